What follows belongs to an exercise in optimizing a design on an open flow for small area; a production flow would make more cautious choices.
RTL that was checked went through simulation tests only; none was proved equivalent to the original.
Order is by start time. A run may have started before the one above it ended, and the first run may already hold edits.
The series may have gaps, and a smaller design here may also do less where the tests do not look.
Only the layout flow was run in runs 8 to 10; the RTL was not checked for function there.
No activity file was given, so power comes from the tool's default toggle rates.

==> design/flow/design.v <==
module ula(
    input [15:0] A,  
    input [15:0] B,
    input [2:0] opcode,
    output reg signed [15:0] res_com_sinal  
);
    localparam LOAD = 3'b000;
    localparam ADD = 3'b001;
    localparam ADDI = 3'b010;
    localparam SUB = 3'b011;
    localparam SUBI = 3'b100;
    localparam MUL = 3'b101;
    localparam CLR = 3'b110;
    localparam DISP = 3'b111;
    always@(*) begin
        res_com_sinal = 16'd0;
        case(opcode)
            LOAD: res_com_sinal = B;
            ADD,
            ADDI: res_com_sinal = A + B;
            SUB,
            SUBI: res_com_sinal = A - B;
            MUL: res_com_sinal = A * B;
            CLR: res_com_sinal = 16'd0;
            DISP: res_com_sinal = A;
            default: res_com_sinal = 16'd0;
        endcase
    end
endmodule
module memoria(input clk, input enable, input ativar_clear,
input [3:0] endereco_reg1, input [3:0] endereco_reg2, 
input [3:0] endereco_escrita, input [15:0] conteudo_escrita, 
output [15:0] conteudo_reg1, output [15:0] conteudo_reg2);
reg [15:0] banco_mem [15:0];
integer i;  
assign conteudo_reg1 = banco_mem[endereco_reg1];
assign conteudo_reg2 = banco_mem[endereco_reg2];
always@(posedge clk) begin
    if(ativar_clear) begin  
        for (i = 0; i < 16; i = i + 1) begin
            banco_mem[i] <= 16'd0;
        end
    end
    else if (enable) begin  
        banco_mem[endereco_escrita] <= conteudo_escrita; 
    end
end
endmodule
module binario_bcd (
    input [15:0] binario,
    output reg [3:0] dezemilhar,
    output reg [3:0] milhar,
    output reg [3:0] centena,
    output reg [3:0] dezena,
    output reg [3:0] unidade
);
    integer i;
    reg [19:0] bcd;
    always @(binario) begin
        bcd = 20'd0;
        for (i = 15; i >= 0; i = i - 1) begin
            if (bcd[3:0] >= 5) bcd[3:0] = bcd[3:0] + 3;
            if (bcd[7:4] >= 5) bcd[7:4] = bcd[7:4] + 3;
            if (bcd[11:8] >= 5) bcd[11:8] = bcd[11:8] + 3;
            if (bcd[15:12] >= 5) bcd[15:12] = bcd[15:12] + 3;
            if (bcd[19:16] >= 5) bcd[19:16] = bcd[19:16] + 3;
            bcd = bcd << 1;
            bcd[0] = binario[i];
        end
        dezemilhar = bcd[19:16];
        milhar = bcd[15:12];
        centena = bcd[11:8];
        dezena = bcd[7:4];
        unidade = bcd[3:0];
    end
endmodule
module displayLCD (
    input wire clk,
    input wire rst,  
    input wire btn_send,  
    input wire [2:0] op_selc,
    input wire [3:0] logger,
    input wire signed [15:0] result,
    output reg [7:0] lcd_data,
    output reg lcd_rs,
    output reg lcd_rw,
    output reg lcd_e
);
    reg [2:0] reg_op;
    reg [3:0] reg_logger;
    reg signed [15:0] reg_result;
    localparam [7:0] CMD_FUNC_SET = 8'h38;
    localparam [7:0] CMD_DISP_ON = 8'h0C;
    localparam [7:0] CMD_CLEAR = 8'h01;
    localparam [7:0] CMD_ENTRY = 8'h06;
    localparam [31:0] D_INIT_WAIT = 32'd20_000;
    localparam [31:0] D_CMD_STD = 32'd40;
    localparam [31:0] D_CMD_CLR = 32'd1_600;
    localparam [31:0] D_PULSE = 32'd8;
    localparam [31:0] D_SYNC = 32'd16;
    reg [7:0] cmd_rom_data;
    always @(*) begin
        case (cmd_idx[1:0])
            2'd0: cmd_rom_data = CMD_FUNC_SET;
            2'd1: cmd_rom_data = CMD_DISP_ON;
            2'd2: cmd_rom_data = CMD_CLEAR;
            default: cmd_rom_data = CMD_ENTRY;
        endcase
    end
    wire [15:0] magnitude = (reg_result < 0) ? -reg_result : reg_result;
    wire [3:0] w_d4, w_d3, w_d2, w_d1, w_d0;
    binario_bcd conversor (
        .binario(magnitude),
        .dezemilhar(w_d4),
        .milhar(w_d3),
        .centena(w_d2),
        .dezena(w_d1),
        .unidade(w_d0)
    );
    reg [7:0] message [0:31];
    integer i;
    always @(*) begin
        for(i=0; i<32; i=i+1)
            message[i] = " ";
        case (reg_op)
            3'b000: begin message[0]="L"; message[1]="O"; message[2]="A"; message[3]="D"; end
            3'b001: begin message[0]="A"; message[1]="D"; message[2]="D"; message[3]=" "; end
            3'b010: begin message[0]="A"; message[1]="D"; message[2]="D"; message[3]="I"; end
            3'b011: begin message[0]="S"; message[1]="U"; message[2]="B"; message[3]=" "; end
            3'b100: begin message[0]="S"; message[1]="U"; message[2]="B"; message[3]="I"; end
            3'b101: begin message[0]="M"; message[1]="U"; message[2]="L"; message[3]="T"; end
            3'b110: begin message[0]="C"; message[1]="L"; message[2]="R"; message[3]=" "; end
            3'b111: begin message[0]="D"; message[1]="P"; message[2]="L"; message[3]=" "; end
            default:begin message[0]="E"; message[1]="R"; message[2]="R"; message[3]="O"; end
        endcase
        message[10] = "[";
        message[11] = (reg_logger[3]) ? "1" : "0";
        message[12] = (reg_logger[2]) ? "1" : "0";
        message[13] = (reg_logger[1]) ? "1" : "0";
        message[14] = (reg_logger[0]) ? "1" : "0";
        message[15] = "]";
        message[26] = (reg_result < 0) ? "-" : "+";
        message[27] = 8'h30 + w_d4;
        message[28] = 8'h30 + w_d3;
        message[29] = 8'h30 + w_d2;
        message[30] = 8'h30 + w_d1;
        message[31] = 8'h30 + w_d0;
    end
    localparam [4:0]
        S_OFF = 5'd0,
        S_INIT_START = 5'd1,
        S_INIT_PULSE = 5'd2,
        S_INIT_WAIT = 5'd3,
        S_IDLE = 5'd4,
        S_SYNC_CPU = 5'd5,
        S_CMD_ADDR = 5'd6,
        S_CMD_PULSE = 5'd7,
        S_CMD_WAIT = 5'd8,
        S_DATA_WRITE = 5'd9,
        S_DATA_PULSE = 5'd10,
        S_DATA_WAIT = 5'd11,
        S_WAIT_RELEASE = 5'd12;
    reg [4:0] state, next_state;
    reg [31:0] cnt, next_cnt;
    reg [2:0] cmd_idx, next_cmd_idx;
    reg [5:0] msg_idx, next_msg_idx;
    reg load_inputs;
    always @(posedge clk) begin
        if(rst) begin
            state <= S_OFF;
            cnt <= 0;
            cmd_idx <= 0;
            msg_idx <= 0;
            reg_op <= 0;
            reg_logger <= 0;
            reg_result <= 0;
        end
        else begin
            state <= next_state;
            cnt <= next_cnt;
            cmd_idx <= next_cmd_idx;
            msg_idx <= next_msg_idx;
            if (load_inputs) begin
                reg_op <= op_selc;
                reg_logger <= logger;
                reg_result <= result;
            end
        end
    end
    always @(*) begin
        next_state = state;
        next_cnt = cnt;
        next_cmd_idx = cmd_idx;
        next_msg_idx = msg_idx;
        load_inputs = 0;
        case(state)
            S_OFF: begin
                next_cnt = 0;
                next_state = S_INIT_START;
            end
            S_INIT_START: begin
                if (cnt < D_INIT_WAIT)
                    next_cnt = cnt + 1;
                else begin
                    next_cnt = 0;
                    next_cmd_idx = 0;
                    next_state = S_INIT_PULSE;
                end
            end
            S_INIT_PULSE: begin
                if (cnt < D_PULSE)
                    next_cnt = cnt + 1;
                else begin
                    next_cnt = 0;
                    next_state = S_INIT_WAIT;
                end
            end
            S_INIT_WAIT: begin
                if (cnt < (cmd_idx == 2 ? D_CMD_CLR : D_CMD_STD))
                    next_cnt = cnt + 1;
                else begin
                    next_cnt = 0;
                    if (cmd_idx < 3) begin
                        next_cmd_idx = cmd_idx + 1;
                        next_state = S_INIT_PULSE;
                    end
                    else begin
                        next_msg_idx = 0;
                        next_state = S_CMD_ADDR;
                    end
                end
            end
            S_IDLE: begin
                if (btn_send) begin  
                    next_cnt = 0;
                    next_state = S_SYNC_CPU;
                end
            end
            S_SYNC_CPU: begin
                if (cnt < D_SYNC)  
                    next_cnt = cnt + 1;  
                else begin
                    load_inputs = 1;  
                    next_msg_idx = 0;
                    next_cnt = 0;
                    next_state = S_CMD_ADDR;
                end
            end
            S_CMD_ADDR: begin
                if (msg_idx == 0 || msg_idx == 16) begin
                    next_cnt = 0;
                    next_state = S_CMD_PULSE;
                end
                else begin
                    next_cnt = 0;
                    next_state = S_DATA_WRITE;
                end
            end
            S_CMD_PULSE: begin
                if (cnt < D_PULSE)
                    next_cnt = cnt + 1;
                else begin
                    next_cnt = 0;
                    next_state = S_CMD_WAIT;
                end
            end
            S_CMD_WAIT: begin
                if (cnt < D_CMD_STD)
                    next_cnt = cnt + 1;
                else begin
                    next_cnt = 0;
                    next_state = S_DATA_WRITE;
                end
            end
            S_DATA_WRITE: begin
                next_cnt = 0;
                next_state = S_DATA_PULSE;
            end
            S_DATA_PULSE: begin
                if (cnt < D_PULSE)
                    next_cnt = cnt + 1;
                else begin
                    next_cnt = 0;
                    next_state = S_DATA_WAIT;
                end
            end
            S_DATA_WAIT: begin
                if (cnt < D_CMD_STD)
                    next_cnt = cnt + 1;
                else begin
                    next_cnt = 0;
                    if (msg_idx == 31)
                        next_state = S_WAIT_RELEASE;
                    else begin
                        next_msg_idx = msg_idx + 1;
                        next_state = S_CMD_ADDR;
                    end
                end
            end
            S_WAIT_RELEASE: begin
                if (!btn_send)
                    next_state = S_IDLE;
            end
            default: begin
                next_state = S_OFF;
            end
        endcase
    end
    always @(*) begin
        lcd_e = 0;
        lcd_rs = 0;
        lcd_rw = 0;
        lcd_data = 0;
        case(state)
            S_INIT_PULSE: begin
                lcd_e = 1;
                lcd_data = cmd_rom_data;
            end
            S_INIT_WAIT: begin
                lcd_data = cmd_rom_data;
            end
            S_CMD_PULSE: begin
                lcd_e = 1;
                lcd_data = (msg_idx == 0) ? 8'h80 : 8'hC0;
            end
            S_CMD_WAIT: begin
                lcd_data = (msg_idx == 0) ? 8'h80 : 8'hC0;
            end
            S_DATA_PULSE: begin
                lcd_e = 1;
                lcd_rs = 1;
                lcd_data = message[msg_idx];
            end
            S_DATA_WAIT: begin
                lcd_rs = 1;
                lcd_data = message[msg_idx];
            end
        endcase
    end
endmodule
module detector_botao(
    input clk,
    input rst,
    input botao_agora,
    output reg flag_botao
);
    reg [19:0] contador;
    reg estado_estavel;
    reg estado_anterior;
    always @(posedge clk) begin
      if (rst) begin
        contador <= 20'd0;
        estado_estavel <= 1'b0;
        estado_anterior <= 1'b0;
        flag_botao <= 1'b0;
      end
      else begin
        if (botao_agora != estado_estavel) begin
            if (contador < 20'd2_000) begin  
                contador <= contador + 1;
            end
            else begin
                estado_estavel <= botao_agora;
                contador <= 0;
            end
        end
        else begin
            contador <= 0;
        end
        estado_anterior <= estado_estavel;
        if (!estado_anterior && estado_estavel)
            flag_botao <= 1;  
        else
            flag_botao <= 0;
      end
    end
endmodule
module CPU (
    input clk,
    input rst,  
    input botao_ligar_agora,
    input botao_enviar_agora,
    input [17:0] instrucao_completa,
    output reg flag_clear_memoria,  
    output reg flag_escrever,  
    output [7:0] lcd_data,
    output lcd_rs,
    output lcd_rw,
    output lcd_e,
    output lcd_on
);
    assign lcd_on = 1'b1;
    localparam OP_LOAD = 3'b000;
    localparam OP_ADD = 3'b001;
    localparam OP_ADDI = 3'b010;
    localparam OP_SUB = 3'b011;
    localparam OP_SUBI = 3'b100;
    localparam OP_MUL = 3'b101;
    localparam OP_CLEAR = 3'b110;
    localparam OP_DISPLAY = 3'b111;
    localparam S_DESLIGADO = 2'd0,
               S_AGUARDANDO = 2'd1,
               S_EXECUTANDO = 2'd2;
    reg [1:0] estado;
    reg sistema_ligado;
    wire flag_ligar, flag_enviar;
    reg [2:0] lcd_opcode_latched;
    reg [3:0] lcd_logger_latched;
    reg [15:0] lcd_result_latched;
    reg [3:0] reg_1_endereco, reg_2_endereco, escrita_endereco;
    wire [15:0] reg_1_conteudo, reg_2_conteudo;
    reg [15:0] operador_1, operador_2;
    wire [15:0] conteudo_resultado;
    wire [2:0] opcode_chaves = instrucao_completa[17:15];
    wire sinal = instrucao_completa[6];
    wire [5:0] modulo_imediato_curto = instrucao_completa[5:0];
    wire [15:0] imediato_estendido;
    assign imediato_estendido =
        (sinal) ? -{10'd0, modulo_imediato_curto} :
                  {10'd0, modulo_imediato_curto};
    memoria banco_memoria(
        .clk(clk),
        .enable(flag_escrever),
        .ativar_clear(flag_clear_memoria || ~sistema_ligado),  
        .endereco_reg1(reg_1_endereco),
        .endereco_reg2(reg_2_endereco),
        .endereco_escrita(escrita_endereco),
        .conteudo_escrita(conteudo_resultado),
        .conteudo_reg1(reg_1_conteudo),
        .conteudo_reg2(reg_2_conteudo)
    );
    ula ula(
        .A(operador_1),
        .B(operador_2),
        .opcode(opcode_chaves),
        .res_com_sinal(conteudo_resultado)
    );
    displayLCD LCD(
        .clk(clk),
        .rst(~sistema_ligado),  
        .btn_send(flag_enviar),  
        .op_selc(lcd_opcode_latched),
        .logger(lcd_logger_latched),
        .result(lcd_result_latched),
        .lcd_data(lcd_data),
        .lcd_rs(lcd_rs),
        .lcd_rw(lcd_rw),
        .lcd_e(lcd_e)
    );
    detector_botao detector_ligar (
        .clk(clk),
        .rst(rst),
        .botao_agora(botao_ligar_agora),
        .flag_botao(flag_ligar)
    );
    detector_botao detector_enviar(
        .clk(clk),
        .rst(rst),
        .botao_agora(botao_enviar_agora),
        .flag_botao(flag_enviar)
    );
    always@(posedge clk) begin
        if(rst)
            sistema_ligado <= 1'b0;
        else if(flag_ligar)
            sistema_ligado <= ~sistema_ligado;
    end
    always@(posedge clk) begin
        if(~sistema_ligado) begin
            estado <= S_DESLIGADO;
            lcd_opcode_latched <= 0;
            lcd_logger_latched <= 0;
            lcd_result_latched <= 0;
        end
        else begin
            case(estado)
                S_DESLIGADO: begin
                    estado <= S_AGUARDANDO;
                end
                S_AGUARDANDO: begin
                    if (flag_enviar) begin
                        lcd_opcode_latched <= opcode_chaves;
                        lcd_logger_latched <= escrita_endereco;  
                        if (opcode_chaves == OP_DISPLAY)
                            lcd_result_latched <= operador_1;  
                        else
                            lcd_result_latched <= conteudo_resultado;  
                        estado <= S_EXECUTANDO;
                    end
                end
                S_EXECUTANDO: begin
                    estado <= S_AGUARDANDO;
                end
            endcase
        end
    end
    always@(*) begin
        flag_escrever = 0;
        flag_clear_memoria = 0;
        reg_1_endereco = 0;
        reg_2_endereco = 0;
        escrita_endereco = 0;
        operador_1 = 0;
        operador_2 = 0;
        if (estado == S_AGUARDANDO || estado == S_EXECUTANDO) begin
            if (estado == S_EXECUTANDO) begin
                if (opcode_chaves == OP_CLEAR)
                    flag_clear_memoria = 1;
                else if (opcode_chaves != OP_DISPLAY)
                    flag_escrever = 1;
            end
            case (opcode_chaves)
                OP_LOAD: begin
                    escrita_endereco = instrucao_completa[14:11];
                    operador_1 = 16'd0;
                    operador_2 = imediato_estendido;
                end
                OP_ADD,
                OP_SUB: begin
                    escrita_endereco = instrucao_completa[14:11];
                    reg_1_endereco = instrucao_completa[10:7];
                    reg_2_endereco = instrucao_completa[3:0];
                    operador_1 = reg_1_conteudo;
                    operador_2 = reg_2_conteudo;
                end
                OP_ADDI,
                OP_SUBI,
                OP_MUL: begin
                    escrita_endereco = instrucao_completa[14:11];
                    reg_1_endereco = instrucao_completa[10:7];
                    operador_1 = reg_1_conteudo;
                    operador_2 = imediato_estendido;
                end
                OP_DISPLAY: begin
                    reg_1_endereco = instrucao_completa[14:11];
                    escrita_endereco = instrucao_completa[14:11];  
                    operador_1 = reg_1_conteudo;
                end
                default: begin
                end
            endcase
        end
    end
endmodule
==> design/flow/run.sh <==
#!/bin/bash
# synth_recipe.tcl (not shown) runs the flow's synth.tcl, then flattens the netlist and writes it again
# the make line also repeats each setting of config.mk as NAME=value (left out here)
make -C /OpenROAD-flow-scripts/flow DESIGN_CONFIG=/design/flow/config.mk WORK_HOME=/design/flow/orfs CLKGATE_MAP_FILE= SYNTH_SCRIPT=/design/flow/synth_recipe.tcl finish
==> design/flow/config.mk <==
export PLATFORM = sky130hd
export DESIGN_NAME = CPU
export DESIGN_NICKNAME = CPU
export VERILOG_FILES = /design/flow/design.v
export SDC_FILE = /design/flow/constraint.sdc
export NUM_CORES = 4
export LEC_CHECK = 0
export CAP_MARGIN = 20
export CORE_MARGIN = 2
export CORE_UTILIZATION = 40
export PLACE_DENSITY = 0.6
export SLEW_MARGIN = 20
==> design/flow/constraint.sdc <==
create_clock -name core_clock -period 25.0 [get_ports {clk}]
set_input_delay 5.0000 -clock core_clock [delete_from_list [all_inputs] [get_ports {clk}]]
set_output_delay 5.0000 -clock core_clock [all_outputs]
set_load 0.01 [all_outputs]
==> summary.md, run 1 <==
| Metric | Value |
|---|---|
| Ys async rst share | `0` |
| CTS tree | `built` |
| Mux cell area share after synthesis | `0.119` |
| Critical Path Most Common Cell | `ha_1` |
| Drc violations | `0` |
| All-layer global routing usage | `0.219` |
| Final HPWL from detailed placement | `about 60 mm` |
| # hold bufs at CTS | `0` |
| F_max | `43.9 MHz` |
| Yosys warning count | `7` |
| Fraction of the yosys area taken by sequential cells | `0.349` |
| Primary FF master, synth | `edfxtp_1` |
| Num CTS Buffers | `43` |
| Grt peak-use layer | `met2` |
| Reg-to-Reg Start | `estado[0]$_SDFFE_PN0P_` |
| Final count of negative-setup-slack endpoints | `0` |
| Area of all sequential standard cells | `10800 µm²` |
| Starting DRT DRC Count | `approximately 2300` |
| Crit path max fanout | `18` |
| TNS Setup | `0 ns` |
| Total power | `1.62 mW` |
| Max Slew Vio Count | `0` |
| Post-layout min period | `22.78 ns` |
| Largest net degree at the start of global routing | `between 60 and 70` |
| Maxcap violations | `0` |
| Post-synth EDFFs | `256` |
| Yosys reg bits | `413` |
| R2r setup slk | `15.01 ns` |
| Max incr delay on CP | `~0.64 ns` |
| Worst hold path class | `register to register` |
| Syn Area/Cell | `9.42 µm²` |
| Lkg Pwr | `roughly 14 nW` |
| Distinct cells, synth | `114` |
| Pwr/cell area | `approximately 48 nW/µm²` |
| Most common cell after layout, fill and taps aside | `nor2_1` |
| Worst Hold End | `detector_enviar.flag_botao$_SDFF_PP0_` |
| DR vias/cell | `5.74` |
| Met1 Use GR | `0.298` |
| Via count | `about 25000` |
| Die height | `283 µm` |
| Core footprint | `77100 µm²` |
| Slew @ Worst Pin | `1.20 ns` |
| PortBufs | `33` |
| Xor/xnor share of the synthesized area | `0.0442` |
| PostCTS Resize Cnt | `0` |
| GRT Residual Overflow | `0` |
| Met2 usage | `0.367` |
| Fin. Hold Viols | `0` |
| I/O pin cnt | `36` |
| Largest family of logic cells by synthesized area | `simple AND/OR/NAND/NOR gates` |
| Clock net sink count | `413` |
| Crit. End Element | `output port` |
| Max rail drop VDD | `57.4 µV` |
| Met3 usage in global routing | `0.0250` |
| Critical path startpoint category | `register` |
| Layout Nets | `3498` |
| Crit Path Category | `register to output port` |
| N_diodes | `0` |
| Post-Synth Adder-Cell Area | `0.111` |
| Clk Latency, worst-skew pair | `0.56 ns` |
| Pre-Repair DR Iteration Count | `6` |
| Commonest non-fill, non-tap cells in the layout | `nor2_1 (479), nand2_1 (310), edfxtp_1 (256)` |
| Drt total wl | `87.4 mm` |
| Critical Path AT | `17.78 ns` |
| RR Endpoint | `lcd_result_latched[15]$_SDFFE_PN0P_` |
| Fillers | `7444` |
| Post-Route Skew | `approximately 0.019 ns` |
| Outcome | `complete, no violations` |
| Area of the multi-input gates | `about 19000 µm²` |
| Unrepaired setup endpoints after global routing | `no` |
| Post-CTS Setup Inserts | `0` |
| WHS Path Cells | `1` |
| Worst hold start | `detector_enviar.estado_anterior$_SDFF_PP0_` |
| Post-Syn Area | `between 30000 and 40000 µm²` |
| Initial Util | `0.403` |
| R2r worst-path depth | `39` |
| Slowest-stage cell, CP | `or4b_2` |
| CTS Buffer Depth | `3` |
| # H-tree levels | `2` |
| Post-DRT Antenna Nets | `0` |
| First-pass GRT wire length | `137 mm` |
| Vias in the first global route | `23700` |
| Post-synthesis compound-gate area fraction | `0.156` |
| # rows | `102` |
| Mean routed wirelength per cell | `20.2 µm` |
| Placer Congestion | `a little under 0.9` |
| Clock root buffer master | `clkbuf_16` |
| Period utilization | `0.911` |
| Clock-pin slew on the worst setup and hold paths | `about 0.06 ns` |
| Initial antenna violation count | `1` |
| Area delta synth->final | `9.24%` |
| Die area | `79800 µm²` |
| Chip Width | `283 µm` |
| Slew HR | `0.201` |
| Post-Synthesis Cells | `3295` |
| Simple-gate share of the synthesized area | `0.171` |
| Share of cells above drive strength 1 | `0.0999` |
| Req. time, crit path | `20.00 ns` |
flip-flops by register name, summed over array words and instances, names as in the netlist, 2 cells and up:
name,count
LCD.cmd_idx,3
LCD.cnt,32
LCD.message,17
LCD.msg_idx,6
LCD.reg_logger,4
LCD.reg_op,3
LCD.reg_result,16
LCD.state,4
banco_memoria.banco_mem,256
detector_enviar.contador,20
detector_ligar.contador,20
estado,2
lcd_logger_latched,4
lcd_opcode_latched,3
lcd_result_latched,16
worst max-delay path by stage:
stage                                   start          end  slack (ns)  depth (start not counted)
5_1_grt        LCD.reg_result[0]$_SDFFE_PN0P_  lcd_data[0]        1.02                         70
3_3_place_gp   LCD.reg_result[0]$_SDFFE_PN0P_  lcd_data[0]        3.60                         70
3_5_place_dp   LCD.reg_result[0]$_SDFFE_PN0P_  lcd_data[0]        3.24                         70
2_1_floorplan  LCD.reg_result[0]$_SDFFE_PN0P_  lcd_data[0]        5.64                         77
6_report       LCD.reg_result[0]$_SDFFE_PN0P_  lcd_data[0]        2.22                         70
4_1_cts        LCD.reg_result[0]$_SDFFE_PN0P_  lcd_data[0]        2.54                         70
final cells by class:
type,instances,share of cell area
Sequential cell,413,0.319
Inverter,209,0.0231
Multi-Input combinational cell,2492,0.554
Tap cell,1040,0.0384
Timing Repair Buffer,91,0.0230
Clock inverter,16,0.00517
Clock buffer,62,0.0365
power by group:
part / internal [mW] / switching [mW] / total, mW / leakage [nW]
Clock: 0.377 / 0.275 / 0.652 / 0.686
Combinational: 0.0763 / 0.134 / 0.210 / 8.62
Sequential: 0.747 / 0.0128 / 0.760 / 4.30
Total: 1.20 / 0.421 / 1.62 / 13.6
routing by layer:
metal  part of all wire  vias up
met3              0.063      131
met2               0.47      836
li1                   -    11800
met5            0.00013        -
met4              0.025        2
met1               0.44    12100
worst max-delay path: cells and delay by family, from the launching register on:
family                     cells  cell delay, ns
AOI/OAI and AO/OA             19            5.76
and+or+nand+nor               24            5.00
adders and majority gates     12            3.10
buffers and inverters          8            1.28
xor gates and xnor gates       5            1.24
muxes                          2            0.45
DFF                            1            0.33
cell families after synthesis:
logic type | after synthesis
and+or+nand+nor | 1171
muxes | 227
AOI/OAI and AO/OA | 697
adders and majority gates | 227
DFF | 413
buffers and inverters | 408
other | 2
xor gates and xnor gates | 150
cell usage after synthesis, types with 17 or more instances:
library cell,n,area (µm²)
nor2_1,481,1810
nand2_1,316,1190
edfxtp_1,256,7690
inv_1,201,754
a21oi_1,185,926
clkbuf_1,169,634
dfxtp_1,157,3140
ha_1,145,1810
mux4_2,110,2480
mux2i_1,99,991
xnor2_1,89,780
o21ai_0,84,420
fa_1,81,1620
xor2_1,55,482
nor3_1,54,270
nand3_1,53,265
a21o_1,51,383
a22oi_1,45,338
and3_1,45,282
nor2b_1,45,282
a221oi_1,41,359
and2_1,40,250
a31oi_1,33,206
a211oi_1,31,233
o211ai_1,25,188
nand2b_1,20,125
nand4_1,19,119
buf_1,18,67.6
or2_2,17,106
through the flow:
step / cell area [µm²] / worst slack (ns) / util / hold slack [ns] / std cells
2_1_floorplan: 31100 / 5.64 / - / 0.367 / 3313
3_3_place_gp: 32400 / 3.60 / 0.421 / 0.372 / 4242
3_5_place_dp: 32400 / 3.24 / 0.421 / 0.375 / 4242
4_1_cts: 33900 / 2.54 / 0.439 / 0.372 / 4320
5_1_grt: 33900 / 1.02 / 0.440 / 0.397 / 4323
6_report: 33900 / 2.22 / 0.440 / 0.372 / 4323
==> run 2, diff against run 1 <==
==> design/flow/design.v (replaced) <==
module ula(
    input [15:0] A,
    input [15:0] B,
    input [5:0] mag,
    input sinal,
    input [2:0] opcode,
    output [15:0] res
);
    wire [15:0] prod = A * mag;
    reg [15:0] x, y;
    reg inv;
    always @(*) begin
        x = 16'd0; y = 16'd0; inv = 1'b0;
        case (opcode)
            3'd0: begin y = {10'd0, mag}; inv = sinal; end
            3'd1: begin x = A; y = B; end
            3'd2: begin x = A; y = {10'd0, mag}; inv = sinal; end
            3'd3: begin x = A; y = B; inv = 1'b1; end
            3'd4: begin x = A; y = {10'd0, mag}; inv = ~sinal; end
            3'd5: begin y = prod; inv = sinal; end
            3'd6: ;
            3'd7: x = A;
        endcase
    end
    assign res = x + (y ^ {16{inv}}) + {15'd0, inv};
endmodule
module memoria(input clk, input enable, input ativar_clear,
    input [3:0] endereco_reg1, input [3:0] endereco_reg2,
    input [3:0] endereco_escrita, input [15:0] conteudo_escrita,
    output [15:0] conteudo_reg1, output [15:0] conteudo_reg2);
    reg [15:0] banco_mem [15:0];
    integer i;
    assign conteudo_reg1 = banco_mem[endereco_reg1];
    assign conteudo_reg2 = banco_mem[endereco_reg2];
    always @(posedge clk) begin
        for (i = 0; i < 16; i = i + 1)
            if (ativar_clear || (enable && endereco_escrita == i))
                banco_mem[i] <= ativar_clear ? 16'd0 : conteudo_escrita;
    end
endmodule
module binario_bcd (
    input [18:0] x,
    input [3:0] k,
    output [18:0] y
);
    wire [18:0] c;
    wire en0 = |k;
    wire en1 = k > 4'd4;
    wire en2 = k > 4'd8;
    wire en3 = k > 4'd12;
    assign c[3:0]   = (en0 && x[3:0]   >= 4'd5) ? x[3:0]   + 4'd3 : x[3:0];
    assign c[7:4]   = (en1 && x[7:4]   >= 4'd5) ? x[7:4]   + 4'd3 : x[7:4];
    assign c[11:8]  = (en2 && x[11:8]  >= 4'd5) ? x[11:8]  + 4'd3 : x[11:8];
    assign c[15:12] = (en3 && x[15:12] >= 4'd5) ? x[15:12] + 4'd3 : x[15:12];
    assign c[18:16] = x[18:16];
    assign y = {c[17:0], c[18]};
endmodule
module displayLCD (
    input wire clk,
    input wire rst,
    input wire btn_send,
    input wire [2:0] op_selc,
    input wire [3:0] logger,
    input wire [15:0] result,
    output reg [7:0] lcd_data,
    output reg lcd_rs,
    output wire lcd_rw,
    output reg lcd_e
);
    assign lcd_rw = 1'b0;
    localparam [3:0]
        S_OFF = 4'd0,
        S_INIT_START = 4'd1,
        S_INIT_PW = 4'd2,
        S_IDLE = 4'd3,
        S_SYNC = 4'd4,
        S_CMD_ADDR = 4'd5,
        S_CMD_PW = 4'd6,
        S_DATA_WRITE = 4'd7,
        S_DATA_PW = 4'd8,
        S_WAIT_RELEASE = 4'd9;
    reg [3:0] state;
    reg [10:0] cnt;
    reg [1:0] cmd_idx;
    reg [4:0] msg_idx;
    reg [2:0] reg_op;
    reg [3:0] reg_logger;
    reg reg_neg;
    reg [18:0] bcd;
    wire [18:0] bcd_step;
    binario_bcd conv(.x(bcd), .k(cnt[3:0]), .y(bcd_step));
    wire [15:0] magnitude = result[15] ? -result : result;
    wire init_end = msg_idx[3] & msg_idx[0] & cnt[10] & cnt[9] & cnt[5];  
    wire pw_end_std = &{cnt[5:4], cnt[0]};                                 
    wire pw_end_clr = &{cnt[10:9], cnt[6], cnt[3], cnt[0]};                
    wire pulse = cnt < 11'd9;
    wire sync_end = cnt[4];                                                
    always @(posedge clk) begin
        if (rst) begin
            state <= S_OFF;
            cnt <= 0;
            cmd_idx <= 0;
            msg_idx <= 0;
            reg_op <= 0;
            reg_logger <= 0;
            reg_neg <= 0;
            bcd <= 0;
        end else begin
            case (state)
                S_OFF: begin
                    cnt <= 0;
                    state <= S_INIT_START;
                end
                S_INIT_START: begin
                    if (init_end) begin
                        cnt <= 0;
                        msg_idx <= 0;
                        cmd_idx <= 0;
                        state <= S_INIT_PW;
                    end else
                        {msg_idx, cnt} <= {msg_idx, cnt} + 16'd1;
                end
                S_INIT_PW: begin
                    if (cmd_idx == 2'd2 ? pw_end_clr : pw_end_std) begin
                        cnt <= 0;
                        cmd_idx <= cmd_idx + 2'd1;
                        if (cmd_idx == 2'd3) begin
                            msg_idx <= 0;
                            state <= S_CMD_ADDR;
                        end
                    end else
                        cnt <= cnt + 11'd1;
                end
                S_IDLE: begin
                    if (btn_send) begin
                        cnt <= 0;
                        reg_op <= op_selc;
                        reg_logger <= logger;
                        reg_neg <= result[15];
                        bcd <= {magnitude, 3'b000};
                        state <= S_SYNC;
                    end
                end
                S_SYNC: begin
                    if (!cnt[4])
                        bcd <= bcd_step;
                    if (sync_end) begin
                        msg_idx <= 0;
                        cnt <= 0;
                        state <= S_CMD_ADDR;
                    end else
                        cnt <= cnt + 11'd1;
                end
                S_CMD_ADDR: begin
                    cnt <= 0;
                    if (msg_idx == 5'd0 || msg_idx == 5'd16)
                        state <= S_CMD_PW;
                    else
                        state <= S_DATA_WRITE;
                end
                S_CMD_PW: begin
                    if (pw_end_std) begin
                        cnt <= 0;
                        state <= S_DATA_WRITE;
                    end else
                        cnt <= cnt + 11'd1;
                end
                S_DATA_WRITE: begin
                    cnt <= 0;
                    state <= S_DATA_PW;
                end
                S_DATA_PW: begin
                    if (pw_end_std) begin
                        cnt <= 0;
                        if (msg_idx == 5'd31)
                            state <= S_WAIT_RELEASE;
                        else begin
                            msg_idx <= msg_idx + 5'd1;
                            state <= S_CMD_ADDR;
                        end
                    end else
                        cnt <= cnt + 11'd1;
                end
                S_WAIT_RELEASE: begin
                    if (!btn_send)
                        state <= S_IDLE;
                end
                default: state <= S_OFF;
            endcase
        end
    end
    reg [7:0] ch;
    reg [3:0] digit;
    always @(*) begin
        case (msg_idx[2:0])
            3'd3: digit = {1'b0, bcd[18:16]};
            3'd4: digit = bcd[15:12];
            3'd5: digit = bcd[11:8];
            3'd6: digit = bcd[7:4];
            default: digit = bcd[3:0];
        endcase
        ch = " ";
        case (msg_idx)
            5'd0: case (reg_op)
                3'd0: ch = "L"; 3'd1: ch = "A"; 3'd2: ch = "A"; 3'd3: ch = "S";
                3'd4: ch = "S"; 3'd5: ch = "M"; 3'd6: ch = "C"; default: ch = "D";
            endcase
            5'd1: case (reg_op)
                3'd0: ch = "O"; 3'd1: ch = "D"; 3'd2: ch = "D"; 3'd3: ch = "U";
                3'd4: ch = "U"; 3'd5: ch = "U"; 3'd6: ch = "L"; default: ch = "P";
            endcase
            5'd2: case (reg_op)
                3'd0: ch = "A"; 3'd1: ch = "D"; 3'd2: ch = "D"; 3'd3: ch = "B";
                3'd4: ch = "B"; 3'd5: ch = "L"; 3'd6: ch = "R"; default: ch = "L";
            endcase
            5'd3: case (reg_op)
                3'd0: ch = "D"; 3'd2: ch = "I"; 3'd4: ch = "I"; 3'd5: ch = "T";
                default: ch = " ";
            endcase
            5'd10: ch = "[";
            5'd11: ch = {7'b0011000, reg_logger[3]};
            5'd12: ch = {7'b0011000, reg_logger[2]};
            5'd13: ch = {7'b0011000, reg_logger[1]};
            5'd14: ch = {7'b0011000, reg_logger[0]};
            5'd15: ch = "]";
            5'd26: ch = reg_neg ? "-" : "+";
            5'd27, 5'd28, 5'd29, 5'd30, 5'd31: ch = {4'b0011, digit};
            default: ch = " ";
        endcase
    end
    always @(*) begin
        lcd_e = 1'b0;
        lcd_rs = 1'b0;
        lcd_data = 8'd0;
        case (state)
            S_INIT_PW: begin
                lcd_e = pulse;
                case (cmd_idx)
                    2'd0: lcd_data = 8'h38;
                    2'd1: lcd_data = 8'h0C;
                    2'd2: lcd_data = 8'h01;
                    default: lcd_data = 8'h06;
                endcase
            end
            S_CMD_PW: begin
                lcd_e = pulse;
                lcd_data = msg_idx[4] ? 8'hC0 : 8'h80;
            end
            S_DATA_PW: begin
                lcd_e = pulse;
                lcd_rs = 1'b1;
                lcd_data = ch;
            end
            default: ;
        endcase
    end
endmodule
module detector_botao(
    input clk,
    input rst,
    input botao_agora,
    output reg flag_botao
);
    reg [10:0] contador;
    reg estado_estavel;
    reg estado_anterior;
    wire fim = &{contador[10:6], contador[4]};
    always @(posedge clk) begin
        if (rst) begin
            contador <= 11'd0;
            estado_estavel <= 1'b0;
            estado_anterior <= 1'b0;
            flag_botao <= 1'b0;
        end else begin
            if (botao_agora != estado_estavel) begin
                if (!fim)
                    contador <= contador + 11'd1;
                else begin
                    estado_estavel <= botao_agora;
                    contador <= 11'd0;
                end
            end else
                contador <= 11'd0;
            estado_anterior <= estado_estavel;
            flag_botao <= estado_estavel & ~estado_anterior;
        end
    end
endmodule
module CPU (
    input clk,
    input rst,  
    input botao_ligar_agora,
    input botao_enviar_agora,
    input [17:0] instrucao_completa,
    output reg flag_clear_memoria,
    output reg flag_escrever,
    output [7:0] lcd_data,
    output lcd_rs,
    output lcd_rw,
    output lcd_e,
    output lcd_on
);
    assign lcd_on = 1'b1;
    localparam OP_CLEAR = 3'b110;
    localparam OP_DISPLAY = 3'b111;
    localparam S_DESLIGADO = 2'd0,
               S_AGUARDANDO = 2'd1,
               S_EXECUTANDO = 2'd2;
    reg [1:0] estado;
    reg sistema_ligado;
    wire flag_ligar, flag_enviar;
    wire [2:0] opcode_chaves = instrucao_completa[17:15];
    wire [3:0] rd = instrucao_completa[14:11];
    wire [15:0] reg_1_conteudo, reg_2_conteudo;
    wire [15:0] conteudo_resultado;
    memoria banco_memoria(
        .clk(clk),
        .enable(flag_escrever),
        .ativar_clear(flag_clear_memoria || ~sistema_ligado),
        .endereco_reg1(opcode_chaves == OP_DISPLAY ? rd : instrucao_completa[10:7]),
        .endereco_reg2(instrucao_completa[3:0]),
        .endereco_escrita(rd),
        .conteudo_escrita(conteudo_resultado),
        .conteudo_reg1(reg_1_conteudo),
        .conteudo_reg2(reg_2_conteudo)
    );
    ula ula(
        .A(reg_1_conteudo),
        .B(reg_2_conteudo),
        .mag(instrucao_completa[5:0]),
        .sinal(instrucao_completa[6]),
        .opcode(opcode_chaves),
        .res(conteudo_resultado)
    );
    displayLCD LCD(
        .clk(clk),
        .rst(~sistema_ligado),
        .btn_send(flag_enviar),
        .op_selc(opcode_chaves),
        .logger(opcode_chaves == OP_CLEAR ? 4'd0 : rd),
        .result(conteudo_resultado),
        .lcd_data(lcd_data),
        .lcd_rs(lcd_rs),
        .lcd_rw(lcd_rw),
        .lcd_e(lcd_e)
    );
    detector_botao detector_ligar (
        .clk(clk), .rst(rst),
        .botao_agora(botao_ligar_agora),
        .flag_botao(flag_ligar)
    );
    detector_botao detector_enviar (
        .clk(clk), .rst(rst),
        .botao_agora(botao_enviar_agora),
        .flag_botao(flag_enviar)
    );
    always @(posedge clk) begin
        if (rst)
            sistema_ligado <= 1'b0;
        else if (flag_ligar)
            sistema_ligado <= ~sistema_ligado;
    end
    always @(posedge clk) begin
        if (~sistema_ligado)
            estado <= S_DESLIGADO;
        else case (estado)
            S_DESLIGADO: estado <= S_AGUARDANDO;
            S_AGUARDANDO: if (flag_enviar) estado <= S_EXECUTANDO;
            default: estado <= S_AGUARDANDO;
        endcase
    end
    always @(*) begin
        flag_escrever = 1'b0;
        flag_clear_memoria = 1'b0;
        if (estado == S_EXECUTANDO) begin
            if (opcode_chaves == OP_CLEAR)
                flag_clear_memoria = 1'b1;
            else if (opcode_chaves != OP_DISPLAY)
                flag_escrever = 1'b1;
        end
    end
endmodule
==> run 2 against run 1 <==
Effect of this change:
- fmax rose by 59%
- clock-buffer cell count fell by 13
- die area fell by 34%
- critical path depth fell by 40
- power fell by 22%
- first-iteration DRC count rose by 4.1%
- largest cell class unchanged
==> summary.md, run 2 <==
| Metric | Value |
|---|---|
| Chip Width | `229 µm (-19%)` |
| Leading area contributor after synthesis | `edfxtp_1` |
| Commonest non-fill, non-tap cells in the layout | `edfxtp_1 (256), nor2_1 (222), a22oi_1 (166)` |
| Placed Cells | `2650 (-38%)` |
| Clock power share | `0.436 (+0.034)` |
| Slew @ Worst Pin | `1.18 ns (-0.0114 ns)` |
| Fillers | `4777 (-36%)` |
| Clk Latency, worst-skew pair | `0.58 ns (+0.02 ns)` |
| Layout Nets | `2143 (-39%)` |
| Post-CTS Setup Inserts | `0 (unchanged)` |
| Starting DRT DRC Count | `2344 (+4.1%)` |
| Critical path startpoint category | `primary input` |
| R2r worst-path depth | `29 (-26%)` |
| Post-synth EDFFs | `256 (unchanged)` |
| Distinct cells, synth | `76 (-33%)` |
| Core footprint | `50100 µm² (-35%)` |
| Total power | `1.26 mW (-22%)` |
| Net Switching | `0.312 mW (-26%)` |
| # hold bufs at CTS | `0 (unchanged)` |
| Synth top area cells | `edfxtp_1 (38%), dfxtp_1 (7.9%), a22oi_1 (6.1%), fa_1 (4.5%), nor2_1 (4.2%)` |
| Fin. Hold Viols | `0 (unchanged)` |
| Unrepaired setup endpoints after global routing | `no` |
| Ys async rst share | `0 (unchanged)` |
| Clock net sink count | `336 (-19%)` |
| Most common cell after layout, fill and taps aside | `edfxtp_1` |
| Primary FF master, synth | `edfxtp_1` |
| Slowest-stage cell, CP | `o22ai_1` |
| Lkg Pwr | `8.56 nW (-37%)` |
| # rows | `82 (-20%)` |
| Post-layout min period | `14.30 ns (-8.48 ns)` |
| GRT Residual Overflow | `0 (unchanged)` |
| Placed Area | `21500 µm² (-34%)` |
| Req. time, crit path | `25.22 ns (+5.22 ns)` |
| Clock root buffer master | `clkbuf_16` |
| Share of cells above drive strength 1 | `0.0826 (-0.0173)` |
| Final count of negative-setup-slack endpoints | `0 (unchanged)` |
| Largest registers | `banco_memoria.banco_mem x256, LCD.bcd x19` |
| Initial antenna violation count | `1 (unchanged)` |
| Fraction of the yosys area taken by sequential cells | `0.458 (+0.109)` |
| Internal | `0.949 mW (-21%)` |
| Top-count cell post-synth | `edfxtp_1` |
| All-layer global routing usage | `0.261 (+0.0422)` |
| Crit. End Element | `register` |
| I/O pin cnt | `36 (unchanged)` |
| Top-area cell type share of the netlist area | `0.379 (+0.132)` |
| Drt total wl | `70.6 mm (-19%)` |
| Post-Route Skew | `0.0370 ns (+0.0176 ns)` |
| Crit path max fanout | `24 (+6)` |
| Largest net degree at the start of global routing | `32 (-51%)` |
| DR vias/cell | `6.50 (+13%)` |
| Yosys reg bits | `336 (-19%)` |
| Maxcap violations | `0 (unchanged)` |
| Vias in the first global route | `16800 (-29%)` |
| Slew HR | `0.208 (+0.00708)` |
| RR Endpoint | `banco_memoria.banco_mem[0][15]$_DFFE_PP_` |
| Die height | `229 µm (-19%)` |
| Sw Ratio | `0.247 (-0.0125)` |
| Largest register FFs | `256 (unchanged)` |
| Post-Syn Area | `20300 µm² (-35%)` |
| Clock-pin slew on the worst setup and hold paths | `0.06 ns (about the same)` |
| Yosys warning count | `6 (-1)` |
| CTS tree | `built` |
| Num CTS Buffers | `38 (-12%)` |
| Max Slew Vio Count | `0 (unchanged)` |
| F_max | `69.9 MHz (+59%)` |
| Area delta synth->final | `12.0%` |
| Seq pwr share | `0.470 (about the same)` |
| Final Hold Slack | `0.380 ns (+0.00836 ns)` |
| Final instance area | `22700 µm² (-33%)` |
| PostCTS Resize Cnt | `0 (unchanged)` |
| PortBufs | `33 (unchanged)` |
| CTS Buffer Depth | `3 (unchanged)` |
| Most instantiated cells after synthesis | `edfxtp_1 (256), nor2_1 (226), a22oi_1 (166)` |
| Mean routed wirelength per cell | `26.0 µm (+28%)` |
| Outcome | `complete, no violations` |
| Worst hold start | `detector_ligar.estado_anterior$_SDFF_PP0_` |
| Die area | `52500 µm² (-34%)` |
| Finished Layout Cells | `2718 (-37%)` |
| Max rail drop VDD | `45.6 µV (-21%)` |
| Top reg by flops | `banco_memoria.banco_mem` |
| Post-Synthesis Cells | `2016 (-39%)` |
| Final HPWL from detailed placement | `45.8 mm (-23%)` |
| Crit Path Category | `primary input to register` |
| Pwr/cell area | `55.6 nW/µm² (+16%)` |
| Initial Util | `0.405 (+0.00210)` |
| Placer Congestion | `0.934 (+6.1%)` |
| Share of total power in combinational logic | `0.094 (-0.036)` |
| # H-tree levels | `2 (unchanged)` |
| Max incr delay on CP | `0.84 ns (+0.20 ns)` |
| Via count | `17700 (-29%)` |
| Worst Hold End | `detector_ligar.flag_botao$_SDFF_PP0_` |
| Syn Area/Cell | `10.1 µm² (+6.7%)` |
| Period utilization | `0.572 (-0.339)` |
| Pre-Repair DR Iteration Count | `7 (+1)` |
| WHS Path Cells | `1 (unchanged)` |
| Reg-to-Reg Start | `banco_memoria.banco_mem[8][0]$_DFFE_PP_` |
| R2r setup slk | `16.62 ns (+1.61 ns)` |
| Critical Path AT | `14.53 ns (-3.25 ns)` |
| Post-DRT Antenna Nets | `0 (unchanged)` |
| Drc violations | `0 (unchanged)` |
| First-pass GRT wire length | `104 mm (-24%)` |
| TNS Setup | `0 ns (unchanged)` |
| N_diodes | `0 (unchanged)` |
| Worst hold path class | `register to register` |
## run 2: changes by cell type after synthesis, sizes merged, moves of 79 or more
| cell | before | now |
|---|---|---|
| nor2 | 481 | 227 |
| nand2 | 316 | 107 |
| a22oi | 45 | 166 |
| mux4 | 110 | 1 |
| inv | 207 | 102 |
| ha | 145 | 57 |
| clkbuf | 170 | 91 |
## run 2: stage by stage
step                setup WS, ns   util
floorplan                  12.66      -
global placement           10.60  0.429
detailed placement         10.37  0.429
CTS                        10.96  0.453
global route               10.15  0.453
finish                     10.70  0.453
## run 2: cells by family after synthesis
group                    after synthesis  share of synthesized area
other                                  2                   0.000371
buffers and inverters                227                     0.0454
adder cells (fa/ha/maj)              103                     0.0806
AO/OA/AOI/OAI                        587                      0.199
AND/OR/NAND/NOR                      626                      0.153
multiplexers                          39                     0.0212
flip-flops                           336                      0.458
XOR/XNOR                              96                     0.0428
## run 2: worst max path at each step
stage               slack, ns                                       end  cells after the start              startpoint
floorplan               12.66  banco_memoria.banco_mem[0][15]$_DFFE_PP_                     33  instrucao_completa[17]
detailed placement      10.37  banco_memoria.banco_mem[3][15]$_DFFE_PP_                     32  instrucao_completa[15]
CTS                     10.96  banco_memoria.banco_mem[9][15]$_DFFE_PP_                     30  instrucao_completa[15]
finish                  10.70  banco_memoria.banco_mem[0][15]$_DFFE_PP_                     30  instrucao_completa[15]
global route            10.15  banco_memoria.banco_mem[9][15]$_DFFE_PP_                     30  instrucao_completa[15]
global placement        10.60  banco_memoria.banco_mem[3][15]$_DFFE_PP_                     32  instrucao_completa[15]
## run 2: area by class of cell
type / instances / area [µm²] / share of cell area
sequential: 336 / 9290 / 0.409
clock buffer: 49 / 1050 / 0.0463
clock inverter: 19 / 163 / 0.00717
multi-input combinational: 1453 / 10200 / 0.452
inverter: 106 / 398 / 0.0175
timing repair buffer: 83 / 706 / 0.0311
tap: 672 / 841 / 0.0371
## run 2: power by group through the flow
stage / registers [mW] / clock network [mW] / logic [mW]
2_1_floorplan: 0.605 / 0 / 0.0737
6_report: 0.593 / 0.550 / 0.118
3_5_place_dp: 0.605 / 0 / 0.112
3_3_place_gp: 0.605 / 0 / 0.111
5_1_grt: 0.593 / 0.580 / 0.124
4_1_cts: 0.593 / 0.559 / 0.113
## run 2: critical path, delay by kind of cell
family / cells / cell delay (ns)
AND/OR/NAND/NOR: 4 / 1.65
multiplexers: 1 / 0.65
AO/OA/AOI/OAI: 14 / 3.41
adder cells (fa/ha/maj): 5 / 2.22
buffers and inverters: 3 / 1.09
XOR/XNOR: 3 / 0.47
## run 2: per-layer routing
layer | GRT usage | part of all wire
met1 | 0.344 | 0.40
met2 | 0.398 | 0.43
met3 | 0.0746 | 0.12
met4 | 0.117 | 0.051
met5 | 0 | 0.0011
==> run 3, diff against run 2 <==
--- a/design/flow/design.v
+++ b/design/flow/design.v
@@ -1,36 +1,111 @@
 module ula(
-    input [15:0] A,
-    input [15:0] B,
-    input [5:0] mag,
-    input sinal,
-    input [2:0] opcode,
-    output [15:0] res
+    input clk,
+    input rst,
+    input start_p,
+    input exec,
+    input [17:0] chaves,
+    input [2:0] op_p,
+    input [3:0] d_p,
+    input [10:0] fonte_p,
+    input [15:0] rd,
+    output [3:0] raddr,
+    output we,
+    output wclr,
+    output [3:0] waddr,
+    output reg [15:0] acc,
+    output neg_step,
+    output xfer_step,
+    output dab_step,
+    output [3:0] k_dab
 );
-    wire [15:0] prod = A * mag;
+    reg [17:0] E;
+    reg [4:0] sc;
+    reg run, pm;
+    wire srcE = sc[3];
+    wire [2:0] op = srcE ? E[17:15] : op_p;
+    wire [3:0] d = srcE ? E[14:11] : d_p;
+    wire [10:0] f = srcE ? E[10:0] : fonte_p;
+    wire [3:0] a = f[10:7];
+    wire s = f[6];
+    wire [5:0] m = f[5:0];
+    wire [3:0] b = f[3:0];
+    wire [2:0] k = sc[2:0];
+    wire step = run && !sc[4] && !(k[2] && k[1]);
+    assign neg_step = run && pm && sc == 5'd6;
+    assign xfer_step = run && pm && sc == 5'd7;
+    assign dab_step = run && pm && sc[4];
+    assign k_dab = sc[3:0];
+    wire wr = run && sc == 5'd14;
+    assign we = wr && (E[17:16] != 2'b11);
+    assign wclr = wr && (E[17:15] == 3'd6);
+    assign waddr = E[14:11];
+    reg mbit;
+    always @(*) begin
+        case (k)
+            3'd0: mbit = m[5];
+            3'd1: mbit = m[4];
+            3'd2: mbit = m[3];
+            3'd3: mbit = m[2];
+            3'd4: mbit = m[1];
+            default: mbit = m[0];
+        endcase
+    end
+    wire k0 = (k == 3'd0);
+    wire k1 = (k == 3'd1);
+    wire addsub = !op[2] && op[0];    
+    assign raddr = (op == 3'd7) ? d : (k1 && addsub) ? b : a;
     reg [15:0] x, y;
     reg inv;
     always @(*) begin
-        x = 16'd0; y = 16'd0; inv = 1'b0;
-        case (opcode)
-            3'd0: begin y = {10'd0, mag}; inv = sinal; end
-            3'd1: begin x = A; y = B; end
-            3'd2: begin x = A; y = {10'd0, mag}; inv = sinal; end
-            3'd3: begin x = A; y = B; inv = 1'b1; end
-            3'd4: begin x = A; y = {10'd0, mag}; inv = ~sinal; end
-            3'd5: begin y = prod; inv = sinal; end
-            3'd6: ;
-            3'd7: x = A;
-        endcase
+        x = acc; y = 16'd0; inv = 1'b0;
+        if (step) begin
+            case (op)
+                3'd0: if (k0) begin x = 0; y = {10'd0, m}; inv = s; end
+                3'd1, 3'd3: if (k0) begin x = 0; y = rd; end
+                            else if (k1) begin y = rd; inv = op[1]; end
+                3'd2, 3'd4: if (k0) begin x = 0; y = rd; end
+                            else if (k1) begin y = {10'd0, m}; inv = s ^ op[2]; end
+                3'd5: begin
+                    x = k0 ? 16'd0 : {acc[14:0], 1'b0};
+                    y = mbit ? rd : 16'd0;
+                    inv = s & mbit;
+                end
+                3'd6: if (k0) x = 0;
+                default: if (k0) begin x = 0; y = rd; end
+            endcase
+        end else if (neg_step) begin
+            x = 0; y = acc; inv = acc[15];
+        end
+    end
+    always @(posedge clk) begin
+        acc <= x + (y ^ {16{inv}}) + {15'd0, inv};
+        if (exec)
+            E <= chaves;
+        if (rst) begin
+            run <= 1'b0;
+            pm <= 1'b0;
+        end else if (start_p) begin
+            run <= 1'b1;
+            pm <= 1'b1;
+            sc <= 5'd0;
+        end else if (exec && !run) begin
+            run <= 1'b1;
+            sc <= 5'd8;
+        end else if (run) begin
+            sc <= sc + 5'd1;
+            if (pm ? (sc == 5'd31) : (sc == 5'd14)) begin
+                run <= 1'b0;
+                pm <= 1'b0;
+            end
+        end
     end
-    assign res = x + (y ^ {16{inv}}) + {15'd0, inv};
 endmodule
 module memoria(input clk, input enable, input ativar_clear,
-    input [3:0] endereco_reg1, input [3:0] endereco_reg2,
+    input [3:0] endereco_leitura,
     input [3:0] endereco_escrita, input [15:0] conteudo_escrita,
-    output [15:0] conteudo_reg1, output [15:0] conteudo_reg2);
+    output [15:0] conteudo_leitura);
     reg [15:0] banco_mem [15:0];
     integer i;
-    assign conteudo_reg1 = banco_mem[endereco_reg1];
-    assign conteudo_reg2 = banco_mem[endereco_reg2];
+    assign conteudo_leitura = banco_mem[endereco_leitura];
     always @(posedge clk) begin
         for (i = 0; i < 16; i = i + 1)
@@ -62,5 +137,14 @@
     input wire [2:0] op_selc,
     input wire [3:0] logger,
-    input wire [15:0] result,
+    input wire [10:0] fonte,
+    input wire [15:0] acc,
+    input wire neg_step,
+    input wire xfer_step,
+    input wire dab_step,
+    input wire [3:0] k_dab,
+    output wire start_p,
+    output wire [2:0] op_p,
+    output wire [3:0] d_p,
+    output wire [10:0] fonte_p,
     output reg [7:0] lcd_data,
     output reg lcd_rs,
@@ -89,6 +173,9 @@
     reg [18:0] bcd;
     wire [18:0] bcd_step;
-    binario_bcd conv(.x(bcd), .k(cnt[3:0]), .y(bcd_step));
-    wire [15:0] magnitude = result[15] ? -result : result;
+    binario_bcd conv(.x(bcd), .k(k_dab), .y(bcd_step));
+    assign start_p = (state == S_IDLE) && btn_send;
+    assign op_p = reg_op;
+    assign d_p = reg_logger;
+    assign fonte_p = bcd[10:0];
     wire init_end = msg_idx[3] & msg_idx[0] & cnt[10] & cnt[9] & cnt[5];  
     wire pw_end_std = &{cnt[5:4], cnt[0]};                                 
@@ -137,12 +224,9 @@
                         reg_op <= op_selc;
                         reg_logger <= logger;
-                        reg_neg <= result[15];
-                        bcd <= {magnitude, 3'b000};
+                        bcd[10:0] <= fonte;
                         state <= S_SYNC;
                     end
                 end
                 S_SYNC: begin
-                    if (!cnt[4])
-                        bcd <= bcd_step;
                     if (sync_end) begin
                         msg_idx <= 0;
@@ -188,4 +272,10 @@
                 default: state <= S_OFF;
             endcase
+            if (neg_step)
+                reg_neg <= acc[15];
+            if (xfer_step)
+                bcd <= {acc, 3'b000};
+            if (dab_step)
+                bcd <= bcd_step;
         end
     end
@@ -312,24 +402,39 @@
     wire [2:0] opcode_chaves = instrucao_completa[17:15];
     wire [3:0] rd = instrucao_completa[14:11];
-    wire [15:0] reg_1_conteudo, reg_2_conteudo;
-    wire [15:0] conteudo_resultado;
+    wire [15:0] leitura, acc;
+    wire [3:0] raddr, waddr;
+    wire we, wclr, start_p, neg_step, xfer_step, dab_step;
+    wire [3:0] k_dab;
+    wire [2:0] op_p;
+    wire [3:0] d_p;
+    wire [10:0] fonte_p;
     memoria banco_memoria(
         .clk(clk),
-        .enable(flag_escrever),
-        .ativar_clear(flag_clear_memoria || ~sistema_ligado),
-        .endereco_reg1(opcode_chaves == OP_DISPLAY ? rd : instrucao_completa[10:7]),
-        .endereco_reg2(instrucao_completa[3:0]),
-        .endereco_escrita(rd),
-        .conteudo_escrita(conteudo_resultado),
-        .conteudo_reg1(reg_1_conteudo),
-        .conteudo_reg2(reg_2_conteudo)
+        .enable(we),
+        .ativar_clear(wclr || ~sistema_ligado),
+        .endereco_leitura(raddr),
+        .endereco_escrita(waddr),
+        .conteudo_escrita(acc),
+        .conteudo_leitura(leitura)
     );
     ula ula(
-        .A(reg_1_conteudo),
-        .B(reg_2_conteudo),
-        .mag(instrucao_completa[5:0]),
-        .sinal(instrucao_completa[6]),
-        .opcode(opcode_chaves),
-        .res(conteudo_resultado)
+        .clk(clk),
+        .rst(~sistema_ligado),
+        .start_p(start_p),
+        .exec(estado == S_EXECUTANDO),
+        .chaves(instrucao_completa),
+        .op_p(op_p),
+        .d_p(d_p),
+        .fonte_p(fonte_p),
+        .rd(leitura),
+        .raddr(raddr),
+        .we(we),
+        .wclr(wclr),
+        .waddr(waddr),
+        .acc(acc),
+        .neg_step(neg_step),
+        .xfer_step(xfer_step),
+        .dab_step(dab_step),
+        .k_dab(k_dab)
     );
     displayLCD LCD(
@@ -339,5 +444,14 @@
         .op_selc(opcode_chaves),
         .logger(opcode_chaves == OP_CLEAR ? 4'd0 : rd),
-        .result(conteudo_resultado),
+        .fonte(instrucao_completa[10:0]),
+        .acc(acc),
+        .neg_step(neg_step),
+        .xfer_step(xfer_step),
+        .dab_step(dab_step),
+        .k_dab(k_dab),
+        .start_p(start_p),
+        .op_p(op_p),
+        .d_p(d_p),
+        .fonte_p(fonte_p),
         .lcd_data(lcd_data),
         .lcd_rs(lcd_rs),
==> run 3 against run 2 <==
Effect of this change:
- synthesized area shrank 11%
- critical endpoint is now flag_clear_memoria
- critical path depth shrank 26
- hold slack gained 0.0024 ns
- synthesized cell count shrank 20%
- cell area shrank 9.4%
- die area shrank 11%
- first-iteration DRC count shrank 38%
- fmax grew 25%
- non-clock buffer count shrank 11
- sequential share of layout area grew 9.4 points
- via count shrank 24%
==> summary.md, run 3 <==
| Metric | Value |
|---|---|
| Outcome | `complete, no violations` |
| Final Hold Slack | `0.383 ns (+0.00240 ns)` |
| Mean routed wirelength per cell | `22.3 µm (-14%)` |
| Worst-path cell chain | `clkdlybuf4s50_1, nand3b_1, nor2_1, clkdlybuf4s50_1` |
| Req. time, crit path | `20.00 ns (-5.22 ns)` |
| Primary FF master, synth | `edfxtp_1` |
| Clock root buffer master | `clkbuf_16` |
| Post-DRT Antenna Nets | `0 (unchanged)` |
| Post-Syn Area | `18100 µm² (-11%)` |
| DR vias/cell | `5.89 (-9.5%)` |
| Distinct cells, synth | `87 (+14%)` |
| Final count of negative-setup-slack endpoints | `0 (unchanged)` |
| Fin. Hold Viols | `0 (unchanged)` |
| Post-synth EDFFs | `279 (+9.0%)` |
| Core footprint | `44400 µm² (-11%)` |
| Most common cell after layout, fill and taps aside | `edfxtp_1` |
| PortBufs | `33 (unchanged)` |
| Vias in the first global route | `12800 (-24%)` |
| Largest net degree at the start of global routing | `34 (+6.3%)` |
| # H-tree levels | `2 (unchanged)` |
| Ys async rst share | `0 (unchanged)` |
| Top reg by flops | `banco_memoria.banco_mem` |
| Most instantiated cells after synthesis | `edfxtp_1 (279), nand2_1 (139), nor2_1 (110)` |
| F_max | `87.7 MHz (+25%)` |
| Yosys warning count | `6 (unchanged)` |
| Top-count cell post-synth | `edfxtp_1` |
| Slowest-stage cell, CP | `clkdlybuf4s50_1` |
| I/O pin cnt | `36 (unchanged)` |
| Reg-to-Reg Start | `ula.sc[3]$_SDFFCE_PP0P_` |
| Drt total wl | `50.6 mm (-28%)` |
| Post-Synthesis Cells | `1613 (-20%)` |
| Post-synthesis compound-gate area fraction | `0.176 (-0.0225)` |
| Xor/xnor share of the synthesized area | `0.0330 (-0.00985)` |
| Die area | `46800 µm² (-11%)` |
| Leading area contributor after synthesis | `edfxtp_1` |
| Critical path startpoint category | `primary input` |
| Finished Layout Cells | `2271 (-16%)` |
| Chip Width | `216 µm (-5.5%)` |
| Crit path max fanout | `5 (-79%)` |
| Die height | `216 µm (-5.5%)` |
| TNS Setup | `0 ns (unchanged)` |
| Largest family of logic cells by synthesized area | `compound AO/OA/AOI/OAI gates` |
| Clock-pin slew on the worst setup and hold paths | `0.05 ns (about the same)` |
| Critical Path AT | `6.40 ns (-8.13 ns)` |
| Final instance area | `20600 µm² (-9.4%)` |
| Yosys reg bits | `377 (+12%)` |
| Worst hold path class | `register to register` |
| Placed Cells | `2194 (-17%)` |
| Period utilization | `0.456 (-0.116)` |
| Largest register FFs | `256 (unchanged)` |
| Post-Synth Adder-Cell Area | `0.0309 (-0.0497)` |
| RR Endpoint | `ula.acc[15]$_DFF_P_` |
| Starting DRT DRC Count | `1446 (-38%)` |
| Critical Path Most Common Cell | `clkdlybuf4s50_1` |
| Max incr delay on CP | `0.55 ns (-0.29 ns)` |
| Fillers | `4066 (-15%)` |
| Worst Hold End | `detector_ligar.flag_botao$_SDFF_PP0_` |
| WHS Path Cells | `1 (unchanged)` |
| N_diodes | `0 (unchanged)` |
| # hold bufs at CTS | `0 (unchanged)` |
| Via count | `13400 (-24%)` |
| Slew HR | `0.352 (+0.144)` |
| Fraction of the yosys area taken by sequential cells | `0.573 (+0.114)` |
| GRT Residual Overflow | `0 (unchanged)` |
| Worst path bufs/invs | `2 (-1)` |
| Mux cell area share after synthesis | `0.0182 (-0.00308)` |
| Unrepaired setup endpoints after global routing | `no` |
| Simple-gate share of the synthesized area | `0.139 (-0.0139)` |
| Slew @ Worst Pin | `0.970 ns (-0.215 ns)` |
| Max Slew Vio Count | `0 (unchanged)` |
| Top-area cell type share of the netlist area | `0.464 (+0.0848)` |
| Placer Congestion | `0.862 (-7.7%)` |
| Clock net sink count | `377 (+12%)` |
| R2r setup slk | `17.46 ns (+0.84 ns)` |
| Crit. End Element | `output port` |
| Syn Area/Cell | `11.2 µm² (+11%)` |
| CTS Buffer Depth | `3 (unchanged)` |
| Placed Area | `19200 µm² (-11%)` |
| First-pass GRT wire length | `77.4 mm (-26%)` |
| Share of cells above drive strength 1 | `0.0858 (+0.00317)` |
| All-layer global routing usage | `0.216 (-0.0451)` |
| CTS tree | `built` |
| Largest registers | `banco_memoria.banco_mem x256, LCD.bcd x19, ula.E x18` |
| Synth top area cells | `edfxtp_1 (46%), dfxtp_1 (11%), a22oi_1 (3.8%), ha_1 (3.0%), nand2_1 (2.9%)` |
| Layout Nets | `1712 (-20%)` |
| Area delta synth->final | `13.9%` |
| # rows | `77 (-6.1%)` |
| Crit Path Category | `primary input to output port` |
| Worst hold start | `detector_ligar.estado_anterior$_SDFF_PP0_` |
| Final HPWL from detailed placement | `32.2 mm (-30%)` |
| Worst path top cell family by delay | `buffers and inverters` |
| Pre-Repair DR Iteration Count | `5 (-2)` |
| Initial antenna violation count | `0 (-1)` |
| Drc violations | `0 (unchanged)` |
| Commonest non-fill, non-tap cells in the layout | `edfxtp_1 (279), nand2_1 (139), nor2_1 (110)` |
| PostCTS Resize Cnt | `0 (unchanged)` |
| Maxcap violations | `0 (unchanged)` |
| Post-Route Skew | `0.0403 ns (+0.00338 ns)` |
| Num CTS Buffers | `42 (+11%)` |
| Initial Util | `0.406 (+0.00167)` |
| Post-CTS Setup Inserts | `0 (unchanged)` |
| Post-layout min period | `11.40 ns (-2.90 ns)` |
| Clk Latency, worst-skew pair | `0.59 ns (about the same)` |
| R2r worst-path depth | `21 (-28%)` |
==> run 3: how the worst max path moves through the flow <==
| stage | startpoint | depth (start not counted) | slack, ns | to |
|---|---|---|---|---|
| global route | instrucao_completa[16] | 4 | 13.52 | flag_clear_memoria |
| finish | instrucao_completa[15] | 4 | 13.60 | flag_clear_memoria |
| floorplan | instrucao_completa[15] | 2 | 14.61 | flag_clear_memoria |
| detailed placement | instrucao_completa[15] | 4 | 13.60 | flag_clear_memoria |
| CTS | instrucao_completa[15] | 4 | 13.58 | flag_clear_memoria |
| global placement | instrucao_completa[17] | 4 | 13.64 | flag_clear_memoria |
==> run 3: cell families after synthesis <==
| group | count (synthesis) |
|---|---|
| and+or+nand+nor | 499 |
| AOI/OAI and AO/OA | 460 |
| DFF | 377 |
| buffers and inverters | 131 |
| xor gates and xnor gates | 68 |
| adders and majority gates | 44 |
| muxes | 32 |
| other | 2 |
==> run 3: per-stage QoR <==
step | setup slack (ns) | util
final | 13.60 | 0.463
after global placement | 13.64 | 0.431
after detailed placement | 13.60 | 0.431
after floorplan | 14.61 | -
after global routing | 13.52 | 0.463
after CTS | 13.58 | 0.463
==> run 3: cell type report <==
| class | instances | area, µm² | share of cell area |
|---|---|---|---|
| clock buffer | 49 | 1100 | 0.0534 |
| timing repair buffer | 72 | 623 | 0.0303 |
| clock inverter | 28 | 304 | 0.0148 |
| sequential | 377 | 10300 | 0.503 |
| inverter | 48 | 180 | 0.00876 |
| tap | 592 | 741 | 0.0360 |
| multi-input combinational | 1105 | 7270 | 0.354 |
==> run 3: layer usage <==
layer / up-vias / track usage / share of wire
met5: - / 0 / 0
met4: 0 / 0.0655 / 0.027
met3: 81 / 0.0366 / 0.067
met2: 485 / 0.346 / 0.46
met1: 6574 / 0.299 / 0.44
li1: 6227 / - / -
Power of run 3 is not shown: the default activity estimate is doubtful for this run.
==> run 4, diff against run 3 <==
--- a/design/flow/design.v
+++ b/design/flow/design.v
@@ -15,12 +15,10 @@
     output reg [15:0] acc,
     output neg_step,
-    output xfer_step,
-    output dab_step,
-    output [3:0] k_dab
+    output dab_step
 );
     reg [17:0] E;
     reg [4:0] sc;
     reg run, pm;
-    wire srcE = sc[3];
+    wire srcE = sc[4];
     wire [2:0] op = srcE ? E[17:15] : op_p;
     wire [3:0] d = srcE ? E[14:11] : d_p;
@@ -31,10 +29,8 @@
     wire [3:0] b = f[3:0];
     wire [2:0] k = sc[2:0];
-    wire step = run && !sc[4] && !(k[2] && k[1]);
+    wire step = run && (sc[4] == sc[3]) && !(k[2] && k[1]);
     assign neg_step = run && pm && sc == 5'd6;
-    assign xfer_step = run && pm && sc == 5'd7;
-    assign dab_step = run && pm && sc[4];
-    assign k_dab = sc[3:0];
-    wire wr = run && sc == 5'd14;
+    assign dab_step = run && pm && (sc[4] != sc[3]);
+    wire wr = run && sc == 5'd30;
     assign we = wr && (E[17:16] != 2'b11);
     assign wclr = wr && (E[17:15] == 3'd6);
@@ -55,29 +51,41 @@
     wire addsub = !op[2] && op[0];    
     assign raddr = (op == 3'd7) ? d : (k1 && addsub) ? b : a;
-    reg [15:0] x, y;
-    reg inv;
+    reg x_acc, x_dbl, y_rd, y_mag, y_acc, inv;
     always @(*) begin
-        x = acc; y = 16'd0; inv = 1'b0;
+        x_acc = 1'b1; x_dbl = 1'b0; y_rd = 1'b0; y_mag = 1'b0; y_acc = 1'b0; inv = 1'b0;
         if (step) begin
             case (op)
-                3'd0: if (k0) begin x = 0; y = {10'd0, m}; inv = s; end
-                3'd1, 3'd3: if (k0) begin x = 0; y = rd; end
-                            else if (k1) begin y = rd; inv = op[1]; end
-                3'd2, 3'd4: if (k0) begin x = 0; y = rd; end
-                            else if (k1) begin y = {10'd0, m}; inv = s ^ op[2]; end
+                3'd0: if (k0) begin x_acc = 0; y_mag = 1; inv = s; end
+                3'd1, 3'd3: if (k0) begin x_acc = 0; y_rd = 1; end
+                            else if (k1) begin y_rd = 1; inv = op[1]; end
+                3'd2, 3'd4: if (k0) begin x_acc = 0; y_rd = 1; end
+                            else if (k1) begin y_mag = 1; inv = s ^ op[2]; end
                 3'd5: begin
-                    x = k0 ? 16'd0 : {acc[14:0], 1'b0};
-                    y = mbit ? rd : 16'd0;
+                    x_acc = 0; x_dbl = !k0;
+                    y_rd = mbit;
                     inv = s & mbit;
                 end
-                3'd6: if (k0) x = 0;
-                default: if (k0) begin x = 0; y = rd; end
+                3'd6: if (k0) x_acc = 0;
+                default: if (k0) begin x_acc = 0; y_rd = 1; end
             endcase
         end else if (neg_step) begin
-            x = 0; y = acc; inv = acc[15];
+            x_acc = 0; y_acc = 1; inv = acc[15];
+        end else if (dab_step) begin
+            x_acc = 0; x_dbl = 1;
         end
     end
+    wire [15:0] x = ({16{x_acc}} & acc) | ({16{x_dbl}} & {acc[14:0], 1'b0});
+    wire [15:0] y = (({16{y_rd}} & rd) | ({16{y_mag}} & {10'd0, m}) | ({16{y_acc}} & acc))
+                    ^ {16{inv}};
+    wire [16:0] c;
+    wire [15:0] sum;
+    assign c[0] = inv;
+    genvar i;
+    generate for (i = 0; i < 16; i = i + 1) begin : RC
+        assign sum[i] = x[i] ^ y[i] ^ c[i];
+        assign c[i+1] = (x[i] & y[i]) | (c[i] & (x[i] ^ y[i]));
+    end endgenerate
     always @(posedge clk) begin
-        acc <= x + (y ^ {16{inv}}) + {15'd0, inv};
+        acc <= sum;
         if (exec)
             E <= chaves;
@@ -91,8 +99,8 @@
         end else if (exec && !run) begin
             run <= 1'b1;
-            sc <= 5'd8;
+            sc <= 5'd24;
         end else if (run) begin
             sc <= sc + 5'd1;
-            if (pm ? (sc == 5'd31) : (sc == 5'd14)) begin
+            if (sc == 5'd30) begin
                 run <= 1'b0;
                 pm <= 1'b0;
@@ -116,18 +124,12 @@
 module binario_bcd (
     input [18:0] x,
-    input [3:0] k,
+    input bit_in,
     output [18:0] y
 );
-    wire [18:0] c;
-    wire en0 = |k;
-    wire en1 = k > 4'd4;
-    wire en2 = k > 4'd8;
-    wire en3 = k > 4'd12;
-    assign c[3:0]   = (en0 && x[3:0]   >= 4'd5) ? x[3:0]   + 4'd3 : x[3:0];
-    assign c[7:4]   = (en1 && x[7:4]   >= 4'd5) ? x[7:4]   + 4'd3 : x[7:4];
-    assign c[11:8]  = (en2 && x[11:8]  >= 4'd5) ? x[11:8]  + 4'd3 : x[11:8];
-    assign c[15:12] = (en3 && x[15:12] >= 4'd5) ? x[15:12] + 4'd3 : x[15:12];
-    assign c[18:16] = x[18:16];
-    assign y = {c[17:0], c[18]};
+    function [3:0] corr(input [3:0] d);
+        corr = (d >= 4'd5) ? d + 4'd3 : d;
+    endfunction
+    wire [17:0] c = {x[17:16], corr(x[15:12]), corr(x[11:8]), corr(x[7:4]), corr(x[3:0])};
+    assign y = {c, bit_in};
 endmodule
 module displayLCD (
@@ -140,7 +142,5 @@
     input wire [15:0] acc,
     input wire neg_step,
-    input wire xfer_step,
     input wire dab_step,
-    input wire [3:0] k_dab,
     output wire start_p,
     output wire [2:0] op_p,
@@ -173,5 +173,5 @@
     reg [18:0] bcd;
     wire [18:0] bcd_step;
-    binario_bcd conv(.x(bcd), .k(k_dab), .y(bcd_step));
+    binario_bcd conv(.x(bcd), .bit_in(acc[15]), .y(bcd_step));
     assign start_p = (state == S_IDLE) && btn_send;
     assign op_p = reg_op;
@@ -183,4 +183,21 @@
     wire pulse = cnt < 11'd9;
     wire sync_end = cnt[4];                                                
+    wire [15:0] mc = {msg_idx, cnt};
+    wire [16:0] ci;
+    wire [15:0] mc_inc;
+    wire [5:0] cm;
+    wire [4:0] msg_inc;
+    assign ci[0] = 1'b1;
+    assign cm[0] = 1'b1;
+    genvar gi;
+    generate for (gi = 0; gi < 16; gi = gi + 1) begin : INC
+        assign mc_inc[gi] = mc[gi] ^ ci[gi];
+        assign ci[gi+1] = mc[gi] & ci[gi];
+    end
+    for (gi = 0; gi < 5; gi = gi + 1) begin : INCM
+        assign msg_inc[gi] = msg_idx[gi] ^ cm[gi];
+        assign cm[gi+1] = msg_idx[gi] & cm[gi];
+    end endgenerate
+    wire [10:0] cnt_inc = mc_inc[10:0];
     always @(posedge clk) begin
         if (rst) begin
@@ -206,5 +223,5 @@
                         state <= S_INIT_PW;
                     end else
-                        {msg_idx, cnt} <= {msg_idx, cnt} + 16'd1;
+                        {msg_idx, cnt} <= mc_inc;
                 end
                 S_INIT_PW: begin
@@ -217,5 +234,5 @@
                         end
                     end else
-                        cnt <= cnt + 11'd1;
+                        cnt <= cnt_inc;
                 end
                 S_IDLE: begin
@@ -234,5 +251,5 @@
                         state <= S_CMD_ADDR;
                     end else
-                        cnt <= cnt + 11'd1;
+                        cnt <= cnt_inc;
                 end
                 S_CMD_ADDR: begin
@@ -248,5 +265,5 @@
                         state <= S_DATA_WRITE;
                     end else
-                        cnt <= cnt + 11'd1;
+                        cnt <= cnt_inc;
                 end
                 S_DATA_WRITE: begin
@@ -260,9 +277,9 @@
                             state <= S_WAIT_RELEASE;
                         else begin
-                            msg_idx <= msg_idx + 5'd1;
+                            msg_idx <= msg_inc;
                             state <= S_CMD_ADDR;
                         end
                     end else
-                        cnt <= cnt + 11'd1;
+                        cnt <= cnt_inc;
                 end
                 S_WAIT_RELEASE: begin
@@ -272,8 +289,8 @@
                 default: state <= S_OFF;
             endcase
-            if (neg_step)
+            if (neg_step) begin
                 reg_neg <= acc[15];
-            if (xfer_step)
-                bcd <= {acc, 3'b000};
+                bcd <= 19'd0;
+            end
             if (dab_step)
                 bcd <= bcd_step;
@@ -355,21 +372,19 @@
     reg estado_estavel;
     reg estado_anterior;
-    wire fim = &{contador[10:6], contador[4]};
+    wire fim = (contador == 11'b01110100111);
+    wire difere = botao_agora ^ estado_estavel;
+    wire [10:0] prox = {contador[9:0], ~(contador[10] ^ contador[8])};
     always @(posedge clk) begin
-        if (rst) begin
+        if (rst || !difere || fim)
             contador <= 11'd0;
+        else
+            contador <= prox;
+        if (rst) begin
             estado_estavel <= 1'b0;
             estado_anterior <= 1'b0;
             flag_botao <= 1'b0;
         end else begin
-            if (botao_agora != estado_estavel) begin
-                if (!fim)
-                    contador <= contador + 11'd1;
-                else begin
-                    estado_estavel <= botao_agora;
-                    contador <= 11'd0;
-                end
-            end else
-                contador <= 11'd0;
+            if (difere && fim)
+                estado_estavel <= botao_agora;
             estado_anterior <= estado_estavel;
             flag_botao <= estado_estavel & ~estado_anterior;
@@ -404,6 +419,5 @@
     wire [15:0] leitura, acc;
     wire [3:0] raddr, waddr;
-    wire we, wclr, start_p, neg_step, xfer_step, dab_step;
-    wire [3:0] k_dab;
+    wire we, wclr, start_p, neg_step, dab_step;
     wire [2:0] op_p;
     wire [3:0] d_p;
@@ -434,7 +448,5 @@
         .acc(acc),
         .neg_step(neg_step),
-        .xfer_step(xfer_step),
-        .dab_step(dab_step),
-        .k_dab(k_dab)
+        .dab_step(dab_step)
     );
     displayLCD LCD(
@@ -447,7 +459,5 @@
         .acc(acc),
         .neg_step(neg_step),
-        .xfer_step(xfer_step),
         .dab_step(dab_step),
-        .k_dab(k_dab),
         .start_p(start_p),
         .op_p(op_p),
==> run 4 against run 3 <==
Effect of this change:
- clock-buffer cell count increased by 5
- hold slack better by 0.017 ns
- flip-flop and latch count unchanged
- fmax decreased by 0.46%
- synthesized cell count decreased by 0.37%
- via count rose by 4.2%
==> summary.md, run 4 <==
| Metric | Value |
|---|---|
| Outcome | `complete, no violations` |
| Clk Latency, worst-skew pair | `0.58 ns (about the same)` |
| Starting DRT DRC Count | `1609 (+11%)` |
| Post-DRT Antenna Nets | `0 (unchanged)` |
| CTS tree | `built` |
| Layout Nets | `1705 (-0.41%)` |
| Yosys reg bits | `377 (unchanged)` |
| Most common cell after layout, fill and taps aside | `edfxtp_1` |
| Post-Route Skew | `0.0233 ns (-0.0171 ns)` |
| Vias in the first global route | `13400 (+4.5%)` |
| Finished Layout Cells | `2260 (-0.48%)` |
| Post-Syn Area | `18400 µm² (+1.9%)` |
| Post-layout min period | `11.45 ns (+0.0528 ns)` |
| Critical Path AT | `6.45 ns (+0.05 ns)` |
| I/O pin cnt | `36 (unchanged)` |
| Placed Cells | `2186 (-0.36%)` |
| TNS Setup | `0 ns (unchanged)` |
| Clock-pin slew on the worst setup and hold paths | `0.05 ns (about the same)` |
| Core footprint | `45400 µm² (+2.2%)` |
| Via count | `13900 (+4.2%)` |
| Crit. End Element | `output port` |
| Initial antenna violation count | `0 (unchanged)` |
| Reg-to-Reg Start | `ula.sc[4]$_SDFFCE_PP0P_` |
| Area delta synth->final | `13.1%` |
| Distinct cells, synth | `100 (+15%)` |
| Clock root buffer master | `clkbuf_16` |
| Die area | `47700 µm² (+1.8%)` |
| N_diodes | `0 (unchanged)` |
| Crit path max fanout | `5 (unchanged)` |
| Slew HR | `0.256 (-0.0958)` |
| Primary FF master, synth | `edfxtp_1` |
| F_max | `87.3 MHz (-0.46%)` |
| Largest register FFs | `256 (unchanged)` |
| Unrepaired setup endpoints after global routing | `no` |
| Crit Path Category | `primary input to output port` |
| Placer Congestion | `0.856 (-0.71%)` |
| Fraction of the yosys area taken by sequential cells | `0.562 (-0.0104)` |
| Final count of negative-setup-slack endpoints | `0 (unchanged)` |
| Worst Hold End | `detector_ligar.flag_botao$_SDFF_PP0_` |
| Critical path startpoint category | `primary input` |
| Mean routed wirelength per cell | `24.8 µm (+12%)` |
| Final Hold Slack | `0.400 ns (+0.0172 ns)` |
| GRT Residual Overflow | `0 (unchanged)` |
| Clock net sink count | `377 (unchanged)` |
| R2r setup slk | `14.52 ns (-2.94 ns)` |
| All-layer global routing usage | `0.236 (+0.0203)` |
| # hold bufs at CTS | `0 (unchanged)` |
| Leading area contributor after synthesis | `edfxtp_1` |
| Syn Area/Cell | `11.4 µm² (+2.2%)` |
| Yosys warning count | `7 (+1)` |
| # rows | `78 (+1.3%)` |
| Most instantiated cells after synthesis | `edfxtp_1 (279), o21ai_0 (129), nand2_1 (105)` |
| WHS Path Cells | `1 (unchanged)` |
| Fillers | `4085 (+0.47%)` |
| Worst hold path class | `register to register` |
| Slew @ Worst Pin | `1.12 ns (+0.147 ns)` |
| Post-synth EDFFs | `279 (unchanged)` |
| Ys async rst share | `0 (unchanged)` |
| Final HPWL from detailed placement | `35.5 mm (+10%)` |
| Top-count cell post-synth | `edfxtp_1` |
| Drc violations | `0 (unchanged)` |
| Post-CTS Setup Inserts | `0 (unchanged)` |
| RR Endpoint | `ula.acc[15]$_DFF_P_` |
| Commonest non-fill, non-tap cells in the layout | `edfxtp_1 (279), o21ai_0 (113), nand2_1 (105)` |
| Top reg by flops | `banco_memoria.banco_mem` |
| Chip Width | `218 µm (+0.90%)` |
| CTS Buffer Depth | `3 (unchanged)` |
| Synth top area cells | `edfxtp_1 (46%), dfxtp_1 (11%), o21ai_0 (3.5%), ha_1 (2.7%), nand3_1 (2.4%)` |
| Period utilization | `0.458 (+0.00211)` |
| Max Slew Vio Count | `0 (unchanged)` |
| Die height | `218 µm (+0.90%)` |
| Post-Synthesis Cells | `1607 (-0.37%)` |
| PostCTS Resize Cnt | `0 (unchanged)` |
| Top-area cell type share of the netlist area | `0.456 (-0.00843)` |
| DR vias/cell | `6.16 (+4.7%)` |
| Worst hold start | `detector_ligar.estado_anterior$_SDFF_PP0_` |
| Maxcap violations | `0 (unchanged)` |
| PortBufs | `33 (unchanged)` |
| Largest registers | `banco_memoria.banco_mem x256, LCD.bcd x19, ula.E x18` |
| Initial Util | `0.405 (-0.00130)` |
| Share of cells above drive strength 1 | `0.108 (+0.0227)` |
| Num CTS Buffers | `41 (-2.4%)` |
| Req. time, crit path | `20.00 ns (about the same)` |
| # H-tree levels | `2 (unchanged)` |
| Pre-Repair DR Iteration Count | `6 (+1)` |
| Finished Core Util | `0.458 (-0.00482)` |
| Fin. Hold Viols | `0 (unchanged)` |
| Largest net degree at the start of global routing | `44 (+29%)` |
| R2r worst-path depth | `27 (+29%)` |
| Drt total wl | `56.2 mm (+11%)` |
| First-pass GRT wire length | `84.4 mm (+9.1%)` |
==> run 4: stage by stage <==
| step | cell area [µm²] | setup WS, ns |
|---|---|---|
| floorplan | 18400 | 14.61 |
| global placement | 19400 | 13.53 |
| detailed placement | 19400 | 13.54 |
| CTS | 20800 | 13.52 |
| global route | 20800 | 13.47 |
| finish | 20800 | 13.55 |
==> run 4: cell families after synthesis <==
family | after synthesis | share of synthesized area
flip-flops | 377 | 0.562
adder cells (fa/ha/maj) | 54 | 0.0425
other | 2 | 0.000408
multiplexers | 47 | 0.0276
XOR/XNOR | 31 | 0.0148
buffers and inverters | 135 | 0.0356
AO/OA/AOI/OAI | 497 | 0.191
AND/OR/NAND/NOR | 464 | 0.126
==> run 4: worst max-delay path by stage <==
stage / endpoint / slack, ns / start
6_report: flag_clear_memoria / 13.55 / instrucao_completa[16]
5_1_grt: flag_clear_memoria / 13.47 / instrucao_completa[16]
4_1_cts: flag_clear_memoria / 13.52 / instrucao_completa[16]
3_5_place_dp: flag_clear_memoria / 13.54 / instrucao_completa[16]
3_3_place_gp: flag_clear_memoria / 13.53 / instrucao_completa[16]
2_1_floorplan: flag_clear_memoria / 14.61 / instrucao_completa[15]
==> run 4: final cells by class <==
cell class	instances	area [µm²]	area share
Tap cell	600	751	0.0361
Inverter	32	120	0.00578
Clock inverter	20	240	0.0116
Clock buffer	54	1150	0.0553
Timing Repair Buffer	82	698	0.0336
Sequential cell	377	10300	0.497
Multi-Input combinational cell	1095	7490	0.360
==> run 4: critical path, cell delays in order <==
cell             delay (ns)
clkdlybuf4s50_1        0.53
nand3b_1               0.21
nor2_1                 0.15
clkdlybuf4s50_1        0.56
==> run 4: per-layer routing <==
layer	wire [µm]	up-vias	track usage
met4	2030	0	0.0848
met2	25000	728	0.359
met1	23500	6835	0.330
met3	5590	127	0.0527
met5	0	-	0
li1	-	6234	-
Power of run 4 is not shown: the default activity estimate is doubtful for this run.
==> run 5, diff against run 4 <==
--- a/design/flow/config.mk
+++ b/design/flow/config.mk
@@ -8,5 +8,6 @@
 export CAP_MARGIN = 20
 export CORE_MARGIN = 2
-export CORE_UTILIZATION = 40
-export PLACE_DENSITY = 0.6
+export CORE_UTILIZATION = 60
+export CTS_BUF_LIST = sky130_fd_sc_hd__clkbuf_4
+export PLACE_DENSITY = 0.7
 export SLEW_MARGIN = 20
==> run 5 against run 4 <==
Effect of this change:
- global-route usage is 10 points higher
- critical path depth stayed put
- worst setup slack improved by 0.083 ns
- clock-buffer cell count up 95
- synthesized cell count stayed put
- fmax grew 0.73%
- cell area down 2.2%
- non-clock buffer count shrank 7
- routed wire length shrank 4.5%
- via count is 2.8% higher
- first-iteration DRC count grew 20%
- critical endpoint unchanged
==> summary.md, run 5 <==
| Metric | Value |
|---|---|
| Outcome | `complete, no violations` |
| Chip Width | `179 µm (-18%)` |
| GRT Residual Overflow | `0 (unchanged)` |
| Layout Nets | `1753 (+2.8%)` |
| # rows | `64 (-18%)` |
| Post-layout min period | `11.37 ns (-0.0834 ns)` |
| Final count of negative-setup-slack endpoints | `0 (unchanged)` |
| Max Slew Vio Count | `0 (unchanged)` |
| Largest net degree at the start of global routing | `45 (+2.3%)` |
| Mean routed wirelength per cell | `24.9 µm (+0.34%)` |
| Largest registers | `banco_memoria.banco_mem x256, LCD.bcd x19, ula.E x18` |
| # H-tree levels | `3 (+1)` |
| Crit Path Category | `primary input to output port` |
| Top reg by flops | `banco_memoria.banco_mem` |
| Top-area cell type share of the netlist area | `0.456 (unchanged)` |
| Post-Syn Area | `18400 µm² (unchanged)` |
| Core footprint | `30300 µm² (-33%)` |
| Crit. End Element | `output port` |
| Place WS | `13.65 ns (+0.106 ns)` |
| Critical Path AT | `6.37 ns (-0.08 ns)` |
| TNS Setup | `0 ns (unchanged)` |
| Initial antenna violation count | `2 (+2)` |
| Starting DRT DRC Count | `1925 (+20%)` |
| Top-count cell post-synth | `edfxtp_1` |
| Die area | `32100 µm² (-33%)` |
| Drt total wl | `53.7 mm (-4.5%)` |
| Placed Cells | `1975 (-9.7%)` |
| Clock root buffer master | `clkbuf_4` |
| RR Endpoint | `ula.acc[15]$_DFF_P_` |
| Most instantiated cells after synthesis | `edfxtp_1 (279), o21ai_0 (129), nand2_1 (105)` |
| Crit path max fanout | `5 (unchanged)` |
| R2r setup slk | `14.77 ns (+0.25 ns)` |
| Leading area contributor after synthesis | `edfxtp_1` |
| Clk Latency, worst-skew pair | `0.77 ns (+0.19 ns)` |
| Clock-pin slew on the worst setup and hold paths | `0.07 ns (+0.02 ns)` |
| All-layer global routing usage | `0.339 (+0.103)` |
| R2r worst-path depth | `27 (unchanged)` |
| Placer Congestion | `0.914 (+6.8%)` |
| # hold bufs at CTS | `0 (unchanged)` |
| CTS Buffer Depth | `3 (unchanged)` |
| Die height | `179 µm (-18%)` |
| Post-CTS Setup Inserts | `0 (unchanged)` |
| Num CTS Buffers | `96 (+130%)` |
| Area of all sequential standard cells | `10300 µm² (unchanged)` |
| I/O pin cnt | `36 (unchanged)` |
| Fraction of the yosys area taken by sequential cells | `0.562 (unchanged)` |
| Critical path startpoint category | `primary input` |
| Req. time, crit path | `20.00 ns (about the same)` |
| Distinct cells, synth | `100 (unchanged)` |
| Commonest non-fill, non-tap cells in the layout | `edfxtp_1 (279), clkbuf_4 (149), o21ai_0 (113)` |
| Worst setup margin | `13.63 ns (+0.0834 ns)` |
| Yosys warning count | `7 (unchanged)` |
| Clock net sink count | `377 (unchanged)` |
| Final HPWL from detailed placement | `33.7 mm (-5.1%)` |
| PortBufs | `33 (unchanged)` |
| F_max | `87.9 MHz (+0.73%)` |
| Slew HR | `0.324 (+0.0686)` |
| Yosys reg bits | `377 (unchanged)` |
| Unrepaired setup endpoints after global routing | `no` |
| Primary FF master, synth | `edfxtp_1` |
| Ys async rst share | `0 (unchanged)` |
| DR vias/cell | `6.65 (+8.0%)` |
| Worst hold path class | `register to register` |
| Worst Hold End | `detector_ligar.flag_botao$_SDFF_PP0_` |
| Maxcap violations | `0 (unchanged)` |
| Fillers | `2352 (-42%)` |
| Drc violations | `0 (unchanged)` |
| Post-Route Skew | `0.0372 ns (+0.0140 ns)` |
| PostCTS Resize Cnt | `0 (unchanged)` |
| Reg-to-Reg Start | `ula.sc[4]$_SDFFCE_PP0P_` |
| Synth top area cells | `edfxtp_1 (46%), dfxtp_1 (11%), o21ai_0 (3.5%), ha_1 (2.7%), nand3_1 (2.4%)` |
| WHS Path Cells | `1 (unchanged)` |
| Post-Synthesis Cells | `1607 (unchanged)` |
| Period utilization | `0.455 (-0.00334)` |
| Syn Area/Cell | `11.4 µm² (unchanged)` |
| Finished Core Util | `0.670 (+0.212)` |
| Post-DRT Antenna Nets | `0 (unchanged)` |
| CTS tree | `built` |
| Initial Util | `0.606 (+0.201)` |
| Vias in the first global route | `13700 (+2.7%)` |
| Most common cell after layout, fill and taps aside | `edfxtp_1` |
| Fin. Hold Viols | `0 (unchanged)` |
| Finished Layout Cells | `2152 (-4.8%)` |
| Area delta synth->final | `10.6%` |
| Area of the multi-input gates | `7470 µm² (-0.18%)` |
| Via count | `14300 (+2.8%)` |
| Largest register FFs | `256 (unchanged)` |
| Share of cells above drive strength 1 | `0.152 (+0.0439)` |
| Worst hold start | `detector_ligar.estado_anterior$_SDFF_PP0_` |
| First-pass GRT wire length | `80.8 mm (-4.3%)` |
| Slew @ Worst Pin | `1.01 ns (-0.110 ns)` |
| Pre-Repair DR Iteration Count | `6 (unchanged)` |
| Post-synth EDFFs | `279 (unchanged)` |
## run 5: worst max-delay path by stage
stage | from | to | slack [ns] | depth (start not counted)
2_1_floorplan | instrucao_completa[15] | flag_clear_memoria | 14.61 | 2
3_5_place_dp | instrucao_completa[16] | flag_clear_memoria | 13.65 | 4
5_1_grt | instrucao_completa[17] | flag_clear_memoria | 13.52 | 4
3_3_place_gp | instrucao_completa[17] | flag_clear_memoria | 13.64 | 4
6_report | instrucao_completa[16] | flag_clear_memoria | 13.63 | 4
4_1_cts | instrucao_completa[16] | flag_clear_memoria | 13.63 | 4
## run 5: layer usage
layer,global-route usage,up-vias,part of all wire,wire [µm]
li1,-,6395,-,-
met1,0.442,6881,0.39,20900
met2,0.541,860,0.46,24900
met3,0.0691,181,0.098,5260
met4,0.172,0,0.049,2630
met5,0,-,0,0
## run 5: layout make-up
cell class	instances	area share
multi-input cells	1095	0.368
repair buffers	75	0.0317
inverters	32	0.00591
well taps	396	0.0244
flip-flops and latches	377	0.508
clock inverters	25	0.00658
diodes	3	0.000369
clock buffers	149	0.0550
## run 5: through the flow
step	hold WS, ns	instance area [µm²]
4_1_cts	0.370	20300
3_3_place_gp	0.374	19100
6_report	0.373	20300
2_1_floorplan	0.367	18400
5_1_grt	0.368	20300
3_5_place_dp	0.374	19100
## run 5: worst max-delay path, cell delays in order
cell             delay, ns
clkdlybuf4s50_1       0.53
nand3b_1              0.18
nor2_1                0.13
clkdlybuf4s50_1       0.54
## run 5: kinds of logic after synthesis
family,count (synthesis),synth area share
AOI/OAI and AO/OA,497,0.191
xor gates and xnor gates,31,0.0148
and+or+nand+nor,464,0.126
buffers and inverters,135,0.0356
muxes,47,0.0276
other,2,0.000408
DFF,377,0.562
adders and majority gates,54,0.0425
Power of run 5 is not shown: the default activity estimate is doubtful for this run.
==> run 6, diff against run 5 <==
--- a/design/flow/config.mk
+++ b/design/flow/config.mk
@@ -9,5 +9,6 @@
 export CORE_MARGIN = 2
 export CORE_UTILIZATION = 60
-export CTS_BUF_LIST = sky130_fd_sc_hd__clkbuf_4
+export CTS_BUF_LIST = sky130_fd_sc_hd__clkbuf_2 sky130_fd_sc_hd__clkbuf_4 sky130_fd_sc_hd__clkbuf_8
+export CTS_CLUSTER_SIZE = 40
 export PLACE_DENSITY = 0.7
 export SLEW_MARGIN = 20
==> run 6 against run 5 <==
Effect of this change:
- critical path depth unchanged
- sequential share of layout area is 0.28 points higher
- synthesized cell count is the same
- hold slack better by 0.013 ns
- register-to-register slack got worse by 0.02 ns
- core utilization down 0.37 points
- cell count is 3.2% lower
- still clean on timing, DRC and antenna
- synthesized area did not move
- critical path type unchanged
- cell area shrank 0.55%
- clock skew decreased by 0.0052 ns
- global-route usage is 0.42 points lower
==> summary.md, run 6 <==
| Metric | Value |
|---|---|
| Layout Nets | `1716 (-2.1%)` |
| Post-layout min period | `11.37 ns (-0.00450 ns)` |
| Finished Layout Cells | `2084 (-3.2%)` |
| Pre-Repair DR Iteration Count | `6 (unchanged)` |
| PostCTS Resize Cnt | `0 (unchanged)` |
| Post-Route Skew | `0.0320 ns (-0.00520 ns)` |
| Placed Cells | `1975 (unchanged)` |
| Top-count cell post-synth | `edfxtp_1` |
| DR vias/cell | `6.77 (+1.7%)` |
| Clock-pin slew on the worst setup and hold paths | `0.06 ns (about the same)` |
| Xor/xnor share of the synthesized area | `0.0148 (unchanged)` |
| Die area | `32100 µm² (unchanged)` |
| Clk Latency, worst-skew pair | `0.63 ns (-0.14 ns)` |
| Req. time, crit path | `20.00 ns (about the same)` |
| Primary FF master, synth | `edfxtp_1` |
| Share of cells above drive strength 1 | `0.123 (-0.0291)` |
| Worst setup margin | `13.63 ns (+0.00450 ns)` |
| Num CTS Buffers | `59 (-39%)` |
| Clock root buffer master | `clkbuf_8` |
| Maxcap violations | `0 (unchanged)` |
| Core footprint | `30300 µm² (unchanged)` |
| Fin. Hold Viols | `0 (unchanged)` |
| Crit Path Category | `primary input to output port` |
| Area delta synth->final | `10.0%` |
| Initial antenna violation count | `0 (-2)` |
| Placer Congestion | `0.914 (unchanged)` |
| # rows | `64 (unchanged)` |
| Largest registers | `banco_memoria.banco_mem x256, LCD.bcd x19, ula.E x18` |
| Post-synth EDFFs | `279 (unchanged)` |
| Fillers | `2335 (-0.72%)` |
| Final count of negative-setup-slack endpoints | `0 (unchanged)` |
| Drc violations | `0 (unchanged)` |
| Leading area contributor after synthesis | `edfxtp_1` |
| Fraction of the yosys area taken by sequential cells | `0.562 (unchanged)` |
| Worst hold path class | `register to register` |
| Mux cell area share after synthesis | `0.0276 (unchanged)` |
| Place WS | `13.65 ns (unchanged)` |
| Period utilization | `0.455 (about the same)` |
| Chip Width | `179 µm (unchanged)` |
| Final HPWL from detailed placement | `33.7 mm (unchanged)` |
| Slew HR | `0.333 (+0.00845)` |
| R2r worst-path depth | `27 (unchanged)` |
| CTS Buffer Depth | `3 (unchanged)` |
| Drt total wl | `53.3 mm (-0.60%)` |
| Top reg by flops | `banco_memoria.banco_mem` |
| Critical path startpoint category | `primary input` |
| CTS tree | `built` |
| PortBufs | `33 (unchanged)` |
| Post-Synthesis Cells | `1607 (unchanged)` |
| Largest family of logic cells by synthesized area | `compound AO/OA/AOI/OAI gates` |
| Post-DRT Antenna Nets | `0 (unchanged)` |
| Top-area cell type share of the netlist area | `0.456 (unchanged)` |
| Unrepaired setup endpoints after global routing | `no` |
| First-pass GRT wire length | `80.2 mm (-0.79%)` |
| Synth top area cells | `edfxtp_1 (46%), dfxtp_1 (11%), o21ai_0 (3.5%), ha_1 (2.7%), nand3_1 (2.4%)` |
| Simple-gate share of the synthesized area | `0.126 (unchanged)` |
| Mean routed wirelength per cell | `25.6 µm (+2.6%)` |
| Die height | `179 µm (unchanged)` |
| Clock net sink count | `377 (unchanged)` |
| # H-tree levels | `2 (-1)` |
| Post-synthesis compound-gate area fraction | `0.191 (unchanged)` |
| Starting DRT DRC Count | `1706 (-11%)` |
| Commonest non-fill, non-tap cells in the layout | `edfxtp_1 (279), o21ai_0 (113), nand2_1 (105)` |
| Most instantiated cells after synthesis | `edfxtp_1 (279), o21ai_0 (129), nand2_1 (105)` |
| Max Slew Vio Count | `0 (unchanged)` |
| Syn Area/Cell | `11.4 µm² (unchanged)` |
| Yosys warning count | `7 (unchanged)` |
| TNS Setup | `0 ns (unchanged)` |
| F_max | `88.0 MHz (about the same)` |
| I/O pin cnt | `36 (unchanged)` |
| Outcome | `complete, no violations` |
| Via count | `14100 (-1.5%)` |
| Largest register FFs | `256 (unchanged)` |
| Crit path max fanout | `5 (unchanged)` |
| Post-CTS Setup Inserts | `0 (unchanged)` |
| Critical Path AT | `6.37 ns (about the same)` |
| WHS Path Cells | `1 (unchanged)` |
| GRT Residual Overflow | `0 (unchanged)` |
| Vias in the first global route | `13400 (-2.4%)` |
| Initial Util | `0.606 (unchanged)` |
| Crit. End Element | `output port` |
| Yosys reg bits | `377 (unchanged)` |
| Slew @ Worst Pin | `0.997 ns (-0.00963 ns)` |
| Post-Syn Area | `18400 µm² (unchanged)` |
| Distinct cells, synth | `100 (unchanged)` |
| Most common cell after layout, fill and taps aside | `edfxtp_1` |
| All-layer global routing usage | `0.335 (-0.00422)` |
| # hold bufs at CTS | `0 (unchanged)` |
| Ys async rst share | `0 (unchanged)` |
| N_diodes | `0 (-3)` |
| Largest net degree at the start of global routing | `45 (unchanged)` |
| Finished Core Util | `0.666 (-0.00367)` |
| Post-Synth Adder-Cell Area | `0.0425 (unchanged)` |
run 6: kinds of logic (layout without fill, tap and decap cells):
| group | count (synthesis) | count (layout) |
|---|---|---|
| AOI/OAI and AO/OA | 497 | 497 |
| and+or+nand+nor | 464 | 464 |
| DFF | 377 | 377 |
| buffers and inverters | 135 | 216 |
| adders and majority gates | 54 | 54 |
| muxes | 47 | 47 |
| xor gates and xnor gates | 31 | 31 |
| other | 2 | 2 |
run 6: layout make-up:
type | instances | area [µm²] | area share
clock buffer | 86 | 1030 | 0.0511
clock inverter | 23 | 115 | 0.00569
inverter | 32 | 120 | 0.00594
multi-input combinational | 1095 | 7470 | 0.370
sequential | 377 | 10300 | 0.511
tap | 396 | 495 | 0.0245
timing repair buffer | 75 | 646 | 0.0319
run 6: path summary, 6_finish.rpt:
kind	from	to	slack [ns]
worst max-delay path	instrucao_completa[17]	flag_clear_memoria	13.63
worst min-delay path	detector_enviar.estado_anterior$_SDFF_PP0_	detector_enviar.flag_botao$_SDFF_PP0_	0.39
worst max register to register	ula.sc[4]$_SDFFCE_PP0P_	ula.acc[15]$_DFF_P_	14.75
worst min register to register	detector_enviar.estado_anterior$_SDFF_PP0_	detector_enviar.flag_botao$_SDFF_PP0_	0.39
run 6: layer usage:
metal	vias up	GRT usage	share of wire	routed length [µm]
li1	6270	-	-	-
met1	6801	0.444	0.39	20600
met2	847	0.543	0.47	24800
met3	188	0.0553	0.099	5280
met4	0	0.155	0.050	2660
met5	-	0	0	0
run 6: stage by stage:
step	cell area (µm²)	hold WS, ns
after floorplan	18400	0.367
after global placement	19100	0.374
after detailed placement	19100	0.374
after CTS	20200	0.385
after global routing	20200	0.387
final	20200	0.387
run 6: critical path, stage by stage:
cell	delay, ns
clkdlybuf4s50_1	0.52
nand3b_1	0.18
nor2_1	0.12
clkdlybuf4s50_1	0.54
Power of run 6 is not shown: the default activity estimate is doubtful for this run.
==> run 7, diff against run 6 <==
--- a/design/flow/design.v
+++ b/design/flow/design.v
@@ -9,16 +9,17 @@
     input [10:0] fonte_p,
     input [15:0] rd,
-    output [3:0] raddr,
+    input [3:0] pos,
     output we,
     output wclr,
-    output [3:0] waddr,
     output reg [15:0] acc,
     output neg_step,
     output dab_step
 );
+    localparam [2:0] F_IDLE = 3'd0, F_RP = 3'd1, F_NEG = 3'd2, F_DAB = 3'd3,
+                     F_RE = 3'd4, F_WR = 3'd5;
     reg [17:0] E;
-    reg [4:0] sc;
-    reg run, pm;
-    wire srcE = sc[4];
+    reg [2:0] fase;
+    reg [2:0] k;
+    wire srcE = fase[2];
     wire [2:0] op = srcE ? E[17:15] : op_p;
     wire [3:0] d = srcE ? E[14:11] : d_p;
@@ -28,12 +29,16 @@
     wire [5:0] m = f[5:0];
     wire [3:0] b = f[3:0];
-    wire [2:0] k = sc[2:0];
-    wire step = run && (sc[4] == sc[3]) && !(k[2] && k[1]);
-    assign neg_step = run && pm && sc == 5'd6;
-    assign dab_step = run && pm && (sc[4] != sc[3]);
-    wire wr = run && sc == 5'd30;
-    assign we = wr && (E[17:16] != 2'b11);
-    assign wclr = wr && (E[17:15] == 3'd6);
-    assign waddr = E[14:11];
+    wire k0 = (k == 3'd0);
+    wire k1 = (k == 3'd1);
+    wire k5 = (k == 3'd5);
+    wire addsub = !op[2] && op[0];    
+    wire [3:0] raddr = (fase == F_WR || op == 3'd7) ? d : (k1 && addsub) ? b : a;
+    wire hit = (pos == raddr);
+    wire pos15 = &pos;
+    wire step = (fase == F_RP || fase == F_RE) && hit;
+    assign neg_step = (fase == F_NEG) && pos15;
+    assign dab_step = (fase == F_DAB);
+    assign we = (fase == F_WR) && hit && (E[17:16] != 2'b11);
+    assign wclr = (fase == F_RE) && (E[17:15] == 3'd6);
     reg mbit;
     always @(*) begin
@@ -47,8 +52,4 @@
         endcase
     end
-    wire k0 = (k == 3'd0);
-    wire k1 = (k == 3'd1);
-    wire addsub = !op[2] && op[0];    
-    assign raddr = (op == 3'd7) ? d : (k1 && addsub) ? b : a;
     reg x_acc, x_dbl, y_rd, y_mag, y_acc, inv;
     always @(*) begin
@@ -91,33 +92,34 @@
             E <= chaves;
         if (rst) begin
-            run <= 1'b0;
-            pm <= 1'b0;
-        end else if (start_p) begin
-            run <= 1'b1;
-            pm <= 1'b1;
-            sc <= 5'd0;
-        end else if (exec && !run) begin
-            run <= 1'b1;
-            sc <= 5'd24;
-        end else if (run) begin
-            sc <= sc + 5'd1;
-            if (sc == 5'd30) begin
-                run <= 1'b0;
-                pm <= 1'b0;
-            end
+            fase <= F_IDLE;
+            k <= 3'd0;
+        end else begin
+            if (step)
+                k <= k5 ? 3'd0 : k + 3'd1;
+            case (fase)
+                F_IDLE: if (start_p) fase <= F_RP;
+                        else if (exec) fase <= F_RE;
+                F_RP:  if (step && k5) fase <= F_NEG;
+                F_NEG: if (pos15) fase <= F_DAB;
+                F_DAB: if (pos15) fase <= F_RE;
+                F_RE:  if (step && k5) fase <= F_WR;
+                default: if (hit) fase <= F_IDLE;
+            endcase
         end
     end
 endmodule
-module memoria(input clk, input enable, input ativar_clear,
-    input [3:0] endereco_leitura,
-    input [3:0] endereco_escrita, input [15:0] conteudo_escrita,
+module memoria(input clk, input rst, input enable, input ativar_clear,
+    input [15:0] conteudo_escrita,
+    output [3:0] pos,
     output [15:0] conteudo_leitura);
-    reg [15:0] banco_mem [15:0];
-    integer i;
-    assign conteudo_leitura = banco_mem[endereco_leitura];
+    reg [255:0] anel;    
+    reg [3:0] p;
+    assign pos = p;
+    assign conteudo_leitura = anel[255:240];
+    wire [15:0] entrada = ativar_clear ? 16'd0 :
+                          enable ? conteudo_escrita : anel[255:240];
     always @(posedge clk) begin
-        for (i = 0; i < 16; i = i + 1)
-            if (ativar_clear || (enable && endereco_escrita == i))
-                banco_mem[i] <= ativar_clear ? 16'd0 : conteudo_escrita;
+        anel <= {anel[239:0], entrada};
+        p <= rst ? 4'd0 : p + 4'd1;
     end
 endmodule
@@ -418,16 +420,16 @@
     wire [3:0] rd = instrucao_completa[14:11];
     wire [15:0] leitura, acc;
-    wire [3:0] raddr, waddr;
     wire we, wclr, start_p, neg_step, dab_step;
     wire [2:0] op_p;
     wire [3:0] d_p;
     wire [10:0] fonte_p;
+    wire [3:0] pos;
     memoria banco_memoria(
         .clk(clk),
+        .rst(~sistema_ligado),
         .enable(we),
         .ativar_clear(wclr || ~sistema_ligado),
-        .endereco_leitura(raddr),
-        .endereco_escrita(waddr),
         .conteudo_escrita(acc),
+        .pos(pos),
         .conteudo_leitura(leitura)
     );
@@ -442,8 +444,7 @@
         .fonte_p(fonte_p),
         .rd(leitura),
-        .raddr(raddr),
+        .pos(pos),
         .we(we),
         .wclr(wclr),
-        .waddr(waddr),
         .acc(acc),
         .neg_step(neg_step),
==> design/flow/config.mk (replaced) <==
export PLATFORM = sky130hd
export DESIGN_NAME = CPU
export DESIGN_NICKNAME = CPU
export VERILOG_FILES = /design/flow/design.v
export SDC_FILE = /design/flow/constraint.sdc
export NUM_CORES = 4
export LEC_CHECK = 0
export CAP_MARGIN = 20
export CORE_MARGIN = 2
export CORE_UTILIZATION = 40
export PLACE_DENSITY = 0.6
export SLEW_MARGIN = 20
==> run 7 against run 6 <==
Effect of this change:
- via count fell by 37%
- cell count fell by 18%
- first-iteration DRC count fell by 58%
- global-route usage fell by 17 points
- hold slack got worse by 0.068 ns
- flip-flop and latch count rose by 3
- sequential share of layout area rose by 0.10 points
- routed wire length fell by 49%
- clock-buffer cell count fell by 35
- synthesized area fell by 28%
- synthesized cell count fell by 24%
==> summary.md, run 7 <==
| Metric | Value |
|---|---|
| Slew HR | `0.342 (+0.00868)` |
| Clk Latency, worst-skew pair | `0.53 ns (-0.10 ns)` |
| Ys async rst share | `0 (unchanged)` |
| Distinct cells, synth | `75 (-25%)` |
| TNS Setup | `0 ns (unchanged)` |
| Finished Layout Cells | `1714 (-18%)` |
| Area delta synth->final | `15.4%` |
| Mean routed wirelength per cell | `15.9 µm (-38%)` |
| Most common cell after layout, fill and taps aside | `dfxtp_1` |
| Die area | `34400 µm² (+7.3%)` |
| # hold bufs at CTS | `0 (unchanged)` |
| Drc violations | `0 (unchanged)` |
| Fillers | `2977 (+27%)` |
| Largest register FFs | `256 (unchanged)` |
| Crit path max fanout | `5 (unchanged)` |
| Post-CTS Setup Inserts | `0 (unchanged)` |
| Synth top area cells | `dfxtp_1 (55%), edfxtp_1 (4.1%), ha_1 (3.4%), nor2_1 (3.0%), a21oi_1 (2.7%)` |
| Core footprint | `32500 µm² (+6.9%)` |
| Top-area cell type share of the netlist area | `0.550 (+0.0943)` |
| Top reg by flops | `banco_memoria.anel` |
| Share of cells above drive strength 1 | `0.0716 (-0.0516)` |
| Top-count cell post-synth | `dfxtp_1` |
| Syn Area/Cell | `10.8 µm² (-5.8%)` |
| Period utilization | `0.456 (+0.00154)` |
| PortBufs | `33 (unchanged)` |
| Crit Path Category | `primary input to output port` |
| Clock-pin slew on the worst setup and hold paths | `0.06 ns (about the same)` |
| CTS tree | `built` |
| Via count | `8920 (-37%)` |
| I/O pin cnt | `36 (unchanged)` |
| Post-synth EDFFs | `18 (-94%)` |
| First-pass GRT wire length | `44.0 mm (-45%)` |
| Max Slew Vio Count | `0 (unchanged)` |
| Post-Syn Area | `13200 µm² (-28%)` |
| Post-layout min period | `11.40 ns (+0.0384 ns)` |
| Drt total wl | `27.3 mm (-49%)` |
| Final count of negative-setup-slack endpoints | `0 (unchanged)` |
| Yosys reg bits | `380 (+0.80%)` |
| Post-DRT Antenna Nets | `0 (unchanged)` |
| Fraction of the yosys area taken by sequential cells | `0.591 (+0.0286)` |
| F_max | `87.7 MHz (-0.34%)` |
| Maxcap violations | `0 (unchanged)` |
| Initial antenna violation count | `1 (+1)` |
| Placer Congestion | `0.871 (-4.7%)` |
| PostCTS Resize Cnt | `0 (unchanged)` |
| Num CTS Buffers | `39 (-34%)` |
| Largest registers | `banco_memoria.anel x256, LCD.bcd x19, ula.E x18` |
| Chip Width | `186 µm (+3.6%)` |
| Final Hold Slack | `0.319 ns (-0.0678 ns)` |
| # H-tree levels | `2 (unchanged)` |
| Critical Path AT | `6.40 ns (+0.03 ns)` |
| Yosys warning count | `6 (-1)` |
| Most instantiated cells after synthesis | `dfxtp_1 (362), nor2_1 (104), nand2_1 (76)` |
| Primary FF master, synth | `dfxtp_1` |
| Leading area contributor after synthesis | `dfxtp_1` |
| DR vias/cell | `5.20 (-23%)` |
| Placed Cells | `1645 (-17%)` |
| Pre-Repair DR Iteration Count | `5 (-1)` |
| Unrepaired setup endpoints after global routing | `no` |
| All-layer global routing usage | `0.161 (-0.174)` |
| Post-Route Skew | `0.0178 ns (-0.0142 ns)` |
| Outcome | `complete, no violations` |
| Worst hold path class | `register to register` |
| Fin. Hold Viols | `0 (unchanged)` |
| Initial Util | `0.406 (-0.200)` |
| Slew @ Worst Pin | `0.980 ns (-0.0168 ns)` |
| # rows | `66 (+3.1%)` |
| Area of all sequential standard cells | `7790 µm² (-25%)` |
| Crit. End Element | `output port` |
| Starting DRT DRC Count | `725 (-58%)` |
| Clock root buffer master | `clkbuf_16` |
| Area of the multi-input gates | `5000 µm² (-33%)` |
| Die height | `186 µm (+3.6%)` |
| GRT Residual Overflow | `0 (unchanged)` |
| Vias in the first global route | `8277 (-38%)` |
| Final HPWL from detailed placement | `17.8 mm (-47%)` |
| CTS Buffer Depth | `3 (unchanged)` |
| Commonest non-fill, non-tap cells in the layout | `dfxtp_1 (362), nor2_1 (104), nand2_1 (76)` |
| Critical path startpoint category | `primary input` |
| Largest net degree at the start of global routing | `52 (+16%)` |
| Layout Nets | `1316 (-23%)` |
| Req. time, crit path | `20.00 ns (about the same)` |
| Post-Synthesis Cells | `1223 (-24%)` |
| Clock net sink count | `380 (+0.80%)` |
-- run 7: cell count changes after synthesis, moves of 11 or more --
cell	change
a22o_1	-11
a22oi_1	-16
and2_1	-16
buf_2	-25
dfxtp_1	+264
edfxtp_1	-261
nand2_1	-29
nand3_1	-44
nand4_1	-14
o211ai_1	-13
o21ai_0	-80
xor2_1	+14
-- run 7: worst paths after layout --
path	from	endpoint	cells past startpoint	slack [ns]
hold reg to reg	banco_memoria.anel[188]$_DFF_P_	banco_memoria.anel[204]$_DFF_P_	0	0.32
setup / recovery	instrucao_completa[16]	flag_clear_memoria	4	13.60
setup reg to reg	ula.fase[2]$_SDFFE_PN0P_	ula.acc[15]$_DFF_P_	25	14.95
hold / removal	banco_memoria.anel[188]$_DFF_P_	banco_memoria.anel[204]$_DFF_P_	0	0.32
-- run 7: logic make-up (layout without fill, tap and decap cells) --
kind of cell	count (synthesis)	after routing	share of synthesized area
compound gates	274	274	0.139
buf+inv	94	142	0.0299
mux	40	40	0.0324
other cells	2	3	0.000570
simple gates	348	348	0.128
fa+ha+maj	50	50	0.0554
flops	380	380	0.591
xor+xnor	35	35	0.0233
-- run 7: layout make-up --
type                            count  share of cell area
Clock inverter                     17              0.0150
Sequential cell                   380               0.512
Tap cell                          442              0.0364
Timing Repair Buffer               41              0.0257
Multi-Input combinational cell    749               0.329
Antenna cell                        1            0.000165
Inverter                           33             0.00815
Clock buffer                       51              0.0733
-- run 7: metal layers --
layer | vias up | routed length (µm) | track usage
met4 | 0 | 449 | 0.0473
met3 | 36 | 1650 | 0.0344
met1 | 4270 | 13500 | 0.237
li1 | 4376 | - | -
met2 | 238 | 11700 | 0.237
met5 | - | 0 | 0
-- run 7: worst max-delay path, stage by stage --
cell and delay [ns]:
clkdlybuf4s50_1 0.55, nand3b_1 0.19, nor2_1 0.12, clkdlybuf4s50_1 0.54
-- run 7: metrics by stage --
| step | util | worst slack [ns] | area (µm²) |
|---|---|---|---|
| final | 0.468 | 13.60 | 15200 |
| after global routing | 0.468 | 13.48 | 15200 |
| after CTS | 0.468 | 13.60 | 15200 |
| after detailed placement | 0.427 | 13.61 | 13900 |
| after global placement | 0.427 | 13.62 | 13900 |
| after floorplan | - | 14.60 | 13200 |
Power of run 7 is not shown: the default activity estimate is doubtful for this run.
==> run 8, diff against run 7 <==
--- a/design/flow/design.v
+++ b/design/flow/design.v
@@ -155,16 +155,14 @@
 );
     assign lcd_rw = 1'b0;
-    localparam [3:0]
-        S_OFF = 4'd0,
-        S_INIT_START = 4'd1,
-        S_INIT_PW = 4'd2,
-        S_IDLE = 4'd3,
-        S_SYNC = 4'd4,
-        S_CMD_ADDR = 4'd5,
-        S_CMD_PW = 4'd6,
-        S_DATA_WRITE = 4'd7,
-        S_DATA_PW = 4'd8,
-        S_WAIT_RELEASE = 4'd9;
-    reg [3:0] state;
+    localparam [2:0]
+        S_OFF = 3'd0,
+        S_INIT_START = 3'd1,
+        S_INIT = 3'd2,
+        S_IDLE = 3'd3,
+        S_SYNC = 3'd4,
+        S_CMD = 3'd5,
+        S_DATA = 3'd6,
+        S_WAIT_RELEASE = 3'd7;
+    reg [2:0] state;
     reg [10:0] cnt;
     reg [1:0] cmd_idx;
@@ -180,122 +178,103 @@
     assign d_p = reg_logger;
     assign fonte_p = bcd[10:0];
-    wire init_end = msg_idx[3] & msg_idx[0] & cnt[10] & cnt[9] & cnt[5];  
-    wire pw_end_std = &{cnt[5:4], cnt[0]};                                 
-    wire pw_end_clr = &{cnt[10:9], cnt[6], cnt[3], cnt[0]};                
-    wire pulse = cnt < 11'd9;
-    wire sync_end = cnt[4];                                                
-    wire [15:0] mc = {msg_idx, cnt};
+    wire msg_step;
     wire [16:0] ci;
+    wire [15:0] mc = {msg_idx, cnt};
     wire [15:0] mc_inc;
-    wire [5:0] cm;
-    wire [4:0] msg_inc;
     assign ci[0] = 1'b1;
-    assign cm[0] = 1'b1;
     genvar gi;
     generate for (gi = 0; gi < 16; gi = gi + 1) begin : INC
-        assign mc_inc[gi] = mc[gi] ^ ci[gi];
-        assign ci[gi+1] = mc[gi] & ci[gi];
-    end
-    for (gi = 0; gi < 5; gi = gi + 1) begin : INCM
-        assign msg_inc[gi] = msg_idx[gi] ^ cm[gi];
-        assign cm[gi+1] = msg_idx[gi] & cm[gi];
+        wire cin = (gi == 11) ? (ci[gi] | msg_step) : ci[gi];
+        assign mc_inc[gi] = mc[gi] ^ cin;
+        assign ci[gi+1] = mc[gi] & cin;
     end endgenerate
-    wire [10:0] cnt_inc = mc_inc[10:0];
+    wire init_end = msg_idx[3] & msg_idx[0] & cnt[10] & cnt[9] & cnt[5];  
+    wire end50 = cnt[5] & cnt[4] & cnt[1];                                 
+    wire end1610 = cnt[10] & cnt[9] & cnt[6] & cnt[3] & cnt[1];            
+    wire zero = ~|cnt;
+    wire pulse = ~zero & (cnt < 11'd10);
+    wire sync_end = cnt[4];                                                
+    wire cmd_char = ~|msg_idx[3:0];                                        
+    wire unit_end = (state == S_INIT) ? (cmd_idx == 2'd2 ? end1610 : end50) :
+                    (state == S_CMD) ? (end50 | (zero & ~cmd_char)) : end50;
+    assign msg_step = (state == S_DATA) && end50;
+    reg [2:0] next_state;
+    reg cnt_clr, cnt_one, msg_clr, msg_en;
+    always @(*) begin
+        next_state = state;
+        cnt_clr = 1'b0; cnt_one = 1'b0; msg_clr = 1'b0; msg_en = 1'b0;
+        case (state)
+            S_OFF: begin
+                cnt_clr = 1'b1; msg_clr = 1'b1;
+                next_state = S_INIT_START;
+            end
+            S_INIT_START: begin
+                msg_en = 1'b1;
+                if (init_end) begin
+                    cnt_one = 1'b1; msg_clr = 1'b1;
+                    next_state = S_INIT;
+                end
+            end
+            S_INIT: if (unit_end) begin
+                cnt_one = 1'b1;
+                if (cmd_idx == 2'd3) begin
+                    cnt_clr = 1'b1; msg_clr = 1'b1;
+                    next_state = S_CMD;
+                end
+            end
+            S_IDLE: begin
+                cnt_clr = 1'b1;
+                if (btn_send) next_state = S_SYNC;
+            end
+            S_SYNC: if (sync_end) begin
+                cnt_clr = 1'b1; msg_clr = 1'b1;
+                next_state = S_CMD;
+            end
+            S_CMD: if (unit_end) begin
+                cnt_clr = 1'b1;
+                next_state = S_DATA;
+            end
+            S_DATA: if (end50) begin
+                cnt_clr = 1'b1;
+                if (msg_idx == 5'd31)
+                    next_state = S_WAIT_RELEASE;
+                else begin
+                    msg_en = 1'b1;
+                    next_state = S_CMD;
+                end
+            end
+            default: begin
+                cnt_clr = 1'b1;
+                if (!btn_send) next_state = S_IDLE;
+            end
+        endcase
+    end
     always @(posedge clk) begin
         if (rst) begin
             state <= S_OFF;
-            cnt <= 0;
             cmd_idx <= 0;
-            msg_idx <= 0;
             reg_op <= 0;
             reg_logger <= 0;
-            reg_neg <= 0;
-            bcd <= 0;
         end else begin
-            case (state)
-                S_OFF: begin
-                    cnt <= 0;
-                    state <= S_INIT_START;
-                end
-                S_INIT_START: begin
-                    if (init_end) begin
-                        cnt <= 0;
-                        msg_idx <= 0;
-                        cmd_idx <= 0;
-                        state <= S_INIT_PW;
-                    end else
-                        {msg_idx, cnt} <= mc_inc;
-                end
-                S_INIT_PW: begin
-                    if (cmd_idx == 2'd2 ? pw_end_clr : pw_end_std) begin
-                        cnt <= 0;
-                        cmd_idx <= cmd_idx + 2'd1;
-                        if (cmd_idx == 2'd3) begin
-                            msg_idx <= 0;
-                            state <= S_CMD_ADDR;
-                        end
-                    end else
-                        cnt <= cnt_inc;
-                end
-                S_IDLE: begin
-                    if (btn_send) begin
-                        cnt <= 0;
-                        reg_op <= op_selc;
-                        reg_logger <= logger;
-                        bcd[10:0] <= fonte;
-                        state <= S_SYNC;
-                    end
-                end
-                S_SYNC: begin
-                    if (sync_end) begin
-                        msg_idx <= 0;
-                        cnt <= 0;
-                        state <= S_CMD_ADDR;
-                    end else
-                        cnt <= cnt_inc;
-                end
-                S_CMD_ADDR: begin
-                    cnt <= 0;
-                    if (msg_idx == 5'd0 || msg_idx == 5'd16)
-                        state <= S_CMD_PW;
-                    else
-                        state <= S_DATA_WRITE;
-                end
-                S_CMD_PW: begin
-                    if (pw_end_std) begin
-                        cnt <= 0;
-                        state <= S_DATA_WRITE;
-                    end else
-                        cnt <= cnt_inc;
-                end
-                S_DATA_WRITE: begin
-                    cnt <= 0;
-                    state <= S_DATA_PW;
-                end
-                S_DATA_PW: begin
-                    if (pw_end_std) begin
-                        cnt <= 0;
-                        if (msg_idx == 5'd31)
-                            state <= S_WAIT_RELEASE;
-                        else begin
-                            msg_idx <= msg_inc;
-                            state <= S_CMD_ADDR;
-                        end
-                    end else
-                        cnt <= cnt_inc;
-                end
-                S_WAIT_RELEASE: begin
-                    if (!btn_send)
-                        state <= S_IDLE;
-                end
-                default: state <= S_OFF;
-            endcase
-            if (neg_step) begin
-                reg_neg <= acc[15];
-                bcd <= 19'd0;
+            state <= next_state;
+            if (state == S_INIT && unit_end)
+                cmd_idx <= cmd_idx + 2'd1;
+            if (start_p) begin
+                reg_op <= op_selc;
+                reg_logger <= logger;
             end
-            if (dab_step)
-                bcd <= bcd_step;
         end
+        cnt <= (rst || cnt_clr) ? 11'd0 : cnt_one ? 11'd1 : mc_inc[10:0];
+        if (rst || msg_clr)
+            msg_idx <= 5'd0;
+        else if (msg_en)
+            msg_idx <= mc_inc[15:11];
+        if (rst || neg_step) begin
+            reg_neg <= rst ? 1'b0 : acc[15];
+            bcd <= 19'd0;
+        end else if (start_p)
+            bcd[10:0] <= fonte;
+        else if (dab_step)
+            bcd <= bcd_step;
     end
     reg [7:0] ch;
@@ -309,5 +288,4 @@
             default: digit = bcd[3:0];
         endcase
-        ch = " ";
         case (msg_idx)
             5'd0: case (reg_op)
@@ -342,6 +320,6 @@
         lcd_rs = 1'b0;
         lcd_data = 8'd0;
-        case (state)
-            S_INIT_PW: begin
+        if (!zero) case (state)
+            S_INIT: begin
                 lcd_e = pulse;
                 case (cmd_idx)
@@ -352,9 +330,9 @@
                 endcase
             end
-            S_CMD_PW: begin
+            S_CMD: begin
                 lcd_e = pulse;
                 lcd_data = msg_idx[4] ? 8'hC0 : 8'h80;
             end
-            S_DATA_PW: begin
+            S_DATA: begin
                 lcd_e = pulse;
                 lcd_rs = 1'b1;
==> design/flow/flow/run.sh (new file) <==
#!/bin/bash
# Own layout flow: the standard ORFS flow with
#  - an area-oriented ABC script for the combinational logic in synthesis
#    (flow/abc_area.script, used through ABC_AREA=1 and a copy of ORFS's
#    scripts folder in which only that file differs);
#  - clock tree synthesis without dummy loads, with larger sink clusters;
#  - the smallest buffer for the port buffers;
#  - power recovery (downsizing of gates off the critical paths).
# Each tool's output goes to the ORFS logs under orfs/logs and to
# standard.log in this folder.
set -euo pipefail
HERE=$(pwd)
rm -rf "$HERE/scripts_area"
cp -r "$FLOW_HOME/scripts" "$HERE/scripts_area"
cp "$HERE/flow/abc_area.script" "$HERE/scripts_area/abc_area.script"
CTS="-sink_clustering_enable -repair_clock_nets -dont_use_dummy_load -sink_clustering_size 12 -sink_clustering_max_diameter 60 -buf_list sky130_fd_sc_hd__clkbuf_8"
bash standard.sh SCRIPTS_DIR="$HERE/scripts_area" ABC_AREA=1 \
  CTS_ARGS="$CTS" \
  BUFFER_PORTS_ARGS="-buffer_cell sky130_fd_sc_hd__buf_1" \
  RECOVER_POWER=100 \
  finish > "$HERE/standard.log" 2>&1
==> design/flow/flow/abc_area.script (new file) <==
strash
ifraig
dch -f
amap
topo
==> design/flow/standard.sh (new file) <==
#!/bin/bash
# synth_recipe.tcl (not shown) runs the flow's synth.tcl, then flattens the netlist and writes it again
# the make line also repeats each setting of config.mk as NAME=value (left out here)
make -C /OpenROAD-flow-scripts/flow DESIGN_CONFIG=/design/flow/config.mk WORK_HOME=/design/flow/orfs CLKGATE_MAP_FILE= SYNTH_SCRIPT=/design/flow/synth_recipe.tcl "${@:-finish}"
removed: design/flow/run.sh
==> run 8 against run 7 <==
Effect of this change:
- global-route usage down 1.3 points
- fmax about the same
- sequential share of layout area up 8.1 points
- critical path depth up 30
- core utilization down 2.4 points
- cell count down 8.4%
- clock-buffer cell count down 12
- critical path type is now register to register
- critical endpoint is now ula.acc[15]$_DFF_P_
==> summary.md, run 8 <==
| Metric | Value |
|---|---|
| Via count | `7878 (-12%)` |
| Clock root buffer master | `clkbuf_8` |
| Area of the multi-input gates | `3670 µm² (-27%)` |
| Post-synth EDFFs | `19 (+1)` |
| PortBufs | `33 (unchanged)` |
| Distinct cells, synth | `42 (-44%)` |
| Syn Area/Cell | `10.8 µm² (+0.32%)` |
| Largest register FFs | `256 (unchanged)` |
| Yosys reg bits | `379 (-0.26%)` |
| Drt total wl | `22.6 mm (-17%)` |
| Clock-pin slew on the worst setup and hold paths | `0.08 ns (+0.02 ns)` |
| Fillers | `2794 (-6.1%)` |
| DR vias/cell | `5.02 (-3.6%)` |
| Final count of negative-setup-slack endpoints | `0 (unchanged)` |
| Yosys warning count | `6 (unchanged)` |
| Leading area contributor after synthesis | `dfxtp_1` |
| Top-area cell type share of the netlist area | `0.605 (+0.0551)` |
| Critical Path AT | `11.83 ns (+5.43 ns)` |
| Critical Path Most Common Cell | `fa_1` |
| Mean routed wirelength per cell | `14.4 µm (-9.9%)` |
| First-pass GRT wire length | `37.5 mm (-15%)` |
| Starting DRT DRC Count | `553 (-24%)` |
| Clock net sink count | `379 (-0.26%)` |
| Share of cells above drive strength 1 | `0.0390 (-0.0326)` |
| Post-Route Skew | `0.0703 ns (+0.0524 ns)` |
| Max Slew Vio Count | `0 (unchanged)` |
| Top-count cell post-synth | `dfxtp_1` |
| Period utilization | `0.456 (about the same)` |
| Unrepaired setup endpoints after global routing | `no` |
| # H-tree levels | `2 (unchanged)` |
| I/O pin cnt | `36 (unchanged)` |
| Chip Width | `177 µm (-4.8%)` |
| Largest net degree at the start of global routing | `33 (-37%)` |
| Initial Util | `0.404 (-0.00200)` |
| Worst path bufs/invs | `4 (+2)` |
| Fraction of the yosys area taken by sequential cells | `0.653 (+0.0620)` |
| Max incr delay on CP | `0.79 ns (+0.24 ns)` |
| Post-layout min period | `11.41 ns (+0.00490 ns)` |
| Area delta synth->final | `9.99%` |
| Largest registers | `banco_memoria.anel x256, LCD.bcd x19, ula.E x18` |
| PostCTS Resize Cnt | `0 (unchanged)` |
| Layout Nets | `1249 (-5.1%)` |
| N_diodes | `0 (-1)` |
| Vias in the first global route | `7420 (-10%)` |
| Critical path startpoint category | `register` |
| Commonest non-fill, non-tap cells in the layout | `dfxtp_1 (360), nor2_1 (139), clkinv_1 (121)` |
| R2r setup slk | `13.59 ns (-1.36 ns)` |
| Pre-Repair DR Iteration Count | `5 (unchanged)` |
| Slowest-stage cell, CP | `dfxtp_1` |
| Crit Path Category | `register to register` |
| Most common cell after layout, fill and taps aside | `dfxtp_1` |
| Maxcap violations | `0 (unchanged)` |
| Final Hold Slack | `0.274 ns (-0.0450 ns)` |
| CTS tree | `built` |
| Area of all sequential standard cells | `7780 µm² (-0.13%)` |
| Top reg by flops | `banco_memoria.anel` |
| Outcome | `complete, no violations` |
| Initial antenna violation count | `0 (-1)` |
| Primary FF master, synth | `dfxtp_1` |
| Die height | `177 µm (-4.8%)` |
| Worst path top cell family by delay | `adder cells` |
| Crit. End Element | `register` |
| Placed Area | `12600 µm² (-9.3%)` |
| Clk Latency, worst-skew pair | `0.55 ns (+0.02 ns)` |
| Core footprint | `29500 µm² (-9.2%)` |
| Placer Congestion | `0.881 (+1.1%)` |
| Final instance area | `13100 µm² (-14%)` |
| All-layer global routing usage | `0.148 (-0.0129)` |
| Worst hold path class | `register to register` |
| TNS Setup | `0 ns (unchanged)` |
| Final HPWL from detailed placement | `15.4 mm (-13%)` |
| Post-DRT Antenna Nets | `0 (unchanged)` |
| Most instantiated cells after synthesis | `dfxtp_1 (360), nor2_1 (139), clkinv_1 (121)` |
| Post-Syn Area | `11900 µm² (-9.6%)` |
| # hold bufs at CTS | `0 (unchanged)` |
| Die area | `31200 µm² (-9.4%)` |
| Post-CTS Setup Inserts | `0 (unchanged)` |
| Finished Core Util | `0.444 (-0.0240)` |
| Slew @ Worst Pin | `1.25 ns (+0.269 ns)` |
| Req. time, crit path | `25.42 ns (+5.42 ns)` |
| Synth top area cells | `dfxtp_1 (61%), edfxtp_1 (4.8%), nor2_1 (4.4%), clkinv_1 (3.8%), ha_1 (3.3%)` |
| CTS Buffer Depth | `3 (unchanged)` |
| # rows | `63 (-4.5%)` |
| Num CTS Buffers | `39 (unchanged)` |
| Drc violations | `0 (unchanged)` |
| Fin. Hold Viols | `0 (unchanged)` |
| F_max | `87.6 MHz (about the same)` |
| Slew HR | `0.167 (-0.174)` |
| Ys async rst share | `0 (unchanged)` |
| GRT Residual Overflow | `0 (unchanged)` |
| Post-Synthesis Cells | `1102 (-9.9%)` |
| Crit path max fanout | `23 (+18)` |
-- run 8: changes by cell type after synthesis, moves of 17 or more --
| cell | previous run | this run |
|---|---|---|
| and2_1 | 26 | 0 |
| nand2_1 | 76 | 57 |
| clkinv_1 | 3 | 121 |
| inv_1 | 30 | 0 |
| a211oi_1 | 24 | 7 |
| o22ai_1 | 6 | 57 |
| nor2_1 | 104 | 139 |
| mux2i_1 | 28 | 0 |
| clkbuf_1 | 44 | 0 |
| nand3_1 | 46 | 12 |
| xor2_1 | 21 | 0 |
-- run 8: cells by family after synthesis --
group,Yosys count,synth area share
flops,379,0.653
simple gates,281,0.104
compound gates,271,0.146
buf+inv,123,0.0394
fa+ha+maj,45,0.0561
other cells,2,0.000630
xor+xnor,1,0.000735
-- run 8: metrics by stage --
step	setup WS, ns	instances
detailed placement	13.25	1530
finish	13.59	1570
global placement	13.64	1530
global route	12.71	1570
floorplan	14.37	1102
CTS	13.21	1569
-- run 8: final cells by class --
type,count,share of cell area
Timing Repair Buffer,41,0.0135
Clock buffer,39,0.0410
Multi-Input combinational cell,600,0.280
Inverter,121,0.0347
Sequential cell,379,0.594
Tap cell,390,0.0372
-- run 8: worst paths after layout --
kind,startpoint,end,depth (start not counted)
setup / recovery,ula.fase[2]$_SDFFE_PN0P_,ula.acc[15]$_DFF_P_,34
setup reg to reg,ula.fase[2]$_SDFFE_PN0P_,ula.acc[15]$_DFF_P_,34
hold reg to reg,banco_memoria.anel[138]$_DFF_P_,banco_memoria.anel[154]$_DFF_P_,0
hold / removal,banco_memoria.anel[138]$_DFF_P_,banco_memoria.anel[154]$_DFF_P_,0
-- run 8: metal layers --
metal	global-route usage	up-vias	routed length [µm]
li1	-	3989	-
met1	0.215	3672	11600
met2	0.222	176	9450
met3	0.0291	41	1030
met4	0.0479	0	512
met5	0	-	0
Power of run 8 is not shown: the default activity estimate is doubtful for this run.
==> run 9, diff against run 8 <==
--- a/design/flow/flow/run.sh
+++ b/design/flow/flow/run.sh
@@ -14,5 +14,5 @@
 cp -r "$FLOW_HOME/scripts" "$HERE/scripts_area"
 cp "$HERE/flow/abc_area.script" "$HERE/scripts_area/abc_area.script"
-CTS="-sink_clustering_enable -repair_clock_nets -dont_use_dummy_load -sink_clustering_size 12 -sink_clustering_max_diameter 60 -buf_list sky130_fd_sc_hd__clkbuf_8"
+CTS="-sink_clustering_enable -repair_clock_nets -dont_use_dummy_load -sink_clustering_size 20 -sink_clustering_max_diameter 80 -buf_list \"sky130_fd_sc_hd__clkbuf_8 sky130_fd_sc_hd__clkbuf_16\""
 bash standard.sh SCRIPTS_DIR="$HERE/scripts_area" ABC_AREA=1 \
   CTS_ARGS="$CTS" \
==> run 9 against run 8 <==
Effect of this change:
- synthesized cell count unchanged
- synthesized area unchanged
- the run now fails in clock tree synthesis
==> summary.md, run 9 <==
| Metric | Value |
|---|---|
| Die height | `177 µm (unchanged)` |
| Initial Util | `0.404 (unchanged)` |
| Top-area cell type share of the netlist area | `0.605 (unchanged)` |
| Placer Congestion | `0.881 (unchanged)` |
| Syn Area/Cell | `10.8 µm² (unchanged)` |
| Post-synth EDFFs | `19 (unchanged)` |
| Error msg | `[ERROR STA-0564] clock_tree_synthesis positional arguments not supported.` |
| Primary FF master, synth | `dfxtp_1` |
| Most instantiated cells after synthesis | `dfxtp_1 (360), nor2_1 (139), clkinv_1 (121)` |
| Post-Syn Area | `11900 µm² (unchanged)` |
| Leading area contributor after synthesis | `dfxtp_1` |
| Place WS | `13.25 ns (unchanged)` |
| Chip Width | `177 µm (unchanged)` |
| Yosys reg bits | `379 (unchanged)` |
| Post-Synthesis Cells | `1102 (unchanged)` |
| I/O pin cnt | `36 (unchanged)` |
| Distinct cells, synth | `42 (unchanged)` |
| Outcome | `did not finish` |
| Synth top area cells | `dfxtp_1 (61%), edfxtp_1 (4.8%), nor2_1 (4.4%), clkinv_1 (3.8%), ha_1 (3.3%)` |
| Placed Cells | `1530 (unchanged)` |
| Yosys warning count | `6 (unchanged)` |
| PortBufs | `33 (unchanged)` |
| Fraction of the yosys area taken by sequential cells | `0.653 (unchanged)` |
| Ys async rst share | `0 (unchanged)` |
| Exit stage | `clock tree synthesis` |
| # rows | `63 (unchanged)` |
| Top-count cell post-synth | `dfxtp_1` |
| Final HPWL from detailed placement | `15.4 mm (unchanged)` |
-- run 9: cell counts after synthesis --
Identical to the previous run, type by type.
-- run 9: worst min path at each step --
stage	depth (start not counted)	slack, ns	end
after detailed placement	0	0.31	banco_memoria.anel[237]$_DFF_P_
after global placement	0	0.31	banco_memoria.anel[77]$_DFF_P_
after floorplan	0	0.31	banco_memoria.anel[100]$_DFF_P_
-- run 9: cells by family after synthesis --
logic type / Yosys count / share of synthesized area
AOI/OAI and AO/OA: 271 / 0.146
xor gates and xnor gates: 1 / 0.000735
adders and majority gates: 45 / 0.0561
buffers and inverters: 123 / 0.0394
DFF: 379 / 0.653
other: 2 / 0.000630
and+or+nand+nor: 281 / 0.104
-- run 9: stage by stage --
step | instance area (µm²) | util | total power, mW
after global placement | 12600 | 0.426 | 0.627
after floorplan | 11900 | - | 0.625
after detailed placement | 12600 | 0.426 | 0.627
-- run 9: power groups by stage --
stage	registers (mW)	logic [mW]	clock network [mW]
after floorplan	0.623	0.00201	0
after global placement	0.623	0.00452	0
after detailed placement	0.623	0.00458	0
==> run 10, diff against run 9 <==
==> design/flow/flow/run.sh (replaced) <==
#!/bin/bash
# Own layout flow: the standard ORFS flow (standard.sh) run on a copy of
# ORFS's scripts folder with these changes:
#  - synthesis maps the combinational logic with an area-oriented ABC script
#    (flow/abc_area.script, selected by ABC_AREA=1);
#  - clock tree synthesis inserts no dummy loads and uses larger sink clusters;
#  - the port buffers use the smallest buffer;
#  - power recovery downsizes gates off the critical paths.
# Each tool's output goes to the ORFS logs under orfs/logs; make's output
# goes to standard.log in this folder.
set -euo pipefail
HERE=$(pwd)
S="$HERE/scripts_area"
rm -rf "$S"
cp -r "$FLOW_HOME/scripts" "$S"
cp "$HERE/flow/abc_area.script" "$S/abc_area.script"
sed -i 's/^  -repair_clock_nets\]/  -repair_clock_nets -dont_use_dummy_load]/' "$S/cts.tcl"
grep -q -- '-dont_use_dummy_load' "$S/cts.tcl"
bash standard.sh SCRIPTS_DIR="$S" ABC_AREA=1 \
  CTS_BUF_LIST="sky130_fd_sc_hd__clkbuf_8 sky130_fd_sc_hd__clkbuf_16" \
  CTS_CLUSTER_SIZE=20 CTS_CLUSTER_DIAMETER=80 \
  BUFFER_PORTS_ARGS="-buffer_cell sky130_fd_sc_hd__buf_1" \
  RECOVER_POWER=100 \
  finish > "$HERE/standard.log" 2>&1
==> run 10 against run 9 <==
Effect of this change:
- now clean on timing, DRC and antenna
- synthesized cell count did not move
- synthesized area unchanged
==> summary.md, run 10 <==
| Metric | Value |
|---|---|
| Fin. Hold Viols | `0` |
| Xor/xnor share of the synthesized area | `0.000735 (unchanged)` |
| GRT Residual Overflow | `0` |
| Final count of negative-setup-slack endpoints | `0` |
| Drc violations | `0` |
| Clock net sink count | `379` |
| Post-Synthesis Cells | `1102 (unchanged)` |
| Ys async rst share | `0 (unchanged)` |
| Clock-pin slew on the worst setup and hold paths | `~0.080 ns` |
| Largest registers | `banco_memoria.anel x256, LCD.bcd x19, ula.E x18` |
| Core footprint | `29500 µm²` |
| Largest net degree at the start of global routing | `33` |
| Area delta synth->final | `10.3%` |
| Drt total wl | `about 22 mm` |
| Initial Util | `0.404 (unchanged)` |
| Synth top area cells | `dfxtp_1 (61%), edfxtp_1 (4.8%), nor2_1 (4.4%), clkinv_1 (3.8%), ha_1 (3.3%)` |
| Commonest non-fill, non-tap cells in the layout | `dfxtp_1 (360), nor2_1 (139), clkinv_1 (121)` |
| CTS Buffer Depth | `3` |
| Mux cell area share after synthesis | `0 (unchanged)` |
| # rows | `63 (unchanged)` |
| Post-Syn Area | `11900 µm² (unchanged)` |
| N_diodes | `0` |
| Slowest-stage cell, CP | `dfxtp_1` |
| Die area | `31200 µm²` |
| Worst path top cell family by delay | `adder cells` |
| Largest family of logic cells by synthesized area | `compound AO/OA/AOI/OAI gates` |
| Clk Latency, worst-skew pair | `0.53 ns` |
| Clock root buffer master | `clkbuf_16` |
| DR vias/cell | `around 5` |
| Via count | `7768` |
| Vias in the first global route | `7259` |
| Chip Width | `177 µm (unchanged)` |
| Worst hold path class | `register to register` |
| Post-DRT Antenna Nets | `0` |
| Post-Route Skew | `0.0268 ns` |
| Die height | `177 µm (unchanged)` |
| Crit path max fanout | `23` |
| Most instantiated cells after synthesis | `dfxtp_1 (360), nor2_1 (139), clkinv_1 (121)` |
| Max incr delay on CP | `roughly 0.8 ns` |
| TNS Setup | `0 ns` |
| Initial antenna violation count | `0` |
| Distinct cells, synth | `42 (unchanged)` |
| Maxcap violations | `0` |
| Share of cells above drive strength 1 | `0.0258` |
| Top-count cell post-synth | `dfxtp_1` |
| # H-tree levels | `1` |
| Pre-Repair DR Iteration Count | `6` |
| Most common cell after layout, fill and taps aside | `dfxtp_1` |
| Yosys warning count | `6 (unchanged)` |
| Critical Path AT | `approximately 12 ns` |
| Simple-gate share of the synthesized area | `0.104 (unchanged)` |
| All-layer global routing usage | `0.144` |
| Post-CTS Setup Inserts | `0` |
| Crit Path Category | `register to register` |
| F_max | `approximately 88 MHz` |
| CTS tree | `built` |
| Leading area contributor after synthesis | `dfxtp_1` |
| PortBufs | `33 (unchanged)` |
| Num CTS Buffers | `23` |
| # hold bufs at CTS | `0` |
| Critical Path Most Common Cell | `fa_1` |
| Max Slew Vio Count | `0` |
| Unrepaired setup endpoints after global routing | `no` |
| Largest register FFs | `256` |
| I/O pin cnt | `36 (unchanged)` |
| Post-layout min period | `11.42 ns` |
| Critical path startpoint category | `register` |
| Final HPWL from detailed placement | `15.4 mm (unchanged)` |
| Top-area cell type share of the netlist area | `0.605 (unchanged)` |
| Mean routed wirelength per cell | `14.3 µm` |
| Primary FF master, synth | `dfxtp_1` |
| Post-synth EDFFs | `19 (unchanged)` |
| Post-Synth Adder-Cell Area | `0.0561 (unchanged)` |
| PostCTS Resize Cnt | `0` |
| Slew @ Worst Pin | `1.26 ns` |
| Yosys reg bits | `379 (unchanged)` |
| Post-synthesis compound-gate area fraction | `0.146 (unchanged)` |
| Slew HR | `0.162` |
| Top reg by flops | `banco_memoria.anel` |
| Starting DRT DRC Count | `518` |
| Req. time, crit path | `25.40 ns` |
| Worst path bufs/invs | `4` |
| Crit. End Element | `register` |
| Outcome | `complete, no violations` |
| Syn Area/Cell | `10.8 µm² (unchanged)` |
| Fraction of the yosys area taken by sequential cells | `0.653 (unchanged)` |
| First-pass GRT wire length | `around 37 mm` |
| Period utilization | `0.457` |
| Fillers | `2790` |
| Placer Congestion | `0.881 (unchanged)` |
| Layout Nets | `around 1200` |
## run 10: cell counts after synthesis
No cell type changed its count.
## run 10: worst reg2reg max path: cells and delay by family, from the launching register on
family	cells	cell delay (ns)
buffers and inverters	4	1.36
AOI/OAI and AO/OA	8	1.75
and+or+nand+nor	8	1.92
adders and majority gates	14	5.52
DFF	1	0.78
## run 10: area by class of cell
cell class | count | area [µm²] | area share
inverters | 121 | 454 | 0.0346
repair buffers | 41 | 176 | 0.0134
clock buffers | 23 | 576 | 0.0438
flip-flops and latches | 379 | 7780 | 0.592
well taps | 390 | 488 | 0.0371
multi-input cells | 600 | 3670 | 0.279
## run 10: through the flow
step	worst slack, ns	instances	util	hold slack [ns]	instance area (µm²)
after floorplan	14.37	1102	-	0.310	11900
after global placement	13.64	1530	0.426	0.310	12600
after detailed placement	13.25	1530	0.426	0.312	12600
after CTS	13.22	1553	0.446	0.312	13100
after global routing	12.72	1554	0.446	0.322	13100
final	13.58	1554	0.446	0.309	13100
## run 10: layer usage
layer,share of wire,GRT usage,up-vias,wire [µm]
li1,-,-,3962,-
met1,0.52,0.216,3610,11500
met2,0.42,0.219,161,9330
met3,0.043,0.0209,35,951
met4,0.020,0.0351,0,434
met5,0,0,-,0
## run 10: cell families after synthesis
| group | Yosys count |
|---|---|
| DFF | 379 |
| and+or+nand+nor | 281 |
| AOI/OAI and AO/OA | 271 |
| buffers and inverters | 123 |
| adders and majority gates | 45 |
| other | 2 |
| xor gates and xnor gates | 1 |
## run 10: path summary, 6_finish.rpt
kind | start | to | slack, ns | cells after the start
worst max-delay path | ula.fase[2]$_SDFFE_PN0P_ | ula.acc[15]$_DFF_P_ | 13.58 | 34
worst min-delay path | banco_memoria.anel[203]$_DFF_P_ | banco_memoria.anel[219]$_DFF_P_ | 0.31 | 0
worst max register to register | ula.fase[2]$_SDFFE_PN0P_ | ula.acc[15]$_DFF_P_ | 13.58 | 34
worst min register to register | banco_memoria.anel[203]$_DFF_P_ | banco_memoria.anel[219]$_DFF_P_ | 0.31 | 0
Power of run 10 is not shown: the default activity estimate is doubtful for this run.
==> run 11, diff against run 10 <==
--- a/design/flow/design.v
+++ b/design/flow/design.v
@@ -166,5 +166,4 @@
     reg [2:0] state;
     reg [10:0] cnt;
-    reg [1:0] cmd_idx;
     reg [4:0] msg_idx;
     reg [2:0] reg_op;
@@ -196,7 +195,8 @@
     wire sync_end = cnt[4];                                                
     wire cmd_char = ~|msg_idx[3:0];                                        
+    wire [1:0] cmd_idx = msg_idx[1:0];
     wire unit_end = (state == S_INIT) ? (cmd_idx == 2'd2 ? end1610 : end50) :
                     (state == S_CMD) ? (end50 | (zero & ~cmd_char)) : end50;
-    assign msg_step = (state == S_DATA) && end50;
+    assign msg_step = ((state == S_DATA) && end50) || ((state == S_INIT) && unit_end);
     reg [2:0] next_state;
     reg cnt_clr, cnt_one, msg_clr, msg_en;
@@ -218,4 +218,5 @@
             S_INIT: if (unit_end) begin
                 cnt_one = 1'b1;
+                msg_en = 1'b1;
                 if (cmd_idx == 2'd3) begin
                     cnt_clr = 1'b1; msg_clr = 1'b1;
@@ -253,11 +254,8 @@
         if (rst) begin
             state <= S_OFF;
-            cmd_idx <= 0;
             reg_op <= 0;
             reg_logger <= 0;
         end else begin
             state <= next_state;
-            if (state == S_INIT && unit_end)
-                cmd_idx <= cmd_idx + 2'd1;
             if (start_p) begin
                 reg_op <= op_selc;
--- a/design/flow/flow/run.sh
+++ b/design/flow/flow/run.sh
@@ -18,6 +18,6 @@
 grep -q -- '-dont_use_dummy_load' "$S/cts.tcl"
 bash standard.sh SCRIPTS_DIR="$S" ABC_AREA=1 \
-  CTS_BUF_LIST="sky130_fd_sc_hd__clkbuf_8 sky130_fd_sc_hd__clkbuf_16" \
-  CTS_CLUSTER_SIZE=20 CTS_CLUSTER_DIAMETER=80 \
+  CTS_BUF_LIST=sky130_fd_sc_hd__clkbuf_8 \
+  CTS_CLUSTER_SIZE=12 CTS_CLUSTER_DIAMETER=60 \
   BUFFER_PORTS_ARGS="-buffer_cell sky130_fd_sc_hd__buf_1" \
   RECOVER_POWER=100 \
==> run 11 against run 10 <==
Effect of this change:
- still clean on timing, DRC and antenna
- first-iteration DRC count is 4.2% lower
- synthesized cell count is 0.64% lower
- clock-buffer cell count is 15 higher
- clock skew is 0.040 ns higher
- highest routed layer unchanged
==> summary.md, run 11 <==
| Metric | Value |
|---|---|
| Req. time, crit path | `25.40 ns (about the same)` |
| Via count | `7928 (+2.1%)` |
| Slowest-stage cell, CP | `dfxtp_1` |
| DR vias/cell | `5.10 (+2.0%)` |
| Drc violations | `0 (unchanged)` |
| Initial antenna violation count | `0 (unchanged)` |
| Slew HR | `0.154 (-0.00734)` |
| Top reg by flops | `banco_memoria.anel` |
| Top-area cell type share of the netlist area | `0.608 (+0.00328)` |
| Critical path startpoint category | `register` |
| Num CTS Buffers | `38 (+65%)` |
| Crit path max fanout | `27 (+17%)` |
| WL met1 | `11.3 mm (-2.0%)` |
| Top sig layer | `met4` |
| Max Slew Vio Count | `0 (unchanged)` |
| Slew @ Worst Pin | `1.27 ns (+0.0110 ns)` |
| Worst setup margin | `13.28 ns (-0.300 ns)` |
| Ys async rst share | `0 (unchanged)` |
| Synth top area cells | `dfxtp_1 (61%), edfxtp_1 (4.8%), nor2_1 (4.4%), clkinv_1 (3.8%), o21ai_0 (2.8%)` |
| PortBufs | `33 (unchanged)` |
| Crit. End Element | `register` |
| # rows | `62 (-1.6%)` |
| Largest register FFs | `256 (unchanged)` |
| Fin. Hold Viols | `0 (unchanged)` |
| Clock root buffer master | `clkbuf_8` |
| TNS Setup | `0 ns (unchanged)` |
| Largest net degree at the start of global routing | `33 (unchanged)` |
| Clock-pin slew on the worst setup and hold paths | `0.08 ns (about the same)` |
| CTS Buffer Depth | `3 (unchanged)` |
| Final HPWL from detailed placement | `15.6 mm (+0.86%)` |
| Finished Core Util | `0.449 (+0.00295)` |
| # H-tree levels | `2 (+1)` |
| All-layer global routing usage | `0.149 (+0.00407)` |
| I/O pin cnt | `36 (unchanged)` |
| Post-CTS Setup Inserts | `0 (unchanged)` |
| F_max | `85.3 MHz (-2.6%)` |
| Starting DRT DRC Count | `496 (-4.2%)` |
| Placed Area | `12400 µm² (-1.1%)` |
| Final count of negative-setup-slack endpoints | `0 (unchanged)` |
| Primary FF master, synth | `dfxtp_1` |
| Final Hold Slack | `0.283 ns (-0.0268 ns)` |
| Crit Path Category | `register to register` |
| Yosys warning count | `6 (unchanged)` |
| Period utilization | `0.469 (+0.0120)` |
| Core footprint | `28900 µm² (-2.1%)` |
| Most instantiated cells after synthesis | `dfxtp_1 (358), nor2_1 (137), clkinv_1 (118)` |
| R2r setup slk | `13.28 ns (-0.30 ns)` |
| Chip Width | `176 µm (-0.54%)` |
| Die area | `30800 µm² (-1.1%)` |
| Unrepaired setup endpoints after global routing | `no` |
| Vias in the first global route | `7465 (+2.8%)` |
| Commonest non-fill, non-tap cells in the layout | `dfxtp_1 (358), nor2_1 (137), clkinv_1 (118)` |
| Max incr delay on CP | `0.76 ns (-0.02 ns)` |
| Finished Layout Cells | `1555 (+0.064%)` |
| Placed Cells | `1516 (-0.92%)` |
| Post-DRT Antenna Nets | `0 (unchanged)` |
| Total power | `between 0.9 and 1 mW` |
| Maxcap violations | `0 (unchanged)` |
| CTS tree | `built` |
| Distinct cells, synth | `40 (-4.8%)` |
| Yosys reg bits | `377 (-0.53%)` |
| Routed wl met2 | `9.39 mm (+0.62%)` |
| PostCTS Resize Cnt | `0 (unchanged)` |
| Post-Syn Area | `11800 µm² (-1.1%)` |
| Mean routed wirelength per cell | `14.6 µm (+1.9%)` |
| Layout Nets | `1234 (+0.081%)` |
| Worst hold path class | `register to register` |
| Post-Route Skew | `0.0666 ns (+0.0398 ns)` |
| Leading area contributor after synthesis | `dfxtp_1` |
| First-pass GRT wire length | `37.3 mm (+1.2%)` |
| Largest registers | `banco_memoria.anel x256, LCD.bcd x19, ula.E x18` |
| Die height | `176 µm (-0.54%)` |
| Placer Congestion | `0.896 (+1.7%)` |
| Critical Path AT | `12.13 ns (+0.31 ns)` |
| Pre-Repair DR Iteration Count | `5 (-1)` |
| Drt total wl | `22.7 mm (+2.0%)` |
| Clock net sink count | `377 (-0.53%)` |
| Clk Latency, worst-skew pair | `0.54 ns (about the same)` |
| Post-Synthesis Cells | `1095 (-0.64%)` |
| Syn Area/Cell | `10.8 µm² (-0.46%)` |
| Final instance area | `12900 µm² (-1.5%)` |
| Pwr/cell area | `71.9 nW/µm²` |
| Critical Path Most Common Cell | `fa_1` |
| DR WL met3 | `1.40 mm (+47%)` |
| Share of cells above drive strength 1 | `0.0384 (+0.0127)` |
| Post-layout min period | `11.72 ns (+0.300 ns)` |
| Post-synth EDFFs | `19 (unchanged)` |
| Place WS | `13.11 ns (-0.138 ns)` |
| Most common cell after layout, fill and taps aside | `dfxtp_1` |
| Area delta synth->final | `9.90%` |
| Initial Util | `0.408 (+0.00421)` |
| Lkg Pwr | `4.57 nW` |
| Fraction of the yosys area taken by sequential cells | `0.657 (+0.00381)` |
| Outcome | `complete, no violations` |
| # hold bufs at CTS | `0 (unchanged)` |
| Max rail drop VDD | `28.5 µV` |
| N_diodes | `0 (unchanged)` |
| Top-count cell post-synth | `dfxtp_1` |
| GRT Residual Overflow | `0 (unchanged)` |
==> run 11: kinds of logic after synthesis <==
logic type	synth area share
buffers and inverters	0.0389
and+or+nand+nor	0.105
AOI/OAI and AO/OA	0.148
other	0.000637
adders and majority gates	0.0503
DFF	0.657
==> run 11: final cells by class <==
cell class | instances | area, µm²
clock buffers | 38 | 523
fillers | 2764 | 15900
inverters | 118 | 443
multi-input cells | 598 | 3590
flip-flops and latches | 377 | 7740
well taps | 384 | 480
repair buffers | 40 | 173
==> run 11: critical path: cells and delay by family, from the launching register on <==
| family | cells | cell delay (ns) |
|---|---|---|
| AOI/OAI and AO/OA | 8 | 1.55 |
| DFF | 1 | 0.76 |
| and+or+nand+nor | 8 | 2.03 |
| buffers and inverters | 4 | 1.73 |
| adders and majority gates | 14 | 5.54 |
==> run 11: power by group <==
group          switching (mW)  internal, mW
combinational         0.00550       0.00281
sequential            0.00109         0.607
clock                   0.179         0.136
==> run 11: path summary, 6_finish.rpt <==
kind                                   start                              end  depth (start not counted)
max                 ula.fase[2]$_SDFFE_PN0P_              ula.acc[15]$_DFF_P_                         34
min          banco_memoria.anel[144]$_DFF_P_  banco_memoria.anel[160]$_DFF_P_                          0
max reg2reg         ula.fase[2]$_SDFFE_PN0P_              ula.acc[15]$_DFF_P_                         34
min reg2reg  banco_memoria.anel[144]$_DFF_P_  banco_memoria.anel[160]$_DFF_P_                          0
==> run 11: per-layer routing <==
metal / up-vias / track usage
li1: 3953 / -
met1: 3718 / 0.216
met2: 205 / 0.215
met3: 52 / 0.0335
met4: 0 / 0.0568
met5: - / 0
==> run 12, diff against run 11 <==
--- a/design/flow/flow/run.sh
+++ b/design/flow/flow/run.sh
@@ -19,5 +19,5 @@
 bash standard.sh SCRIPTS_DIR="$S" ABC_AREA=1 \
   CTS_BUF_LIST=sky130_fd_sc_hd__clkbuf_8 \
-  CTS_CLUSTER_SIZE=12 CTS_CLUSTER_DIAMETER=60 \
+  CTS_CLUSTER_SIZE=16 CTS_CLUSTER_DIAMETER=70 \
   BUFFER_PORTS_ARGS="-buffer_cell sky130_fd_sc_hd__buf_1" \
   RECOVER_POWER=100 \
==> run 12 against run 11 <==
Effect of this change:
- fmax down 0.25%
- hold slack worse by 0.012 ns
- via count decreased by 0.49%
- clock power shrank 13%
- critical path type unchanged
==> summary.md, run 12 <==
| Metric | Value |
|---|---|
| CTS Buffer Depth | `3 (unchanged)` |
| Area delta synth->final | `8.85%` |
| Period utilization | `0.470 (+0.00118)` |
| Initial Util | `0.408 (unchanged)` |
| Critical path origin | `ula.fase[2]$_SDFFE_PN0P_` |
| Layout Nets | `1225 (-0.73%)` |
| Chip Width | `176 µm (unchanged)` |
| DR vias/cell | `5.10 (about the same)` |
| Crit path max fanout | `27 (unchanged)` |
| Worst hold path class | `register to register` |
| Slew @ Worst Pin | `1.27 ns (-0.00172 ns)` |
| Clock-pin slew on the worst setup and hold paths | `0.10 ns (+0.02 ns)` |
| N_diodes | `0 (unchanged)` |
| Synth top area cells | `dfxtp_1 (61%), edfxtp_1 (4.8%), nor2_1 (4.4%), clkinv_1 (3.8%), o21ai_0 (2.8%)` |
| Top-area cell type share of the netlist area | `0.608 (unchanged)` |
| Top reg by flops | `banco_memoria.anel` |
| Clock power share | `0.308 (-0.030)` |
| Die area | `30800 µm² (unchanged)` |
| Post-CTS Setup Inserts | `0 (unchanged)` |
| Core footprint | `28900 µm² (unchanged)` |
| Initial antenna violation count | `0 (unchanged)` |
| Largest register FFs | `256 (unchanged)` |
| Max Slew Vio Count | `0 (unchanged)` |
| Net Switching | `0.177 mW (-4.5%)` |
| Unrepaired setup endpoints after global routing | `no` |
| Fraction of the yosys area taken by sequential cells | `0.657 (unchanged)` |
| Final count of negative-setup-slack endpoints | `0 (unchanged)` |
| Pre-Repair DR Iteration Count | `5 (unchanged)` |
| Slew HR | `0.156 (+0.00114)` |
| First-pass GRT wire length | `37.0 mm (-0.69%)` |
| Met2 usage | `0.215 (+0.000328)` |
| Share of cells above drive strength 1 | `0.0310 (-0.00745)` |
| PortBufs | `33 (unchanged)` |
| Grt peak-use layer | `met1` |
| Top-count cell post-synth | `dfxtp_1` |
| Clk Latency, worst-skew pair | `0.57 ns (+0.03 ns)` |
| Die height | `176 µm (unchanged)` |
| Reg-to-Reg Start | `ula.fase[2]$_SDFFE_PN0P_` |
| Most common cell after layout, fill and taps aside | `dfxtp_1` |
| Post-Route Skew | `0.0542 ns (-0.0124 ns)` |
| Maxcap violations | `0 (unchanged)` |
| Mean routed wirelength per cell | `14.5 µm (-0.45%)` |
| Post-synth EDFFs | `19 (unchanged)` |
| Outcome | `complete, no violations` |
| RR Endpoint | `ula.acc[15]$_DFF_P_` |
| # rows | `62 (unchanged)` |
| R2r setup slk | `13.25 ns (-0.03 ns)` |
| Slowest-stage cell, CP | `dfxtp_1` |
| Post-DRT Antenna Nets | `0 (unchanged)` |
| Critical path startpoint category | `register` |
| Clock root buffer master | `clkbuf_8` |
| GRT Residual Overflow | `0 (unchanged)` |
| Crit. End Element | `register` |
| Final HPWL from detailed placement | `15.6 mm (unchanged)` |
| Worst setup path endpoint | `ula.acc[15]$_DFF_P_` |
| Placer Congestion | `0.896 (unchanged)` |
| R2r worst-path depth | `34 (unchanged)` |
| Ys async rst share | `0 (unchanged)` |
| Fin. Hold Viols | `0 (unchanged)` |
| Via count | `7889 (-0.49%)` |
| CTS tree | `built` |
| Worst setup margin | `13.25 ns (-0.0295 ns)` |
| Met1 Use GR | `0.216 (about the same)` |
| Crit Path Category | `register to register` |
| Post-Synthesis Cells | `1095 (unchanged)` |
| Starting DRT DRC Count | `567 (+14%)` |
| # hold bufs at CTS | `0 (unchanged)` |
| Most instantiated cells after synthesis | `dfxtp_1 (358), nor2_1 (137), clkinv_1 (118)` |
| Largest registers | `banco_memoria.anel x256, LCD.bcd x19, ula.E x18` |
| Clock net sink count | `377 (unchanged)` |
| All-layer global routing usage | `0.146 (-0.00261)` |
| Drc violations | `0 (unchanged)` |
| Max incr delay on CP | `0.77 ns (about the same)` |
| Primary FF master, synth | `dfxtp_1` |
| Yosys reg bits | `377 (unchanged)` |
| Internal | `0.713 mW (-4.4%)` |
| Met3 usage in global routing | `0.0277 (-0.00584)` |
| Num CTS Buffers | `29 (-24%)` |
| Commonest non-fill, non-tap cells in the layout | `dfxtp_1 (358), nor2_1 (137), clkinv_1 (118)` |
| Drt total wl | `22.4 mm (-1.0%)` |
| I/O pin cnt | `36 (unchanged)` |
| Lkg Pwr | `4.50 nW (-1.4%)` |
| Yosys warning count | `6 (unchanged)` |
| Critical Path AT | `12.19 ns (+0.06 ns)` |
| Critical Path Most Common Cell | `fa_1` |
| Place WS | `13.11 ns (unchanged)` |
| Max rail drop VDD | `34.1 µV (+19%)` |
| Post-Syn Area | `11800 µm² (unchanged)` |
| Syn Area/Cell | `10.8 µm² (unchanged)` |
| PostCTS Resize Cnt | `0 (unchanged)` |
| Share of total power in combinational logic | `0.009 (about the same)` |
| Post-layout min period | `11.75 ns (+0.0295 ns)` |
| Sw Ratio | `0.199 (-0.000268)` |
| Distinct cells, synth | `40 (unchanged)` |
| F_max | `85.1 MHz (-0.25%)` |
| # H-tree levels | `1 (-1)` |
| Req. time, crit path | `25.44 ns (+0.04 ns)` |
| Leading area contributor after synthesis | `dfxtp_1` |
| Vias in the first global route | `7375 (-1.2%)` |
| Seq pwr share | `0.683 (+0.030)` |
| Pwr/cell area | `69.4 nW/µm² (-3.5%)` |
| TNS Setup | `0 ns (unchanged)` |
| Largest net degree at the start of global routing | `33 (unchanged)` |
## run 12: how the worst min path moves through the flow
stage / startpoint / endpoint / slack, ns / depth (start not counted)
detailed placement: banco_memoria.anel[27]$_DFF_P_ / banco_memoria.anel[43]$_DFF_P_ / 0.31 / 0
floorplan: banco_memoria.anel[84]$_DFF_P_ / banco_memoria.anel[100]$_DFF_P_ / 0.31 / 0
global route: banco_memoria.anel[12]$_SDFF_PP0_ / banco_memoria.anel[28]$_DFF_P_ / 0.28 / 0
CTS: banco_memoria.anel[12]$_SDFF_PP0_ / banco_memoria.anel[28]$_DFF_P_ / 0.27 / 0
global placement: banco_memoria.anel[138]$_DFF_P_ / banco_memoria.anel[154]$_DFF_P_ / 0.31 / 0
finish: banco_memoria.anel[12]$_SDFF_PP0_ / banco_memoria.anel[28]$_DFF_P_ / 0.27 / 0
## run 12: area by class of cell
cell class	count	area [µm²]
Multi-Input combinational cell	598	3590
Sequential cell	377	7740
Clock buffer	29	399
Tap cell	384	480
Fill cell	2782	16000
Timing Repair Buffer	40	173
Inverter	118	443
## run 12: cells by family (layout without fill, tap and decap cells)
logic type                 count (synthesis)  after routing  synth area share
DFF                                      377            377             0.657
and+or+nand+nor                          284            284             0.105
AOI/OAI and AO/OA                        273            273             0.148
buffers and inverters                    120            187            0.0389
adders and majority gates                 39             39            0.0503
other                                      2              2          0.000637
## run 12: critical path: cells and delay by family, from the launching register on
kind	cells	cell delay, ns
compound gates	8	1.53
flops	1	0.77
buf+inv	4	1.76
simple gates	8	2.03
fa+ha+maj	14	5.55
## run 12: per-layer routing
layer	vias to the layer above	routed length [µm]
li1	3936	-
met1	3719	11200
met2	184	9350
met3	50	1250
met4	0	623
met5	-	0
## run 12: metrics by stage
step	cells	util	cell area, µm²	power, mW	hold WS (ns)
finish	1546	0.444	12800	0.890	0.271
global route	1546	0.444	12800	0.926	0.283
CTS	1545	0.444	12800	0.904	0.272
detailed placement	1516	0.431	12400	0.630	0.312
global placement	1516	0.431	12400	0.630	0.310
floorplan	1095	-	11800	0.626	0.310
## run 12: power by group through the flow
stage               clock, mW  combinational [mW]  sequential (mW)
floorplan                   0             0.00499            0.622
global placement            0             0.00830            0.622
detailed placement          0             0.00828            0.622
CTS                     0.288             0.00834            0.608
global route            0.308             0.00944            0.608
finish                  0.274             0.00831            0.608
==> run 13, diff against run 12 <==
--- a/design/flow/flow/run.sh
+++ b/design/flow/flow/run.sh
@@ -18,6 +18,6 @@
 grep -q -- '-dont_use_dummy_load' "$S/cts.tcl"
 bash standard.sh SCRIPTS_DIR="$S" ABC_AREA=1 \
-  CTS_BUF_LIST=sky130_fd_sc_hd__clkbuf_8 \
-  CTS_CLUSTER_SIZE=16 CTS_CLUSTER_DIAMETER=70 \
+  CTS_BUF_LIST=sky130_fd_sc_hd__clkbuf_16 \
+  CTS_CLUSTER_SIZE=28 CTS_CLUSTER_DIAMETER=100 \
   BUFFER_PORTS_ARGS="-buffer_cell sky130_fd_sc_hd__buf_1" \
   RECOVER_POWER=100 \
==> run 13 against run 12 <==
Effect of this change:
- highest routed layer unchanged
- still clean on timing, DRC and antenna
- clock power rose by 7.3%
- die area did not move
- synthesized cell count did not move
- critical endpoint unchanged
- clock skew fell by 0.011 ns
- sequential share of layout area fell by 0.12 points
==> summary.md, run 13 <==
| Metric | Value |
|---|---|
| Die area | `30800 µm² (unchanged)` |
| Max incr delay on CP | `0.77 ns (about the same)` |
| Critical path startpoint category | `register` |
| GRT Residual Overflow | `0 (unchanged)` |
| Met2 usage | `0.213 (-0.00180)` |
| # H-tree levels | `1 (unchanged)` |
| PortBufs | `33 (unchanged)` |
| Clk Latency, worst-skew pair | `0.52 ns (-0.05 ns)` |
| Seq pwr share | `0.668 (-0.015)` |
| Starting DRT DRC Count | `621 (+9.5%)` |
| Worst setup path endpoint | `ula.acc[15]$_DFF_P_` |
| Reg-to-Reg Start | `ula.fase[2]$_SDFFE_PN0P_` |
| R2r setup slk | `13.27 ns (+0.02 ns)` |
| Fin. Hold Viols | `0 (unchanged)` |
| Area of all sequential standard cells | `7740 µm² (unchanged)` |
| Post-Synthesis Cells | `1095 (unchanged)` |
| First-pass GRT wire length | `36.7 mm (-0.84%)` |
| Chip Width | `176 µm (unchanged)` |
| Worst setup margin | `13.27 ns (+0.0229 ns)` |
| Commonest non-fill, non-tap cells in the layout | `dfxtp_1 (358), nor2_1 (137), clkinv_1 (118)` |
| Area of the multi-input gates | `3590 µm² (unchanged)` |
| DR vias/cell | `5.11 (+0.18%)` |
| Largest register FFs | `256 (unchanged)` |
| N_diodes | `0 (unchanged)` |
| Slew HR | `0.143 (-0.0121)` |
| I/O pin cnt | `36 (unchanged)` |
| Met3 usage in global routing | `0.0247 (-0.00303)` |
| Via count | `7842 (-0.60%)` |
| All-layer global routing usage | `0.145 (-0.000400)` |
| Crit Path Category | `register to register` |
| Sw Ratio | `0.195 (-0.00391)` |
| Final count of negative-setup-slack endpoints | `0 (unchanged)` |
| RR Endpoint | `ula.acc[15]$_DFF_P_` |
| Place WS | `13.11 ns (unchanged)` |
| Distinct cells, synth | `40 (unchanged)` |
| Crit path max fanout | `27 (unchanged)` |
| Post-CTS Setup Inserts | `0 (unchanged)` |
| Ys async rst share | `0 (unchanged)` |
| Primary FF master, synth | `dfxtp_1` |
| Worst hold start | `banco_memoria.anel[121]$_DFF_P_` |
| Die height | `176 µm (unchanged)` |
| Most common cell after layout, fill and taps aside | `dfxtp_1` |
| Fraction of the yosys area taken by sequential cells | `0.657 (unchanged)` |
| R2r worst-path depth | `34 (unchanged)` |
| Top reg by flops | `banco_memoria.anel` |
| Pwr/cell area | `70.8 nW/µm² (+2.0%)` |
| Synth top area cells | `dfxtp_1 (61%), edfxtp_1 (4.8%), nor2_1 (4.4%), clkinv_1 (3.8%), o21ai_0 (2.8%)` |
| Placer Congestion | `0.896 (unchanged)` |
| Share of total power in combinational logic | `0.009 (about the same)` |
| CTS tree | `built` |
| Final HPWL from detailed placement | `15.6 mm (unchanged)` |
| Leading area contributor after synthesis | `dfxtp_1` |
| Unrepaired setup endpoints after global routing | `no` |
| Internal | `0.733 mW (+2.8%)` |
| Req. time, crit path | `25.39 ns (-0.05 ns)` |
| Crit. End Element | `register` |
| Yosys warning count | `6 (unchanged)` |
| Period utilization | `0.469 (-0.000916)` |
| CTS Buffer Depth | `3 (unchanged)` |
| # rows | `62 (unchanged)` |
| Largest net degree at the start of global routing | `33 (unchanged)` |
| Grt peak-use layer | `met1` |
| Post-layout min period | `11.73 ns (-0.0229 ns)` |
| Vias in the first global route | `7217 (-2.1%)` |
| Critical Path Most Common Cell | `fa_1` |
| Initial Util | `0.408 (unchanged)` |
| PostCTS Resize Cnt | `0 (unchanged)` |
| # hold bufs at CTS | `0 (unchanged)` |
| Share of cells above drive strength 1 | `0.0209 (-0.0101)` |
| Drt total wl | `22.3 mm (-0.44%)` |
| Clock-pin slew on the worst setup and hold paths | `0.11 ns (about the same)` |
| Post-Syn Area | `11800 µm² (unchanged)` |
| Post-Route Skew | `0.0430 ns (-0.0112 ns)` |
| Slew @ Worst Pin | `1.28 ns (+0.0182 ns)` |
| Pre-Repair DR Iteration Count | `5 (unchanged)` |
| Core footprint | `28900 µm² (unchanged)` |
| Syn Area/Cell | `10.8 µm² (unchanged)` |
| Net Switching | `0.177 mW (+0.25%)` |
| Yosys reg bits | `377 (unchanged)` |
| TNS Setup | `0 ns (unchanged)` |
| Mean routed wirelength per cell | `14.6 µm (+0.34%)` |
| Top-area cell type share of the netlist area | `0.608 (unchanged)` |
| F_max | `85.2 MHz (+0.20%)` |
| Lkg Pwr | `4.50 nW (about the same)` |
| Num CTS Buffers | `17 (-41%)` |
| Maxcap violations | `0 (unchanged)` |
| Met1 Use GR | `0.218 (+0.00238)` |
| Layout Nets | `1213 (-0.98%)` |
| Slowest-stage cell, CP | `dfxtp_1` |
| Critical path origin | `ula.fase[2]$_SDFFE_PN0P_` |
| Drc violations | `0 (unchanged)` |
| Largest registers | `banco_memoria.anel x256, LCD.bcd x19, ula.E x18` |
| Critical Path AT | `12.12 ns (-0.07 ns)` |
| Max Slew Vio Count | `0 (unchanged)` |
| Top-count cell post-synth | `dfxtp_1` |
| Post-synth EDFFs | `19 (unchanged)` |
| Most instantiated cells after synthesis | `dfxtp_1 (358), nor2_1 (137), clkinv_1 (118)` |
| Fillers | `2760 (-0.79%)` |
| Worst hold path class | `register to register` |
| Post-DRT Antenna Nets | `0 (unchanged)` |
| Clock root buffer master | `clkbuf_16` |
| Initial antenna violation count | `0 (unchanged)` |
| Clock power share | `0.323 (+0.015)` |
| Max rail drop VDD | `40.0 µV (+17%)` |
| Outcome | `complete, no violations` |
| Clock net sink count | `377 (unchanged)` |
| Area delta synth->final | `9.07%` |
-- run 13: critical path: cells and delay by family (launching register included) --
family | cells | cell delay (ns)
simple gates | 8 | 2.04
buf+inv | 4 | 1.74
compound gates | 8 | 1.52
flops | 1 | 0.77
fa+ha+maj | 14 | 5.53
-- run 13: logic make-up after synthesis --
family	Yosys count	share of synthesized area
flops	377	0.657
simple gates	284	0.105
compound gates	273	0.148
buf+inv	120	0.0389
fa+ha+maj	39	0.0503
other cells	2	0.000637
-- run 13: cell type report --
class	instances	area share
inverters	118	0.0345
flip-flops and latches	377	0.602
repair buffers	40	0.0134
multi-input cells	598	0.279
clock buffers	17	0.0331
well taps	384	0.0374
-- run 13: worst min path at each step --
| stage | end | slack (ns) | cells past startpoint |
|---|---|---|---|
| after floorplan | banco_memoria.anel[100]$_DFF_P_ | 0.31 | 0 |
| after global placement | banco_memoria.anel[154]$_DFF_P_ | 0.31 | 0 |
| after CTS | banco_memoria.anel[96]$_DFF_P_ | 0.32 | 0 |
| after global routing | banco_memoria.anel[89]$_DFF_P_ | 0.33 | 0 |
| after detailed placement | banco_memoria.anel[43]$_DFF_P_ | 0.31 | 0 |
| final | banco_memoria.anel[137]$_DFF_P_ | 0.32 | 0 |
-- run 13: routing by layer --
layer,wire length (µm),part of all wire,vias to the layer above
met5,0,0,-
met4,597,0.027,0
met3,1140,0.051,42
met2,9290,0.42,196
met1,11300,0.51,3682
li1,-,-,3922
-- run 13: per-stage QoR --
| step | total power [mW] | hold WS [ns] | instances | area [µm²] | util |
|---|---|---|---|---|---|
| global route | 0.945 | 0.331 | 1534 | 12800 | 0.445 |
| finish | 0.910 | 0.316 | 1534 | 12800 | 0.445 |
| global placement | 0.630 | 0.310 | 1516 | 12400 | 0.431 |
| detailed placement | 0.630 | 0.312 | 1516 | 12400 | 0.431 |
| CTS | 0.923 | 0.322 | 1533 | 12900 | 0.445 |
| floorplan | 0.626 | 0.310 | 1095 | 11800 | - |
-- run 13: power by group through the flow --
stage	Clock (mW)	Sequential [mW]	Combinational, mW
after floorplan	0	0.622	0.00499
after global placement	0	0.622	0.00830
after detailed placement	0	0.622	0.00828
after CTS	0.307	0.608	0.00834
after global routing	0.327	0.608	0.00943
final	0.294	0.608	0.00833
==> run 14, diff against run 13 <==
--- a/design/flow/design.v
+++ b/design/flow/design.v
@@ -8,11 +8,13 @@
     input [3:0] d_p,
     input [10:0] fonte_p,
-    input [15:0] rd,
-    input [3:0] pos,
+    input [3:0] rd,
+    input [5:0] pos,
     output we,
     output wclr,
-    output reg [15:0] acc,
-    output neg_step,
-    output dab_step
+    output [3:0] wdig,
+    output neg_cap,
+    output dab_step,
+    output dab_bit,
+    output reg neg
 );
     localparam [2:0] F_IDLE = 3'd0, F_RP = 3'd1, F_NEG = 3'd2, F_DAB = 3'd3,
@@ -20,5 +22,12 @@
     reg [17:0] E;
     reg [2:0] fase;
-    reg [2:0] k;
+    reg [3:0] k;
+    reg inpass;
+    reg [15:0] acc;
+    reg c;
+    reg hb;      
+    wire [1:0] q = pos[1:0];
+    wire q0 = (q == 2'd0);
+    wire q3 = (q == 2'd3);
     wire srcE = fase[2];
     wire [2:0] op = srcE ? E[17:15] : op_p;
@@ -29,19 +38,21 @@
     wire [5:0] m = f[5:0];
     wire [3:0] b = f[3:0];
-    wire k0 = (k == 3'd0);
-    wire k1 = (k == 3'd1);
-    wire k5 = (k == 3'd5);
-    wire addsub = !op[2] && op[0];    
-    wire [3:0] raddr = (fase == F_WR || op == 3'd7) ? d : (k1 && addsub) ? b : a;
-    wire hit = (pos == raddr);
-    wire pos15 = &pos;
-    wire step = (fase == F_RP || fase == F_RE) && hit;
-    assign neg_step = (fase == F_NEG) && pos15;
-    assign dab_step = (fase == F_DAB);
-    assign we = (fase == F_WR) && hit && (E[17:16] != 2'b11);
-    assign wclr = (fase == F_RE) && (E[17:15] == 3'd6);
+    wire addsub = !op[2] && op[0];                  
+    wire addisubi = (op == 3'd2) || (op == 3'd4);   
+    wire is_mul = (op == 3'd5);
+    wire is_clr = (op == 3'd6);
+    wire last_k = is_mul ? (k[2] && k[0]) : (k[0] || !(addsub || addisubi));
+    wire need_read = !(op == 3'd0 || is_clr || (k[0] && addisubi));
+    wire [3:0] raddr = (fase == F_WR) ? (is_clr ? 4'd0 : d) :
+                       (op == 3'd7) ? d : (k[0] && addsub) ? b : a;
+    wire hit = (pos[5:2] == raddr);
+    wire comp = (fase == F_RP) || (fase == F_RE);
+    wire start_pass = !inpass && q0 &&
+        ((comp && (hit || !need_read)) || (fase == F_NEG) || (fase == F_WR && hit));
+    wire act = start_pass || inpass;
+    wire end_pass = (fase == F_WR && is_clr) ? (&pos) : q3;
     reg mbit;
     always @(*) begin
-        case (k)
+        case (k[2:0])
             3'd0: mbit = m[5];
             3'd1: mbit = m[4];
@@ -52,57 +63,78 @@
         endcase
     end
-    reg x_acc, x_dbl, y_rd, y_mag, y_acc, inv;
+    wire [3:0] imm = q0 ? m[3:0] : (q == 2'd1) ? {2'b00, m[5:4]} : 4'd0;
+    wire [3:0] acc_d = acc[3:0];
+    wire [3:0] dbl = {acc_d[2:0], hb & !q0};
+    reg [3:0] x, y;
+    reg inv;
     always @(*) begin
-        x_acc = 1'b1; x_dbl = 1'b0; y_rd = 1'b0; y_mag = 1'b0; y_acc = 1'b0; inv = 1'b0;
-        if (step) begin
+        x = acc_d; y = 4'd0; inv = 1'b0;
+        if (act && comp) begin
+            x = 4'd0;
             case (op)
-                3'd0: if (k0) begin x_acc = 0; y_mag = 1; inv = s; end
-                3'd1, 3'd3: if (k0) begin x_acc = 0; y_rd = 1; end
-                            else if (k1) begin y_rd = 1; inv = op[1]; end
-                3'd2, 3'd4: if (k0) begin x_acc = 0; y_rd = 1; end
-                            else if (k1) begin y_mag = 1; inv = s ^ op[2]; end
+                3'd0: begin y = imm; inv = s; end
+                3'd1, 3'd3: if (k[0]) begin x = acc_d; y = rd; inv = op[1]; end
+                            else y = rd;
+                3'd2, 3'd4: if (k[0]) begin x = acc_d; y = imm; inv = s ^ op[2]; end
+                            else y = rd;
                 3'd5: begin
-                    x_acc = 0; x_dbl = !k0;
-                    y_rd = mbit;
+                    x = (k == 4'd0) ? 4'd0 : dbl;
+                    y = mbit ? rd : 4'd0;
                     inv = s & mbit;
                 end
-                3'd6: if (k0) x_acc = 0;
-                default: if (k0) begin x_acc = 0; y_rd = 1; end
+                3'd6: ;
+                default: y = rd;
             endcase
-        end else if (neg_step) begin
-            x_acc = 0; y_acc = 1; inv = acc[15];
-        end else if (dab_step) begin
-            x_acc = 0; x_dbl = 1;
+        end else if (act && fase == F_NEG) begin
+            x = 4'd0; y = acc_d; inv = neg;
         end
     end
-    wire [15:0] x = ({16{x_acc}} & acc) | ({16{x_dbl}} & {acc[14:0], 1'b0});
-    wire [15:0] y = (({16{y_rd}} & rd) | ({16{y_mag}} & {10'd0, m}) | ({16{y_acc}} & acc))
-                    ^ {16{inv}};
-    wire [16:0] c;
-    wire [15:0] sum;
-    assign c[0] = inv;
-    genvar i;
-    generate for (i = 0; i < 16; i = i + 1) begin : RC
-        assign sum[i] = x[i] ^ y[i] ^ c[i];
-        assign c[i+1] = (x[i] & y[i]) | (c[i] & (x[i] ^ y[i]));
+    wire [3:0] yi = y ^ {4{inv}};
+    wire [4:0] cc;
+    wire [3:0] sum;
+    assign cc[0] = act ? (q0 ? inv : c) : 1'b0;
+    genvar gi;
+    generate for (gi = 0; gi < 4; gi = gi + 1) begin : RC
+        assign sum[gi] = x[gi] ^ yi[gi] ^ cc[gi];
+        assign cc[gi+1] = (x[gi] & yi[gi]) | (cc[gi] & (x[gi] ^ yi[gi]));
     end endgenerate
+    assign neg_cap = act && fase == F_RP && q3 && last_k;
+    assign dab_step = (fase == F_DAB) && (q == ~k[3:2]);
+    assign dab_bit = acc_d[~k[1:0]];
+    assign we = act && fase == F_WR && (E[17:16] != 2'b11);
+    assign wclr = act && fase == F_WR && (E[17:15] == 3'd6);
+    assign wdig = acc_d;
     always @(posedge clk) begin
-        acc <= sum;
+        acc <= {sum, acc[15:4]};
+        c <= cc[4];
+        hb <= acc_d[3];
         if (exec)
             E <= chaves;
         if (rst) begin
             fase <= F_IDLE;
-            k <= 3'd0;
+            k <= 4'd0;
+            inpass <= 1'b0;
+            neg <= 1'b0;
         end else begin
-            if (step)
-                k <= k5 ? 3'd0 : k + 3'd1;
+            inpass <= act && !end_pass;
+            if (neg_cap)
+                neg <= sum[3];
             case (fase)
                 F_IDLE: if (start_p) fase <= F_RP;
                         else if (exec) fase <= F_RE;
-                F_RP:  if (step && k5) fase <= F_NEG;
-                F_NEG: if (pos15) fase <= F_DAB;
-                F_DAB: if (pos15) fase <= F_RE;
-                F_RE:  if (step && k5) fase <= F_WR;
-                default: if (hit) fase <= F_IDLE;
+                F_RP: if (act && q3)
+                    if (last_k) begin k <= 4'd0; fase <= F_NEG; end
+                    else k <= k + 4'd1;
+                F_NEG: if (act && q3) fase <= F_DAB;
+                F_DAB: if (dab_step) begin
+                    k <= k + 4'd1;
+                    if (&k) fase <= F_RE;
+                end
+                F_RE: if (act && q3)
+                    if (last_k) begin
+                        k <= 4'd0;
+                        fase <= (E[17:15] == 3'd7) ? F_IDLE : F_WR;
+                    end else k <= k + 4'd1;
+                default: if (act && end_pass) fase <= F_IDLE;
             endcase
         end
@@ -110,16 +142,15 @@
 endmodule
 module memoria(input clk, input rst, input enable, input ativar_clear,
-    input [15:0] conteudo_escrita,
-    output [3:0] pos,
-    output [15:0] conteudo_leitura);
-    reg [255:0] anel;    
-    reg [3:0] p;
+    input [3:0] escrita,
+    output [5:0] pos,
+    output [3:0] leitura);
+    reg [255:0] anel;
+    reg [5:0] p;
     assign pos = p;
-    assign conteudo_leitura = anel[255:240];
-    wire [15:0] entrada = ativar_clear ? 16'd0 :
-                          enable ? conteudo_escrita : anel[255:240];
+    assign leitura = anel[255:252];
+    wire [3:0] entrada = ativar_clear ? 4'd0 : enable ? escrita : anel[255:252];
     always @(posedge clk) begin
-        anel <= {anel[239:0], entrada};
-        p <= rst ? 4'd0 : p + 4'd1;
+        anel <= {anel[251:0], entrada};
+        p <= rst ? 6'd0 : p + 6'd1;
     end
 endmodule
@@ -142,6 +173,7 @@
     input wire [3:0] logger,
     input wire [10:0] fonte,
-    input wire [15:0] acc,
-    input wire neg_step,
+    input wire dab_bit,
+    input wire neg,
+    input wire neg_cap,
     input wire dab_step,
     output wire start_p,
@@ -169,8 +201,7 @@
     reg [2:0] reg_op;
     reg [3:0] reg_logger;
-    reg reg_neg;
     reg [18:0] bcd;
     wire [18:0] bcd_step;
-    binario_bcd conv(.x(bcd), .bit_in(acc[15]), .y(bcd_step));
+    binario_bcd conv(.x(bcd), .bit_in(dab_bit), .y(bcd_step));
     assign start_p = (state == S_IDLE) && btn_send;
     assign op_p = reg_op;
@@ -268,8 +299,7 @@
         else if (msg_en)
             msg_idx <= mc_inc[15:11];
-        if (rst || neg_step) begin
-            reg_neg <= rst ? 1'b0 : acc[15];
+        if (rst || neg_cap)
             bcd <= 19'd0;
-        end else if (start_p)
+        else if (start_p)
             bcd[10:0] <= fonte;
         else if (dab_step)
@@ -309,5 +339,5 @@
             5'd14: ch = {7'b0011000, reg_logger[0]};
             5'd15: ch = "]";
-            5'd26: ch = reg_neg ? "-" : "+";
+            5'd26: ch = neg ? "-" : "+";
             5'd27, 5'd28, 5'd29, 5'd30, 5'd31: ch = {4'b0011, digit};
             default: ch = " ";
@@ -395,10 +425,11 @@
     wire [2:0] opcode_chaves = instrucao_completa[17:15];
     wire [3:0] rd = instrucao_completa[14:11];
-    wire [15:0] leitura, acc;
-    wire we, wclr, start_p, neg_step, dab_step;
+    wire [3:0] leitura, wdig;
+    wire dab_bit, neg;
+    wire we, wclr, start_p, neg_cap, dab_step;
     wire [2:0] op_p;
     wire [3:0] d_p;
     wire [10:0] fonte_p;
-    wire [3:0] pos;
+    wire [5:0] pos;
     memoria banco_memoria(
         .clk(clk),
@@ -406,7 +437,7 @@
         .enable(we),
         .ativar_clear(wclr || ~sistema_ligado),
-        .conteudo_escrita(acc),
+        .escrita(wdig),
         .pos(pos),
-        .conteudo_leitura(leitura)
+        .leitura(leitura)
     );
     ula ula(
@@ -423,7 +454,9 @@
         .we(we),
         .wclr(wclr),
-        .acc(acc),
-        .neg_step(neg_step),
-        .dab_step(dab_step)
+        .wdig(wdig),
+        .neg_cap(neg_cap),
+        .dab_step(dab_step),
+        .dab_bit(dab_bit),
+        .neg(neg)
     );
     displayLCD LCD(
@@ -434,6 +467,7 @@
         .logger(opcode_chaves == OP_CLEAR ? 4'd0 : rd),
         .fonte(instrucao_completa[10:0]),
-        .acc(acc),
-        .neg_step(neg_step),
+        .dab_bit(dab_bit),
+        .neg(neg),
+        .neg_cap(neg_cap),
         .dab_step(dab_step),
         .start_p(start_p),
--- a/design/flow/flow/run.sh
+++ b/design/flow/flow/run.sh
@@ -18,6 +18,6 @@
 grep -q -- '-dont_use_dummy_load' "$S/cts.tcl"
 bash standard.sh SCRIPTS_DIR="$S" ABC_AREA=1 \
-  CTS_BUF_LIST=sky130_fd_sc_hd__clkbuf_16 \
-  CTS_CLUSTER_SIZE=28 CTS_CLUSTER_DIAMETER=100 \
+  CTS_BUF_LIST=sky130_fd_sc_hd__clkbuf_8 \
+  CTS_CLUSTER_SIZE=16 CTS_CLUSTER_DIAMETER=70 \
   BUFFER_PORTS_ARGS="-buffer_cell sky130_fd_sc_hd__buf_1" \
   RECOVER_POWER=100 \
==> run 14 against run 13 <==
Effect of this change:
- critical path depth shrank 29
- worst setup slack better by 0.78 ns
- via count decreased by 3.2%
- cell area shrank 1.5%
- sequential power increased by 2%
- register-to-register slack improved by 4.0 ns
- largest cell class unchanged
==> summary.md, run 14 <==
| Metric | Value |
|---|---|
| Outcome | `complete, no violations` |
| Final instance area | `12700 µm² (-1.5%)` |
| Leading area contributor after synthesis | `dfxtp_1` |
| Yosys reg bits | `383 (+1.6%)` |
| Critical path startpoint category | `primary input` |
| Largest register FFs | `256 (unchanged)` |
| Pre-Repair DR Iteration Count | `5 (unchanged)` |
| Share of cells above drive strength 1 | `0.0263 (+0.00545)` |
| Post-Synthesis Cells | `1079 (-1.5%)` |
| Area delta synth->final | `8.54%` |
| Top-count cell post-synth | `dfxtp_1` |
| Core footprint | `28700 µm² (-0.54%)` |
| CTS tree | `built` |
| Largest net degree at the start of global routing | `30 (-9.1%)` |
| Yosys warning count | `6 (unchanged)` |
| Clock power share | `0.306 (-0.017)` |
| Starting DRT DRC Count | `482 (-22%)` |
| Largest registers | `banco_memoria.anel x256, LCD.bcd x19, ula.E x18` |
| Layout Nets | `1199 (-1.2%)` |
| Req. time, crit path | `20.00 ns (-5.39 ns)` |
| Net Switching | `0.180 mW (+1.8%)` |
| DR vias/cell | `4.98 (-2.6%)` |
| Final HPWL from detailed placement | `15.0 mm (-3.6%)` |
| All-layer global routing usage | `0.144 (-0.00129)` |
| Sw Ratio | `0.200 (+0.00476)` |
| Post-CTS Setup Inserts | `0 (unchanged)` |
| Critical Path AT | `5.95 ns (-6.17 ns)` |
| I/O pin cnt | `36 (unchanged)` |
| Post-Syn Area | `11700 µm² (-1.0%)` |
| Fraction of the yosys area taken by sequential cells | `0.673 (+0.0161)` |
| Primary FF master, synth | `dfxtp_1` |
| Top reg by flops | `banco_memoria.anel` |
| Slew @ Worst Pin | `1.01 ns (-0.273 ns)` |
| Initial antenna violation count | `0 (unchanged)` |
| Fin. Hold Viols | `0 (unchanged)` |
| Max rail drop VDD | `34.6 µV (-14%)` |
| WHS Path Cells | `0 (unchanged)` |
| N_diodes | `0 (unchanged)` |
| PortBufs | `33 (unchanged)` |
| R2r worst-path depth | `28 (-18%)` |
| Slew HR | `0.323 (+0.180)` |
| Initial Util | `0.406 (-0.00193)` |
| First-pass GRT wire length | `36.5 mm (-0.49%)` |
| GRT Residual Overflow | `0 (unchanged)` |
| Most common cell after layout, fill and taps aside | `dfxtp_1` |
| Clock-pin slew on the worst setup and hold paths | `0.09 ns (-0.02 ns)` |
| Pwr/cell area | `71.4 nW/µm² (+0.88%)` |
| Placed Area | `12300 µm² (-1.3%)` |
| Critical path origin | `instrucao_completa[16]` |
| Unrepaired setup endpoints after global routing | `no` |
| Top-area cell type share of the netlist area | `0.627 (+0.0182)` |
| Die height | `175 µm (-0.50%)` |
| Mean routed wirelength per cell | `14.3 µm (-2.0%)` |
| Post-layout min period | `10.95 ns (-0.783 ns)` |
| Synth top area cells | `dfxtp_1 (63%), nor2_1 (4.8%), edfxtp_1 (4.6%), clkinv_1 (3.9%), ha_1 (3.3%)` |
| Clock net sink count | `383 (+1.6%)` |
| Via count | `7589 (-3.2%)` |
| Reg-to-Reg Start | `ula.fase[2]$_SDFFE_PN0P_` |
| CTS Buffer Depth | `3 (unchanged)` |
| # H-tree levels | `1 (unchanged)` |
| Most instantiated cells after synthesis | `dfxtp_1 (365), nor2_1 (149), clkinv_1 (122)` |
| Drc violations | `0 (unchanged)` |
| Worst hold start | `banco_memoria.anel[217]$_DFF_P_` |
| Maxcap violations | `0 (unchanged)` |
| Worst hold path class | `register to register` |
| # hold bufs at CTS | `0 (unchanged)` |
| Post-DRT Antenna Nets | `0 (unchanged)` |
| Final count of negative-setup-slack endpoints | `0 (unchanged)` |
| Crit path max fanout | `5 (-81%)` |
| Post-Route Skew | `0.0516 ns (+0.00861 ns)` |
| Lkg Pwr | `4.46 nW (-0.90%)` |
| Total power | `0.904 mW (-0.63%)` |
| Clock root buffer master | `clkbuf_8` |
| # rows | `62 (unchanged)` |
| PostCTS Resize Cnt | `0 (unchanged)` |
| Num CTS Buffers | `29 (+12)` |
| Die area | `30500 µm² (-0.99%)` |
| Distinct cells, synth | `42 (+5.0%)` |
| Period utilization | `0.438 (-0.0313)` |
| Chip Width | `175 µm (-0.50%)` |
| Post-synth EDFFs | `18 (-1)` |
| F_max | `91.3 MHz (+7.2%)` |
| Placer Congestion | `0.911 (+1.7%)` |
| Crit. End Element | `output port` |
| Commonest non-fill, non-tap cells in the layout | `dfxtp_1 (365), nor2_1 (149), clkinv_1 (122)` |
| TNS Setup | `0 ns (unchanged)` |
| Internal | `0.724 mW (-1.2%)` |
| Crit Path Category | `primary input to output port` |
| Final Hold Slack | `0.317 ns (+0.000997 ns)` |
| Ys async rst share | `0 (unchanged)` |
| Share of total power in combinational logic | `0.010 (about the same)` |
| Clk Latency, worst-skew pair | `0.58 ns (+0.06 ns)` |
| Syn Area/Cell | `10.8 µm² (+0.46%)` |
| Drt total wl | `21.7 mm (-2.6%)` |
| Max Slew Vio Count | `0 (unchanged)` |
| Vias in the first global route | `7286 (+0.96%)` |
| Seq pwr share | `0.684 (+0.016)` |
[run 14: changes by cell type after synthesis, moves of 9 or more]
cell and delta:
a22oi_1 -9, o21ai_0 -22, a21oi_1 -17, fa_1 -10, nor2_1 +12, o22a_1 +11, o221a_1 -9, o22ai_1 -9
[run 14: power by group through the flow]
stage	Clock (mW)	Sequential (mW)	Combinational, mW
floorplan	0	0.632	0.00574
global placement	0	0.632	0.00939
detailed placement	0	0.633	0.00928
CTS	0.292	0.618	0.00936
global route	0.312	0.619	0.0107
finish	0.277	0.618	0.00927
[run 14: per-stage QoR]
| step | util | std cells | setup slack, ns |
|---|---|---|---|
| after floorplan | - | 1079 | 14.37 |
| after global placement | 0.427 | 1495 | 14.09 |
| after CTS | 0.441 | 1524 | 14.07 |
| after global routing | 0.441 | 1524 | 13.98 |
| after detailed placement | 0.427 | 1495 | 14.07 |
| final | 0.441 | 1524 | 14.05 |
[run 14: area by class of cell]
type / instances / area, µm²
Multi-Input combinational cell: 572 / 3340
Inverter: 122 / 458
Fill cell: 2787 / 16000
Clock buffer: 29 / 399
Sequential cell: 383 / 7850
Timing Repair Buffer: 34 / 131
Tap cell: 384 / 480
[run 14: path summary, 6_finish.rpt]
check,end,slack [ns]
worst max register to register,ula.neg$_SDFFE_PN0P_,17.25
worst max-delay path,flag_clear_memoria,14.05
worst min-delay path,banco_memoria.anel[221]$_DFF_P_,0.32
worst min register to register,banco_memoria.anel[221]$_DFF_P_,0.32
[run 14: per-layer routing]
| metal | global-route usage | share of wire | vias to the layer above |
|---|---|---|---|
| met3 | 0.0294 | 0.057 | 39 |
| li1 | - | - | 3833 |
| met5 | 0 | 0 | - |
| met4 | 0.0427 | 0.023 | 0 |
| met2 | 0.211 | 0.41 | 187 |
| met1 | 0.215 | 0.50 | 3530 |
[run 14: cell families (layout without fill, tap and decap cells)]
logic type      count (synthesis)  after routing  share of synthesized area
simple gates                  307            307                      0.115
fa+ha+maj                      35             35                     0.0401
flops                         383            383                      0.673
compound gates                228            228                      0.130
buf+inv                       124            185                     0.0406
other cells                     2              2                   0.000644
[run 14: critical path: stages]
cell and delay (ns):
buf_1 0.14, clkinv_1 0.10, or3_1 0.44, nor2_1 0.12
buf_1 0.15
==> run 15, diff against run 14 <==
--- a/design/flow/config.mk
+++ b/design/flow/config.mk
@@ -8,5 +8,5 @@
 export CAP_MARGIN = 20
 export CORE_MARGIN = 2
-export CORE_UTILIZATION = 40
-export PLACE_DENSITY = 0.6
+export CORE_UTILIZATION = 65
+export PLACE_DENSITY = 0.75
 export SLEW_MARGIN = 20
==> run 15 against run 14 <==
Effect of this change:
- routed wire length shrank 1.8%
- sequential power is essentially flat
- clock skew fell by 0.026 ns
- die area down 38%
- critical path depth did not move
- clock-buffer cell count is 1 lower
- worst setup slack better by 0.039 ns
- synthesized area unchanged
- sequential share of layout area up 1.1 points
- core utilization up 27 points
- clock power is 2% lower
- hold slack better by 0.010 ns
==> summary.md, run 15 <==
| Metric | Value |
|---|---|
| I/O pin cnt | `36 (unchanged)` |
| Clock net sink count | `383 (unchanged)` |
| Syn Area/Cell | `10.8 µm² (unchanged)` |
| Total power | `0.898 mW (-0.65%)` |
| Final HPWL from detailed placement | `14.7 mm (-1.8%)` |
| F_max | `91.7 MHz (+0.36%)` |
| DR vias/cell | `5.60 (+12%)` |
| # H-tree levels | `1 (unchanged)` |
| Mean routed wirelength per cell | `15.7 µm (+9.7%)` |
| Worst hold path class | `register to register` |
| Worst path top cell family by delay | `simple AND/OR/NAND/NOR gates` |
| Primary FF master, synth | `dfxtp_1` |
| Post-DRT Antenna Nets | `0 (unchanged)` |
| GRT Residual Overflow | `0 (unchanged)` |
| Post-Synthesis Cells | `1079 (unchanged)` |
| Yosys warning count | `6 (unchanged)` |
| Die area | `19000 µm² (-38%)` |
| Vias in the first global route | `7152 (-1.8%)` |
| Crit. End Element | `output port` |
| Yosys reg bits | `383 (unchanged)` |
| Critical Path Most Common Cell | `buf_1` |
| Post-Syn Area | `11700 µm² (unchanged)` |
| Period utilization | `0.436 (-0.00156)` |
| Max Slew Vio Count | `0 (unchanged)` |
| R2r setup slk | `17.43 ns (+0.18 ns)` |
| Distinct cells, synth | `42 (unchanged)` |
| CTS tree | `built` |
| Largest register FFs | `256 (unchanged)` |
| Die height | `138 µm (-21%)` |
| Initial antenna violation count | `0 (unchanged)` |
| Clock root buffer master | `clkbuf_8` |
| Worst-path cell chain | `buf_1, clkinv_1, or3_1, nor2_1, buf_1` |
| Num CTS Buffers | `28 (-3.4%)` |
| Via count | `7637 (+0.63%)` |
| Max rail drop VDD | `68.4 µV (+98%)` |
| Clk Latency, worst-skew pair | `0.57 ns (about the same)` |
| Top-area cell type share of the netlist area | `0.627 (unchanged)` |
| Largest registers | `banco_memoria.anel x256, LCD.bcd x19, ula.E x18` |
| Share of cells above drive strength 1 | `0.0255 (-0.000855)` |
| Area delta synth->final | `6.72%` |
| Clock-pin slew on the worst setup and hold paths | `0.09 ns (about the same)` |
| Synth top area cells | `dfxtp_1 (63%), nor2_1 (4.8%), edfxtp_1 (4.6%), clkinv_1 (3.9%), ha_1 (3.3%)` |
| Initial Util | `0.670 (+0.263)` |
| Post-CTS Setup Inserts | `0 (unchanged)` |
| Drc violations | `0 (unchanged)` |
| # hold bufs at CTS | `0 (unchanged)` |
| Lkg Pwr | `4.46 nW (-0.16%)` |
| Commonest non-fill, non-tap cells in the layout | `dfxtp_1 (365), nor2_1 (149), clkinv_1 (122)` |
| Crit Path Category | `primary input to output port` |
| Largest net degree at the start of global routing | `30 (unchanged)` |
| Top-count cell post-synth | `dfxtp_1` |
| Unrepaired setup endpoints after global routing | `no` |
| Slew HR | `0.340 (+0.0165)` |
| Starting DRT DRC Count | `600 (+24%)` |
| Maxcap violations | `0 (unchanged)` |
| Drt total wl | `21.4 mm (-1.8%)` |
| Pwr/cell area | `72.2 nW/µm² (+1.0%)` |
| Most instantiated cells after synthesis | `dfxtp_1 (365), nor2_1 (149), clkinv_1 (122)` |
| Leading area contributor after synthesis | `dfxtp_1` |
| # rows | `48 (-23%)` |
| Worst path bufs/invs | `3 (unchanged)` |
| Core footprint | `17400 µm² (-39%)` |
| Critical path startpoint category | `primary input` |
| Fraction of the yosys area taken by sequential cells | `0.673 (unchanged)` |
| Post-Route Skew | `0.0256 ns (-0.0260 ns)` |
| Crit path max fanout | `5 (unchanged)` |
| Top reg by flops | `banco_memoria.anel` |
| CTS Buffer Depth | `3 (unchanged)` |
| Post-synth EDFFs | `18 (unchanged)` |
| Fin. Hold Viols | `0 (unchanged)` |
| Outcome | `complete, no violations` |
| Most common cell after layout, fill and taps aside | `dfxtp_1` |
| Max incr delay on CP | `0.43 ns (about the same)` |
| PostCTS Resize Cnt | `0 (unchanged)` |
| TNS Setup | `0 ns (unchanged)` |
| Final count of negative-setup-slack endpoints | `0 (unchanged)` |
| Slew @ Worst Pin | `0.987 ns (-0.0247 ns)` |
| Post-layout min period | `10.91 ns (-0.0389 ns)` |
| Layout Nets | `1198 (-0.083%)` |
| First-pass GRT wire length | `34.5 mm (-5.5%)` |
| N_diodes | `0 (unchanged)` |
| Slowest-stage cell, CP | `or3_1` |
| All-layer global routing usage | `0.228 (+0.0843)` |
| Chip Width | `138 µm (-21%)` |
| PortBufs | `33 (unchanged)` |
| Placer Congestion | `0.979 (+7.5%)` |
| Pre-Repair DR Iteration Count | `5 (unchanged)` |
| Req. time, crit path | `20.00 ns (about the same)` |
| Ys async rst share | `0 (unchanged)` |
| Critical Path AT | `5.91 ns (-0.04 ns)` |
==> run 15: stage by stage <==
step	setup WS [ns]	hold WS [ns]	std cells	instance area, µm²	util
floorplan	14.37	0.310	1079	11700	-
global placement	14.10	0.310	1336	12100	0.692
detailed placement	14.09	0.312	1336	12100	0.692
CTS	14.09	0.328	1364	12400	0.715
global route	13.96	0.332	1364	12400	0.715
finish	14.09	0.327	1364	12400	0.715
==> run 15: final cells by class <==
class | instances | area, µm²
sequential | 383 | 7850
inverter | 122 | 458
clock buffer | 28 | 385
timing repair buffer | 34 | 131
tap | 225 | 282
multi-input combinational | 572 | 3340
fill | 1280 | 4970
==> run 15: report_power, final <==
part	internal [mW]	switching [mW]	leakage, nW
Sequential	0.617	0.00115	3.10
Clock	0.100	0.170	0.201
Combinational	0.00309	0.00623	1.15
Total	0.720	0.178	4.46
==> run 15: layer usage <==
| metal | global-route usage | share of wire | vias up |
|---|---|---|---|
| li1 | - | - | 3836 |
| met3 | 0.0365 | 0.067 | 56 |
| met4 | 0.0703 | 0.030 | 0 |
| met2 | 0.362 | 0.44 | 273 |
| met1 | 0.324 | 0.47 | 3472 |
| met5 | 0 | 0 | - |
==> run 15: worst paths after layout <==
check                                      start                             end  cells past startpoint
setup / recovery          instrucao_completa[16]              flag_clear_memoria                      5
hold / removal    banco_memoria.anel[41]$_DFF_P_  banco_memoria.anel[45]$_DFF_P_                      0
setup reg to reg        ula.fase[2]$_SDFFE_PN0P_            ula.neg$_SDFFE_PN0P_                     28
hold reg to reg   banco_memoria.anel[41]$_DFF_P_  banco_memoria.anel[45]$_DFF_P_                      0
==> run 15: cells by family (layout without fill, tap and decap cells) <==
logic type | Yosys count | count (layout) | synth area share
buf+inv | 124 | 184 | 0.0406
flops | 383 | 383 | 0.673
fa+ha+maj | 35 | 35 | 0.0401
compound gates | 228 | 228 | 0.130
simple gates | 307 | 307 | 0.115
other cells | 2 | 2 | 0.000644
==> run 16, diff against run 15 <==
==> design/flow/flow/abc_area.script (replaced) <==
strash
&get -n
&st
&deepsyn -T 300
&put
ifraig
dch -f
amap
topo
--- a/design/flow/config.mk
+++ b/design/flow/config.mk
@@ -8,5 +8,5 @@
 export CAP_MARGIN = 20
 export CORE_MARGIN = 2
-export CORE_UTILIZATION = 65
-export PLACE_DENSITY = 0.75
+export CORE_UTILIZATION = 40
+export PLACE_DENSITY = 0.6
 export SLEW_MARGIN = 20
==> run 16 against run 15 <==
Effect of this change:
- still clean
- die area rose by 57%
- synthesized area down 2.5%
- sequential share of layout area rose by 0.55 points
- register-to-register slack improved by 0.22 ns
- critical path type unchanged
==> summary.md, run 16 <==
| Metric | Value |
|---|---|
| Post-Route Skew | `0.0262 ns (+0.000572 ns)` |
| Top-count cell post-synth | `dfxtp_1` |
| Fin. Hold Viols | `0 (unchanged)` |
| R2r setup slk | `17.65 ns (+0.22 ns)` |
| Vias in the first global route | `6751 (-5.6%)` |
| Distinct cells, synth | `44 (+4.8%)` |
| Initial antenna violation count | `1 (+1)` |
| Num CTS Buffers | `27 (-3.6%)` |
| Drc violations | `0 (unchanged)` |
| Final count of negative-setup-slack endpoints | `0 (unchanged)` |
| Most common cell after layout, fill and taps aside | `dfxtp_1` |
| Drt total wl | `21.0 mm (-1.7%)` |
| Post-synth EDFFs | `18 (unchanged)` |
| Placer Congestion | `0.913 (-6.7%)` |
| TNS Setup | `0 ns (unchanged)` |
| Mean routed wirelength per cell | `14.5 µm (-7.7%)` |
| Fraction of the yosys area taken by sequential cells | `0.690 (+0.0171)` |
| Maxcap violations | `0 (unchanged)` |
| PortBufs | `33 (unchanged)` |
| Die area | `29800 µm² (+57%)` |
| Max Slew Vio Count | `0 (unchanged)` |
| Critical Path AT | `5.73 ns (-0.18 ns)` |
| F_max | `93.2 MHz (+1.7%)` |
| Leading area contributor after synthesis | `dfxtp_1` |
| Worst hold path class | `register to register` |
| I/O pin cnt | `36 (unchanged)` |
| Post-DRT Antenna Nets | `0 (unchanged)` |
| Period utilization | `0.429 (-0.00724)` |
| Synth top area cells | `dfxtp_1 (64%), edfxtp_1 (4.8%), clkinv_1 (4.2%), ha_1 (3.4%), nor2_1 (3.2%)` |
| Placed Cells | `1425 (+6.7%)` |
| Outcome | `complete, no violations` |
| Largest registers | `banco_memoria.anel x256, LCD.bcd x19, ula.E x18` |
| Share of cells above drive strength 1 | `0.0261 (+0.000610)` |
| Largest register FFs | `256 (unchanged)` |
| Area delta synth->final | `8.48%` |
| Commonest non-fill, non-tap cells in the layout | `dfxtp_1 (365), clkinv_1 (128), nor2_1 (96)` |
| Most instantiated cells after synthesis | `dfxtp_1 (365), clkinv_1 (128), nor2_1 (96)` |
| First-pass GRT wire length | `34.6 mm (+0.38%)` |
| N_diodes | `0 (unchanged)` |
| Top reg by flops | `banco_memoria.anel` |
| Finished Layout Cells | `1452 (+6.5%)` |
| Top-area cell type share of the netlist area | `0.642 (+0.0159)` |
| DR vias/cell | `4.95 (-12%)` |
| Pre-Repair DR Iteration Count | `5 (unchanged)` |
| PostCTS Resize Cnt | `0 (unchanged)` |
| Grt peak-use layer | `met1` |
| Core footprint | `27900 µm² (+60%)` |
| CTS Buffer Depth | `3 (unchanged)` |
| Reg-to-Reg Start | `ula.fase[2]$_SDFFE_PN0P_` |
| Syn Area/Cell | `11.2 µm² (+3.8%)` |
| Clock net sink count | `383 (unchanged)` |
| Slew HR | `0.292 (-0.0472)` |
| Layout Nets | `1133 (-5.4%)` |
| RR Endpoint | `ula.neg$_SDFFE_PN0P_` |
| Worst setup path endpoint | `flag_clear_memoria` |
| Via count | `7194 (-5.8%)` |
| GRT Residual Overflow | `0 (unchanged)` |
| Clock-pin slew on the worst setup and hold paths | `0.09 ns (about the same)` |
| R2r worst-path depth | `31 (+11%)` |
| Crit Path Category | `primary input to output port` |
| # H-tree levels | `1 (unchanged)` |
| WHS Path Cells | `0 (unchanged)` |
| # hold bufs at CTS | `0 (unchanged)` |
| Unrepaired setup endpoints after global routing | `no` |
| Crit. End Element | `output port` |
| Critical path origin | `instrucao_completa[16]` |
| Final HPWL from detailed placement | `14.8 mm (+0.59%)` |
| Clock root buffer master | `clkbuf_8` |
| Largest net degree at the start of global routing | `19 (-37%)` |
| Yosys warning count | `6 (unchanged)` |
| Slew @ Worst Pin | `1.03 ns (+0.0477 ns)` |
| Met3 usage in global routing | `0.0248 (-0.0117)` |
| Chip Width | `173 µm (+25%)` |
| All-layer global routing usage | `0.140 (-0.0880)` |
| Initial Util | `0.408 (-0.261)` |
| Die height | `173 µm (+25%)` |
| Crit path max fanout | `3 (-2)` |
| Critical path startpoint category | `primary input` |
| Met1 Use GR | `0.212 (-0.112)` |
| Primary FF master, synth | `dfxtp_1` |
| Post-Synthesis Cells | `1014 (-6.0%)` |
| Max rail drop VDD | `38.6 µV (-44%)` |
| Ys async rst share | `0 (unchanged)` |
| Post-Syn Area | `11400 µm² (-2.5%)` |
| # rows | `61 (+27%)` |
| CTS tree | `built` |
| Met2 usage | `0.203 (-0.159)` |
| Yosys reg bits | `383 (unchanged)` |
| Starting DRT DRC Count | `607 (+1.2%)` |
| Pwr/cell area | `72.7 nW/µm² (+0.78%)` |
| Lkg Pwr | `4.39 nW (-1.6%)` |
| Req. time, crit path | `20.00 ns (about the same)` |
| Clk Latency, worst-skew pair | `0.57 ns (about the same)` |
| Post-layout min period | `10.73 ns (-0.181 ns)` |
| Post-CTS Setup Inserts | `0 (unchanged)` |
run 16: changes by cell type after synthesis, moves of 4 or more:
cell,previous run,this run
o21a_1,1,6
a211oi_1,11,15
o22a_1,13,4
o22ai_1,42,47
nor3_1,29,35
nor2b_1,24,28
nor4_1,8,4
a21oi_1,45,33
or2_0,1,8
clkinv_1,122,128
nor2_1,149,96
nand2_1,63,46
run 16: how the worst min path moves through the flow:
| stage | to | startpoint | slack, ns |
|---|---|---|---|
| floorplan | banco_memoria.anel[100]$_DFF_P_ | banco_memoria.anel[96]$_DFF_P_ | 0.31 |
| global placement | ula.acc[6]$_DFF_P_ | ula.acc[10]$_DFF_P_ | 0.31 |
| detailed placement | banco_memoria.anel[202]$_DFF_P_ | banco_memoria.anel[198]$_DFF_P_ | 0.31 |
| CTS | banco_memoria.anel[70]$_DFF_P_ | banco_memoria.anel[66]$_DFF_P_ | 0.33 |
| global route | banco_memoria.anel[171]$_DFF_P_ | banco_memoria.anel[167]$_DFF_P_ | 0.32 |
| finish | banco_memoria.anel[143]$_DFF_P_ | banco_memoria.anel[139]$_DFF_P_ | 0.33 |
run 16: kinds of logic after synthesis:
family	Yosys count	synth area share
flops	383	0.690
other cells	2	0.000660
fa+ha+maj	35	0.0411
buf+inv	130	0.0436
simple gates	253	0.103
compound gates	211	0.121
run 16: through the flow:
stage	utilization	area, µm²	worst slack (ns)	hold WS, ns	total power, mW
after floorplan	-	11400	14.47	0.310	0.642
after detailed placement	0.430	12000	14.28	0.312	0.646
final	0.443	12300	14.27	0.330	0.897
after global routing	0.443	12300	14.10	0.324	0.935
after CTS	0.443	12300	14.27	0.330	0.912
after global placement	0.430	12000	14.29	0.311	0.646
run 16: report_power, final:
part	internal, mW	switching (mW)
Sequential	0.621	0.00151
Clock	0.0968	0.169
Combinational	0.00311	0.00588
run 16: area by class of cell:
cell class	instances	area [µm²]
Fill cell	2640	15500
Inverter	128	480
Timing Repair Buffer	35	135
Tap cell	378	473
Multi-Input combinational cell	501	3030
Clock buffer	27	372
Sequential cell	383	7850
run 16: worst max-delay path: stages:
cell and delay, ns:
buf_1 0.13, clkinv_1 0.12, nor4_1 0.29, buf_1 0.18
run 16: per-layer routing:
metal | wire [µm] | share of wire
met5 | 16 | 0.00076
met4 | 583 | 0.028
met3 | 1190 | 0.057
met2 | 8660 | 0.41
met1 | 10500 | 0.50
==> run 17, diff against run 16 <==
--- a/design/flow/design.v
+++ b/design/flow/design.v
@@ -8,9 +8,9 @@
     input [3:0] d_p,
     input [10:0] fonte_p,
-    input [3:0] rd,
-    input [5:0] pos,
+    input [1:0] rd,
+    input [6:0] pos,
     output we,
     output wclr,
-    output [3:0] wdig,
+    output [1:0] wdig,
     output neg_cap,
     output dab_step,
@@ -27,7 +27,7 @@
     reg c;
     reg hb;      
-    wire [1:0] q = pos[1:0];
-    wire q0 = (q == 2'd0);
-    wire q3 = (q == 2'd3);
+    wire [2:0] q = pos[2:0];
+    wire q0 = (q == 3'd0);
+    wire qlast = (q == 3'd7);
     wire srcE = fase[2];
     wire [2:0] op = srcE ? E[17:15] : op_p;
@@ -46,10 +46,10 @@
     wire [3:0] raddr = (fase == F_WR) ? (is_clr ? 4'd0 : d) :
                        (op == 3'd7) ? d : (k[0] && addsub) ? b : a;
-    wire hit = (pos[5:2] == raddr);
+    wire hit = (pos[6:3] == raddr);
     wire comp = (fase == F_RP) || (fase == F_RE);
     wire start_pass = !inpass && q0 &&
         ((comp && (hit || !need_read)) || (fase == F_NEG) || (fase == F_WR && hit));
     wire act = start_pass || inpass;
-    wire end_pass = (fase == F_WR && is_clr) ? (&pos) : q3;
+    wire end_pass = (fase == F_WR && is_clr) ? (&pos) : qlast;
     reg mbit;
     always @(*) begin
@@ -63,13 +63,13 @@
         endcase
     end
-    wire [3:0] imm = q0 ? m[3:0] : (q == 2'd1) ? {2'b00, m[5:4]} : 4'd0;
-    wire [3:0] acc_d = acc[3:0];
-    wire [3:0] dbl = {acc_d[2:0], hb & !q0};
-    reg [3:0] x, y;
+    wire [1:0] imm = q0 ? m[1:0] : (q == 3'd1) ? m[3:2] : (q == 3'd2) ? m[5:4] : 2'd0;
+    wire [1:0] acc_d = acc[1:0];
+    wire [1:0] dbl = {acc_d[0], hb & !q0};
+    reg [1:0] x, y;
     reg inv;
     always @(*) begin
-        x = acc_d; y = 4'd0; inv = 1'b0;
+        x = acc_d; y = 2'd0; inv = 1'b0;
         if (act && comp) begin
-            x = 4'd0;
+            x = 2'd0;
             case (op)
                 3'd0: begin y = imm; inv = s; end
@@ -79,6 +79,6 @@
                             else y = rd;
                 3'd5: begin
-                    x = (k == 4'd0) ? 4'd0 : dbl;
-                    y = mbit ? rd : 4'd0;
+                    x = (k == 4'd0) ? 2'd0 : dbl;
+                    y = mbit ? rd : 2'd0;
                     inv = s & mbit;
                 end
@@ -87,26 +87,26 @@
             endcase
         end else if (act && fase == F_NEG) begin
-            x = 4'd0; y = acc_d; inv = neg;
+            x = 2'd0; y = acc_d; inv = neg;
         end
     end
-    wire [3:0] yi = y ^ {4{inv}};
-    wire [4:0] cc;
-    wire [3:0] sum;
+    wire [1:0] yi = y ^ {2{inv}};
+    wire [2:0] cc;
+    wire [1:0] sum;
     assign cc[0] = act ? (q0 ? inv : c) : 1'b0;
     genvar gi;
-    generate for (gi = 0; gi < 4; gi = gi + 1) begin : RC
+    generate for (gi = 0; gi < 2; gi = gi + 1) begin : RC
         assign sum[gi] = x[gi] ^ yi[gi] ^ cc[gi];
         assign cc[gi+1] = (x[gi] & yi[gi]) | (cc[gi] & (x[gi] ^ yi[gi]));
     end endgenerate
-    assign neg_cap = act && fase == F_RP && q3 && last_k;
-    assign dab_step = (fase == F_DAB) && (q == ~k[3:2]);
-    assign dab_bit = acc_d[~k[1:0]];
+    assign neg_cap = act && fase == F_RP && qlast && last_k;
+    assign dab_step = (fase == F_DAB) && (q == ~k[3:1]);
+    assign dab_bit = acc_d[~k[0]];
     assign we = act && fase == F_WR && (E[17:16] != 2'b11);
     assign wclr = act && fase == F_WR && (E[17:15] == 3'd6);
     assign wdig = acc_d;
     always @(posedge clk) begin
-        acc <= {sum, acc[15:4]};
-        c <= cc[4];
-        hb <= acc_d[3];
+        acc <= {sum, acc[15:2]};
+        c <= cc[2];
+        hb <= acc_d[1];
         if (exec)
             E <= chaves;
@@ -119,17 +119,17 @@
             inpass <= act && !end_pass;
             if (neg_cap)
-                neg <= sum[3];
+                neg <= sum[1];
             case (fase)
                 F_IDLE: if (start_p) fase <= F_RP;
                         else if (exec) fase <= F_RE;
-                F_RP: if (act && q3)
+                F_RP: if (act && qlast)
                     if (last_k) begin k <= 4'd0; fase <= F_NEG; end
                     else k <= k + 4'd1;
-                F_NEG: if (act && q3) fase <= F_DAB;
+                F_NEG: if (act && qlast) fase <= F_DAB;
                 F_DAB: if (dab_step) begin
                     k <= k + 4'd1;
                     if (&k) fase <= F_RE;
                 end
-                F_RE: if (act && q3)
+                F_RE: if (act && qlast)
                     if (last_k) begin
                         k <= 4'd0;
@@ -142,15 +142,15 @@
 endmodule
 module memoria(input clk, input rst, input enable, input ativar_clear,
-    input [3:0] escrita,
-    output [5:0] pos,
-    output [3:0] leitura);
+    input [1:0] escrita,
+    output [6:0] pos,
+    output [1:0] leitura);
     reg [255:0] anel;
-    reg [5:0] p;
+    reg [6:0] p;
     assign pos = p;
-    assign leitura = anel[255:252];
-    wire [3:0] entrada = ativar_clear ? 4'd0 : enable ? escrita : anel[255:252];
+    assign leitura = anel[255:254];
+    wire [1:0] entrada = ativar_clear ? 2'd0 : enable ? escrita : anel[255:254];
     always @(posedge clk) begin
-        anel <= {anel[251:0], entrada};
-        p <= rst ? 6'd0 : p + 6'd1;
+        anel <= {anel[253:0], entrada};
+        p <= rst ? 7'd0 : p + 7'd1;
     end
 endmodule
@@ -425,5 +425,5 @@
     wire [2:0] opcode_chaves = instrucao_completa[17:15];
     wire [3:0] rd = instrucao_completa[14:11];
-    wire [3:0] leitura, wdig;
+    wire [1:0] leitura, wdig;
     wire dab_bit, neg;
     wire we, wclr, start_p, neg_cap, dab_step;
@@ -431,5 +431,5 @@
     wire [3:0] d_p;
     wire [10:0] fonte_p;
-    wire [5:0] pos;
+    wire [6:0] pos;
     memoria banco_memoria(
         .clk(clk),
==> run 17 against run 16 <==
Effect of this change:
- hold slack worse by 0.033 ns
- clock skew is 0.020 ns higher
- first-iteration DRC count is 2.6% lower
- largest power group unchanged
- flip-flop and latch count is 1 higher
- highest routed layer is now met4
- cell area is 0.43% lower
==> summary.md, run 17 <==
| Metric | Value |
|---|---|
| Outcome | `complete, no violations` |
| Worst hold start | `ula.acc[15]$_DFF_P_` |
| First-pass GRT wire length | `34.3 mm (-0.96%)` |
| Post-synth EDFFs | `18 (unchanged)` |
| Placed Area | `11900 µm² (-0.58%)` |
| Initial antenna violation count | `0 (-1)` |
| Post-Route Skew | `0.0466 ns (+0.0205 ns)` |
| Synth top area cells | `dfxtp_1 (65%), edfxtp_1 (4.8%), clkinv_1 (3.8%), ha_1 (3.6%), nor2_1 (3.4%)` |
| Lkg Pwr | `4.43 nW (+1.1%)` |
| Crit Path Category | `primary input to output port` |
| Post-DRT Antenna Nets | `0 (unchanged)` |
| Max Slew Vio Count | `0 (unchanged)` |
| Drc violations | `0 (unchanged)` |
| Most common cell after layout, fill and taps aside | `dfxtp_1` |
| Mean routed wirelength per cell | `14.5 µm (+0.21%)` |
| Req. time, crit path | `20.00 ns (about the same)` |
| Top reg by flops | `banco_memoria.anel` |
| Slew @ Worst Pin | `1.13 ns (+0.0971 ns)` |
| Layout Nets | `1118 (-1.3%)` |
| Crit. End Element | `output port` |
| Ys async rst share | `0 (unchanged)` |
| Worst-path cell chain | `buf_1, clkinv_1, nor4_1, buf_1` |
| Critical Path AT | `5.77 ns (+0.04 ns)` |
| CTS tree | `built` |
| Clock root buffer master | `clkbuf_8` |
| N_diodes | `0 (unchanged)` |
| Starting DRT DRC Count | `591 (-2.6%)` |
| Worst Hold End | `ula.acc[13]$_DFF_P_` |
| Post-layout min period | `10.77 ns (+0.0378 ns)` |
| Vias in the first global route | `6790 (+0.58%)` |
| Worst path top cell family by delay | `buffers and inverters` |
| Top-area cell type share of the netlist area | `0.647 (+0.00489)` |
| PortBufs | `33 (unchanged)` |
| Finished Core Util | `0.441 (-0.00189)` |
| Reg-to-Reg Start | `ula.fase[2]$_SDFFE_PN0P_` |
| Die height | `172 µm (-0.23%)` |
| Share of cells above drive strength 1 | `0.0264 (+0.000369)` |
| Slew HR | `0.226 (-0.0664)` |
| Clock net sink count | `384 (+0.26%)` |
| Num CTS Buffers | `28 (+3.7%)` |
| # rows | `61 (unchanged)` |
| Clock-pin slew on the worst setup and hold paths | `0.09 ns (about the same)` |
| GRT Residual Overflow | `0 (unchanged)` |
| Pwr/cell area | `73.3 nW/µm² (+0.81%)` |
| Core footprint | `27900 µm² (unchanged)` |
| Via count | `7088 (-1.5%)` |
| Slowest-stage cell, CP | `nor4_1` |
| Fin. Hold Viols | `0 (unchanged)` |
| Yosys warning count | `6 (unchanged)` |
| CTS Buffer Depth | `3 (unchanged)` |
| Max rail drop VDD | `52.1 µV (+35%)` |
| Distinct cells, synth | `49 (+11%)` |
| R2r setup slk | `18.07 ns (+0.42 ns)` |
| Placer Congestion | `0.919 (+0.60%)` |
| Leading area contributor after synthesis | `dfxtp_1` |
| Placed Cells | `1409 (-1.1%)` |
| PostCTS Resize Cnt | `0 (unchanged)` |
| Critical path startpoint category | `primary input` |
| Primary FF master, synth | `dfxtp_1` |
| Post-Synthesis Cells | `1000 (-1.4%)` |
| RR Endpoint | `ula.neg$_SDFFE_PN0P_` |
| Fraction of the yosys area taken by sequential cells | `0.695 (+0.00512)` |
| Period utilization | `0.431 (+0.00151)` |
| Final count of negative-setup-slack endpoints | `0 (unchanged)` |
| R2r worst-path depth | `25 (-19%)` |
| F_max | `92.9 MHz (-0.35%)` |
| Initial Util | `0.406 (-0.00198)` |
| Commonest non-fill, non-tap cells in the layout | `dfxtp_1 (366), clkinv_1 (114), nor2_1 (104)` |
| Unrepaired setup endpoints after global routing | `no` |
| Worst hold path class | `register to register` |
| Max incr delay on CP | `0.31 ns (+0.02 ns)` |
| # hold bufs at CTS | `0 (unchanged)` |
| DR vias/cell | `4.93 (-0.44%)` |
| # H-tree levels | `1 (unchanged)` |
| Finished Layout Cells | `1437 (-1.0%)` |
| Maxcap violations | `0 (unchanged)` |
| Crit path max fanout | `3 (unchanged)` |
| Largest registers | `banco_memoria.anel x256, LCD.bcd x19, ula.E x18` |
| Final Hold Slack | `0.297 ns (-0.0335 ns)` |
| TNS Setup | `0 ns (unchanged)` |
| Area delta synth->final | `8.54% (about the same)` |
| Syn Area/Cell | `11.3 µm² (+0.91%)` |
| WHS Path Cells | `0 (unchanged)` |
| Largest net degree at the start of global routing | `20 (+1)` |
| Chip Width | `172 µm (-0.23%)` |
| Critical Path Most Common Cell | `buf_1` |
| Worst path bufs/invs | `3 (unchanged)` |
| I/O pin cnt | `36 (unchanged)` |
| Top-count cell post-synth | `dfxtp_1` |
| All-layer global routing usage | `0.144 (+0.00338)` |
| Largest register FFs | `256 (unchanged)` |
| Die area | `29700 µm² (-0.47%)` |
| Clk Latency, worst-skew pair | `0.57 ns (about the same)` |
| Yosys reg bits | `384 (+0.26%)` |
| Final instance area | `12300 µm² (-0.43%)` |
| Post-Syn Area | `11300 µm² (-0.48%)` |
| Most instantiated cells after synthesis | `dfxtp_1 (366), clkinv_1 (114), nor2_1 (104)` |
| Final HPWL from detailed placement | `14.3 mm (-3.4%)` |
| Drt total wl | `20.8 mm (-0.82%)` |
| Pre-Repair DR Iteration Count | `5 (unchanged)` |
| Post-CTS Setup Inserts | `0 (unchanged)` |
| Critical path origin | `instrucao_completa[17]` |
## run 17: cell count changes after synthesis, sizes merged, moves of 5 or more
cell / change
o21ai: -5
a211oi: -6
clkinv: -14
a31oi: -6
o22ai: -9
o221ai: -8
a222oi: +5
nor2: +8
a21oi: +7
nor3: +9
## run 17: power by group
part	switching (mW)	total, mW	internal [mW]
registers	0.000998	0.619	0.618
logic	0.00718	0.0110	0.00381
clock network	0.171	0.271	0.100
total	0.179	0.901	0.722
## run 17: cell type report
type                    count  area, µm²
clock buffers              28        385
fillers                  2627      15600
inverters                 114        428
multi-input cells         500       3010
flip-flops and latches    384       7870
well taps                 378        473
repair buffers             33        124
## run 17: kinds of logic after synthesis
kind of cell | share of synthesized area
and+or+nand+nor | 0.107
DFF | 0.695
adders and majority gates | 0.0400
other | 0.000664
buffers and inverters | 0.0391
xor gates and xnor gates | 0.000774
AOI/OAI and AO/OA | 0.117
## run 17: worst max-delay path by stage
stage / end / slack (ns) / cells after the start
2_1_floorplan: flag_clear_memoria / 14.47 / 2
3_3_place_gp: flag_clear_memoria / 14.31 / 4
3_5_place_dp: flag_clear_memoria / 14.27 / 4
4_1_cts: flag_clear_memoria / 14.26 / 4
5_1_grt: flag_clear_memoria / 14.20 / 4
6_report: flag_clear_memoria / 14.23 / 4
## run 17: metal layers
| metal | vias up | wire length (µm) | global-route usage |
|---|---|---|---|
| met5 | - | 0 | 0 |
| met4 | 0 | 750 | 0.0552 |
| met3 | 48 | 1360 | 0.0293 |
| met2 | 218 | 8300 | 0.210 |
| met1 | 3290 | 10400 | 0.210 |
| li1 | 3532 | - | - |
## run 17: worst register-to-register path: stages, from the launching register on
cell	delay [ns]
dfxtp_1	0.72
clkinv_1	0.65
o22ai_1	0.55
nand2_1	0.23
and3_1	0.22
a2111oi_0	0.97
nor2_1	0.08
a211oi_1	0.25
o2111ai_1	0.13
o41ai_1	0.09
a21oi_1	0.11
nor2_1	0.09
nor2_1	0.08
nor2_1	0.22
clkinv_1	0.17
o21ai_0	0.35
a21oi_1	0.09
o221ai_1	0.18
o21ai_0	0.22
nand2_1	0.10
o21ai_0	0.11
fa_1	0.42
clkinv_1	0.06
fa_1	0.44
a22oi_1	0.20
nor2_1	0.05
## run 17: through the flow
stage | setup slack (ns) | power (mW)
after global placement | 14.31 | 0.644
after global routing | 14.20 | 0.939
after floorplan | 14.47 | 0.640
after CTS | 14.26 | 0.915
after detailed placement | 14.27 | 0.644
final | 14.23 | 0.901
==> run 18, diff against run 17 <==
--- a/design/flow/flow/run.sh
+++ b/design/flow/flow/run.sh
@@ -19,5 +19,5 @@
 bash standard.sh SCRIPTS_DIR="$S" ABC_AREA=1 \
   CTS_BUF_LIST=sky130_fd_sc_hd__clkbuf_8 \
-  CTS_CLUSTER_SIZE=16 CTS_CLUSTER_DIAMETER=70 \
+  CTS_CLUSTER_SIZE=14 CTS_CLUSTER_DIAMETER=50 \
   BUFFER_PORTS_ARGS="-buffer_cell sky130_fd_sc_hd__buf_1" \
   RECOVER_POWER=100 \
==> run 18 against run 17 <==
Effect of this change:
- still clean on timing, DRC and antenna
- clock power grew 17%
- register-to-register slack lost 0.04 ns
- core utilization grew 0.49 points
- via count grew 0.52%
- combinational power is essentially flat
- power grew 5.1%
- sequential share of layout area shrank 0.71 points
- sequential power is essentially flat
- routed wire length grew 1.2%
- cell count grew 0.70%
- flip-flop and latch count is the same
- critical path type unchanged
- critical endpoint unchanged
- highest routed layer unchanged
==> summary.md, run 18 <==
| Metric | Value |
|---|---|
| Period utilization | `0.430 (about the same)` |
| Share of total power in combinational logic | `0.012 (about the same)` |
| Mean routed wirelength per cell | `14.5 µm (+0.47%)` |
| Most common cell after layout, fill and taps aside | `dfxtp_1` |
| Via count | `7125 (+0.52%)` |
| Worst hold path class | `register to register` |
| Sw Ratio | `0.200 (+0.00147)` |
| Chip Width | `172 µm (unchanged)` |
| Area delta synth->final | `9.76%` |
| Crit path max fanout | `3 (unchanged)` |
| CP Depth | `4 (unchanged)` |
| Pre-Repair DR Iteration Count | `5 (unchanged)` |
| Initial Util | `0.406 (unchanged)` |
| Most instantiated cells after synthesis | `dfxtp_1 (366), clkinv_1 (114), nor2_1 (104)` |
| Primary FF master, synth | `dfxtp_1` |
| Worst setup path endpoint | `flag_clear_memoria` |
| Die area | `29700 µm² (unchanged)` |
| Die height | `172 µm (unchanged)` |
| Critical Path Most Common Cell | `buf_1` |
| # hold bufs at CTS | `0 (unchanged)` |
| # H-tree levels | `2 (+1)` |
| Fin. Hold Viols | `0 (unchanged)` |
| Post-DRT Antenna Nets | `0 (unchanged)` |
| DR vias/cell | `4.92 (-0.17%)` |
| Initial antenna violation count | `0 (unchanged)` |
| Max Slew Vio Count | `0 (unchanged)` |
| PostCTS Resize Cnt | `0 (unchanged)` |
| Clock-pin slew on the worst setup and hold paths | `0.08 ns (about the same)` |
| Largest register FFs | `256 (unchanged)` |
| R2r worst-path depth | `25 (unchanged)` |
| Unrepaired setup endpoints after global routing | `no` |
| Seq pwr share | `0.653 (-0.034)` |
| CTS Buffer Depth | `3 (unchanged)` |
| Yosys warning count | `6 (unchanged)` |
| Critical path origin | `instrucao_completa[17]` |
| Final HPWL from detailed placement | `14.3 mm (unchanged)` |
| Post-Synthesis Cells | `1000 (unchanged)` |
| RR Endpoint | `ula.neg$_SDFFE_PN0P_` |
| Final count of negative-setup-slack endpoints | `0 (unchanged)` |
| Finished Layout Cells | `1447 (+0.70%)` |
| Leading area contributor after synthesis | `dfxtp_1` |
| TNS Setup | `0 ns (unchanged)` |
| Post-Route Skew | `0.0639 ns (+0.0172 ns)` |
| Layout Nets | `1128 (+0.89%)` |
| Area of the multi-input gates | `3010 µm² (unchanged)` |
| Max rail drop VDD | `48.8 µV (-6.3%)` |
| Num CTS Buffers | `38 (+36%)` |
| Clock power share | `0.335 (+0.034)` |
| Outcome | `complete, no violations` |
| Fillers | `2618 (-0.34%)` |
| Pwr/cell area | `76.2 nW/µm² (+4.0%)` |
| Worst path bufs/invs | `3 (unchanged)` |
| F_max | `92.9 MHz (about the same)` |
| Net Switching | `0.190 mW (+5.9%)` |
| Area of all sequential standard cells | `7870 µm² (unchanged)` |
| Crit. End Element | `output port` |
| All-layer global routing usage | `0.147 (+0.00321)` |
| Starting DRT DRC Count | `632 (+6.9%)` |
| Max incr delay on CP | `0.30 ns (about the same)` |
| # rows | `61 (unchanged)` |
| I/O pin cnt | `36 (unchanged)` |
| Slew @ Worst Pin | `1.14 ns (+0.00528 ns)` |
| Top-count cell post-synth | `dfxtp_1` |
| Drt total wl | `21.1 mm (+1.2%)` |
| Post-synth EDFFs | `18 (unchanged)` |
| GRT Residual Overflow | `0 (unchanged)` |
| Req. time, crit path | `20.00 ns (about the same)` |
| Reg-to-Reg Start | `ula.fase[2]$_SDFFE_PN0P_` |
| Lkg Pwr | `4.50 nW (+1.6%)` |
| Worst path top cell family by delay | `buffers and inverters` |
| Slew HR | `0.222 (-0.00361)` |
| Placed Cells | `1409 (unchanged)` |
| First-pass GRT wire length | `34.7 mm (+1.0%)` |
| Placer Congestion | `0.919 (unchanged)` |
| Commonest non-fill, non-tap cells in the layout | `dfxtp_1 (366), clkinv_1 (114), nor2_1 (104)` |
| PortBufs | `33 (unchanged)` |
| CTS tree | `built` |
| Yosys reg bits | `384 (unchanged)` |
| Clk Latency, worst-skew pair | `0.55 ns (-0.02 ns)` |
| Finished Core Util | `0.446 (+0.00494)` |
| Clock root buffer master | `clkbuf_8` |
| Crit Path Category | `primary input to output port` |
| Post-CTS Setup Inserts | `0 (unchanged)` |
| Internal | `0.757 mW (+4.9%)` |
| N_diodes | `0 (unchanged)` |
| R2r setup slk | `18.03 ns (-0.04 ns)` |
| Critical path startpoint category | `primary input` |
| Largest registers | `banco_memoria.anel x256, LCD.bcd x19, ula.E x18` |
| Ys async rst share | `0 (unchanged)` |
| Fraction of the yosys area taken by sequential cells | `0.695 (unchanged)` |
| Syn Area/Cell | `11.3 µm² (unchanged)` |
| Top-area cell type share of the netlist area | `0.647 (unchanged)` |
| Post-layout min period | `10.76 ns (-0.00530 ns)` |
| Maxcap violations | `0 (unchanged)` |
| Worst-path cell chain | `buf_1, clkinv_1, nor4_1, buf_1` |
| Slowest-stage cell, CP | `nor4_1` |
| Post-Syn Area | `11300 µm² (unchanged)` |
| Largest net degree at the start of global routing | `20 (unchanged)` |
| Share of cells above drive strength 1 | `0.0355 (+0.00911)` |
| Clock net sink count | `384 (unchanged)` |
| Drc violations | `0 (unchanged)` |
| Critical Path AT | `5.76 ns (about the same)` |
| Synth top area cells | `dfxtp_1 (65%), edfxtp_1 (4.8%), clkinv_1 (3.8%), ha_1 (3.6%), nor2_1 (3.4%)` |
| Distinct cells, synth | `49 (unchanged)` |
| Core footprint | `27900 µm² (unchanged)` |
| Top reg by flops | `banco_memoria.anel` |
| Vias in the first global route | `6910 (+1.8%)` |
-- run 18: layer usage --
metal	part of all wire	track usage	vias up
li1	-	-	3563
met1	0.50	0.209	3285
met2	0.40	0.211	216
met3	0.060	0.0323	61
met4	0.043	0.0734	0
met5	0	0	-
-- run 18: through the flow --
| stage | power (mW) | worst slack (ns) | instance area [µm²] | hold WS [ns] |
|---|---|---|---|---|
| 2_1_floorplan | 0.640 | 14.47 | 11300 | 0.310 |
| 6_report | 0.947 | 14.24 | 12400 | 0.265 |
| 3_5_place_dp | 0.644 | 14.27 | 11900 | 0.312 |
| 3_3_place_gp | 0.644 | 14.31 | 11900 | 0.311 |
| 5_1_grt | 0.986 | 14.20 | 12400 | 0.251 |
| 4_1_cts | 0.961 | 14.26 | 12400 | 0.255 |
-- run 18: worst min-delay path by stage --
stage | to | cells after the start | startpoint
detailed placement | banco_memoria.anel[175]$_DFF_P_ | 0 | banco_memoria.anel[173]$_DFF_P_
global placement | banco_memoria.anel[169]$_DFF_P_ | 0 | banco_memoria.anel[167]$_DFF_P_
CTS | ula.acc[13]$_DFF_P_ | 0 | ula.acc[15]$_DFF_P_
floorplan | banco_memoria.anel[100]$_DFF_P_ | 0 | banco_memoria.anel[98]$_DFF_P_
finish | ula.acc[13]$_DFF_P_ | 0 | ula.acc[15]$_DFF_P_
global route | ula.acc[13]$_DFF_P_ | 0 | ula.acc[15]$_DFF_P_
-- run 18: cell families after synthesis --
logic type,count (synthesis),share of synthesized area
flops,384,0.695
simple gates,264,0.107
compound gates,198,0.117
buf+inv,116,0.0391
fa+ha+maj,35,0.0400
other cells,2,0.000664
xor+xnor,1,0.000774
-- run 18: worst register-to-register path, cell delays in order (launching register included) --
cell and delay (ns):
dfxtp_1 0.71, clkinv_1 0.64, o22ai_1 0.54, nand2_1 0.23, and3_1 0.22, a2111oi_0 0.97
nor2_1 0.08, a211oi_1 0.25, o2111ai_1 0.13, o41ai_1 0.09, a21oi_1 0.11, nor2_1 0.09
nor2_1 0.08, nor2_1 0.23, clkinv_1 0.17, o21ai_0 0.36, a21oi_1 0.09, o221ai_1 0.18
o21ai_0 0.23, nand2_1 0.10, o21ai_0 0.11, fa_1 0.42, clkinv_1 0.06, fa_1 0.44
a22oi_1 0.20, nor2_1 0.05
-- run 18: layout make-up --
cell class / instances / share of cell area
Multi-Input combinational cell: 500 / 0.242
Timing Repair Buffer: 33 / 0.00997
Tap cell: 378 / 0.0381
Sequential cell: 384 / 0.633
Clock buffer: 38 / 0.0421
Inverter: 114 / 0.0344
-- run 18: power groups by stage --
stage	clock network, mW	logic [mW]	registers (mW)
after detailed placement	0	0.0108	0.633
after global placement	0	0.0109	0.633
after global routing	0.354	0.0125	0.619
after CTS	0.331	0.0111	0.619
final	0.317	0.0111	0.619
after floorplan	0	0.00677	0.633
==> run 19, diff against run 18 <==
--- a/design/flow/design.v
+++ b/design/flow/design.v
@@ -22,5 +22,5 @@
     reg [17:0] E;
     reg [2:0] fase;
-    reg [3:0] k;
+    reg [2:0] k;
     reg inpass;
     reg [15:0] acc;
@@ -49,7 +49,8 @@
     wire comp = (fase == F_RP) || (fase == F_RE);
     wire start_pass = !inpass && q0 &&
-        ((comp && (hit || !need_read)) || (fase == F_NEG) || (fase == F_WR && hit));
+        ((comp && (hit || !need_read)) || (fase == F_NEG) || (fase == F_WR && hit) ||
+         (fase == F_DAB && pos[6:3] == 4'd0));
     wire act = start_pass || inpass;
-    wire end_pass = (fase == F_WR && is_clr) ? (&pos) : qlast;
+    wire end_pass = ((fase == F_WR && is_clr) || fase == F_DAB) ? (&pos) : qlast;
     reg mbit;
     always @(*) begin
@@ -79,5 +80,5 @@
                             else y = rd;
                 3'd5: begin
-                    x = (k == 4'd0) ? 2'd0 : dbl;
+                    x = (k == 3'd0) ? 2'd0 : dbl;
                     y = mbit ? rd : 2'd0;
                     inv = s & mbit;
@@ -100,6 +101,6 @@
     end endgenerate
     assign neg_cap = act && fase == F_RP && qlast && last_k;
-    assign dab_step = (fase == F_DAB) && (q == ~k[3:1]);
-    assign dab_bit = acc_d[~k[0]];
+    assign dab_step = act && (fase == F_DAB) && (q == ~pos[6:4]);
+    assign dab_bit = acc_d[~pos[3]];
     assign we = act && fase == F_WR && (E[17:16] != 2'b11);
     assign wclr = act && fase == F_WR && (E[17:15] == 3'd6);
@@ -113,5 +114,5 @@
         if (rst) begin
             fase <= F_IDLE;
-            k <= 4'd0;
+            k <= 3'd0;
             inpass <= 1'b0;
             neg <= 1'b0;
@@ -124,16 +125,13 @@
                         else if (exec) fase <= F_RE;
                 F_RP: if (act && qlast)
-                    if (last_k) begin k <= 4'd0; fase <= F_NEG; end
-                    else k <= k + 4'd1;
+                    if (last_k) begin k <= 3'd0; fase <= F_NEG; end
+                    else k <= k + 3'd1;
                 F_NEG: if (act && qlast) fase <= F_DAB;
-                F_DAB: if (dab_step) begin
-                    k <= k + 4'd1;
-                    if (&k) fase <= F_RE;
-                end
+                F_DAB: if (act && end_pass) fase <= F_RE;
                 F_RE: if (act && qlast)
                     if (last_k) begin
-                        k <= 4'd0;
+                        k <= 3'd0;
                         fase <= (E[17:15] == 3'd7) ? F_IDLE : F_WR;
-                    end else k <= k + 4'd1;
+                    end else k <= k + 3'd1;
                 default: if (act && end_pass) fase <= F_IDLE;
             endcase
@@ -156,12 +154,12 @@
 endmodule
 module binario_bcd (
-    input [18:0] x,
+    input [17:0] x,
     input bit_in,
-    output [18:0] y
+    output [17:0] y
 );
     function [3:0] corr(input [3:0] d);
         corr = (d >= 4'd5) ? d + 4'd3 : d;
     endfunction
-    wire [17:0] c = {x[17:16], corr(x[15:12]), corr(x[11:8]), corr(x[7:4]), corr(x[3:0])};
+    wire [16:0] c = {x[16], corr(x[15:12]), corr(x[11:8]), corr(x[7:4]), corr(x[3:0])};
     assign y = {c, bit_in};
 endmodule
@@ -201,6 +199,6 @@
     reg [2:0] reg_op;
     reg [3:0] reg_logger;
-    reg [18:0] bcd;
-    wire [18:0] bcd_step;
+    reg [17:0] bcd;    
+    wire [17:0] bcd_step;
     binario_bcd conv(.x(bcd), .bit_in(dab_bit), .y(bcd_step));
     assign start_p = (state == S_IDLE) && btn_send;
@@ -300,5 +298,5 @@
             msg_idx <= mc_inc[15:11];
         if (rst || neg_cap)
-            bcd <= 19'd0;
+            bcd <= 18'd0;
         else if (start_p)
             bcd[10:0] <= fonte;
@@ -310,5 +308,5 @@
     always @(*) begin
         case (msg_idx[2:0])
-            3'd3: digit = {1'b0, bcd[18:16]};
+            3'd3: digit = {2'b00, bcd[17:16]};
             3'd4: digit = bcd[15:12];
             3'd5: digit = bcd[11:8];
--- a/design/flow/flow/run.sh
+++ b/design/flow/flow/run.sh
@@ -19,5 +19,5 @@
 bash standard.sh SCRIPTS_DIR="$S" ABC_AREA=1 \
   CTS_BUF_LIST=sky130_fd_sc_hd__clkbuf_8 \
-  CTS_CLUSTER_SIZE=14 CTS_CLUSTER_DIAMETER=50 \
+  CTS_CLUSTER_SIZE=16 CTS_CLUSTER_DIAMETER=70 \
   BUFFER_PORTS_ARGS="-buffer_cell sky130_fd_sc_hd__buf_1" \
   RECOVER_POWER=100 \
==> run 19 against run 18 <==
Effect of this change:
- hold slack improved by 0.056 ns
- fmax grew 0.50%
- critical path depth unchanged
- cell area shrank 2.0%
- via count shrank 2.1%
- synthesized area down 0.99%
- clock skew shrank 0.0087 ns
- core utilization is 0.66 points lower
- critical path type unchanged
==> summary.md, run 19 <==
| Metric | Value |
|---|---|
| Outcome | `complete, no violations` |
| Starting DRT DRC Count | `531 (-16%)` |
| Slew @ Worst Pin | `0.877 ns (-0.260 ns)` |
| Drt total wl | `20.9 mm (-0.96%)` |
| Initial Util | `0.404 (-0.00183)` |
| Via count | `6972 (-2.1%)` |
| Post-Syn Area | `11200 µm² (-0.99%)` |
| PostCTS Resize Cnt | `0 (unchanged)` |
| Crit. End Element | `output port` |
| Primary FF master, synth | `dfxtp_1` |
| Clock-pin slew on the worst setup and hold paths | `0.09 ns (about the same)` |
| Slowest-stage cell, CP | `nor4_1` |
| Largest net degree at the start of global routing | `21 (+5.0%)` |
| Place WS | `14.29 ns (+0.0281 ns)` |
| Post-layout min period | `10.71 ns (-0.0538 ns)` |
| Area delta synth->final | `8.63%` |
| Final instance area | `12200 µm² (-2.0%)` |
| Chip Width | `171 µm (-0.49%)` |
| Max Slew Vio Count | `0 (unchanged)` |
| Fraction of the yosys area taken by sequential cells | `0.699 (+0.00341)` |
| Finished Core Util | `0.439 (-0.00658)` |
| Period utilization | `0.428 (-0.00215)` |
| Post-Route Skew | `0.0552 ns (-0.00869 ns)` |
| Largest family of logic cells by synthesized area | `compound AO/OA/AOI/OAI gates` |
| All-layer global routing usage | `0.147 (-0.000309)` |
| First-pass GRT wire length | `34.7 mm (+0.16%)` |
| Die area | `29400 µm² (-0.97%)` |
| Leading area contributor after synthesis | `dfxtp_1` |
| Simple-gate share of the synthesized area | `0.0985 (-0.00897)` |
| N_diodes | `0 (unchanged)` |
| Synth top area cells | `dfxtp_1 (65%), edfxtp_1 (4.8%), clkinv_1 (4.1%), ha_1 (3.7%), nor2_1 (3.2%)` |
| Post-CTS Setup Inserts | `0 (unchanged)` |
| Placer Congestion | `0.903 (-1.7%)` |
| PortBufs | `33 (unchanged)` |
| Fillers | `2632 (+0.53%)` |
| Top reg by flops | `banco_memoria.anel` |
| # hold bufs at CTS | `0 (unchanged)` |
| Critical Path AT | `5.71 ns (-0.05 ns)` |
| R2r setup slk | `18.61 ns (+0.58 ns)` |
| Most instantiated cells after synthesis | `dfxtp_1 (364), clkinv_1 (122), nor2_1 (97)` |
| # H-tree levels | `1 (-1)` |
| Clk Latency, worst-skew pair | `0.57 ns (+0.02 ns)` |
| Worst-path cell chain | `buf_1, clkinv_1, nor4_1, buf_1` |
| Post-synthesis compound-gate area fraction | `0.120 (+0.00285)` |
| Vias in the first global route | `6847 (-0.91%)` |
| Req. time, crit path | `20.00 ns (about the same)` |
| CTS tree | `built` |
| Top-count cell post-synth | `dfxtp_1` |
| Critical Path Most Common Cell | `buf_1` |
| Distinct cells, synth | `45 (-8.2%)` |
| Post-DRT Antenna Nets | `0 (unchanged)` |
| Most common cell after layout, fill and taps aside | `dfxtp_1` |
| Largest register FFs | `256 (unchanged)` |
| Critical path startpoint category | `primary input` |
| Post-Synthesis Cells | `981 (-1.9%)` |
| Slew HR | `0.413 (+0.191)` |
| Worst setup margin | `14.29 ns (+0.0538 ns)` |
| Num CTS Buffers | `28 (-26%)` |
| Clock root buffer master | `clkbuf_8` |
| Worst hold path class | `register to register` |
| Maxcap violations | `0 (unchanged)` |
| Die height | `171 µm (-0.49%)` |
| Ys async rst share | `0 (unchanged)` |
| Yosys reg bits | `382 (-0.52%)` |
| Commonest non-fill, non-tap cells in the layout | `dfxtp_1 (364), clkinv_1 (122), nor2_1 (97)` |
| Final count of negative-setup-slack endpoints | `0 (unchanged)` |
| Max incr delay on CP | `0.27 ns (-0.03 ns)` |
| Pre-Repair DR Iteration Count | `5 (unchanged)` |
| Final HPWL from detailed placement | `14.5 mm (+1.4%)` |
| CTS Buffer Depth | `3 (unchanged)` |
| GRT Residual Overflow | `0 (unchanged)` |
| Clock net sink count | `382 (-0.52%)` |
| Crit path max fanout | `4 (+1)` |
| Placed Area | `11800 µm² (-0.95%)` |
| Post-synth EDFFs | `18 (unchanged)` |
| TNS Setup | `0 ns (unchanged)` |
| Unrepaired setup endpoints after global routing | `no` |
| I/O pin cnt | `36 (unchanged)` |
| Core footprint | `27700 µm² (-0.55%)` |
| Top-area cell type share of the netlist area | `0.650 (+0.00293)` |
| # rows | `61 (unchanged)` |
| Mux cell area share after synthesis | `0 (unchanged)` |
| Fin. Hold Viols | `0 (unchanged)` |
| Xor/xnor share of the synthesized area | `0 (-0.000774)` |
| F_max | `93.4 MHz (+0.50%)` |
| Share of cells above drive strength 1 | `0.0269 (-0.00862)` |
| DR vias/cell | `4.92 (-0.15%)` |
| Syn Area/Cell | `11.4 µm² (+0.92%)` |
| Yosys warning count | `6 (unchanged)` |
| Drc violations | `0 (unchanged)` |
| Post-Synth Adder-Cell Area | `0.0404 (+0.000402)` |
| Mean routed wirelength per cell | `14.7 µm (+1.1%)` |
| Initial antenna violation count | `0 (unchanged)` |
| Largest registers | `banco_memoria.anel x256, LCD.bcd x18, ula.E x18` |
| Layout Nets | `1099 (-2.6%)` |
| Crit Path Category | `primary input to output port` |
## run 19: layout make-up
| type | instances | area [µm²] | share of cell area |
|---|---|---|---|
| clock buffers | 28 | 385 | 0.0317 |
| flip-flops and latches | 382 | 7830 | 0.643 |
| inverters | 122 | 458 | 0.0376 |
| well taps | 378 | 473 | 0.0389 |
| multi-input cells | 475 | 2910 | 0.239 |
| repair buffers | 33 | 124 | 0.0102 |
## run 19: metrics by stage
step / hold WS [ns] / std cells
3_5_place_dp: 0.312 / 1390
5_1_grt: 0.313 / 1418
4_1_cts: 0.306 / 1418
6_report: 0.321 / 1418
3_3_place_gp: 0.310 / 1390
2_1_floorplan: 0.310 / 981
## run 19: cells by family after synthesis
| kind of cell | Yosys count |
|---|---|
| DFF | 382 |
| buffers and inverters | 124 |
| AOI/OAI and AO/OA | 201 |
| adders and majority gates | 35 |
| other | 2 |
| and+or+nand+nor | 237 |
## run 19: worst max-delay path: cells and delay by family
kind / cells / cell delay [ns]
buf+inv: 3 / 0.43
simple gates: 1 / 0.27
## run 19: metal layers
layer,vias to the layer above,track usage,part of all wire
li1,3485,-,-
met2,201,0.223,0.42
met1,3233,0.206,0.49
met4,0,0.0601,0.039
met3,53,0.0281,0.056
met5,-,0,0
## run 19: path summary, 6_finish.rpt
kind | depth (start not counted) | startpoint | to
max reg2reg | 21 | ula.fase[2]$_SDFFE_PN0P_ | ula.neg$_SDFFE_PN0P_
max | 4 | instrucao_completa[16] | flag_clear_memoria
min | 0 | banco_memoria.anel[230]$_DFF_P_ | banco_memoria.anel[232]$_DFF_P_
min reg2reg | 0 | banco_memoria.anel[230]$_DFF_P_ | banco_memoria.anel[232]$_DFF_P_
Power of run 19 is not shown: the default activity estimate is doubtful for this run.

[static timing again, ports no longer ideal]
In the flow no input, the clock included, has a driving cell. The finished layouts below were timed again as built, in two steps. Step 1, drivers: a clkbuf_16 drives clk and a buf_2 each remaining input, both assumed. Step 2 times the ports against the registers' clock, not the clock port: input delays grow and output delays shrink by t, the midpoint of the rising clock arrivals with the driver on. a / b / c = ideal / step 1 / step 2; a / b = the first two.
run	t, ns	setup slack, ns	worst setup path at the end	pins driven straight from the clock port
run 1	0.603	2.217 / 2.160 / 2.763	register to output	1
run 2	0.613	10.695 / 10.722 / 10.109	input to register	1
run 3	0.623	13.599 / 13.572 / 13.572	input to output	1
run 4	0.625	13.546 / 13.523 / 13.523	input to output	1
run 5	0.804	13.629 / 13.607 / 13.607	input to output	1
run 6	0.658	13.634 / 13.612 / 13.612	input to output	1
run 7	0.577	13.595 / 13.566 / 13.566	input to output	1
run 8	0.564	13.590 / 13.590 / 13.590	register to register	1
run 10	0.553	13.576 / 13.576 / 13.576	register to register	1
run 11	0.557	13.276 / 13.276 / 13.276	register to register	1
run 12	0.584	13.246 / 13.246 / 13.246	register to register	1
run 13	0.546	13.269 / 13.269 / 13.269	register to register	1
run 14	0.600	14.053 / 14.029 / 14.029	input to output	1
run 15	0.598	14.092 / 14.064 / 14.064	input to output	1
run 16	0.605	14.273 / 14.248 / 14.248	input to output	1
run 17	0.587	14.235 / 14.213 / 14.213	input to output	1
run 18	0.560	14.240 / 14.218 / 14.218	input to output	1
run 19	0.581	14.294 / 14.268 / 14.268	input to output	1
After both steps every run listed still meets setup and hold. The setup slack of run 2, which loses most, moves by +0.027 ns with the drivers and by -0.586 ns with both steps.
